Source: an optimization exercise on an open RTL-to-GDS flow (aim: small area, a short achievable clock period and few clock cycles per item). Production flows keep margins and buffers that such runs may drop. At most, simulation tests tie the RTL to the original design; equivalence was not proved. Order is by start time. A run may have started before the one above it ended, and the first run may already hold edits. Not every run is shown, and edits may drop behaviour that the tests do not exercise. The RTL of runs 2 to 9, 13, 15, 17, 18 and 23 was laid out without a check of its function. Power and IR drop assume default switching activity.

**design/flow/design.v**
```verilog
`timescale 1ns / 1ps
module mmult(
  input  clk,                  
  input  reset_n,              
  input  enable,               
  input  [0:9*8-1] A_mat,      
  input  [0:9*8-1] B_mat,      
  output reg valid,            
  output reg [0:9*17-1] C_mat  
);
reg [7:0] A00,A01,A02,A10,A11,A12,A20,A21,A22,B00,B01,B02,B10,B11,B12,B20,B21,B22;
reg [1:0] counter;
always@(posedge clk)
begin
  if(!reset_n)
  begin
    counter<=2'd0;
    valid<=1'd0;
  end
  else
  begin
    valid<=1'd0;
    if(counter==2'd0)
    begin
      if(enable)
      begin
        A00<=A_mat[0:7];
        A01<=A_mat[8:15];
        A02<=A_mat[16:23];
        A10<=A_mat[24:31];
        A11<=A_mat[32:39];
        A12<=A_mat[40:47];
        A20<=A_mat[48:55];
        A21<=A_mat[56:63];
        A22<=A_mat[64:71];
        B00<=B_mat[0:7];
        B01<=B_mat[8:15];
        B02<=B_mat[16:23];
        B10<=B_mat[24:31];
        B11<=B_mat[32:39];
        B12<=B_mat[40:47];
        B20<=B_mat[48:55];
        B21<=B_mat[56:63];
        B22<=B_mat[64:71];
        counter<=2'd1;
      end
    end
    else if(counter==2'd1)
    begin
      C_mat[0:16]<=A00*B00+A01*B10+A02*B20;
      C_mat[51:67]<=A10*B00+A11*B10+A12*B20;
      C_mat[102:118]<=A20*B00+A21*B10+A22*B20;
      counter<=2'd2;
    end
    else if(counter==2'd2)
    begin
      C_mat[17:33]<=A00*B01+A01*B11+A02*B21;
      C_mat[68:84]<=A10*B01+A11*B11+A12*B21;
      C_mat[119:135]<=A20*B01+A21*B11+A22*B21;
      counter<=2'd3;
    end
    else
    begin
      C_mat[34:50]<=A00*B02+A01*B12+A02*B22;
      C_mat[85:101]<=A10*B02+A11*B12+A12*B22;
      C_mat[136:152]<=A20*B02+A21*B12+A22*B22;
      counter<=2'd0;
      valid<=1'd1;
    end
  end
end
endmodule
```
**design/flow/run.sh**
```bash
#!/bin/bash
# synth_recipe.tcl (not shown) runs the flow's synth.tcl, then flattens the netlist and writes it again
# the make line also repeats each setting of config.mk as NAME=value (left out here)
make -C /OpenROAD-flow-scripts/flow DESIGN_CONFIG=/design/flow/config.mk WORK_HOME=/design/flow/orfs CLKGATE_MAP_FILE= SYNTH_SCRIPT=/design/flow/synth_recipe.tcl finish
```
**design/flow/config.mk**
```make
export PLATFORM = sky130hd
export DESIGN_NAME = mmult
export DESIGN_NICKNAME = mmult
export VERILOG_FILES = /design/flow/design.v
export SDC_FILE = /design/flow/constraint.sdc
export NUM_CORES = 4
export LEC_CHECK = 0
export CAP_MARGIN = 20
export CORE_MARGIN = 2
export CORE_UTILIZATION = 40
export SLEW_MARGIN = 20
```
**design/flow/constraint.sdc**
```tcl
create_clock -name core_clock -period 9.0 [get_ports {clk}]
set_input_delay 1.8000 -clock core_clock [delete_from_list [all_inputs] [get_ports {clk}]]
set_output_delay 1.8000 -clock core_clock [all_outputs]
set_load 0.01 [all_outputs]
```
==> metrics.cfg, run 1 <==
[job]
drv_cap = 0

[min_path]
min_to = counter[0]$_SDFFE_PN0P_
hp-class = reg2reg
worstHoldStart = counter[0]$_SDFFE_PN0P_
worstHoldPathCells = 2

[final_layout]
final_nets = 9878
fin_area_sq_mm = 0.0781
drive_above_1_share_pct = 2.64
fill_cells = 16900
syn2layout_area_growth_pct = 10.7

[clock_network]
cts_buffers = 45
clock_latency_ns = 0.68
cts_resized = 0
cts_root_buffer = clkbuf_16
cts_num_sinks = 300
cts_setup_buffers = 0
tritoncts = built
cts_buffer_depth = 3
postCtsHoldBufs = 0
clk_pin_slew_ns = 0.07
cts_max_level = 2

[detailed_routing]
drc = 0
dr.pass1.iters = 6
ant_nets = 0
drt-total-wl_um = 195000
wl_per_cell_um = 19.9
vias = 47400
drt_iter0_drc = 2246
detail_route.vias_per_cell = 4.83

[global_route]
grt_overflow = 0
grt_pass1_wl_um = 309000
grt_antenna_before_repair = 7
grtUsageTotal_pct = 22.5
grt_max_degree = 113
grt_pass1_vias = 53200

[die]
dieArea_sq_mm = 0.180
dieHeight_um = 424
row_count = 154
initial_core_util_pct = 40.1
io_pins = 301
core_sq_mm = 0.176
fp.dieW_um = 424

[critical_path]
worstSetupEndpointType = register
rr_worst_depth = 18
r2r_setup_slack_ns = 1.88
crit_required_ns = 9.41
critPathMaxFanout = 24
start_kind = register
criticalPathCategory = reg2reg
arrival_ns = 7.53
r2r-end = C_mat[103]$_DFFE_PP_
r2r-start = B00[3]$_DFFE_PP_

[synthesis]
synthCells = 7242
netlist.area_leader.share_pct = 40.9
yosysTopAreaCell = fa_1
ys_ff_latch = 300
synth_area_leaders = fa_1 (41%), ha_1 (16%), edfxtp_1 (13%), inv_1 (11%), and2_1 (9.9%)
yosysWarnings = 1
netlist_area_sq_mm = 0.0705
synth_ff_type = edfxtp_1
yosysUniqueCellTypes = 47
ys_async_sr_fraction_pct = 0
synth_area_per_cell_sq_um = 9.74
seq_area_frac_synth_pct = 12.7
synth-edff-count = 297

[placement]
place_hpwl_um = 158000
dp_slack_ns = 1.91
gp_congestion = 0.882
post_dp_cell_area_sq_mm = 0.0763
portBuffers = 300

[sta]
max-slew-margin-rel_pct = 19.7
final.setup_skew_ns = 0.0329
setup_violations = 0
fin_crit_sh_pct = 79.1
worst_pin_slew_ns = 1.20
finalHoldViolations = 0
max_clock_freq_mhz = 140
fin_crit_ns = 7.12
rsz0062_at_grt = false
worst_slack_ns = 1.88
maxSlewViolCount = 0
fin_setup_tns_ns = 0

[run_status]
outcome = complete, no violations

-- worst max-delay path, cell delays in order (launching register included) --
cell      delay (ns)
edfxtp_1        1.08
nand2_1         0.19
fa_1            0.61
fa_1            0.46
fa_1            0.55
inv_1           0.06
fa_1            0.48
fa_1            0.51
fa_1            0.51
inv_1           0.05
fa_1            0.48
inv_1           0.04
ha_1            0.31
nor2b_1         0.15
o21a_1          0.17
o21ai_0         0.40
a21oi_1         0.27
a311oi_1        0.38
xnor2_1         0.11
-- logic make-up after synthesis --
family	after synthesis	share of synthesized area (%)
AO/OA/AOI/OAI	240	2.19
XOR/XNOR	132	1.64
adder cells (fa/ha/maj)	2317	56.4
buffers and inverters	2350	12.5
flip-flops	300	12.7
multiplexers	3	0.0426
AND/OR/NAND/NOR	1900	14.5
-- synth_stat cells (2+ instances only) --
| cell type | n |
|---|---|
| a2111oi_0 | 2 |
| a211o_1 | 8 |
| and4_1 | 2 |
| nor2b_1 | 19 |
| a311oi_1 | 7 |
| o311ai_0 | 3 |
| nand4b_1 | 2 |
| xor2_1 | 33 |
| o22ai_1 | 5 |
| a21oi_1 | 66 |
| xnor2_1 | 99 |
| nand4_1 | 14 |
| a211oi_1 | 19 |
| ha_1 | 877 |
| nand3_1 | 4 |
| o211ai_1 | 2 |
| o31a_1 | 2 |
| o21a_1 | 23 |
| edfxtp_1 | 297 |
| fa_1 | 1440 |
| o31ai_1 | 10 |
| a22oi_1 | 2 |
| dfxtp_1 | 3 |
| inv_1 | 2059 |
| clkbuf_1 | 290 |
| o21ai_0 | 46 |
| nor3b_1 | 4 |
| a21o_1 | 24 |
| and3_1 | 8 |
| nand2_1 | 631 |
| and2_1 | 1117 |
| nor4_1 | 11 |
| or4_1 | 4 |
| nor2_1 | 42 |
| o21bai_1 | 9 |
| nor3_1 | 15 |
| mux2i_1 | 3 |
| nand2b_1 | 26 |
| a31oi_1 | 6 |
-- cell type report --
class	count	area (sq um)	share of cell area (%)
sequential	300	8980	11.5
multi-input combinational	4592	52800	67.6
clock inverter	35	480	0.615
clock buffer	49	1140	1.46
antenna	9	22.5	0.0288
timing repair buffer	416	4040	5.17
inverter	2059	7730	9.90
tap	2340	2930	3.75
-- layout by cell type (no fill, tap or decap), types with 14 or more instances in the layout --
master           instances
a211oi_1                19
a21o_1                  24
a21oi_1                 66
and2_1                1117
buf_4                  103
clkbuf_16               45
clkdlybuf4s50_1        300
edfxtp_1               297
fa_1                  1440
ha_1                   877
inv_1                 2059
nand2_1                631
nand2b_1                26
nand4_1                 14
nor2_1                  40
nor2b_1                 19
nor3_1                  15
o21a_1                  23
o21ai_0                 46
xnor2_1                 99
xor2_1                  33
-- how the worst max path moves through the flow --
stage / depth (start not counted) / endpoint / slack, ns / from
after floorplan: 2 / C_mat[119]$_DFFE_PP_ / 2.82 / reset_n
after global placement: 17 / C_mat[35]$_DFFE_PP_ / 1.85 / B22[1]$_DFFE_PP_
after detailed placement: 18 / C_mat[103]$_DFFE_PP_ / 1.91 / A20[2]$_DFFE_PP_
after CTS: 18 / C_mat[103]$_DFFE_PP_ / 1.89 / A20[2]$_DFFE_PP_
after global routing: 18 / C_mat[35]$_DFFE_PP_ / 1.62 / B02[3]$_DFFE_PP_
final: 18 / C_mat[103]$_DFFE_PP_ / 1.88 / B00[3]$_DFFE_PP_
-- sequential cells by signal (all words and copies together), names as in the netlist --
signal / count
A21: 8
A00: 8
valid: 1
B20: 8
A10: 8
B22: 8
A11: 8
C_mat: 153
counter: 2
A02: 8
B21: 8
B10: 8
A20: 8
A22: 8
B02: 8
B01: 8
A12: 8
B11: 8
B12: 8
B00: 8
A01: 8
-- through the flow --
step	std cells	hold slack (ns)	utilization, %
after floorplan	7242	0.502	-
final	9800	0.543	44.4
after global routing	9791	0.613	44.4
after CTS	9786	0.545	44.4
after global placement	9695	0.520	43.4
after detailed placement	9702	0.535	43.4
-- layer usage --
layer	vias up	global-route usage (%)	part of all wire [%]
met5	-	0	0.0067
li1	21400	-	-
met3	283	2.71	4.2
met2	1059	39.4	50
met1	24600	27.8	41
met4	2	9.65	4.9
Testbench counts, summed over its fixed seeds: cycles 6,400, products 1,600.
Power of run 1 is left out: the tool's default activity adds up to more than one toggle a clock period on the data nets, which glitch-free logic cannot reach.
--- run 2: outline of the changes from run 1 ---
design/flow/design.v: 72 -> 6542 lines; modules unchanged: 0
  fa: new, 4 lines
  mmult: edited, 71 -> 6538 lines, shown in part
  code outside the modules changed too, not shown
==> module fa as of run 2 <==
module fa(input a, input b, input c, output s, output co);
  assign s = a ^ b ^ c;
  assign co = (a & b) | (a & c) | (b & c);
endmodule
==> module mmult, changes in run 2, first 77 of 6593 lines <==
@@ -7,65 +7,6532 @@
   output reg valid,            
   output reg [0:9*17-1] C_mat  
 );
-reg [7:0] A00,A01,A02,A10,A11,A12,A20,A21,A22,B00,B01,B02,B10,B11,B12,B20,B21,B22;
-reg [1:0] counter;
-always@(posedge clk)
-begin
-  if(!reset_n)
-  begin
-    counter<=2'd0;
-    valid<=1'd0;
+  wire [7:0] a00 = A_mat[0:7];
+  wire [7:0] b00 = B_mat[0:7];
+  wire [7:0] a01 = A_mat[8:15];
+  wire [7:0] b01 = B_mat[8:15];
+  wire [7:0] a02 = A_mat[16:23];
+  wire [7:0] b02 = B_mat[16:23];
+  wire [7:0] a10 = A_mat[24:31];
+  wire [7:0] b10 = B_mat[24:31];
+  wire [7:0] a11 = A_mat[32:39];
+  wire [7:0] b11 = B_mat[32:39];
+  wire [7:0] a12 = A_mat[40:47];
+  wire [7:0] b12 = B_mat[40:47];
+  wire [7:0] a20 = A_mat[48:55];
+  wire [7:0] b20 = B_mat[48:55];
+  wire [7:0] a21 = A_mat[56:63];
+  wire [7:0] b21 = B_mat[56:63];
+  wire [7:0] a22 = A_mat[64:71];
+  wire [7:0] b22 = B_mat[64:71];
+  wire pp0_0_0_0;
+  wire pp0_0_0_1;
+  wire pp0_0_0_2;
+  wire pp0_0_0_3;
+  wire pp0_0_0_4;
+  wire pp0_0_0_5;
+  wire pp0_0_0_6;
+  wire pp0_0_0_7;
+  wire pp0_0_1_0;
+  wire pp0_0_1_1;
+  wire pp0_0_1_2;
+  wire pp0_0_1_3;
+  wire pp0_0_1_4;
+  wire pp0_0_1_5;
+  wire pp0_0_1_6;
+  wire pp0_0_1_7;
+  wire pp0_0_2_0;
+  wire pp0_0_2_1;
+  wire pp0_0_2_2;
+  wire pp0_0_2_3;
+  wire pp0_0_2_4;
+  wire pp0_0_2_5;
+  wire pp0_0_2_6;
+  wire pp0_0_2_7;
+  wire pp0_0_3_0;
+  wire pp0_0_3_1;
+  wire pp0_0_3_2;
+  wire pp0_0_3_3;
+  wire pp0_0_3_4;
+  wire pp0_0_3_5;
+  wire pp0_0_3_6;
+  wire pp0_0_3_7;
+  wire pp0_0_4_0;
+  wire pp0_0_4_1;
+  wire pp0_0_4_2;
+  wire pp0_0_4_3;
+  wire pp0_0_4_4;
+  wire pp0_0_4_5;
+  wire pp0_0_4_6;
+  wire pp0_0_4_7;
+  wire pp0_0_5_0;
+  wire pp0_0_5_1;
+  wire pp0_0_5_2;
+  wire pp0_0_5_3;
+  wire pp0_0_5_4;
+  wire pp0_0_5_5;
+  wire pp0_0_5_6;
--- a/design/flow/config.mk
+++ b/design/flow/config.mk
@@ -9,3 +9,4 @@
 export CORE_MARGIN = 2
 export CORE_UTILIZATION = 40
 export SLEW_MARGIN = 20
+export SYNTH_HIERARCHICAL = 1
==> metrics.cfg, run 2 <==
[detailed_routing]
dr.pass1.iters = 6  ; unchanged
vias = 36000  ; -24%
wl_per_cell_um = 26.4  ; +32%
drc = 0  ; unchanged
drt-total-wl_um = 167000  ; -15%
ant_nets = 0  ; unchanged
drt_iter0_drc = 3722  ; +66%
detail_route.vias_per_cell = 5.70  ; +18%

[clock_network]
cts_setup_buffers = 0  ; unchanged
clk_pin_slew_ns = 0.09  ; +0.02 ns
cts_max_level = 4  ; +2
tritoncts = built
cts_num_sinks = 154  ; -49%
cts_buffers = 17  ; -62%
cts_buffer_depth = 2  ; -1
postCtsHoldBufs = 0  ; unchanged
cts_root_buffer = clkbuf_16
cts_resized = 0  ; unchanged

[synthesis]
netlist.area_leader.share_pct = 65.6  ; +25 points
synth_mux_area_share_pct = 0.0434  ; +0.00081 points
ys_async_sr_fraction_pct = 0  ; unchanged
synth_top_family_by_area = adder cells
yosys.area_share.simple_pct = 17.3  ; +2.8 points
yosys.area_share.xor_xnor_pct = 1.56  ; -0.083 points
synth_most_common_cell = nand2_1
synth_area_leaders = fa_1 (66%), nand2_1 (14%), dfxtp_1 (6.7%), clkbuf_1 (2.4%), ha_1 (2.0%)
synthCells = 4480  ; -38%
netlist_area_sq_mm = 0.0461  ; -35%
yosysUniqueCellTypes = 56  ; +19%
synth_commonest_cells = nand2_1 (1766), fa_1 (1512), clkbuf_1 (295), inv_1 (185), dfxtp_1 (154)
yosysTopAreaCell = fa_1
ys_ff_latch = 154  ; -49%
synth_ff_type = dfxtp_1
yosysWarnings = 7  ; +6
synth_area_per_cell_sq_um = 10.3  ; +5.7%
synth-adder-area-share_pct = 67.5  ; +11 points
seq_area_frac_synth_pct = 6.68  ; -6.0 points
synth-compound-area-share_pct = 3.00  ; +0.81 points
synth-edff-count = 0  ; -100%

[sta]
fin_setup_tns_ns = 0  ; unchanged
max-slew-margin-rel_pct = 41.4  ; +22 points
worst_pin_slew_ns = 0.866  ; -0.338 ns
maxSlewViolCount = 0  ; unchanged
rsz0062_at_grt = false
max_clock_freq_mhz = 125  ; -11%
setup_violations = 0  ; unchanged
finalHoldViolations = 0  ; unchanged
fin_crit_sh_pct = 88.9  ; +9.8 points
fin_crit_ns = 8.00  ; +0.882 ns

[global_route]
grt_antenna_before_repair = 22  ; +15
grtUsageTotal_pct = 29.4  ; +6.9 points
grt_overflow = 0  ; unchanged
grt_pass1_wl_um = 254000  ; -18%
grt_pass1_vias = 40800  ; -23%
grt_max_degree = 25  ; -78%

[final_layout]
mostFrequentLayoutCell = nand2_1
drive_above_1_share_pct = 7.17  ; +4.5 points
fill_cells = 10600  ; -38%
final_nets = 6517  ; -34%
final_cell_mix = nand2_1 (1766), fa_1 (1512), clkdlybuf4s50_1 (300)
seq_area_sq_mm = 0.00308  ; -66%
fin_util_pct = 46.4  ; +1.9 points
multi_input_area_sq_mm = 0.0413  ; -22%
top_regs = C_mat x153, valid x1
syn2layout_area_growth_pct = 14.9
regMostFlops = C_mat
largest_reg_flops = 153  ; unchanged

[placement]
place_hpwl_um = 134000  ; -16%
gp_congestion = 0.958  ; +8.6%
portBuffers = 300  ; unchanged

[min_path]
hp-class = in2reg

[die]
initial_core_util_pct = 40.4  ; +0.21 points
dieArea_sq_mm = 0.118  ; -34%
io_pins = 301  ; unchanged
core_sq_mm = 0.114  ; -35%
fp.dieW_um = 344  ; -19%
dieHeight_um = 344  ; -19%
row_count = 124  ; -19%

[critical_path]
critPathMaxFanout = 7  ; -71%
worstSetupEndpointType = register
criticalPathCategory = in2reg
arrival_ns = 8.46  ; +0.93 ns
crit_required_ns = 9.46  ; +0.05 ns
start_kind = primary input

[run_status]
outcome = complete, no violations

[job]
drv_cap = 0  ; unchanged

[run 2: changes by cell type after synthesis, sizes merged, moves of 151 or more]
cell    previous run  this run
and2            1117         1
dfxtp              3       154
edfxtp           297         0
ha               877        72
inv             2059       185
nand2            631      1766
[run 2: layout make-up]
cell class	instances	area share (%)
sequential	154	5.82
antenna	11	0.0519
inverter	185	1.31
multi-input combinational	3846	77.8
timing repair buffer	582	10.3
tap	1512	3.57
clock inverter	14	0.304
clock buffer	18	0.828
[run 2: critical path, cell delays in order]
cell,delay (ns)
clkdlybuf4s50_1,0.91
nand2_1,0.16
fa_1,0.45
fa_1,0.53
fa_1,0.43
fa_1,0.41
fa_1,0.43
fa_1,0.43
fa_1,0.39
fa_1,0.42
fa_1,0.38
inv_1,0.07
ha_1,0.15
or3b_2,0.49
or4_4,0.53
o211a_1,0.25
o311ai_1,0.23
[run 2: layer usage]
layer  vias up  track usage [%]  wire length [um]
met5         -                0               156
met4        22             14.0              9250
met3       569             7.98             18600
met2      2417             46.5             77500
met1     18800             37.5             61300
li1      14200                -                 -
[run 2: per-stage QoR]
stage	std cells	hold slack, ns	setup WS, ns	cell area [sq um]
floorplan	4480	1.92	1.38	46100
global placement	6279	2.38	0.528	52400
detailed placement	6279	2.38	0.408	52400
CTS	6311	1.80	1.05	53000
global route	6318	1.83	0.814	53000
finish	6322	1.83	0.998	53000
[run 2: worst paths after layout]
| check | depth (start not counted) | slack, ns | end | from |
|---|---|---|---|---|
| worst max-delay path | 17 | 1.0 | C_mat[137]$_DFF_P_ | B_mat[46] |
| worst min-delay path | 2 | 1.83 | valid$_DFF_P_ | enable |
[run 2: logic make-up (layout without fill, tap and decap cells)]
kind of cell / count (synthesis) / in the layout
buffers and inverters: 480 / 799
adder cells (fa/ha/maj): 1584 / 1584
multiplexers: 2 / 2
AO/OA/AOI/OAI: 198 / 198
other: 0 / 11
XOR/XNOR: 82 / 82
flip-flops: 154 / 154
AND/OR/NAND/NOR: 1980 / 1980
[run 2: per-module statistics from Yosys (local to each module, per instance)]
module  cell area, sq um  times used
fa                  20.0        1512
mmult              15900           1
Power of run 2 is not shown: the default activity estimate is doubtful for this run.
==> run 3, diff against run 2 <==
--- a/design/flow/design.v
+++ b/design/flow/design.v
@@ -6528,15 +6528,44 @@
   wire [16:0] x8_0 = {~e8_c1511, ~e8_c1510, ~e8_c1506, ~e8_c1499, ~e8_c1489, ~e8_c1476, ~e8_s1476, ~e8_c1442, ~e8_s1442, ~e8_s1422, ~e8_s1402, ~e8_s1385, ~e8_s1371, ~e8_s1360, ~e8_s1351, ~e8_s1347, ~e8_s1344};
   wire [16:0] x8_1 = {1'b0, ~e8_s1511, ~e8_s1510, ~e8_s1506, ~e8_s1499, ~e8_s1489, 1'b0, ~e8_s1460, 1'b0, 1'b0, 1'b0, 1'b0, 1'b0, 1'b0, ~e8_s1352, 1'b0, 1'b0};
   always @(posedge clk) valid <= reset_n & enable;
+  reg [16:0] r0_0, r0_1;
+  reg [16:0] r1_0, r1_1;
+  reg [16:0] r2_0, r2_1;
+  reg [16:0] r3_0, r3_1;
+  reg [16:0] r4_0, r4_1;
+  reg [16:0] r5_0, r5_1;
+  reg [16:0] r6_0, r6_1;
+  reg [16:0] r7_0, r7_1;
+  reg [16:0] r8_0, r8_1;
   always @(posedge clk) begin
-    C_mat[0:16] <= x0_0 + x0_1;
-    C_mat[17:33] <= x1_0 + x1_1;
-    C_mat[34:50] <= x2_0 + x2_1;
-    C_mat[51:67] <= x3_0 + x3_1;
-    C_mat[68:84] <= x4_0 + x4_1;
-    C_mat[85:101] <= x5_0 + x5_1;
-    C_mat[102:118] <= x6_0 + x6_1;
-    C_mat[119:135] <= x7_0 + x7_1;
-    C_mat[136:152] <= x8_0 + x8_1;
+    r0_0 <= x0_0;
+    r0_1 <= x0_1;
+    r1_0 <= x1_0;
+    r1_1 <= x1_1;
+    r2_0 <= x2_0;
+    r2_1 <= x2_1;
+    r3_0 <= x3_0;
+    r3_1 <= x3_1;
+    r4_0 <= x4_0;
+    r4_1 <= x4_1;
+    r5_0 <= x5_0;
+    r5_1 <= x5_1;
+    r6_0 <= x6_0;
+    r6_1 <= x6_1;
+    r7_0 <= x7_0;
+    r7_1 <= x7_1;
+    r8_0 <= x8_0;
+    r8_1 <= x8_1;
+  end
+  always @* begin
+    C_mat[0:16] = r0_0 + r0_1;
+    C_mat[17:33] = r1_0 + r1_1;
+    C_mat[34:50] = r2_0 + r2_1;
+    C_mat[51:67] = r3_0 + r3_1;
+    C_mat[68:84] = r4_0 + r4_1;
+    C_mat[85:101] = r5_0 + r5_1;
+    C_mat[102:118] = r6_0 + r6_1;
+    C_mat[119:135] = r7_0 + r7_1;
+    C_mat[136:152] = r8_0 + r8_1;
   end
 endmodule
==> metrics.cfg, run 3 <==
[global_route]
grtUsageTotal_pct = 28.8  ; -0.58 points
grt_max_degree = 25  ; unchanged
grt_pass1_wl_um = 255000  ; +0.20%
grt_overflow = 0  ; unchanged
grt_pass1_vias = 40600  ; -0.44%
grt_antenna_before_repair = 26  ; +18%

[detailed_routing]
drt_iter0_drc = 3158  ; -15%
detail_route.vias_per_cell = 5.60  ; -1.7%
drc = 0  ; unchanged
ant_nets = 0  ; unchanged
vias = 34800  ; -3.5%
wl_per_cell_um = 26.8  ; +1.6%
dr.pass1.iters = 5  ; -1
drt-total-wl_um = 166000  ; -0.26%

[clock_network]
cts_setup_buffers = 0  ; unchanged
cts_buffer_depth = 3  ; +1
cts_resized = 0  ; unchanged
cts_root_buffer = clkbuf_16
tritoncts = built
cts_max_level = 2  ; -2
clk_pin_slew_ns = 0.06  ; -0.03 ns
cts_num_sinks = 217  ; +41%
postCtsHoldBufs = 0  ; unchanged
cts_buffers = 34  ; +17

[synthesis]
synth_ff_type = dfxtp_1
ys_ff_latch = 217  ; +41%
netlist.area_leader.share_pct = 64.9  ; -0.69 points
synth-edff-count = 0  ; unchanged
yosysTopAreaCell = fa_1
netlist_area_sq_mm = 0.0466  ; +1.1%
synth_area_leaders = fa_1 (65%), nand2_1 (14%), dfxtp_1 (9.3%), clkbuf_1 (2.3%), ha_1 (1.9%)
yosysWarnings = 7  ; unchanged
synth_area_per_cell_sq_um = 10.5  ; +2.0%
synthCells = 4441  ; -0.87%
ys_async_sr_fraction_pct = 0  ; unchanged
synth_commonest_cells = nand2_1 (1756), fa_1 (1512), clkbuf_1 (288), inv_1 (228), dfxtp_1 (217)
seq_area_frac_synth_pct = 9.32  ; +2.6 points
synth_most_common_cell = nand2_1
yosysUniqueCellTypes = 52  ; -7.1%

[sta]
worst_pin_slew_ns = 1.27  ; +0.407 ns
max_clock_freq_mhz = 144  ; +15%
fin_setup_tns_ns = 0  ; unchanged
finalHoldViolations = 0  ; unchanged
fin_crit_ns = 6.94  ; -1.06 ns
setup_violations = 0  ; unchanged
fin_crit_sh_pct = 77.1  ; -12 points
rsz0062_at_grt = false
max-slew-margin-rel_pct = 14.8  ; -27 points
maxSlewViolCount = 0  ; unchanged

[min_path]
worstHoldStart = enable
hp-class = in2reg

[critical_path]
path_buf_inv = 2  ; unchanged
path_cells = clkdlybuf4s50_1 > nand2_1 > fa_1 > fa_1 > fa_1 > fa_1 > fa_1 > fa_1 > fa_1 > fa_1 > fa_1 > inv_1
critPathMaxFanout = 18  ; +11
critPathMostFrequentCell = fa_1
cp_top_family = adder cells
arrival_ns = 7.43  ; -1.03 ns
criticalPathCategory = in2reg
crit_required_ns = 9.49  ; +0.03 ns
start_kind = primary input
crit_start = A_mat[63]
worst_path_largest_cell_delay_ns = 1.31  ; +0.40 ns
critical_path.slowest_cell = clkdlybuf4s50_1
worstSetupEndpointType = register

[power_and_ir_drop]
leakage_uw = 0.0193
power.density_mw_per_mm2 = 329
peakVddDrop_uv = 226

[final_layout]
seq_area_sq_mm = 0.00434  ; +41%
drive_above_1_share_pct = 6.24  ; -0.93 points
final_cell_mix = nand2_1 (1756), fa_1 (1512), clkdlybuf4s50_1 (257)
fill_cells = 10800  ; +2.5%
final_nets = 6371  ; -2.2%
fin_area_sq_mm = 0.0526  ; -0.79%
mostFrequentLayoutCell = nand2_1
fin_util_pct = 45.4  ; -0.98 points
syn2layout_area_growth_pct = 12.8
multi_input_area_sq_mm = 0.0402  ; -2.5%

[placement]
post_dp_cell_area_sq_mm = 0.0514  ; -1.9%
gp_congestion = 0.921  ; -3.8%
place_hpwl_um = 128000  ; -4.0%
portBuffers = 300  ; unchanged

[die]
fp.dieW_um = 345  ; +0.52%
io_pins = 301  ; unchanged
initial_core_util_pct = 40.2  ; -0.12 points
core_sq_mm = 0.116  ; +1.4%
dieHeight_um = 345  ; +0.52%
row_count = 125  ; +0.81%
dieArea_sq_mm = 0.119  ; +1.1%

[run_status]
outcome = complete, no violations

[job]
drv_cap = 0  ; unchanged

==> run 3: cell types whose count changed after synthesis, sizes merged, moves of 14 or more <==
cell     previous run  this run
dfxtp             154       217
nor3               34        11
nand3               5        41
o21ai              38        20
o2111ai            18         0
and3                1        15
nor3b              32         0
inv               185       228
or4b               15         1
nor2               53        30
xnor2              48        73
nor2b              14         0
buf                 0        18
==> run 3: layer usage <==
metal	vias up	wire length, um	global-route usage [%]
li1	13600	-	-
met1	18200	62400	37.2
met2	2417	74300	43.7
met3	534	20900	9.56
met4	16	8760	14.0
met5	-	94	0.0800
==> run 3: path summary, 6_finish.rpt <==
check              end  depth (start not counted)  slack [ns]
max    r6_0[8]$_DFF_P_                         12        2.06
min      valid$_DFF_P_                          2        1.77
==> run 3: logic make-up after synthesis <==
group,synth area share [%]
buffers and inverters,4.44
DFF,9.32
muxes,0.0215
and+or+nand+nor,15.6
AOI/OAI and AO/OA,1.60
xor gates and xnor gates,2.16
adders and majority gates,66.8
==> run 3: power by group <==
part	leakage (uW)	switching (uW)	internal, uW
logic	0.0169	7480	6420
registers	0.00183	299	1720
clock network	0.000563	570	832
==> run 3: through the flow <==
step / worst slack [ns] / power [uW] / instances / hold WS (ns)
after floorplan: 2.81 / 11000 / 4441 / 1.92
after global placement: 1.51 / 16000 / 6128 / 2.37
after detailed placement: 1.48 / 16000 / 6128 / 2.39
after CTS: 2.11 / 17600 / 6188 / 1.75
after global routing: 1.98 / 19600 / 6202 / 1.80
final: 2.06 / 17300 / 6207 / 1.77
==> run 3: per-module statistics from Yosys, one instance, submodules excluded <==
module / cells inside / flip-flops and latches / copies in the design
fa: 1 / 0 / 1512
mmult: 2929 / 217 / 1
==> run 3: layout make-up <==
| class | count | share of cell area (%) |
|---|---|---|
| clock buffers | 43 | 1.86 |
| diodes | 19 | 0.0904 |
| repair buffers | 469 | 7.74 |
| clock inverters | 17 | 0.335 |
| well taps | 1524 | 3.63 |
| flip-flops and latches | 217 | 8.26 |
| inverters | 228 | 1.63 |
| multi-input cells | 3690 | 76.5 |
==> run 4, diff against run 3 <==
--- a/design/flow/config.mk
+++ b/design/flow/config.mk
@@ -8,5 +8,6 @@
 export CAP_MARGIN = 20
 export CORE_MARGIN = 2
 export CORE_UTILIZATION = 40
+export SETUP_SLACK_MARGIN = 2.5
 export SLEW_MARGIN = 20
 export SYNTH_HIERARCHICAL = 1
==> metrics.cfg, run 4 <==
[synthesis]
synth_commonest_cells = nand2_1 (1756), fa_1 (1512), clkbuf_1 (288), inv_1 (228), dfxtp_1 (217)
yosys.area_share.simple_pct = 15.6  ; unchanged
synth-compound-area-share_pct = 1.60  ; unchanged
synth_mux_area_share_pct = 0.0215  ; unchanged
synth-adder-area-share_pct = 66.8  ; unchanged
yosysTopAreaCell = fa_1
synth_top_family_by_area = adder cells
netlist_area_sq_mm = 0.0466  ; unchanged
synthCells = 4441  ; unchanged
synth_ff_type = dfxtp_1
synth_area_leaders = fa_1 (65%), nand2_1 (14%), dfxtp_1 (9.3%), clkbuf_1 (2.3%), ha_1 (1.9%)
yosysUniqueCellTypes = 52  ; unchanged
yosysWarnings = 7  ; unchanged
ys_async_sr_fraction_pct = 0  ; unchanged
seq_area_frac_synth_pct = 9.32  ; unchanged
netlist.area_leader.share_pct = 64.9  ; unchanged
yosys.area_share.xor_xnor_pct = 2.16  ; unchanged
ys_ff_latch = 217  ; unchanged
synth_most_common_cell = nand2_1
synth-edff-count = 0  ; unchanged
synth_area_per_cell_sq_um = 10.5  ; unchanged

[final_layout]
fill_cells = 10900  ; +0.17%
final_cell_mix = nand2_1 (1756), fa_1 (1512), inv_1 (228)
mostFrequentLayoutCell = nand2_1
syn2layout_area_growth_pct = 12.7  ; about the same
final_nets = 6372  ; +0.016%
drive_above_1_share_pct = 6.69  ; +0.45 points

[placement]
gp_congestion = 0.921  ; unchanged
place_hpwl_um = 128000  ; unchanged
portBuffers = 300  ; unchanged
dp_slack_ns = 1.48  ; unchanged

[min_path]
hp-class = in2reg
worstHoldPathCells = 2  ; unchanged
worstHoldStart = enable

[critical_path]
crit_required_ns = 9.49  ; about the same
crit_start = B_mat[30]
path_cells = clkdlybuf4s15_1 > nand2_1 > fa_1 > fa_1 > fa_1 > fa_1 > fa_1 > fa_1 > fa_1 > fa_1 > fa_1 > inv_1
endpoint = r3_0[8]$_DFF_P_
cp_top_family = adder cells
worst_path_largest_cell_delay_ns = 0.87  ; -0.44 ns
criticalPathCategory = in2reg
start_kind = primary input
critical_path_depth = 12  ; unchanged
critPathMaxFanout = 14  ; -4
arrival_ns = 6.96  ; -0.47 ns
critical_path.slowest_cell = clkdlybuf4s15_1
worstSetupEndpointType = register
path_buf_inv = 2  ; unchanged
critPathMostFrequentCell = fa_1

[clock_network]
cts_buffer_depth = 3  ; unchanged
cts_buffers = 34  ; unchanged
cts_setup_buffers = 0  ; unchanged
postCtsHoldBufs = 0  ; unchanged
cts_max_level = 2  ; unchanged
cts_num_sinks = 217  ; unchanged
cts_root_buffer = clkbuf_16
clk_pin_slew_ns = 0.06  ; about the same
tritoncts = built

[global_route]
grtUsageTotal_pct = 28.8  ; about the same
grt_max_degree = 25  ; unchanged
grt_pass1_vias = 40600  ; -0.037%
grt_antenna_before_repair = 28  ; +7.7%
grt_pass1_wl_um = 255000  ; unchanged
grt_overflow = 0  ; unchanged

[detailed_routing]
drt_iter0_drc = 3206  ; +1.5%
detail_route.vias_per_cell = 5.62  ; +0.38%
drc = 0  ; unchanged
ant_nets = 0  ; unchanged
dr.pass1.iters = 7  ; +2
drt-total-wl_um = 167000  ; about the same
vias = 34900  ; +0.39%
wl_per_cell_um = 26.8  ; about the same

[die]
io_pins = 301  ; unchanged
core_sq_mm = 0.116  ; unchanged
row_count = 125  ; unchanged
dieHeight_um = 345  ; unchanged
initial_core_util_pct = 40.2  ; unchanged
dieArea_sq_mm = 0.119  ; unchanged
fp.dieW_um = 345  ; unchanged

[sta]
fin_crit_ns = 6.47  ; -0.468 ns
worst_pin_slew_ns = 1.22  ; -0.0548 ns
max_clock_freq_mhz = 154  ; +7.2%
fin_setup_tns_ns = 0  ; unchanged
finalHoldViolations = 0  ; unchanged
worst_slack_ns = 2.53  ; +0.468 ns
setup_violations = 0  ; unchanged
maxSlewViolCount = 0  ; unchanged
rsz0062_at_grt = true
fin_crit_sh_pct = 71.9  ; -5.2 points
max-slew-margin-rel_pct = 18.6  ; +3.8 points

[job]
drv_cap = 0  ; unchanged

[power_and_ir_drop]
peakVddDrop_uv = 226  ; about the same
power.density_mw_per_mm2 = 329  ; about the same
leakage_uw = 0.0195  ; +1.0%

[run_status]
outcome = complete, no violations

## run 4: cell types whose count changed in the layout (fill, tap and decap cells not counted)
cell	previous run	this run
clkbuf_2	0	22
buf_6	0	2
clkdlybuf4s15_1	0	5
buf_2	43	40
dlygate4sd2_1	0	13
buf_4	168	167
clkdlybuf4s15_2	0	1
dlymetal6s2s_1	0	18
clkdlybuf4s50_1	257	201
## run 4: timing repair
item,CTS,global route
resized for setup,45,66
hold endpoints to repair,0,0
setup endpoints to repair,30,33
## run 4: kinds of logic after synthesis
kind of cell    Yosys count
buf+inv                 534
flops                   217
simple gates           1882
fa+ha+maj              1584
mux                       1
compound gates          108
xor+xnor                115
## run 4: metal layers
layer  GRT usage [%]  routed length (um)
met1            37.2               62100
met2            43.6               74000
met3            9.57               21200
met4            14.1                9150
met5          0.0800                 102
## run 4: area by class of cell
class | count | area (sq um) | share of cell area, %
flip-flops and latches | 217 | 4340 | 8.27
repair buffers | 470 | 4020 | 7.65
well taps | 1524 | 1910 | 3.63
inverters | 228 | 856 | 1.63
multi-input cells | 3690 | 40200 | 76.5
diodes | 19 | 47.5 | 0.0905
clock inverters | 17 | 176 | 0.336
clock buffers | 43 | 976 | 1.86
## run 4: worst min path at each step
stage                     slack [ns]       endpoint
after floorplan                 1.92  valid$_DFF_P_
after global placement          2.37  valid$_DFF_P_
after detailed placement        2.39  valid$_DFF_P_
after CTS                       1.75  valid$_DFF_P_
after global routing            1.80  valid$_DFF_P_
final                           1.77  valid$_DFF_P_
## run 4: Yosys stat by module, one instance, submodules excluded
module,cells,flip-flops and latches,times used
mmult,2929,217,1
fa,1,0,1512
## run 4: report_power, final
| part | leakage [uW] | switching (uW) | internal, uW |
|---|---|---|---|
| registers | 0.00183 | 300 | 1720 |
| logic | 0.0171 | 7470 | 6410 |
| clock network | 0.000563 | 570 | 832 |
| total | 0.0195 | 8340 | 8960 |
## run 4: per-stage QoR
step                instance area [sq um]  utilization, %  std cells  hold WS (ns)  power [uW]
floorplan                           46600               -       4441          1.92       11000
global placement                    51400            44.4       6128          2.37       16000
detailed placement                  51400            44.4       6128          2.39       16000
CTS                                 52500            45.3       6188          1.75       17600
global route                        52500            45.3       6203          1.80       19600
finish                              52500            45.3       6208          1.77       17300
==> run 5, diff against run 4 <==
--- a/design/flow/config.mk
+++ b/design/flow/config.mk
@@ -8,6 +8,6 @@
 export CAP_MARGIN = 20
 export CORE_MARGIN = 2
 export CORE_UTILIZATION = 40
-export SETUP_SLACK_MARGIN = 2.5
+export SETUP_SLACK_MARGIN = 4
 export SLEW_MARGIN = 20
 export SYNTH_HIERARCHICAL = 1
==> metrics.cfg, run 5 <==
[sta]
fin_crit_ns = 5.50  ; -0.975 ns
max_clock_freq_mhz = 182  ; +18%
setup_violations = 0  ; unchanged
maxSlewViolCount = 0  ; unchanged
max-slew-margin-rel_pct = 67.3  ; +49 points
fin_crit_sh_pct = 61.1  ; -11 points
rsz0062_at_grt = true
hold_slack_ns = 1.71  ; -0.0627 ns
worst_pin_slew_ns = 0.487  ; -0.732 ns
fin_setup_tns_ns = 0  ; unchanged
finalHoldViolations = 0  ; unchanged

[synthesis]
ys_async_sr_fraction_pct = 0  ; unchanged
synth_most_common_cell = nand2_1
netlist.area_leader.share_pct = 64.9  ; unchanged
synthCells = 4441  ; unchanged
ys_ff_latch = 217  ; unchanged
synth_ff_type = dfxtp_1
netlist_area_sq_mm = 0.0466  ; unchanged
yosysUniqueCellTypes = 52  ; unchanged
synth_commonest_cells = nand2_1 (1756), fa_1 (1512), clkbuf_1 (288), inv_1 (228), dfxtp_1 (217)
seq_area_frac_synth_pct = 9.32  ; unchanged
synth-edff-count = 0  ; unchanged
synth_area_per_cell_sq_um = 10.5  ; unchanged
yosysWarnings = 7  ; unchanged
synth_area_leaders = fa_1 (65%), nand2_1 (14%), dfxtp_1 (9.3%), clkbuf_1 (2.3%), ha_1 (1.9%)
yosysTopAreaCell = fa_1

[power_and_ir_drop]
peakVddDrop_uv = 290  ; +28%
power.density_mw_per_mm2 = 319  ; -3.3%
leakage_uw = 0.0221  ; +13%

[final_layout]
final_cell_mix = nand2_1 (1578), fa_1 (867), fa_2 (645)
fill_cells = 9906  ; -8.8%
drive_above_1_share_pct = 29.7  ; +23 points
fin_area_sq_mm = 0.0604  ; +15%
syn2layout_area_growth_pct = 29.5
mostFrequentLayoutCell = nand2_1
final_nets = 6574  ; +3.2%

[detailed_routing]
ant_nets = 0  ; unchanged
drc = 0  ; unchanged
detail_route.vias_per_cell = 5.91  ; +5.1%
drt_iter0_drc = 4240  ; +32%
dr.pass1.iters = 8  ; +1
wl_per_cell_um = 30.1  ; +12%
vias = 37800  ; +8.4%
drt-total-wl_um = 193000  ; +16%

[critical_path]
worstSetupEndpointType = register
endpoint = r8_0[8]$_DFF_P_
criticalPathCategory = in2reg
start_kind = primary input
crit_start = B_mat[44]
arrival_ns = 5.99  ; -0.97 ns
critPathMaxFanout = 6  ; -8
crit_required_ns = 9.49  ; about the same

[global_route]
grt_pass1_vias = 42000  ; +3.5%
grt_antenna_before_repair = 7  ; -75%
grtUsageTotal_pct = 32.9  ; +4.0 points
grt_overflow = 0  ; unchanged
grt_pass1_wl_um = 283000  ; +11%
grt_max_degree = 25  ; unchanged

[die]
dieArea_sq_mm = 0.119  ; unchanged
dieHeight_um = 345  ; unchanged
core_sq_mm = 0.116  ; unchanged
fp.dieW_um = 345  ; unchanged
initial_core_util_pct = 40.2  ; unchanged
row_count = 125  ; unchanged
io_pins = 301  ; unchanged

[run_status]
outcome = complete, no violations

[placement]
post_dp_cell_area_sq_mm = 0.0525  ; +2.0%
gp_congestion = 0.920  ; -0.15%
portBuffers = 300  ; unchanged
place_hpwl_um = 123000  ; -3.9%

[clock_network]
cts_buffer_depth = 3  ; unchanged
tritoncts = built
cts_num_sinks = 217  ; unchanged
clk_pin_slew_ns = 0.06  ; about the same
cts_buffers = 36  ; +5.9%
cts_max_level = 2  ; unchanged
cts_root_buffer = clkbuf_16

[job]
drv_cap = 0  ; unchanged

[min_path]
hp-class = in2reg
worstHoldStart = A_mat[39]

[run 5: cell counts after synthesis]
No cell type changed its count.
[run 5: how the worst min path moves through the flow]
stage	slack, ns	endpoint	cells after the start
finish	1.71	r5_0[0]$_DFF_P_	4
global route	1.72	r5_0[0]$_DFF_P_	4
CTS	1.71	r6_0[0]$_DFF_P_	4
detailed placement	2.39	valid$_DFF_P_	2
global placement	2.38	valid$_DFF_P_	2
floorplan	1.92	valid$_DFF_P_	1
[run 5: power by group]
part           leakage, uW  total [uW]  internal [uW]  switching [uW]
clock network     0.000598        1480            892             584
registers          0.00183        2010           1720             287
logic               0.0197       15800           7570            8180
total               0.0221       19200          10200            9050
[run 5: final cells by class]
type / instances / area [sq um] / share of cell area, %
clock inverter: 20 / 234 / 0.387
timing repair buffer: 670 / 9500 / 15.7
multi-input combinational: 3690 / 42500 / 70.4
sequential: 217 / 4340 / 7.19
antenna: 9 / 22.5 / 0.0373
tap: 1524 / 1910 / 3.16
clock buffer: 44 / 1000 / 1.66
inverter: 228 / 856 / 1.42
[run 5: repair_timing]
action                      CTS  global route
gates resized for setup    1249           144
buffers inserted            175            28
setup endpoints to repair   166            72
hold buffers                  0             0
pin swaps                   258           102
cloned                       54             1
[run 5: stage by stage]
stage	setup slack (ns)	instances	power (uW)	utilization (%)
2_1_floorplan	3.24	4441	11700	-
3_3_place_gp	1.70	6071	16900	45.3
3_5_place_dp	1.74	6071	17000	45.3
4_1_cts	3.55	6364	19100	51.5
5_1_grt	3.48	6397	21200	52.1
6_report	3.50	6402	19200	52.1
[run 5: per-module statistics from Yosys (local to each module, per instance)]
module	cell area, sq um	times used	flip-flops and latches	cells
fa	20.0	1512	0	1
mmult	16400	1	217	2929
[run 5: layer usage]
metal / vias to the layer above / track usage [%] / part of all wire, %
met5: - / 1.36 / 0.12
li1: 14100 / - / -
met2: 3251 / 48.8 / 43
met4: 6 / 21.2 / 8.1
met1: 19600 / 39.7 / 34
met3: 911 / 13.0 / 14
[run 5: critical path: stages]
cell,delay (ns)
buf_12,0.14
buf_12,0.18
nand2_1,0.11
fa_1,0.44
fa_2,0.59
fa_2,0.46
fa_1,0.55
fa_1,0.45
fa_2,0.38
fa_2,0.34
fa_1,0.51
inv_1,0.05
[run 5: kinds of logic (layout without fill, tap and decap cells)]
kind of cell,after synthesis,count (layout),share of synthesized area [%]
AO/OA/AOI/OAI,108,108,1.60
other,0,9,0
AND/OR/NAND/NOR,1882,1882,15.6
flip-flops,217,217,9.32
buffers and inverters,534,962,4.44
XOR/XNOR,115,115,2.16
multiplexers,1,1,0.0215
adder cells (fa/ha/maj),1584,1584,66.8
==> run 6, diff against run 5 <==
--- a/design/flow/config.mk
+++ b/design/flow/config.mk
@@ -8,6 +8,6 @@
 export CAP_MARGIN = 20
 export CORE_MARGIN = 2
 export CORE_UTILIZATION = 40
-export SETUP_SLACK_MARGIN = 4
-export SLEW_MARGIN = 20
+export SETUP_SLACK_MARGIN = 2.5
+export SLEW_MARGIN = 70
 export SYNTH_HIERARCHICAL = 1
==> metrics.cfg, run 6 <==
[synthesis]
netlist.area_leader.share_pct = 64.9  ; unchanged
synth_mux_area_share_pct = 0.0215  ; unchanged
synth_area_per_cell_sq_um = 10.5  ; unchanged
yosysUniqueCellTypes = 52  ; unchanged
synth_top_family_by_area = adder cells
synth-edff-count = 0  ; unchanged
netlist_area_sq_mm = 0.0466  ; unchanged
seq_area_frac_synth_pct = 9.32  ; unchanged
synthCells = 4441  ; unchanged
ys_ff_latch = 217  ; unchanged
synth_ff_type = dfxtp_1
synth_area_leaders = fa_1 (65%), nand2_1 (14%), dfxtp_1 (9.3%), clkbuf_1 (2.3%), ha_1 (1.9%)
synth-adder-area-share_pct = 66.8  ; unchanged
synth-compound-area-share_pct = 1.60  ; unchanged
ys_async_sr_fraction_pct = 0  ; unchanged
synth_most_common_cell = nand2_1
yosysTopAreaCell = fa_1
yosys.area_share.simple_pct = 15.6  ; unchanged
yosys.area_share.xor_xnor_pct = 2.16  ; unchanged
synth_commonest_cells = nand2_1 (1756), fa_1 (1512), clkbuf_1 (288), inv_1 (228), dfxtp_1 (217)
yosysWarnings = 7  ; unchanged

[job]
drv_cap = 0  ; unchanged

[critical_path]
worst_path_largest_cell_delay_ns = 0.54  ; -0.05 ns
path_buf_inv = 3  ; unchanged
start_kind = primary input
critical_path.slowest_cell = fa_1
critPathMostFrequentCell = fa_1
path_cells = clkdlybuf4s50_1 > buf_4 > nand2_1 > fa_1 > fa_1 > fa_1 > fa_1 > fa_1 > fa_1 > fa_1 > fa_1 > fa_1 > inv_1
criticalPathCategory = in2reg
crit_required_ns = 9.48  ; about the same
critPathMaxFanout = 24  ; +18
arrival_ns = 6.83  ; +0.84 ns
worstSetupEndpointType = register
cp_top_family = adder cells

[min_path]
worstHoldStart = enable
min_to = valid$_DFF_P_
worstHoldPathCells = 2  ; -2
hp-class = in2reg

[sta]
finalHoldViolations = 0  ; unchanged
max-slew-margin-rel_pct = 68.5  ; +1.2 points
fin_crit_ns = 6.35  ; +0.850 ns
worst_pin_slew_ns = 0.472  ; -0.0147 ns
fin_crit_sh_pct = 70.6  ; +9.4 points
fin_setup_tns_ns = 0  ; unchanged
setup_violations = 0  ; unchanged
rsz0062_at_grt = false
maxSlewViolCount = 0  ; unchanged
max_clock_freq_mhz = 157  ; -13%

[detailed_routing]
detail_route.vias_per_cell = 5.62  ; -4.9%
drt_iter0_drc = 3169  ; -25%
drc = 0  ; unchanged
ant_nets = 0  ; unchanged
wl_per_cell_um = 26.9  ; -11%
vias = 34900  ; -7.7%
drt-total-wl_um = 167000  ; -14%
dr.pass1.iters = 6  ; -2

[final_layout]
final_cell_mix = nand2_1 (1756), fa_1 (1512), buf_4 (236)
drive_above_1_share_pct = 8.37  ; -21 points
final_nets = 6376  ; -3.0%
fin_util_pct = 45.7  ; -6.4 points
mostFrequentLayoutCell = nand2_1
syn2layout_area_growth_pct = 13.5

[clock_network]
cts_buffers = 34  ; -5.6%
cts_root_buffer = clkbuf_16
cts_resized = 1  ; -99.9%
cts_setup_buffers = 0  ; -100%
cts_max_level = 2  ; unchanged
postCtsHoldBufs = 0  ; unchanged
clk_pin_slew_ns = 0.05  ; about the same
tritoncts = built
cts_buffer_depth = 3  ; unchanged
cts_num_sinks = 217  ; unchanged

[die]
core_sq_mm = 0.116  ; unchanged
row_count = 125  ; unchanged
fp.dieW_um = 345  ; unchanged
dieArea_sq_mm = 0.119  ; unchanged
io_pins = 301  ; unchanged
initial_core_util_pct = 40.2  ; unchanged
dieHeight_um = 345  ; unchanged

[power_and_ir_drop]
power.density_mw_per_mm2 = 332  ; +4.1%
peakVddDrop_uv = 200  ; -31%
leakage_uw = 0.0196  ; -11%

[global_route]
grt_pass1_wl_um = 255000  ; -9.6%
grt_pass1_vias = 40700  ; -3.3%
grt_antenna_before_repair = 20  ; +13
grt_overflow = 0  ; unchanged
grtUsageTotal_pct = 28.8  ; -4.1 points
grt_max_degree = 25  ; unchanged

[placement]
place_hpwl_um = 129000  ; +4.5%
gp_congestion = 0.921  ; +0.15%
portBuffers = 300  ; unchanged

[run_status]
outcome = complete, no violations

==> run 6: cell count changes in the layout (fill, tap and decap cells not counted), sizes merged, moves of 2 or more <==
| cell | delta |
|---|---|
| buf | -210 |
| clkdlybuf4s50 | +29 |
| bufbuf | -13 |
| clkbuf | -7 |
| diode | +5 |
| bufinv | +3 |
| inv | -2 |
==> run 6: cell type report <==
class / instances / area (sq um)
Clock inverter: 22 / 312
Sequential cell: 217 / 4340
Clock buffer: 39 / 890
Timing Repair Buffer: 474 / 4170
Antenna cell: 14 / 35.0
Fill cell: 10800 / 62900
Inverter: 228 / 856
Tap cell: 1524 / 1910
Multi-Input combinational cell: 3690 / 40400
==> run 6: kinds of logic (layout without fill, tap and decap cells) <==
family                   after synthesis  in the layout
flip-flops                           217            217
adder cells (fa/ha/maj)             1584           1584
XOR/XNOR                             115            115
AND/OR/NAND/NOR                     1882           1882
AO/OA/AOI/OAI                        108            108
buffers and inverters                534            763
other                                  0             14
multiplexers                           1              1
==> run 6: power by group <==
group	switching, uW	internal (uW)	leakage [uW]
registers	305	1720	0.00183
clock network	567	893	0.000576
logic	7570	6510	0.0172
==> run 6: worst max path at each step <==
stage / start / endpoint / depth (start not counted)
final: B_mat[31] / r6_0[8]$_DFF_P_ / 13
after global routing: A_mat[7] / r0_0[8]$_DFF_P_ / 13
after CTS: A_mat[53] / r6_0[8]$_DFF_P_ / 13
after detailed placement: B_mat[7] / r6_0[8]$_DFF_P_ / 13
after global placement: A_mat[47] / r3_0[8]$_DFF_P_ / 12
after floorplan: A_mat[31] / r3_0[8]$_DFF_P_ / 12
==> run 6: Yosys stat by module, one instance, submodules excluded <==
module / area (sq um) / times used / cells
fa: 20.0 / 1512 / 1
mmult: 16400 / 1 / 2929
==> run 6: metrics by stage <==
stage / cell area (sq um) / hold WS, ns / cells / power (uW) / worst slack [ns]
after floorplan: 46600 / 1.92 / 4441 / 11000 / 2.81
after global placement: 51400 / 2.37 / 6128 / 16000 / 1.51
after detailed placement: 51600 / 2.38 / 6132 / 16200 / 1.87
after CTS: 52800 / 1.75 / 6193 / 17800 / 2.58
after global routing: 52900 / 1.80 / 6204 / 19700 / 2.51
final: 53000 / 1.77 / 6208 / 17600 / 2.65
==> run 6: routing by layer <==
| layer | up-vias | wire [um] | global-route usage (%) |
|---|---|---|---|
| li1 | 13600 | - | - |
| met1 | 18300 | 62100 | 37.4 |
| met2 | 2471 | 75200 | 44.1 |
| met3 | 516 | 21000 | 9.07 |
| met4 | 12 | 8350 | 13.4 |
| met5 | - | 65 | 0 |
--- run 7: outline of the changes from run 6 ---
design/flow/design.v: 6571 -> 5392 lines; modules unchanged: 1
  mmult: edited, 6567 -> 5388 lines, shown in part
==> module mmult as of run 7, first 94 of 5388 lines <==
module mmult(
  input  clk,                  
  input  reset_n,              
  input  enable,               
  input  [0:9*8-1] A_mat,      
  input  [0:9*8-1] B_mat,      
  output reg valid,            
  output reg [0:9*17-1] C_mat  
);
  wire [7:0] a00 = A_mat[0:7];
  wire [7:0] b00 = B_mat[0:7];
  wire [7:0] a01 = A_mat[8:15];
  wire [7:0] b01 = B_mat[8:15];
  wire [7:0] a02 = A_mat[16:23];
  wire [7:0] b02 = B_mat[16:23];
  wire [7:0] a10 = A_mat[24:31];
  wire [7:0] b10 = B_mat[24:31];
  wire [7:0] a11 = A_mat[32:39];
  wire [7:0] b11 = B_mat[32:39];
  wire [7:0] a12 = A_mat[40:47];
  wire [7:0] b12 = B_mat[40:47];
  wire [7:0] a20 = A_mat[48:55];
  wire [7:0] b20 = B_mat[48:55];
  wire [7:0] a21 = A_mat[56:63];
  wire [7:0] b21 = B_mat[56:63];
  wire [7:0] a22 = A_mat[64:71];
  wire [7:0] b22 = B_mat[64:71];
  reg q0_0_0;
  reg q0_1_0;
  reg q0_2_0;
  reg q0_2_1;
  reg q0_3_0;
  reg q0_4_0;
  reg q0_5_0;
  reg q0_6_0;
  reg q0_6_1;
  reg q0_6_2;
  reg q0_7_0;
  reg q0_7_1;
  reg q0_8_0;
  reg q0_8_1;
  reg q0_8_2;
  reg q0_8_3;
  reg q0_9_0;
  reg q0_9_1;
  reg q0_10_0;
  reg q0_10_1;
  reg q0_10_2;
  reg q0_10_3;
  reg q0_11_0;
  reg q0_11_1;
  reg q0_12_0;
  reg q0_12_1;
  reg q0_12_2;
  reg q0_13_0;
  reg q0_14_0;
  reg q0_14_1;
  reg q0_15_0;
  reg q0_15_1;
  reg q0_16_0;
  reg q1_0_0;
  reg q1_1_0;
  reg q1_2_0;
  reg q1_2_1;
  reg q1_3_0;
  reg q1_4_0;
  reg q1_5_0;
  reg q1_6_0;
  reg q1_6_1;
  reg q1_6_2;
  reg q1_7_0;
  reg q1_7_1;
  reg q1_8_0;
  reg q1_8_1;
  reg q1_8_2;
  reg q1_8_3;
  reg q1_9_0;
  reg q1_9_1;
  reg q1_10_0;
  reg q1_10_1;
  reg q1_10_2;
  reg q1_10_3;
  reg q1_11_0;
  reg q1_11_1;
  reg q1_12_0;
  reg q1_12_1;
  reg q1_12_2;
  reg q1_13_0;
  reg q1_14_0;
  reg q1_14_1;
  reg q1_15_0;
  reg q1_15_1;
  reg q1_16_0;
  reg q2_0_0;
--- a/design/flow/config.mk
+++ b/design/flow/config.mk
@@ -8,6 +8,6 @@
 export CAP_MARGIN = 20
 export CORE_MARGIN = 2
 export CORE_UTILIZATION = 40
-export SETUP_SLACK_MARGIN = 2.5
+export SETUP_SLACK_MARGIN = 3.5
 export SLEW_MARGIN = 70
 export SYNTH_HIERARCHICAL = 1
==> metrics.cfg, run 7 <==
[synthesis]
netlist_area_sq_mm = 0.0480  ; +2.8%
netlist.area_leader.share_pct = 63.1  ; -1.8 points
synth_commonest_cells = nand2_1 (1760), fa_1 (1512), dfxtp_1 (298), clkbuf_1 (288), inv_1 (165)
synth_most_common_cell = nand2_1
yosysUniqueCellTypes = 41  ; -21%
ys_async_sr_fraction_pct = 0  ; unchanged
synth_area_per_cell_sq_um = 10.8  ; +2.6%
synth-edff-count = 0  ; unchanged
synth_ff_type = dfxtp_1
yosysWarnings = 7  ; unchanged
yosysTopAreaCell = fa_1
seq_area_frac_synth_pct = 12.4  ; +3.1 points
synth_area_leaders = fa_1 (63%), nand2_1 (14%), dfxtp_1 (12%), clkbuf_1 (2.3%), ha_1 (1.9%)
ys_ff_latch = 298  ; +37%
synthCells = 4450  ; +0.20%

[clock_network]
tritoncts = built
cts_buffer_depth = 3  ; unchanged
cts_num_sinks = 298  ; +37%
cts_root_buffer = clkbuf_16
cts_max_level = 2  ; unchanged
cts_buffers = 41  ; +21%
clk_pin_slew_ns = 0.06  ; about the same

[die]
dieHeight_um = 350  ; +1.4%
io_pins = 301  ; unchanged
row_count = 127  ; +1.6%
core_sq_mm = 0.119  ; +3.1%
initial_core_util_pct = 40.1  ; -0.11 points
fp.dieW_um = 350  ; +1.4%
dieArea_sq_mm = 0.123  ; +2.8%

[global_route]
grt_pass1_wl_um = 254000  ; -0.38%
grt_antenna_before_repair = 18  ; -10%
grt_overflow = 0  ; unchanged
grtUsageTotal_pct = 28.2  ; -0.61 points
grt_max_degree = 25  ; unchanged
grt_pass1_vias = 40900  ; +0.62%

[min_path]
hp-class = in2reg
worstHoldStart = enable

[sta]
fin_setup_tns_ns = 0  ; unchanged
hold_slack_ns = 1.73  ; -0.0405 ns
rsz0062_at_grt = true
worst_slack_ns = 3.46  ; +0.812 ns
max_clock_freq_mhz = 181  ; +15%
worst_pin_slew_ns = 0.550  ; +0.0780 ns
fin_crit_sh_pct = 61.5  ; -9.0 points
max-slew-margin-rel_pct = 62.8  ; -5.7 points
fin_crit_ns = 5.54  ; -0.812 ns
finalHoldViolations = 0  ; unchanged
maxSlewViolCount = 0  ; unchanged
setup_violations = 0  ; unchanged

[final_layout]
final_nets = 6356  ; -0.31%
fin_util_pct = 46.2  ; +0.54 points
mostFrequentLayoutCell = nand2_1
final_cell_mix = nand2_1 (1760), fa_1 (1490), dfxtp_1 (296)
drive_above_1_share_pct = 8.14  ; -0.23 points
syn2layout_area_growth_pct = 15.2

[critical_path]
worst_path_largest_cell_delay_ns = 0.52  ; -0.02 ns
critical_path.slowest_cell = fa_1
criticalPathCategory = reg2out
crit_start = q5_8_0$_DFF_P_
arrival_ns = 3.74  ; -3.09 ns
crit_required_ns = 7.20  ; -2.28 ns
endpoint = C_mat[86]
start_kind = register
cp_top_family = adder cells
critical_path_depth = 11  ; -2
path_cells = fa_1 > fa_1 > inv_1 > ha_4 > or4b_4 > o211ai_1 > buf_2 > a31o_1 > a21oi_2 > xnor2_2 > buf_2
path_buf_inv = 3  ; unchanged
worstSetupEndpointType = primary output
critPathMaxFanout = 2  ; -92%

[run_status]
outcome = complete, no violations

[detailed_routing]
detail_route.vias_per_cell = 5.63  ; +0.13%
drt-total-wl_um = 167000  ; +0.17%
dr.pass1.iters = 5  ; -1
wl_per_cell_um = 26.6  ; -0.96%
ant_nets = 0  ; unchanged
vias = 35300  ; +1.3%
drt_iter0_drc = 3091  ; -2.5%
drc = 0  ; unchanged

[placement]
portBuffers = 300  ; unchanged
place_hpwl_um = 119000  ; -8.0%
dp_slack_ns = 3.15  ; +1.28 ns
gp_congestion = 0.880  ; -4.4%

[power_and_ir_drop]
leakage_uw = 0.0198  ; +1.0%
power.density_mw_per_mm2 = 363  ; +9.5%
peakVddDrop_uv = 523  ; +160%

[job]
drv_cap = 0  ; unchanged

run 7: cell types whose count changed after synthesis, moves of 7 or more:
cell     previous run  this run
dfxtp_1           217       298
inv_1             228       165
nand3_1            38         2
a21oi_1            28        53
buf_4              18         0
and3_1             15         0
xor2_1             42        53
nand4_1            10         0
xnor2_1            73        63
nor3b_1             0         9
o21ai_1             1         9
a31oi_1             9        16
nor4b_1             1         8
run 7: area by class of cell:
type                    instances  area, sq um
multi-input cells            3699        41000
diodes                         12         30.0
inverters                     165          619
clock inverters                19          254
clock buffers                  54         1140
repair buffers                420         4210
fillers                     11000        64300
well taps                    1612         2020
flip-flops and latches        298         5970
run 7: worst min path at each step:
stage / to / cells past startpoint / slack, ns
3_3_place_gp: valid$_DFF_P_ / 2 / 2.37
2_1_floorplan: valid$_DFF_P_ / 1 / 1.92
3_5_place_dp: q2_0_0$_DFF_P_ / 3 / 2.35
5_1_grt: q2_0_0$_DFF_P_ / 3 / 1.73
4_1_cts: q2_0_0$_DFF_P_ / 3 / 1.68
6_report: valid$_DFF_P_ / 2 / 1.73
run 7: modules after synthesis, one instance, submodules excluded:
module	cells	area [sq um]	copies in the design
fa	1	20.0	1512
mmult	2938	17700	1
run 7: layer usage:
layer  share of wire (%)  global-route usage [%]  wire length, um
met3                  11                    7.40            17800
met4                 4.9                    13.1             8160
met2                  47                    45.2            78800
met1                  37                    35.8            62200
met5               0.053                       0               88
run 7: power by group:
group,switching [uW],leakage (uW),internal [uW]
Clock,690,0.000680,1040
Sequential,394,0.00251,2110
Combinational,8440,0.0166,7390
run 7: per-stage QoR:
| stage | total power (uW) | cell area (sq um) | cells |
|---|---|---|---|
| 4_1_cts | 19900 | 54700 | 6256 |
| 5_1_grt | 22000 | 55200 | 6275 |
| 2_1_floorplan | 11000 | 48000 | 4450 |
| 3_5_place_dp | 17600 | 52900 | 6175 |
| 3_3_place_gp | 17400 | 52300 | 6167 |
| 6_report | 20100 | 55200 | 6279 |
run 7: what timing repair did:
action | in CTS | in global routing
hold buffers | 0 | 0
pin swaps | 36 | 35
buffers inserted | 8 | 1
resized for setup | 139 | 57
setup endpoints to repair | 53 | 33
run 7: cell families (layout without fill, tap and decap cells):
group	count (synthesis)	after routing	share of synthesized area, %
XOR/XNOR	116	116	2.12
AND/OR/NAND/NOR	1863	1863	15.2
buffers and inverters	453	658	3.55
other	0	12	0
adder cells (fa/ha/maj)	1584	1584	65.0
flip-flops	298	298	12.4
AO/OA/AOI/OAI	136	136	1.71
==> run 8, diff against run 7 <==
==> design/flow/flow/run.sh (new file) <==
#!/bin/bash
# Layout flow: the standard ORFS flow (standard.sh, unchanged synthesis),
# except that the port buffers are plain buffers (buf_4) instead of the
# delay-cell buffers buffer_ports picks by default. Every input and output
# port still gets its own buffer. Each step's full output goes to a log here.
set -euo pipefail
export BUFFER_PORTS_ARGS="-buffer_cell sky130_fd_sc_hd__buf_4"
bash standard.sh finish > standard_finish.log 2>&1
==> design/flow/standard.sh (new file) <==
#!/bin/bash
# synth_recipe.tcl (not shown) runs the flow's synth.tcl, then flattens the netlist and writes it again
# the make line also repeats each setting of config.mk as NAME=value (left out here)
make -C /OpenROAD-flow-scripts/flow DESIGN_CONFIG=/design/flow/config.mk WORK_HOME=/design/flow/orfs CLKGATE_MAP_FILE= SYNTH_SCRIPT=/design/flow/synth_recipe.tcl "${@:-finish}"
removed: design/flow/run.sh
==> metrics.cfg, run 8 <==
[run_status]
outcome = complete, no violations

[detailed_routing]
detail_route.vias_per_cell = 5.65  ; +0.37%
dr.pass1.iters = 8  ; +3
drc = 0  ; unchanged
drt_iter0_drc = 3243  ; +4.9%
ant_nets = 0  ; unchanged
wl_per_cell_um = 27.2  ; +2.4%
drt-total-wl_um = 169000  ; +0.99%
vias = 35000  ; -1.1%

[final_layout]
mostFrequentLayoutCell = nand2_1
final_cell_mix = nand2_1 (1760), fa_1 (1484), dfxtp_1 (296)
drive_above_1_share_pct = 11.1  ; +2.9 points
layoutNonFillerInstCount = 6190  ; -1.4%
final_nets = 6265  ; -1.4%
syn2layout_area_growth_pct = 12.8

[global_route]
grt_max_degree = 25  ; unchanged
grt_use_met3_pct = 8.38  ; +0.99 points
grt_pass1_wl_um = 254000  ; -0.14%
use_met2_pct = 44.2  ; -1.1 points
grtUsageTotal_pct = 28.3  ; +0.16 points
grt.busiest_layer = met2
grt_overflow = 0  ; unchanged
grtUsageMet1_pct = 36.9  ; +1.0 points
grt_antenna_before_repair = 12  ; -6
grt_pass1_vias = 39800  ; -2.8%

[power_and_ir_drop]
power.density_mw_per_mm2 = 369  ; +1.6%
sw_frac_of_total_pct = 48.4  ; +0.93 points
power_uw = 20000  ; -0.48%
seqPwrFrac_pct = 12.5  ; about the same
peakVddDrop_uv = 397  ; -24%
clkPwrFrac_pct = 10.1  ; +1.5 points
p_int_uw = 10300  ; -2.3%
leakage_uw = 0.0196  ; -1.2%
power_frac_comb_pct = 77.4  ; -1.5 points
power_switching_uw = 9660  ; +1.5%

[synthesis]
synth_area_leaders = fa_1 (63%), nand2_1 (14%), dfxtp_1 (12%), clkbuf_1 (2.3%), ha_1 (1.9%)
ys_async_sr_fraction_pct = 0  ; unchanged
netlist_area_sq_mm = 0.0480  ; unchanged
synth-edff-count = 0  ; unchanged
yosysWarnings = 7  ; unchanged
synth_most_common_cell = nand2_1
netlist.area_leader.share_pct = 63.1  ; unchanged
synthCells = 4450  ; unchanged
synth_ff_type = dfxtp_1
synth_commonest_cells = nand2_1 (1760), fa_1 (1512), dfxtp_1 (298), clkbuf_1 (288), inv_1 (165)
yosysTopAreaCell = fa_1
synth_area_per_cell_sq_um = 10.8  ; unchanged
seq_area_frac_synth_pct = 12.4  ; unchanged
ys_ff_latch = 298  ; unchanged
yosysUniqueCellTypes = 41  ; unchanged

[critical_path]
path_buf_inv = 2  ; -1
crit_required_ns = 7.20  ; about the same
criticalPathCategory = reg2out
critPathMostFrequentCell = fa_2
start_kind = register
arrival_ns = 3.80  ; +0.06 ns
critical_path.slowest_cell = or4b_4
worst_path_largest_cell_delay_ns = 0.48  ; -0.04 ns
cp_top_family = adder cells
path_cells = fa_2 > fa_2 > fa_2 > inv_2 > ha_4 > or4b_4 > o311ai_4 > a31o_1 > a21oi_2 > xnor2_2 > buf_4
worstSetupEndpointType = primary output
critPathMaxFanout = 4  ; +2
critical_path_depth = 11  ; unchanged

[clock_network]
tritoncts = built
cts_buffers = 44  ; +7.3%
cts_num_sinks = 298  ; unchanged
clk_pin_slew_ns = 0.06  ; about the same
cts_root_buffer = clkbuf_16
postCtsHoldBufs = 0  ; unchanged
cts_max_level = 2  ; unchanged
cts_buffer_depth = 3  ; unchanged

[min_path]
hp-class = in2reg
worstHoldPathCells = 2  ; unchanged

[placement]
place_inst = 6087  ; -1.4%
gp_congestion = 0.890  ; +1.2%
portBuffers = 300  ; unchanged
dp_slack_ns = 3.61  ; +0.465 ns
place_hpwl_um = 119000  ; +0.31%

[sta]
hold_slack_ns = 1.34  ; -0.392 ns
fin_setup_tns_ns = 0  ; unchanged
finalHoldViolations = 0  ; unchanged
maxSlewViolCount = 0  ; unchanged
worst_slack_ns = 3.40  ; -0.0671 ns
max-slew-margin-rel_pct = 67.6  ; +4.8 points
setup_violations = 0  ; unchanged
worst_pin_slew_ns = 0.486  ; -0.0643 ns
fin_crit_sh_pct = 62.3  ; +0.75 points
max_clock_freq_mhz = 178  ; -1.2%
fin_crit_ns = 5.60  ; +0.0671 ns
rsz0062_at_grt = true

[die]
initial_core_util_pct = 40.1  ; unchanged
row_count = 127  ; unchanged
dieHeight_um = 350  ; unchanged
core_sq_mm = 0.119  ; unchanged
fp.dieW_um = 350  ; unchanged
io_pins = 301  ; unchanged
dieArea_sq_mm = 0.123  ; unchanged

[job]
drv_cap = 0  ; unchanged

## run 8: cell families after synthesis
group                      synth area share [%]
AOI/OAI and AO/OA                          1.71
xor gates and xnor gates                   2.12
adders and majority gates                  65.0
buffers and inverters                      3.55
DFF                                        12.4
and+or+nand+nor                            15.2
## run 8: area by class of cell
cell class | count | area [sq um]
fillers | 11100 | 65400
well taps | 1612 | 2020
inverters | 165 | 619
multi-input cells | 3699 | 40800
clock inverters | 27 | 463
diodes | 9 | 22.5
repair buffers | 326 | 3010
clock buffers | 54 | 1190
flip-flops and latches | 298 | 5970
## run 8: power groups by stage
| stage | clock (uW) | sequential [uW] | combinational (uW) |
|---|---|---|---|
| finish | 2010 | 2500 | 15500 |
| global route | 2100 | 2570 | 17200 |
| CTS | 2050 | 2500 | 15300 |
| detailed placement | 0 | 2510 | 14800 |
| global placement | 0 | 2490 | 14500 |
| floorplan | 0 | 2400 | 8630 |
## run 8: metrics by stage
step                util, %  cell area [sq um]
global route           45.3              54100
finish                 45.3              54100
CTS                    44.9              53600
global placement       42.8              51100
floorplan                 -              48000
detailed placement     43.3              51700
## run 8: routing by layer
metal	vias up	part of all wire, %
met5	-	0.022
met4	6	4.7
met3	449	12
met2	2435	46
met1	18600	37
li1	13500	-
## run 8: per-module statistics from Yosys, one instance, submodules excluded
module | copies in the design | flops+latches | cells inside
mmult | 1 | 298 | 2938
fa | 1512 | 0 | 1
## run 8: final timing paths
path      startpoint            end  slack [ns]
min           enable  valid$_DFF_P_        1.34
max   q4_6_0$_DFF_P_      C_mat[69]        3.40
## run 8: repair_timing
action	in CTS	in global routing
setup buffers	3	0
pin swaps	24	35
endpoints found under the setup margin	12	14
gates resized for setup	47	33
==> run 9, diff against run 8 <==
==> design/flow/run.sh (new file) <==
#!/bin/bash
# synth_recipe.tcl (not shown) runs the flow's synth.tcl, then flattens the netlist and writes it again
# the make line also repeats each setting of config.mk as NAME=value (left out here)
make -C /OpenROAD-flow-scripts/flow DESIGN_CONFIG=/design/flow/config.mk WORK_HOME=/design/flow/orfs CLKGATE_MAP_FILE= SYNTH_SCRIPT=/design/flow/synth_recipe.tcl finish
--- a/design/flow/config.mk
+++ b/design/flow/config.mk
@@ -5,6 +5,7 @@
 export SDC_FILE = /design/flow/constraint.sdc
 export NUM_CORES = 4
 export LEC_CHECK = 0
+export ABC_CLOCK_PERIOD_IN_PS = 2000
 export CAP_MARGIN = 20
 export CORE_MARGIN = 2
 export CORE_UTILIZATION = 40
removed: design/flow/flow/run.sh
removed: design/flow/standard.sh
==> metrics.cfg, run 9 <==
[run_status]
outcome = complete, no violations

[sta]
rsz0062_at_grt = true
fin_setup_tns_ns = 0  ; unchanged
max-slew-margin-rel_pct = 62.8  ; -4.8 points
finalHoldViolations = 0  ; unchanged
fin_crit_sh_pct = 61.5  ; -0.75 points
worst_pin_slew_ns = 0.550  ; +0.0643 ns
worst_slack_ns = 3.46  ; +0.0671 ns
maxSlewViolCount = 0  ; unchanged
max_clock_freq_mhz = 181  ; +1.2%
setup_violations = 0  ; unchanged
hold_slack_ns = 1.73  ; +0.392 ns
fin_crit_ns = 5.54  ; -0.0671 ns

[job]
drv_cap = 0  ; unchanged

[synthesis]
seq_area_frac_synth_pct = 12.4  ; unchanged
synth_area_leaders = fa_1 (63%), nand2_1 (14%), dfxtp_1 (12%), clkbuf_1 (2.3%), ha_1 (1.9%)
ys_ff_latch = 298  ; unchanged
yosysWarnings = 7  ; unchanged
synth_ff_type = dfxtp_1
synthCells = 4450  ; unchanged
synth_area_per_cell_sq_um = 10.8  ; unchanged
yosysTopAreaCell = fa_1
ys_async_sr_fraction_pct = 0  ; unchanged
synth_commonest_cells = nand2_1 (1760), fa_1 (1512), dfxtp_1 (298), clkbuf_1 (288), inv_1 (165)
netlist_area_sq_mm = 0.0480  ; unchanged
synth_most_common_cell = nand2_1
netlist.area_leader.share_pct = 63.1  ; unchanged
yosysUniqueCellTypes = 41  ; unchanged
synth-edff-count = 0  ; unchanged

[clock_network]
tritoncts = built
cts_root_buffer = clkbuf_16
postCtsHoldBufs = 0  ; unchanged
cts_max_level = 2  ; unchanged
cts_buffers = 41  ; -6.8%
cts_num_sinks = 298  ; unchanged
clk_pin_slew_ns = 0.06  ; about the same
cts_buffer_depth = 3  ; unchanged

[global_route]
grt_pass1_vias = 40900  ; +2.8%
grt_pass1_wl_um = 254000  ; +0.14%
grt_overflow = 0  ; unchanged
grt_antenna_before_repair = 18  ; +6
grt_max_degree = 25  ; unchanged
grtUsageTotal_pct = 28.2  ; -0.16 points

[min_path]
min_to = valid$_DFF_P_
worstHoldStart = enable
hp-class = in2reg
worstHoldPathCells = 2  ; unchanged

[die]
row_count = 127  ; unchanged
dieHeight_um = 350  ; unchanged
core_sq_mm = 0.119  ; unchanged
io_pins = 301  ; unchanged
dieArea_sq_mm = 0.123  ; unchanged
initial_core_util_pct = 40.1  ; unchanged
fp.dieW_um = 350  ; unchanged

[critical_path]
worstSetupEndpointType = primary output
crit_required_ns = 7.20  ; about the same
arrival_ns = 3.74  ; -0.06 ns
critical_path.slowest_cell = fa_1
path_cells = fa_1 > fa_1 > inv_1 > ha_4 > or4b_4 > o211ai_1 > buf_2 > a31o_1 > a21oi_2 > xnor2_2 > buf_2
start_kind = register
critPathMaxFanout = 2  ; -2
criticalPathCategory = reg2out
worst_path_largest_cell_delay_ns = 0.52  ; +0.04 ns

[final_layout]
syn2layout_area_growth_pct = 15.2
final_nets = 6356  ; +1.5%
drive_above_1_share_pct = 8.14  ; -2.9 points
mostFrequentLayoutCell = nand2_1
layoutNonFillerInstCount = 6279  ; +1.4%
final_cell_mix = nand2_1 (1760), fa_1 (1490), dfxtp_1 (296)

[detailed_routing]
drt-total-wl_um = 167000  ; -0.98%
drc = 0  ; unchanged
drt_iter0_drc = 3091  ; -4.7%
wl_per_cell_um = 26.6  ; -2.4%
wl_met3_um = 17800  ; -12%
top_layer = met5
detail_route.vias_per_cell = 5.63  ; -0.37%
vias = 35300  ; +1.1%
wl_met2_um = 78800  ; +0.88%
dr.pass1.iters = 5  ; -3
ant_nets = 0  ; unchanged
wl_met1_um = 62200  ; -0.29%

[power_and_ir_drop]
power_uw = 20100  ; +0.48%
peakVddDrop_uv = 523  ; +32%
power.density_mw_per_mm2 = 363  ; -1.6%
leakage_uw = 0.0198  ; +1.2%

[placement]
place_inst = 6175  ; +1.4%
dp_slack_ns = 3.15  ; -0.465 ns
place_hpwl_um = 119000  ; -0.31%
portBuffers = 300  ; unchanged
gp_congestion = 0.880  ; -1.1%

## run 9: layout make-up
| class | instances | area (sq um) |
|---|---|---|
| well taps | 1612 | 2020 |
| clock buffers | 54 | 1140 |
| flip-flops and latches | 298 | 5970 |
| clock inverters | 19 | 254 |
| repair buffers | 420 | 4210 |
| fillers | 11000 | 64300 |
| inverters | 165 | 619 |
| multi-input cells | 3699 | 41000 |
| diodes | 12 | 30.0 |
## run 9: what timing repair did
action                                  4_1_cts  5_1_grt
cloned                                        0        0
buffers inserted                              8        1
pin swaps                                    36       35
resized for setup                           139       57
endpoints found under the setup margin       53       33
## run 9: routing by layer
metal / up-vias / global-route usage (%)
met5: - / 0
met4: 14 / 13.1
met1: 18800 / 35.8
li1: 13700 / -
met3: 533 / 7.40
met2: 2350 / 45.2
## run 9: modules after synthesis, one instance, submodules excluded
module / times used / cell area, sq um / cells
mmult: 1 / 17700 / 2938
fa: 1512 / 20.0 / 1
## run 9: report_power, final
| part | switching [uW] | total [uW] | internal (uW) |
|---|---|---|---|
| Clock | 690 | 1730 | 1040 |
| Sequential | 394 | 2500 | 2110 |
| Combinational | 8440 | 15800 | 7390 |
| Total | 9520 | 20100 | 10500 |
## run 9: kinds of logic (layout without fill, tap and decap cells)
kind of cell	Yosys count	in the layout	synth area share, %
AND/OR/NAND/NOR	1863	1863	15.2
adder cells (fa/ha/maj)	1584	1584	65.0
buffers and inverters	453	658	3.55
flip-flops	298	298	12.4
AO/OA/AOI/OAI	136	136	1.71
XOR/XNOR	116	116	2.12
other	0	12	0
## run 9: per-stage QoR
| step | util [%] | area [sq um] |
|---|---|---|
| final | 46.2 | 55200 |
| after global placement | 43.8 | 52300 |
| after global routing | 46.2 | 55200 |
| after CTS | 45.7 | 54700 |
| after detailed placement | 44.3 | 52900 |
| after floorplan | - | 48000 |
## run 9: worst max path at each step
stage | to | startpoint
2_1_floorplan | q6_13_0$_DFF_P_ | A_mat[51]
3_5_place_dp | q6_11_1$_DFF_P_ | A_mat[54]
5_1_grt | C_mat[86] | q5_8_0$_DFF_P_
6_report | C_mat[86] | q5_8_0$_DFF_P_
3_3_place_gp | q6_11_1$_DFF_P_ | A_mat[54]
4_1_cts | C_mat[35] | q2_8_0$_DFF_P_
## run 9: worst max-delay path, delay by kind of cell (launching register included)
| kind | cells | cell delay [ns] |
|---|---|---|
| buffers and inverters | 3 | 0.45 |
| flip-flops | 1 | 0.32 |
| adder cells (fa/ha/maj) | 3 | 1.22 |
| AND/OR/NAND/NOR | 1 | 0.45 |
| AO/OA/AOI/OAI | 3 | 0.48 |
| XOR/XNOR | 1 | 0.21 |
--- run 10: outline of the changes from run 9 ---
design/flow/design.v: 5392 -> 5413 lines; modules unchanged: 1
  aoi222: new, 3 lines
  mmult: edited, 5388 -> 5406 lines, shown in part
==> module aoi222 as of run 10 <==
module aoi222(input s1, input x1, input s2, input x2, input s3, input x3, output y);
  assign y = ~((s1 & x1) | (s2 & x2) | (s3 & x3));
endmodule
==> module mmult, changes in run 10, first 113 of 4064 lines <==
@@ -39,16 +39,14 @@
   reg q0_7_1;
   reg q0_8_0;
   reg q0_8_1;
-  reg q0_8_2;
-  reg q0_8_3;
   reg q0_9_0;
   reg q0_9_1;
+  reg q0_9_2;
   reg q0_10_0;
   reg q0_10_1;
-  reg q0_10_2;
-  reg q0_10_3;
   reg q0_11_0;
   reg q0_11_1;
+  reg q0_11_2;
   reg q0_12_0;
   reg q0_12_1;
   reg q0_12_2;
@@ -72,16 +70,14 @@
   reg q1_7_1;
   reg q1_8_0;
   reg q1_8_1;
-  reg q1_8_2;
-  reg q1_8_3;
   reg q1_9_0;
   reg q1_9_1;
+  reg q1_9_2;
   reg q1_10_0;
   reg q1_10_1;
-  reg q1_10_2;
-  reg q1_10_3;
   reg q1_11_0;
   reg q1_11_1;
+  reg q1_11_2;
   reg q1_12_0;
   reg q1_12_1;
   reg q1_12_2;
@@ -105,16 +101,14 @@
   reg q2_7_1;
   reg q2_8_0;
   reg q2_8_1;
-  reg q2_8_2;
-  reg q2_8_3;
   reg q2_9_0;
   reg q2_9_1;
+  reg q2_9_2;
   reg q2_10_0;
   reg q2_10_1;
-  reg q2_10_2;
-  reg q2_10_3;
   reg q2_11_0;
   reg q2_11_1;
+  reg q2_11_2;
   reg q2_12_0;
   reg q2_12_1;
   reg q2_12_2;
@@ -138,16 +132,14 @@
   reg q3_7_1;
   reg q3_8_0;
   reg q3_8_1;
-  reg q3_8_2;
-  reg q3_8_3;
   reg q3_9_0;
   reg q3_9_1;
+  reg q3_9_2;
   reg q3_10_0;
   reg q3_10_1;
-  reg q3_10_2;
-  reg q3_10_3;
   reg q3_11_0;
   reg q3_11_1;
+  reg q3_11_2;
   reg q3_12_0;
   reg q3_12_1;
   reg q3_12_2;
@@ -171,16 +163,14 @@
   reg q4_7_1;
   reg q4_8_0;
   reg q4_8_1;
-  reg q4_8_2;
-  reg q4_8_3;
   reg q4_9_0;
   reg q4_9_1;
+  reg q4_9_2;
   reg q4_10_0;
   reg q4_10_1;
-  reg q4_10_2;
-  reg q4_10_3;
   reg q4_11_0;
   reg q4_11_1;
+  reg q4_11_2;
   reg q4_12_0;
   reg q4_12_1;
   reg q4_12_2;
@@ -204,16 +194,14 @@
   reg q5_7_1;
   reg q5_8_0;
   reg q5_8_1;
-  reg q5_8_2;
-  reg q5_8_3;
   reg q5_9_0;
   reg q5_9_1;
+  reg q5_9_2;
   reg q5_10_0;
   reg q5_10_1;
-  reg q5_10_2;
-  reg q5_10_3;
   reg q5_11_0;
   reg q5_11_1;
+  reg q5_11_2;
   reg q5_12_0;
   reg q5_12_1;
removed: design/flow/run.sh
==> design/flow/flow/run.sh (new file) <==
#!/bin/bash
# Layout flow: the standard ORFS flow (standard.sh, unchanged synthesis),
# except that the port buffers are plain buffers (buf_4) instead of the
# delay-cell buffers buffer_ports picks by default. Every input and output
# port still gets its own buffer. Each step's full output goes to a log here.
set -euo pipefail
export BUFFER_PORTS_ARGS="-buffer_cell sky130_fd_sc_hd__buf_4"
bash standard.sh finish > standard_finish.log 2>&1
==> design/flow/standard.sh (new file) <==
#!/bin/bash
# synth_recipe.tcl (not shown) runs the flow's synth.tcl, then flattens the netlist and writes it again
# the make line also repeats each setting of config.mk as NAME=value (left out here)
make -C /OpenROAD-flow-scripts/flow DESIGN_CONFIG=/design/flow/config.mk WORK_HOME=/design/flow/orfs CLKGATE_MAP_FILE= SYNTH_SCRIPT=/design/flow/synth_recipe.tcl "${@:-finish}"
==> design/flow/config.mk (replaced) <==
export PLATFORM = sky130hd
export DESIGN_NAME = mmult
export DESIGN_NICKNAME = mmult
export VERILOG_FILES = /design/flow/design.v
export SDC_FILE = /design/flow/constraint.sdc
export NUM_CORES = 4
export LEC_CHECK = 0
export CAP_MARGIN = 20
export CORE_MARGIN = 2
export CORE_UTILIZATION = 40
export SETUP_SLACK_MARGIN = 4.2
export SLEW_MARGIN = 70
export SYNTH_HIERARCHICAL = 1
==> metrics.cfg, run 10 <==
[synthesis]
netlist.area_leader.share_pct = 60.9  ; -2.3 points
netlist_area_sq_mm = 0.0489  ; +1.9%
synth_ff_type = dfxtp_1
synth_area_leaders = fa_1 (61%), nand2_1 (14%), dfxtp_1 (11%), ha_1 (3.7%), clkbuf_1 (2.3%)
ys_async_sr_fraction_pct = 0  ; unchanged
yosysUniqueCellTypes = 62  ; +51%
synth_commonest_cells = nand2_1 (1773), fa_1 (1485), clkbuf_1 (293), dfxtp_1 (280), inv_1 (227)
yosysTopAreaCell = fa_1
synthCells = 4659  ; +4.7%
synth-edff-count = 0  ; unchanged
ys_ff_latch = 280  ; -6.0%
yosysWarnings = 7  ; unchanged
synth_most_common_cell = nand2_1
seq_area_frac_synth_pct = 11.5  ; -0.97 points
synth_area_per_cell_sq_um = 10.5  ; -2.7%

[die]
initial_core_util_pct = 40.2  ; +0.058 points
io_pins = 301  ; unchanged
dieArea_sq_mm = 0.125  ; +1.9%
row_count = 128  ; +0.79%
dieHeight_um = 353  ; +0.92%
fp.dieW_um = 353  ; +0.92%
core_sq_mm = 0.122  ; +1.7%

[power_and_ir_drop]
leakage_uw = 0.0206  ; +4.2%
power.density_mw_per_mm2 = 357  ; -1.8%
power_uw = 20000  ; -0.35%
peakVddDrop_uv = 521  ; -0.52%

[final_layout]
syn2layout_area_growth_pct = 14.7
drive_above_1_share_pct = 18.2  ; +10 points
mostFrequentLayoutCell = nand2_1
fin_area_sq_mm = 0.0560  ; +1.4%
final_nets = 6511  ; +2.4%
final_cell_mix = nand2_1 (1741), fa_1 (1205), fa_2 (280)

[sta]
rsz0062_at_grt = true
max_clock_freq_mhz = 197  ; +9.3%
fin_setup_tns_ns = 0  ; unchanged
fin_crit_ns = 5.06  ; -0.473 ns
maxSlewViolCount = 0  ; unchanged
fin_crit_sh_pct = 56.3  ; -5.3 points
hold_slack_ns = 1.36  ; -0.376 ns
finalHoldViolations = 0  ; unchanged
max-slew-margin-rel_pct = 67.9  ; +5.1 points
setup_violations = 0  ; unchanged
worst_pin_slew_ns = 0.481  ; -0.0692 ns

[clock_network]
cts_max_level = 2  ; unchanged
cts_buffers = 40  ; -2.4%
cts_buffer_depth = 3  ; unchanged
cts_root_buffer = clkbuf_16
clk_pin_slew_ns = 0.06  ; about the same
cts_num_sinks = 280  ; -6.0%
tritoncts = built

[global_route]
grt_overflow = 0  ; unchanged
grt_pass1_wl_um = 260000  ; +2.2%
grtUsageTotal_pct = 28.0  ; -0.20 points
grt_antenna_before_repair = 8  ; -10
grt_max_degree = 25  ; unchanged
grt_pass1_vias = 41500  ; +1.4%

[critical_path]
crit_required_ns = 7.20  ; about the same
criticalPathCategory = reg2out
critPathMaxFanout = 3  ; +1
critical_path.slowest_cell = or4_4
path_cells = fa_1 > inv_2 > ha_4 > and2_4 > a221o_1 > o21ai_2 > a31oi_1 > or4_4 > buf_6
worstSetupEndpointType = primary output
start_kind = register
worst_path_largest_cell_delay_ns = 0.58  ; +0.06 ns
arrival_ns = 3.26  ; -0.48 ns

[detailed_routing]
detail_route.vias_per_cell = 5.75  ; +2.2%
drt_iter0_drc = 3542  ; +15%
ant_nets = 0  ; unchanged
drt-total-wl_um = 173000  ; +3.4%
vias = 36800  ; +4.1%
wl_per_cell_um = 27.0  ; +1.5%
dr.pass1.iters = 7  ; +2
drc = 0  ; unchanged

[placement]
post_dp_cell_area_sq_mm = 0.0533  ; +0.75%
place_hpwl_um = 125000  ; +5.3%
portBuffers = 300  ; unchanged
gp_congestion = 0.917  ; +4.2%

[min_path]
hp-class = in2reg

[job]
drv_cap = 0  ; unchanged

[run_status]
outcome = complete, no violations

-- run 10: cell count changes in the layout (fill, tap and decap cells not counted), sizes merged, moves of 18 or more --
| cell | before | now |
|---|---|---|
| xor2 | 53 | 21 |
| inv | 169 | 232 |
| dfxtp | 298 | 280 |
| ha | 72 | 145 |
| nor2 | 34 | 59 |
| buf | 177 | 335 |
| fa | 1512 | 1485 |
| clkdlybuf4s50 | 204 | 0 |
| dlygate4sd2 | 28 | 0 |
-- run 10: logic make-up after synthesis --
logic type | after synthesis | share of synthesized area [%]
buffers and inverters | 529 | 4.13
AND/OR/NAND/NOR | 1952 | 15.7
AO/OA/AOI/OAI | 161 | 2.18
flip-flops | 280 | 11.5
XOR/XNOR | 100 | 1.79
multiplexers | 7 | 0.151
adder cells (fa/ha/maj) | 1630 | 64.6
-- run 10: final timing paths --
kind                            from            end  slack [ns]  cells after the start
worst max-delay path  q5_9_2$_DFF_P_      C_mat[86]        3.94                      9
worst min-delay path          enable  valid$_DFF_P_        1.36                      2
-- run 10: what timing repair did --
item,4_1_cts,5_1_grt
pin swaps,51,50
setup endpoints to repair,42,39
resized for setup,100,73
buffers inserted,9,9
hold buffers,0,0
-- run 10: metrics by stage --
step | utilization [%] | worst slack (ns) | instances
floorplan | - | 4.20 | 4659
global placement | 43.4 | 3.69 | 6282
detailed placement | 43.8 | 3.69 | 6293
CTS | 45.5 | 3.93 | 6376
global route | 46.1 | 3.85 | 6391
finish | 46.1 | 3.94 | 6395
-- run 10: worst max-delay path, delay by kind of cell, from the launching register on --
kind	cells	cell delay [ns]
fa+ha+maj	2	0.77
simple gates	2	0.72
compound gates	3	0.63
flops	1	0.32
buf+inv	2	0.20
-- run 10: cell type report --
cell class | count | area (sq um)
Timing Repair Buffer | 335 | 3110
Clock inverter | 17 | 239
Clock buffer | 57 | 1200
Multi-Input combinational cell | 3850 | 43000
Fill cell | 11200 | 65500
Antenna cell | 4 | 10.0
Tap cell | 1625 | 2030
Sequential cell | 280 | 5620
Inverter | 227 | 852
-- run 10: routing by layer --
metal  global-route usage [%]  share of wire (%)
met2                     45.0                 47
met4                     14.5                5.7
met1                     35.4                 36
met3                     6.57                 11
met5                        0              0.023
-- run 10: per-module statistics from Yosys (local to each module, per instance) --
module / flip-flops and latches / cells
mmult: 280 / 3174
fa: 0 / 1
-- run 10: where the power goes --
group | switching (uW) | total, uW | internal [uW]
clock network | 681 | 1750 | 1070
registers | 268 | 2280 | 2010
logic | 8550 | 16000 | 7410
total | 9500 | 20000 | 10500
Testbench counts for the RTL of run 10, summed over its fixed seeds: cycles 1,600, products 1,600.
==> run 11, diff against run 10 <==
--- a/design/flow/config.mk
+++ b/design/flow/config.mk
@@ -8,6 +8,6 @@
 export CAP_MARGIN = 20
 export CORE_MARGIN = 2
 export CORE_UTILIZATION = 40
-export SETUP_SLACK_MARGIN = 4.2
+export SETUP_SLACK_MARGIN = 3.5
 export SLEW_MARGIN = 70
 export SYNTH_HIERARCHICAL = 1
==> metrics.cfg, run 11 <==
[run_status]
outcome = complete, no violations

[synthesis]
synthCells = 4659  ; unchanged
synth_area_per_cell_sq_um = 10.5  ; unchanged
synth_ff_type = dfxtp_1
synth_most_common_cell = nand2_1
ys_ff_latch = 280  ; unchanged
yosysTopAreaCell = fa_1
netlist_area_sq_mm = 0.0489  ; unchanged
seq_area_frac_synth_pct = 11.5  ; unchanged
netlist.area_leader.share_pct = 60.9  ; unchanged
yosysWarnings = 7  ; unchanged
synth_area_leaders = fa_1 (61%), nand2_1 (14%), dfxtp_1 (11%), ha_1 (3.7%), clkbuf_1 (2.3%)
ys_async_sr_fraction_pct = 0  ; unchanged
yosysUniqueCellTypes = 62  ; unchanged
synth-edff-count = 0  ; unchanged
synth_commonest_cells = nand2_1 (1773), fa_1 (1485), clkbuf_1 (293), dfxtp_1 (280), inv_1 (227)

[placement]
post_dp_cell_area_sq_mm = 0.0522  ; -2.1%
dp_slack_ns = 3.64  ; -0.0493 ns
gp_congestion = 0.887  ; -3.3%
portBuffers = 300  ; unchanged
place_hpwl_um = 116000  ; -7.5%

[sta]
max_clock_freq_mhz = 191  ; -3.4%
fin_crit_sh_pct = 58.2  ; +2.0 points
fin_crit_ns = 5.24  ; +0.177 ns
finalHoldViolations = 0  ; unchanged
rsz0062_at_grt = false
fin_setup_tns_ns = 0  ; unchanged
setup_violations = 0  ; unchanged
max-slew-margin-rel_pct = 67.8  ; -0.099 points
worst_pin_slew_ns = 0.482  ; +0.00148 ns
worst_slack_ns = 3.76  ; -0.177 ns
hold_slack_ns = 1.37  ; +0.0120 ns
maxSlewViolCount = 0  ; unchanged

[critical_path]
critical_path.slowest_cell = fa_1
worst_path_largest_cell_delay_ns = 0.42  ; -0.16 ns
criticalPathCategory = reg2out
path_cells = fa_1 > inv_1 > ha_1 > nor4bb_1 > a221oi_1 > buf_1 > o21ai_0 > nand4b_1 > o211ai_1 > clkdlybuf4s15_2 > buf_4
arrival_ns = 3.44  ; +0.18 ns
worstSetupEndpointType = primary output
start_kind = register
crit_required_ns = 7.20  ; about the same
critPathMaxFanout = 4  ; +1

[clock_network]
cts_buffers = 41  ; +2.5%
cts_resized = 0  ; -100%
postCtsHoldBufs = 0  ; unchanged
tritoncts = built
clk_pin_slew_ns = 0.06  ; about the same
cts_num_sinks = 280  ; unchanged
cts_root_buffer = clkbuf_16
cts_setup_buffers = 0  ; -9
cts_max_level = 2  ; unchanged
cts_buffer_depth = 3  ; unchanged

[final_layout]
fill_cells = 11400  ; +1.8%
final_cell_mix = nand2_1 (1773), fa_1 (1485), dfxtp_1 (280)
syn2layout_area_growth_pct = 10.2
multi_input_area_sq_mm = 0.0414  ; -3.8%
mostFrequentLayoutCell = nand2_1
fin_area_sq_mm = 0.0538  ; -3.9%
final_nets = 6488  ; -0.35%
drive_above_1_share_pct = 8.77  ; -9.4 points
antenna_cells = 0  ; -4
seq_area_sq_mm = 0.00561  ; -0.22%

[global_route]
grtUsageTotal_pct = 26.6  ; -1.4 points
grt_overflow = 0  ; unchanged
grt_pass1_wl_um = 250000  ; -3.8%
grt_pass1_vias = 40900  ; -1.4%
grt_antenna_before_repair = 3  ; -5
grt_max_degree = 25  ; unchanged

[power_and_ir_drop]
power_frac_comb_pct = 78.1  ; -1.7 points
power_switching_uw = 8780  ; -7.5%
power.density_mw_per_mm2 = 340  ; -4.7%
seqPwrFrac_pct = 12.4  ; +1.0 points
peakVddDrop_uv = 289  ; -45%
power_uw = 18300  ; -8.5%
leakage_uw = 0.0203  ; -1.8%
sw_frac_of_total_pct = 48.0  ; +0.47 points
p_int_uw = 9520  ; -9.3%
clkPwrFrac_pct = 9.6  ; +0.8 points

[die]
core_sq_mm = 0.122  ; unchanged
dieArea_sq_mm = 0.125  ; unchanged
fp.dieW_um = 353  ; unchanged
io_pins = 301  ; unchanged
row_count = 128  ; unchanged
initial_core_util_pct = 40.2  ; unchanged
dieHeight_um = 353  ; unchanged

[job]
drv_cap = 0  ; unchanged

[min_path]
worstHoldPathCells = 2  ; unchanged
worstHoldStart = enable
hp-class = in2reg
min_to = valid$_DFF_P_

[detailed_routing]
detail_route.vias_per_cell = 5.58  ; -3.1%
drc = 0  ; unchanged
drt-total-wl_um = 161000  ; -7.0%
dr.pass1.iters = 6  ; -1
wl_per_cell_um = 25.2  ; -6.6%
ant_nets = 0  ; unchanged
drt_iter0_drc = 3096  ; -13%
vias = 35500  ; -3.5%

## run 11: area by class of cell
type	count	share of cell area [%]
Inverter	227	1.58
Multi-Input combinational cell	3850	76.8
Clock inverter	21	0.544
Sequential cell	280	10.4
Clock buffer	53	2.12
Timing Repair Buffer	311	4.76
Tap cell	1625	3.78
## run 11: stage by stage
step           instances  utilization (%)
2_1_floorplan       4659                -
3_3_place_gp        6283             42.8
3_5_place_dp        6288             42.9
4_1_cts             6362             44.1
5_1_grt             6367             44.3
6_report            6367             44.3
## run 11: layer usage
metal / up-vias / share of wire [%] / GRT usage, %
met4: 6 / 4.5 / 11.5
li1: 14100 / - / -
met2: 2120 / 48 / 43.8
met5: - / 0.046 / 0
met3: 478 / 9.7 / 6.47
met1: 18800 / 37 / 33.5
## run 11: cell families (layout without fill, tap and decap cells)
logic type	after synthesis	after routing	synth area share, %
AND/OR/NAND/NOR	1952	1952	15.7
adder cells (fa/ha/maj)	1630	1630	64.6
buffers and inverters	529	612	4.13
flip-flops	280	280	11.5
AO/OA/AOI/OAI	161	161	2.18
XOR/XNOR	100	100	1.79
multiplexers	7	7	0.151
## run 11: worst max-delay path, delay by kind of cell (launching register included)
family / cells / cell delay, ns
buffers and inverters: 4 / 0.66
AND/OR/NAND/NOR: 2 / 0.54
AO/OA/AOI/OAI: 3 / 0.67
adder cells (fa/ha/maj): 2 / 0.64
flip-flops: 1 / 0.32
## run 11: Yosys stat by module (local to each module, per instance)
module | cell area [sq um] | flops+latches
mmult | 19100 | 280
fa | 20.0 | 0
## run 11: worst max-delay path by stage
stage,start,to,cells after the start,slack (ns)
after CTS,q4_9_0$_DFF_P_,C_mat[69],10,3.75
after global placement,A_mat[30],q3_10_1$_DFF_P_,8,3.67
after global routing,q4_2_0$_DFF_P_,C_mat[69],12,3.52
final,q4_6_0$_DFF_P_,C_mat[69],11,3.76
after detailed placement,B_mat[21],q5_8_1$_DFF_P_,8,3.64
after floorplan,B_mat[8],q1_10_1$_DFF_P_,8,3.93
## run 11: power by group through the flow
stage	Sequential [uW]	Clock [uW]	Combinational [uW]
2_1_floorplan	2220	0	8740
3_3_place_gp	2290	0	14100
3_5_place_dp	2300	0	14400
4_1_cts	2280	1800	14500
5_1_grt	2330	1850	16100
6_report	2270	1750	14300
==> run 12, diff against run 11 <==
--- a/design/flow/config.mk
+++ b/design/flow/config.mk
@@ -7,7 +7,7 @@
 export LEC_CHECK = 0
 export CAP_MARGIN = 20
 export CORE_MARGIN = 2
-export CORE_UTILIZATION = 40
-export SETUP_SLACK_MARGIN = 3.5
+export CORE_UTILIZATION = 55
+export SETUP_SLACK_MARGIN = 3.8
 export SLEW_MARGIN = 70
 export SYNTH_HIERARCHICAL = 1
==> metrics.cfg, run 12 <==
[run_status]
outcome = complete, no violations

[final_layout]
drive_above_1_share_pct = 8.93  ; +0.16 points
syn2layout_area_growth_pct = 9.39
final_cell_mix = nand2_1 (1773), fa_1 (1485), dfxtp_1 (280)
fill_cells = 7487  ; -34%
final_nets = 6495  ; +0.11%
mostFrequentLayoutCell = nand2_1

[synthesis]
synth_commonest_cells = nand2_1 (1773), fa_1 (1485), clkbuf_1 (293), dfxtp_1 (280), inv_1 (227)
synth_most_common_cell = nand2_1
synth_ff_type = dfxtp_1
synth-edff-count = 0  ; unchanged
synth_top_family_by_area = adder cells
yosysUniqueCellTypes = 62  ; unchanged
synth-adder-area-share_pct = 64.6  ; unchanged
seq_area_frac_synth_pct = 11.5  ; unchanged
synth-compound-area-share_pct = 2.18  ; unchanged
netlist_area_sq_mm = 0.0489  ; unchanged
synth_mux_area_share_pct = 0.151  ; unchanged
synth_area_leaders = fa_1 (61%), nand2_1 (14%), dfxtp_1 (11%), ha_1 (3.7%), clkbuf_1 (2.3%)
synthCells = 4659  ; unchanged
netlist.area_leader.share_pct = 60.9  ; unchanged
ys_async_sr_fraction_pct = 0  ; unchanged
yosysTopAreaCell = fa_1
yosys.area_share.xor_xnor_pct = 1.79  ; unchanged
yosysWarnings = 7  ; unchanged
yosys.area_share.simple_pct = 15.7  ; unchanged
ys_ff_latch = 280  ; unchanged
synth_area_per_cell_sq_um = 10.5  ; unchanged

[critical_path]
critPathMaxFanout = 5  ; +1
worstSetupEndpointType = primary output
start_kind = register
crit_required_ns = 7.20  ; about the same
arrival_ns = 3.33  ; -0.11 ns
criticalPathCategory = reg2out

[placement]
portBuffers = 300  ; unchanged
gp_congestion = 0.919  ; +3.6%
place_hpwl_um = 113000  ; -2.1%

[die]
dieArea_sq_mm = 0.0912  ; -27%
core_sq_mm = 0.0882  ; -27%
row_count = 109  ; -15%
fp.dieW_um = 302  ; -15%
dieHeight_um = 302  ; -15%
io_pins = 301  ; unchanged
initial_core_util_pct = 55.4  ; +15 points

[clock_network]
cts_num_sinks = 280  ; unchanged
cts_root_buffer = clkbuf_16
cts_buffer_depth = 3  ; unchanged
cts_max_level = 2  ; unchanged
clk_pin_slew_ns = 0.06  ; about the same
tritoncts = built
cts_buffers = 38  ; -7.3%

[sta]
worst_pin_slew_ns = 0.482  ; -0.000124 ns
finalHoldViolations = 0  ; unchanged
hold_slack_ns = 1.40  ; +0.0324 ns
maxSlewViolCount = 0  ; unchanged
max-slew-margin-rel_pct = 67.9  ; about the same
fin_setup_tns_ns = 0  ; unchanged
fin_crit_sh_pct = 57.0  ; -1.2 points
fin_crit_ns = 5.13  ; -0.111 ns
rsz0062_at_grt = true
setup_violations = 0  ; unchanged
max_clock_freq_mhz = 195  ; +2.2%

[detailed_routing]
ant_nets = 0  ; unchanged
detail_route.vias_per_cell = 6.10  ; +9.3%
drt_iter0_drc = 3362  ; +8.6%
drc = 0  ; unchanged
drt-total-wl_um = 160000  ; -0.42%
dr.pass1.iters = 6  ; unchanged
vias = 36000  ; +1.6%
wl_per_cell_um = 27.0  ; +7.2%

[min_path]
hp-class = in2reg

[power_and_ir_drop]
power_uw = 17900  ; -2.0%
power.density_mw_per_mm2 = 336  ; -1.3%
peakVddDrop_uv = 521  ; +80%
leakage_uw = 0.0203  ; +0.31%

[global_route]
grt_antenna_before_repair = 3  ; unchanged
grt_pass1_vias = 40300  ; -1.4%
grt_max_degree = 25  ; unchanged
grt_pass1_wl_um = 245000  ; -1.9%
grtUsageTotal_pct = 36.7  ; +10 points
grt_overflow = 0  ; unchanged

[job]
drv_cap = 0  ; unchanged

run 12: final timing paths:
kind	startpoint	end	slack [ns]	cells past startpoint
min	enable	valid$_DFF_P_	1.40	2
max	q6_9_0$_DFF_P_	C_mat[102]	3.87	9
run 12: layer usage:
layer / up-vias / part of all wire, % / global-route usage [%] / routed length (um)
li1: 14100 / - / - / -
met1: 19100 / 37 / 49.3 / 59800
met2: 2405 / 47 / 58.4 / 75600
met3: 438 / 11 / 8.23 / 17500
met4: 0 / 4.4 / 15.1 / 7080
met5: - / 0 / 0 / 0
run 12: cell type report:
type	instances	area [sq um]	share of cell area, %
antenna	3	7.51	0.0140
timing repair buffer	321	2810	5.26
inverter	227	852	1.59
sequential	280	5610	10.5
tap	1165	1460	2.73
multi-input combinational	3850	41400	77.5
clock inverter	15	155	0.290
clock buffer	53	1140	2.14
run 12: Yosys stat by module (local to each module, per instance):
module / flip-flops and latches / times used / cell area (sq um)
mmult: 280 / 1 / 19100
fa: 0 / 1485 / 20.0
run 12: logic make-up (layout without fill, tap and decap cells):
kind of cell,Yosys count,in the layout
AND/OR/NAND/NOR,1952,1952
XOR/XNOR,100,100
adder cells (fa/ha/maj),1630,1630
buffers and inverters,529,616
AO/OA/AOI/OAI,161,161
multiplexers,7,7
other,0,3
flip-flops,280,280
run 12: timing repair:
| item | in CTS | in global routing |
|---|---|---|
| setup endpoints to repair | 3 | 8 |
| resized for setup | 0 | 6 |
| pin swaps | 2 | 2 |
| hold buffers | 0 | 0 |
| setup buffers | 2 | 2 |
| cloned | 0 | 0 |
run 12: per-stage QoR:
step / area, sq um / utilization, % / setup WS, ns / cells
after floorplan: 48900 / - / 3.93 / 4659
after CTS: 53000 / 60.1 / 3.80 / 5899
after global placement: 51400 / 58.2 / 3.61 / 5822
after global routing: 53400 / 60.6 / 3.72 / 5914
after detailed placement: 51700 / 58.6 / 3.60 / 5829
final: 53400 / 60.6 / 3.87 / 5914
run 12: critical path, stage by stage, from the launching register on:
cell      delay, ns
dfxtp_1        0.31
fa_1           0.52
inv_1          0.04
ha_1           0.35
and2_1         0.22
a221oi_4       0.34
a21oi_1        0.15
or4_1          0.48
o311ai_0       0.14
buf_4          0.20
run 12: power breakdown:
group          leakage (uW)  switching (uW)  internal, uW  total (uW)
Combinational        0.0173            7570          6490       14100
Clock              0.000631             650           946        1600
Sequential          0.00236             269          2000        2270
Total                0.0203            8490          9440       17900
==> run 13: too many edits to list; what changed since run 12 <==
design/flow/design.v: 5413 -> 5395 lines; modules unchanged: 2
  mmult: edited, 5406 -> 5388 lines, shown in part
==> module mmult, changes in run 13, first 113 of 4008 lines <==
@@ -33,10 +33,9 @@
   reg q0_4_0;
   reg q0_5_0;
   reg q0_6_0;
-  reg q0_6_1;
-  reg q0_6_2;
   reg q0_7_0;
   reg q0_7_1;
+  reg q0_7_2;
   reg q0_8_0;
   reg q0_8_1;
   reg q0_9_0;
@@ -48,9 +47,8 @@
   reg q0_11_1;
   reg q0_11_2;
   reg q0_12_0;
-  reg q0_12_1;
-  reg q0_12_2;
   reg q0_13_0;
+  reg q0_13_1;
   reg q0_14_0;
   reg q0_14_1;
   reg q0_15_0;
@@ -64,10 +62,9 @@
   reg q1_4_0;
   reg q1_5_0;
   reg q1_6_0;
-  reg q1_6_1;
-  reg q1_6_2;
   reg q1_7_0;
   reg q1_7_1;
+  reg q1_7_2;
   reg q1_8_0;
   reg q1_8_1;
   reg q1_9_0;
@@ -79,9 +76,8 @@
   reg q1_11_1;
   reg q1_11_2;
   reg q1_12_0;
-  reg q1_12_1;
-  reg q1_12_2;
   reg q1_13_0;
+  reg q1_13_1;
   reg q1_14_0;
   reg q1_14_1;
   reg q1_15_0;
@@ -95,10 +91,9 @@
   reg q2_4_0;
   reg q2_5_0;
   reg q2_6_0;
-  reg q2_6_1;
-  reg q2_6_2;
   reg q2_7_0;
   reg q2_7_1;
+  reg q2_7_2;
   reg q2_8_0;
   reg q2_8_1;
   reg q2_9_0;
@@ -110,9 +105,8 @@
   reg q2_11_1;
   reg q2_11_2;
   reg q2_12_0;
-  reg q2_12_1;
-  reg q2_12_2;
   reg q2_13_0;
+  reg q2_13_1;
   reg q2_14_0;
   reg q2_14_1;
   reg q2_15_0;
@@ -126,10 +120,9 @@
   reg q3_4_0;
   reg q3_5_0;
   reg q3_6_0;
-  reg q3_6_1;
-  reg q3_6_2;
   reg q3_7_0;
   reg q3_7_1;
+  reg q3_7_2;
   reg q3_8_0;
   reg q3_8_1;
   reg q3_9_0;
@@ -141,9 +134,8 @@
   reg q3_11_1;
   reg q3_11_2;
   reg q3_12_0;
-  reg q3_12_1;
-  reg q3_12_2;
   reg q3_13_0;
+  reg q3_13_1;
   reg q3_14_0;
   reg q3_14_1;
   reg q3_15_0;
@@ -157,10 +149,9 @@
   reg q4_4_0;
   reg q4_5_0;
   reg q4_6_0;
-  reg q4_6_1;
-  reg q4_6_2;
   reg q4_7_0;
   reg q4_7_1;
+  reg q4_7_2;
   reg q4_8_0;
   reg q4_8_1;
   reg q4_9_0;
@@ -172,9 +163,8 @@
   reg q4_11_1;
   reg q4_11_2;
   reg q4_12_0;
-  reg q4_12_1;
-  reg q4_12_2;
   reg q4_13_0;
+  reg q4_13_1;
   reg q4_14_0;
==> metrics.cfg, run 13 <==
[run_status]
outcome = complete, no violations

[sta]
worst_pin_slew_ns = 0.465  ; -0.0173 ns
fin_setup_tns_ns = 0  ; unchanged
max-slew-margin-rel_pct = 69.0  ; +1.2 points
finalHoldViolations = 0  ; unchanged
fin_crit_sh_pct = 57.3  ; +0.25 points
rsz0062_at_grt = true
max_clock_freq_mhz = 194  ; -0.44%
fin_crit_ns = 5.15  ; +0.0224 ns
maxSlewViolCount = 0  ; unchanged
setup_violations = 0  ; unchanged

[clock_network]
cts_num_sinks = 262  ; -6.4%
tritoncts = built
cts_buffer_depth = 3  ; unchanged
cts_max_level = 2  ; unchanged
clk_pin_slew_ns = 0.05  ; about the same
cts_buffers = 37  ; -2.6%
postCtsHoldBufs = 0  ; unchanged
cts_root_buffer = clkbuf_16

[final_layout]
final_nets = 6376  ; -1.8%
mostFrequentLayoutCell = nand2_1
final_cell_mix = nand2_1 (1759), fa_1 (1494), buf_4 (268)
layoutNonFillerInstCount = 5788  ; -2.1%
fin_util_pct = 60.8  ; +0.23 points
drive_above_1_share_pct = 9.41  ; +0.47 points
fill_cells = 7292  ; -2.6%
syn2layout_area_growth_pct = 9.57

[detailed_routing]
drt_iter0_drc = 3134  ; -6.8%
wl_per_cell_um = 27.4  ; +1.3%
drc = 0  ; unchanged
detail_route.vias_per_cell = 6.07  ; -0.36%
drt-total-wl_um = 159000  ; -0.86%
vias = 35200  ; -2.5%
ant_nets = 0  ; unchanged
dr.pass1.iters = 8  ; +2

[placement]
gp_congestion = 0.875  ; -4.8%
portBuffers = 300  ; unchanged
place_inst = 5712  ; -2.0%
place_hpwl_um = 114000  ; +0.33%

[synthesis]
seq_area_frac_synth_pct = 10.9  ; -0.58 points
yosysWarnings = 7  ; unchanged
ys_async_sr_fraction_pct = 0  ; unchanged
synthCells = 4543  ; -2.5%
synth_ff_type = dfxtp_1
ys_ff_latch = 262  ; -6.4%
synth-edff-count = 0  ; unchanged
netlist_area_sq_mm = 0.0481  ; -1.5%
synth-compound-area-share_pct = 2.00  ; -0.18 points
yosysUniqueCellTypes = 68  ; +9.7%
yosys.area_share.xor_xnor_pct = 1.89  ; +0.10 points
synth_mux_area_share_pct = 0.0208  ; -0.13 points
synth_commonest_cells = nand2_1 (1759), fa_1 (1494), clkbuf_1 (288), dfxtp_1 (262), inv_1 (206)
synth-adder-area-share_pct = 65.7  ; +1.1 points
synth_area_leaders = fa_1 (62%), nand2_1 (14%), dfxtp_1 (11%), ha_1 (3.5%), clkbuf_1 (2.2%)
synth_most_common_cell = nand2_1
yosys.area_share.simple_pct = 15.5  ; -0.16 points
netlist.area_leader.share_pct = 62.1  ; +1.3 points
yosysTopAreaCell = fa_1
synth_area_per_cell_sq_um = 10.6  ; +1.0%
synth_top_family_by_area = adder cells

[die]
row_count = 108  ; -0.92%
io_pins = 301  ; unchanged
dieHeight_um = 300  ; -0.73%
core_sq_mm = 0.0868  ; -1.7%
initial_core_util_pct = 55.5  ; +0.12 points
fp.dieW_um = 300  ; -0.73%
dieArea_sq_mm = 0.0899  ; -1.5%

[power_and_ir_drop]
leakage_uw = 0.0199  ; -2.1%
power_uw = 17600  ; -2.0%
peakVddDrop_uv = 531  ; +1.9%
power.density_mw_per_mm2 = 333  ; -0.73%

[critical_path]
endpoint = C_mat[17]
critical_path_depth = 9  ; unchanged
criticalPathCategory = reg2out
critical_path.slowest_cell = fa_1
crit_start = q1_9_0$_DFF_P_
path_buf_inv = 2  ; unchanged
worst_path_largest_cell_delay_ns = 0.55  ; +0.03 ns
worstSetupEndpointType = primary output
arrival_ns = 3.35  ; +0.02 ns
crit_required_ns = 7.20  ; about the same
cp_top_family = adder cells
start_kind = register
path_cells = fa_1 > inv_1 > ha_1 > and2_2 > a22o_1 > a31o_2 > a311o_1 > xnor2_2 > buf_4
critPathMaxFanout = 4  ; -1

[job]
drv_cap = 0  ; unchanged

[global_route]
grtUsageTotal_pct = 37.1  ; +0.37 points
grt_pass1_vias = 40000  ; -0.87%
grt_antenna_before_repair = 14  ; +11
grt_overflow = 0  ; unchanged
grt_max_degree = 25  ; unchanged
grt_pass1_wl_um = 246000  ; +0.10%

[min_path]
hp-class = in2reg

-- run 13: cell types whose count changed in the layout (fill, tap and decap cells not counted), sizes merged, moves of 7 or more --
cell,previous run,this run
ha,145,135
nand2,1773,1759
xor2,21,28
fa,1485,1494
a21oi,41,25
buf,321,311
inv,229,207
dfxtp,280,262
nor2,59,39
o21ai,30,19
-- run 13: repair_timing --
| item | in CTS | in global routing |
|---|---|---|
| resized for setup | 5 | 16 |
| setup endpoints to repair | 5 | 9 |
| pin swaps | 3 | 4 |
| setup buffers | 0 | 1 |
| hold endpoints to repair | 0 | 0 |
-- run 13: layer usage --
layer	global-route usage, %	vias to the layer above	share of wire (%)
met1	48.6	18600	37
met3	9.26	471	11
met5	0	-	0.035
met2	58.7	2248	47
met4	17.3	10	4.8
li1	-	13800	-
-- run 13: power breakdown --
group / total, uW / switching, uW / leakage (uW) / internal, uW
Combinational: 13800 / 7540 / 0.0171 / 6260
Sequential: 2180 / 263 / 0.00221 / 1910
Clock: 1590 / 611 / 0.000625 / 980
-- run 13: modules after synthesis, one instance, submodules excluded --
module  area (sq um)  flops+latches  cells inside  times used
mmult          18200            262          3049           1
fa              20.0              0             1        1494
-- run 13: final cells by class --
| class | instances | area [sq um] | area share [%] |
|---|---|---|---|
| multi-input cells | 3777 | 41300 | 78.4 |
| clock inverters | 14 | 214 | 0.406 |
| clock buffers | 50 | 1080 | 2.04 |
| inverters | 206 | 773 | 1.47 |
| repair buffers | 316 | 2640 | 5.00 |
| flip-flops and latches | 262 | 5250 | 9.95 |
| diodes | 8 | 20.0 | 0.0380 |
| well taps | 1155 | 1450 | 2.74 |
-- run 13: how the worst min path moves through the flow --
| stage | startpoint | endpoint | slack (ns) | cells after the start |
|---|---|---|---|---|
| after floorplan | enable | valid$_DFF_P_ | 1.92 | 1 |
| after global placement | enable | valid$_DFF_P_ | 2.00 | 2 |
| after detailed placement | enable | valid$_DFF_P_ | 2.01 | 2 |
| after CTS | enable | valid$_DFF_P_ | 1.39 | 2 |
| after global routing | enable | valid$_DFF_P_ | 1.42 | 2 |
| final | enable | valid$_DFF_P_ | 1.41 | 2 |
-- run 13: logic make-up after synthesis --
logic type / count (synthesis)
AOI/OAI and AO/OA: 133
xor gates and xnor gates: 104
adders and majority gates: 1629
buffers and inverters: 504
DFF: 262
muxes: 1
and+or+nand+nor: 1910
-- run 13: per-stage QoR --
step / area (sq um) / worst slack (ns) / hold WS, ns
2_1_floorplan: 48400 / 3.78 / 1.92
3_3_place_gp: 50700 / 3.42 / 2.00
3_5_place_dp: 51100 / 3.39 / 2.01
4_1_cts: 52500 / 3.80 / 1.39
5_1_grt: 52700 / 3.74 / 1.42
6_report: 52700 / 3.85 / 1.41
--- run 14: outline of the changes from run 13 ---
design/flow/design.v: 5395 -> 6068 lines; modules unchanged: 2
  pgcell: new, 4 lines
  gcell: new, 3 lines
  mmult: edited, 5388 -> 6054 lines, shown in part
==> module pgcell as of run 14 <==
module pgcell(input g1, input p1, input g0, input p0, output g, output p);
  assign g = g1 | (p1 & g0);
  assign p = p1 & p0;
endmodule
==> module gcell as of run 14 <==
module gcell(input g1, input p1, input g0, output g);
  assign g = g1 | (p1 & g0);
endmodule
==> module mmult, changes in run 14, first 113 of 4692 lines <==
@@ -33,9 +33,10 @@
   reg q0_4_0;
   reg q0_5_0;
   reg q0_6_0;
+  reg q0_6_1;
+  reg q0_6_2;
   reg q0_7_0;
   reg q0_7_1;
-  reg q0_7_2;
   reg q0_8_0;
   reg q0_8_1;
   reg q0_9_0;
@@ -47,8 +48,9 @@
   reg q0_11_1;
   reg q0_11_2;
   reg q0_12_0;
+  reg q0_12_1;
+  reg q0_12_2;
   reg q0_13_0;
-  reg q0_13_1;
   reg q0_14_0;
   reg q0_14_1;
   reg q0_15_0;
@@ -62,9 +64,10 @@
   reg q1_4_0;
   reg q1_5_0;
   reg q1_6_0;
+  reg q1_6_1;
+  reg q1_6_2;
   reg q1_7_0;
   reg q1_7_1;
-  reg q1_7_2;
   reg q1_8_0;
   reg q1_8_1;
   reg q1_9_0;
@@ -76,8 +79,9 @@
   reg q1_11_1;
   reg q1_11_2;
   reg q1_12_0;
+  reg q1_12_1;
+  reg q1_12_2;
   reg q1_13_0;
-  reg q1_13_1;
   reg q1_14_0;
   reg q1_14_1;
   reg q1_15_0;
@@ -91,9 +95,10 @@
   reg q2_4_0;
   reg q2_5_0;
   reg q2_6_0;
+  reg q2_6_1;
+  reg q2_6_2;
   reg q2_7_0;
   reg q2_7_1;
-  reg q2_7_2;
   reg q2_8_0;
   reg q2_8_1;
   reg q2_9_0;
@@ -105,8 +110,9 @@
   reg q2_11_1;
   reg q2_11_2;
   reg q2_12_0;
+  reg q2_12_1;
+  reg q2_12_2;
   reg q2_13_0;
-  reg q2_13_1;
   reg q2_14_0;
   reg q2_14_1;
   reg q2_15_0;
@@ -120,9 +126,10 @@
   reg q3_4_0;
   reg q3_5_0;
   reg q3_6_0;
+  reg q3_6_1;
+  reg q3_6_2;
   reg q3_7_0;
   reg q3_7_1;
-  reg q3_7_2;
   reg q3_8_0;
   reg q3_8_1;
   reg q3_9_0;
@@ -134,8 +141,9 @@
   reg q3_11_1;
   reg q3_11_2;
   reg q3_12_0;
+  reg q3_12_1;
+  reg q3_12_2;
   reg q3_13_0;
-  reg q3_13_1;
   reg q3_14_0;
   reg q3_14_1;
   reg q3_15_0;
@@ -149,9 +157,10 @@
   reg q4_4_0;
   reg q4_5_0;
   reg q4_6_0;
+  reg q4_6_1;
+  reg q4_6_2;
   reg q4_7_0;
   reg q4_7_1;
-  reg q4_7_2;
   reg q4_8_0;
   reg q4_8_1;
   reg q4_9_0;
@@ -163,8 +172,9 @@
   reg q4_11_1;
   reg q4_11_2;
   reg q4_12_0;
+  reg q4_12_1;
+  reg q4_12_2;
   reg q4_13_0;
-  reg q4_13_1;
   reg q4_14_0;
--- a/design/flow/config.mk
+++ b/design/flow/config.mk
@@ -7,7 +7,7 @@
 export LEC_CHECK = 0
 export CAP_MARGIN = 20
 export CORE_MARGIN = 2
-export CORE_UTILIZATION = 55
-export SETUP_SLACK_MARGIN = 3.8
+export CORE_UTILIZATION = 65
+export SETUP_SLACK_MARGIN = 4.5
 export SLEW_MARGIN = 70
 export SYNTH_HIERARCHICAL = 1
==> metrics.cfg, run 14 <==
[clock_network]
tritoncts = built
cts_buffers = 37  ; unchanged
cts_root_buffer = clkbuf_16
cts_buffer_depth = 3  ; unchanged
cts_max_level = 2  ; unchanged
cts_num_sinks = 280  ; +6.9%
postCtsHoldBufs = 0  ; unchanged
clk_pin_slew_ns = 0.06  ; about the same

[final_layout]
final_cell_mix = nand2_1 (1619), fa_1 (936), fa_2 (549)
mostFrequentLayoutCell = nand2_1
final_nets = 6512  ; +2.1%
drive_above_1_share_pct = 26.6  ; +17 points
syn2layout_area_growth_pct = 14.9
fill_cells = 5143  ; -29%
fin_area_sq_mm = 0.0585  ; +11%

[sta]
finalHoldViolations = 0  ; unchanged
max_clock_freq_mhz = 212  ; +9.5%
hold_slack_ns = 1.43  ; +0.0139 ns
setup_violations = 0  ; unchanged
rsz0062_at_grt = true
fin_crit_sh_pct = 52.3  ; -5.0 points
fin_crit_ns = 4.71  ; -0.446 ns
maxSlewViolCount = 0  ; unchanged
fin_setup_tns_ns = 0  ; unchanged

[critical_path]
worstSetupEndpointType = primary output
critPathMaxFanout = 3  ; -1
criticalPathCategory = reg2out
crit_required_ns = 7.20  ; about the same
arrival_ns = 2.91  ; -0.44 ns
start_kind = register

[run_status]
outcome = complete, no violations

[die]
row_count = 102  ; -5.6%
fp.dieW_um = 284  ; -5.4%
core_sq_mm = 0.0775  ; -11%
initial_core_util_pct = 65.7  ; +10 points
io_pins = 301  ; unchanged
dieHeight_um = 284  ; -5.4%
dieArea_sq_mm = 0.0805  ; -10%

[synthesis]
synth-edff-count = 0  ; unchanged
yosysUniqueCellTypes = 13  ; -81%
synth_area_leaders = fa_1 (58%), nand2_1 (13%), dfxtp_1 (11%), buf_6 (5.8%), ha_1 (3.3%)
synth_most_common_cell = nand2_1
ys_ff_latch = 280  ; +6.9%
synth_commonest_cells = nand2_1 (1728), fa_1 (1485), dfxtp_1 (280), buf_6 (262), inv_1 (234)
seq_area_frac_synth_pct = 11.0  ; +0.12 points
yosysTopAreaCell = fa_1
yosysWarnings = 7  ; unchanged
netlist_area_sq_mm = 0.0509  ; +5.7%
synth_area_per_cell_sq_um = 11.1  ; +5.0%
synth_ff_type = dfxtp_1
synthCells = 4575  ; +0.70%
ys_async_sr_fraction_pct = 0  ; unchanged
netlist.area_leader.share_pct = 58.4  ; -3.7 points

[power_and_ir_drop]
power.density_mw_per_mm2 = 347  ; +4.1%
peakVddDrop_uv = 602  ; +13%
leakage_uw = 0.0229  ; +15%

[job]
drv_cap = 0  ; unchanged

[min_path]
min_to = valid$_DFF_P_
worstHoldStart = enable
hp-class = in2reg
worstHoldPathCells = 2  ; unchanged

[global_route]
grt_antenna_before_repair = 4  ; -10
grtUsageTotal_pct = 40.3  ; +3.2 points
grt_pass1_vias = 41400  ; +3.5%
grt_use_met3_pct = 10.8  ; +1.6 points
grt_overflow = 0  ; unchanged
use_met2_pct = 64.6  ; +5.9 points
grt.busiest_layer = met2
grt_max_degree = 25  ; unchanged
grtUsageMet1_pct = 51.1  ; +2.6 points
grt_pass1_wl_um = 241000  ; -1.9%

[detailed_routing]
ant_nets = 0  ; unchanged
drt-total-wl_um = 164000  ; +3.5%
wl_per_cell_um = 28.2  ; +3.1%
dr.pass1.iters = 8  ; unchanged
detail_route.vias_per_cell = 6.30  ; +3.8%
drt_iter0_drc = 3922  ; +25%
drc = 0  ; unchanged
vias = 36600  ; +4.2%

[placement]
portBuffers = 300  ; unchanged
gp_congestion = 0.882  ; +0.89%
post_dp_cell_area_sq_mm = 0.0533  ; +4.3%
place_hpwl_um = 108000  ; -5.3%

==> run 14: critical path, stage by stage, from the launching register on <==
cell	delay [ns]
dfxtp_2	0.32
fa_2	0.60
inv_2	0.05
ha_4	0.22
a21o_1	0.17
a21o_1	0.20
a21o_1	0.18
a21o_1	0.15
xnor3_2	0.28
buf_6	0.15
==> run 14: area by class of cell <==
class	instances	area (sq um)	share of cell area, %
multi-input cells	3799	43900	75.1
flip-flops and latches	280	5650	9.67
repair buffers	393	5470	9.36
well taps	1040	1300	2.23
clock buffers	52	1070	1.83
inverters	234	878	1.50
clock inverters	12	178	0.304
diodes	1	2.50	0.00428
==> run 14: report_power, final <==
| group | leakage, uW | internal [uW] | switching [uW] |
|---|---|---|---|
| registers | 0.00235 | 2020 | 259 |
| clock network | 0.000613 | 944 | 625 |
| logic | 0.0199 | 8080 | 8350 |
==> run 14: per-stage QoR <==
| stage | cells | setup WS (ns) | power (uW) | util (%) |
|---|---|---|---|---|
| 2_1_floorplan | 4619 | 4.23 | 11300 | - |
| 3_3_place_gp | 5653 | 3.75 | 16300 | 68.4 |
| 3_5_place_dp | 5660 | 3.70 | 16600 | 68.8 |
| 4_1_cts | 5766 | 4.27 | 19500 | 72.8 |
| 5_1_grt | 5810 | 4.24 | 21900 | 75.5 |
| 6_report | 5811 | 4.29 | 20300 | 75.5 |
==> run 14: per-layer routing <==
metal / vias to the layer above / wire length, um
met3: 768 / 22000
met5: - / 31
li1: 13900 / -
met2: 2990 / 77300
met1: 19000 / 54700
met4: 4 / 10100
==> run 14: per-module statistics from Yosys (local to each module, per instance) <==
| module | cells | flip-flops and latches | copies in the design | area [sq um] |
|---|---|---|---|---|
| mmult | 2802 | 280 | 1 | 19100 |
| gcell | 1 | 0 | 108 | 7.51 |
| pgcell | 2 | 0 | 90 | 13.8 |
| fa | 1 | 0 | 1485 | 20.0 |
==> run 14: timing repair <==
action	in CTS	in global routing
endpoints found under the setup margin	127	107
gates resized for setup	327	322
hold endpoints to repair	0	0
pin swaps	86	112
setup buffers	39	29
gates cloned	3	15
==> run 14: kinds of logic (layout without fill, tap and decap cells) <==
family | count (synthesis) | after routing | synth area share (%)
xor+xnor | 117 | 117 | 2.26
compound gates | 198 | 198 | 2.92
other cells | 1 | 46 | 0.00737
fa+ha+maj | 1620 | 1620 | 61.8
flops | 280 | 280 | 11.0
buf+inv | 540 | 691 | 8.17
simple gates | 1819 | 1819 | 13.9
==> run 14: worst max-delay path by stage <==
| stage | start | to | slack [ns] |
|---|---|---|---|
| final | q4_12_0$_DFF_P_ | C_mat[68] | 4.29 |
| after global routing | q4_11_0$_DFF_P_ | C_mat[68] | 4.24 |
| after global placement | B_mat[1] | q6_8_1$_DFF_P_ | 3.75 |
| after detailed placement | B_mat[1] | q6_8_1$_DFF_P_ | 3.70 |
| after floorplan | A_mat[10] | q0_10_1$_DFF_P_ | 4.23 |
| after CTS | q4_12_2$_DFF_P_ | C_mat[68] | 4.27 |
Testbench counts for the RTL of run 14, summed over its fixed seeds: cycles 1,600, products 1,600.
==> run 15, diff against run 14 <==
--- a/design/flow/design.v
+++ b/design/flow/design.v
@@ -12,6 +12,15 @@
 module gcell(input g1, input p1, input g0, output g);
   assign g = g1 | (p1 & g0);
 endmodule
+module nor2m(input a, input b, output y);
+  assign y = ~(a | b);
+endmodule
+module and2m(input a, input b, output y);
+  assign y = a & b;
+endmodule
+module andn2m(input a, input bn, output y);
+  assign y = a & ~bn;
+endmodule
 module mmult(
   input  clk,                  
   input  reset_n,              
@@ -672,56 +681,58 @@
   wire s159, c159;
   wire s160, c160;
   wire h0s = q0_2_0 ^ q0_2_1;
-  wire h0c = ~(q0_2_0 | q0_2_1);
+  wire h0c;
   wire s161, c161;
   wire h1s = q0_7_0 ^ q0_7_1;
-  wire h1c = ~(q0_7_0 | q0_7_1);
+  wire h1c;
   wire h2s = q0_8_0 ^ q0_8_1;
-  wire h2c = ~(q0_8_0 | q0_8_1);
+  wire h2c;
   wire s162, c162;
   wire h3s = q0_10_0 ^ q0_10_1;
-  wire h3c = ~(q0_10_0 | q0_10_1);
+  wire h3c;
   wire s163, c163;
   wire s164, c164;
   wire h4s = q0_14_0 ^ q0_14_1;
-  wire h4c = ~(q0_14_0 | q0_14_1);
+  wire h4c;
   wire h5s = q0_15_0 ^ q0_15_1;
-  wire h5c = ~(q0_15_0 | q0_15_1);
-  wire gy0_3 = h0c & ~q0_3_0;
-  wire py0_3 = h0c ^ ~q0_3_0;
+  wire h5c;
+  wire gy0_3;
+  wire py0_3 = ~(h0c ^ q0_3_0);
   wire gy0_4 = 1'b0;
   wire py0_4 = ~q0_4_0;
   wire gy0_5 = 1'b0;
   wire py0_5 = ~q0_5_0;
   wire gy0_6 = 1'b0;
   wire py0_6 = ~s161;
-  wire gy0_7 = ~c161 & h1s;
-  wire py0_7 = ~c161 ^ h1s;
-  wire gy0_8 = h1c & h2s;
+  wire gy0_7;
+  wire py0_7 = ~(h1s ^ c161);
+  wire gy0_8;
   wire py0_8 = h1c ^ h2s;
-  wire gy0_9 = h2c & ~s162;
-  wire py0_9 = h2c ^ ~s162;
-  wire gy0_10 = ~c162 & h3s;
-  wire py0_10 = ~c162 ^ h3s;
-  wire gy0_11 = h3c & ~s163;
-  wire py0_11 = h3c ^ ~s163;
-  wire gy0_12 = ~c163 & ~s164;
-  wire py0_12 = ~c163 ^ ~s164;
-  wire gy0_13 = ~c164 & ~q0_13_0;
-  wire py0_13 = ~c164 ^ ~q0_13_0;
+  wire gy0_9;
+  wire py0_9 = ~(h2c ^ s162);
+  wire gy0_10;
+  wire py0_10 = ~(h3s ^ c162);
+  wire gy0_11;
+  wire py0_11 = ~(h3c ^ s163);
+  wire gy0_12;
+  wire py0_12 = c163 ^ s164;
+  wire gy0_13;
+  wire py0_13 = c164 ^ q0_13_0;
   wire gy0_14 = 1'b0;
   wire py0_14 = h4s;
-  wire gy0_15 = h4c & h5s;
+  wire gy0_15;
   wire py0_15 = h4c ^ h5s;
-  wire gy0_16 = h5c & ~q0_16_0;
-  wire py0_16 = h5c ^ ~q0_16_0;
-  wire Gz0_0_4;
-  wire Gz0_0_6, Pz0_0_6;
+  wire gy0_16;
+  wire py0_16 = ~(h5c ^ q0_16_0);
+  wire Gz0_0_4 = py0_4 & gy0_3;
+  wire Gz0_0_6 = py0_6 & gy0_5;
+  wire Pz0_0_6 = py0_6 & py0_5;
   wire Gz0_0_8, Pz0_0_8;
   wire Gz0_0_10, Pz0_0_10;
   wire Gz0_0_12, Pz0_0_12;
-  wire Gz0_0_14, Pz0_0_14;
-  wire Gz0_1_5;
+  wire Gz0_0_14 = py0_14 & gy0_13;
+  wire Pz0_0_14 = py0_14 & py0_13;
+  wire Gz0_1_5 = py0_5 & Gz0_0_4;
   wire Gz0_1_6;
   wire Gz0_1_9, Pz0_1_9;
   wire Gz0_1_10, Pz0_1_10;
@@ -1091,56 +1102,58 @@
   wire s324, c324;
   wire s325, c325;
   wire h6s = q1_2_0 ^ q1_2_1;
-  wire h6c = ~(q1_2_0 | q1_2_1);
+  wire h6c;
   wire s326, c326;
   wire h7s = q1_7_0 ^ q1_7_1;
-  wire h7c = ~(q1_7_0 | q1_7_1);
+  wire h7c;
   wire h8s = q1_8_0 ^ q1_8_1;
-  wire h8c = ~(q1_8_0 | q1_8_1);
+  wire h8c;
   wire s327, c327;
   wire h9s = q1_10_0 ^ q1_10_1;
-  wire h9c = ~(q1_10_0 | q1_10_1);
+  wire h9c;
   wire s328, c328;
   wire s329, c329;
   wire h10s = q1_14_0 ^ q1_14_1;
-  wire h10c = ~(q1_14_0 | q1_14_1);
+  wire h10c;
   wire h11s = q1_15_0 ^ q1_15_1;
-  wire h11c = ~(q1_15_0 | q1_15_1);
-  wire gy1_3 = h6c & ~q1_3_0;
-  wire py1_3 = h6c ^ ~q1_3_0;
+  wire h11c;
+  wire gy1_3;
+  wire py1_3 = ~(h6c ^ q1_3_0);
   wire gy1_4 = 1'b0;
   wire py1_4 = ~q1_4_0;
   wire gy1_5 = 1'b0;
   wire py1_5 = ~q1_5_0;
   wire gy1_6 = 1'b0;
   wire py1_6 = ~s326;
-  wire gy1_7 = ~c326 & h7s;
-  wire py1_7 = ~c326 ^ h7s;
-  wire gy1_8 = h7c & h8s;
+  wire gy1_7;
+  wire py1_7 = ~(h7s ^ c326);
+  wire gy1_8;
   wire py1_8 = h7c ^ h8s;
-  wire gy1_9 = h8c & ~s327;
-  wire py1_9 = h8c ^ ~s327;
-  wire gy1_10 = ~c327 & h9s;
-  wire py1_10 = ~c327 ^ h9s;
-  wire gy1_11 = h9c & ~s328;
-  wire py1_11 = h9c ^ ~s328;
-  wire gy1_12 = ~c328 & ~s329;
-  wire py1_12 = ~c328 ^ ~s329;
-  wire gy1_13 = ~c329 & ~q1_13_0;
-  wire py1_13 = ~c329 ^ ~q1_13_0;
+  wire gy1_9;
+  wire py1_9 = ~(h8c ^ s327);
+  wire gy1_10;
+  wire py1_10 = ~(h9s ^ c327);
+  wire gy1_11;
+  wire py1_11 = ~(h9c ^ s328);
+  wire gy1_12;
+  wire py1_12 = c328 ^ s329;
+  wire gy1_13;
+  wire py1_13 = c329 ^ q1_13_0;
   wire gy1_14 = 1'b0;
   wire py1_14 = h10s;
-  wire gy1_15 = h10c & h11s;
+  wire gy1_15;
   wire py1_15 = h10c ^ h11s;
-  wire gy1_16 = h11c & ~q1_16_0;
-  wire py1_16 = h11c ^ ~q1_16_0;
-  wire Gz1_0_4;
-  wire Gz1_0_6, Pz1_0_6;
+  wire gy1_16;
+  wire py1_16 = ~(h11c ^ q1_16_0);
+  wire Gz1_0_4 = py1_4 & gy1_3;
+  wire Gz1_0_6 = py1_6 & gy1_5;
+  wire Pz1_0_6 = py1_6 & py1_5;
   wire Gz1_0_8, Pz1_0_8;
   wire Gz1_0_10, Pz1_0_10;
   wire Gz1_0_12, Pz1_0_12;
-  wire Gz1_0_14, Pz1_0_14;
-  wire Gz1_1_5;
+  wire Gz1_0_14 = py1_14 & gy1_13;
+  wire Pz1_0_14 = py1_14 & py1_13;
+  wire Gz1_1_5 = py1_5 & Gz1_0_4;
   wire Gz1_1_6;
   wire Gz1_1_9, Pz1_1_9;
   wire Gz1_1_10, Pz1_1_10;
@@ -1510,56 +1523,58 @@
   wire s489, c489;
   wire s490, c490;
   wire h12s = q2_2_0 ^ q2_2_1;
-  wire h12c = ~(q2_2_0 | q2_2_1);
+  wire h12c;
   wire s491, c491;
   wire h13s = q2_7_0 ^ q2_7_1;
-  wire h13c = ~(q2_7_0 | q2_7_1);
+  wire h13c;
   wire h14s = q2_8_0 ^ q2_8_1;
-  wire h14c = ~(q2_8_0 | q2_8_1);
+  wire h14c;
   wire s492, c492;
   wire h15s = q2_10_0 ^ q2_10_1;
-  wire h15c = ~(q2_10_0 | q2_10_1);
+  wire h15c;
   wire s493, c493;
   wire s494, c494;
   wire h16s = q2_14_0 ^ q2_14_1;
-  wire h16c = ~(q2_14_0 | q2_14_1);
+  wire h16c;
   wire h17s = q2_15_0 ^ q2_15_1;
-  wire h17c = ~(q2_15_0 | q2_15_1);
-  wire gy2_3 = h12c & ~q2_3_0;
-  wire py2_3 = h12c ^ ~q2_3_0;
+  wire h17c;
+  wire gy2_3;
+  wire py2_3 = ~(h12c ^ q2_3_0);
   wire gy2_4 = 1'b0;
   wire py2_4 = ~q2_4_0;
   wire gy2_5 = 1'b0;
   wire py2_5 = ~q2_5_0;
   wire gy2_6 = 1'b0;
   wire py2_6 = ~s491;
-  wire gy2_7 = ~c491 & h13s;
-  wire py2_7 = ~c491 ^ h13s;
-  wire gy2_8 = h13c & h14s;
+  wire gy2_7;
+  wire py2_7 = ~(h13s ^ c491);
+  wire gy2_8;
   wire py2_8 = h13c ^ h14s;
-  wire gy2_9 = h14c & ~s492;
-  wire py2_9 = h14c ^ ~s492;
-  wire gy2_10 = ~c492 & h15s;
-  wire py2_10 = ~c492 ^ h15s;
-  wire gy2_11 = h15c & ~s493;
-  wire py2_11 = h15c ^ ~s493;
-  wire gy2_12 = ~c493 & ~s494;
-  wire py2_12 = ~c493 ^ ~s494;
-  wire gy2_13 = ~c494 & ~q2_13_0;
-  wire py2_13 = ~c494 ^ ~q2_13_0;
+  wire gy2_9;
+  wire py2_9 = ~(h14c ^ s492);
+  wire gy2_10;
+  wire py2_10 = ~(h15s ^ c492);
+  wire gy2_11;
+  wire py2_11 = ~(h15c ^ s493);
+  wire gy2_12;
+  wire py2_12 = c493 ^ s494;
+  wire gy2_13;
+  wire py2_13 = c494 ^ q2_13_0;
   wire gy2_14 = 1'b0;
   wire py2_14 = h16s;
-  wire gy2_15 = h16c & h17s;
+  wire gy2_15;
   wire py2_15 = h16c ^ h17s;
-  wire gy2_16 = h17c & ~q2_16_0;
-  wire py2_16 = h17c ^ ~q2_16_0;
-  wire Gz2_0_4;
-  wire Gz2_0_6, Pz2_0_6;
+  wire gy2_16;
+  wire py2_16 = ~(h17c ^ q2_16_0);
+  wire Gz2_0_4 = py2_4 & gy2_3;
+  wire Gz2_0_6 = py2_6 & gy2_5;
+  wire Pz2_0_6 = py2_6 & py2_5;
   wire Gz2_0_8, Pz2_0_8;
   wire Gz2_0_10, Pz2_0_10;
   wire Gz2_0_12, Pz2_0_12;
-  wire Gz2_0_14, Pz2_0_14;
-  wire Gz2_1_5;
+  wire Gz2_0_14 = py2_14 & gy2_13;
+  wire Pz2_0_14 = py2_14 & py2_13;
+  wire Gz2_1_5 = py2_5 & Gz2_0_4;
   wire Gz2_1_6;
   wire Gz2_1_9, Pz2_1_9;
   wire Gz2_1_10, Pz2_1_10;
@@ -1929,56 +1944,58 @@
   wire s654, c654;
   wire s655, c655;
   wire h18s = q3_2_0 ^ q3_2_1;
-  wire h18c = ~(q3_2_0 | q3_2_1);
+  wire h18c;
   wire s656, c656;
   wire h19s = q3_7_0 ^ q3_7_1;
-  wire h19c = ~(q3_7_0 | q3_7_1);
+  wire h19c;
   wire h20s = q3_8_0 ^ q3_8_1;
-  wire h20c = ~(q3_8_0 | q3_8_1);
+  wire h20c;
   wire s657, c657;
   wire h21s = q3_10_0 ^ q3_10_1;
-  wire h21c = ~(q3_10_0 | q3_10_1);
+  wire h21c;
   wire s658, c658;
   wire s659, c659;
   wire h22s = q3_14_0 ^ q3_14_1;
-  wire h22c = ~(q3_14_0 | q3_14_1);
+  wire h22c;
   wire h23s = q3_15_0 ^ q3_15_1;
-  wire h23c = ~(q3_15_0 | q3_15_1);
-  wire gy3_3 = h18c & ~q3_3_0;
-  wire py3_3 = h18c ^ ~q3_3_0;
+  wire h23c;
+  wire gy3_3;
+  wire py3_3 = ~(h18c ^ q3_3_0);
   wire gy3_4 = 1'b0;
   wire py3_4 = ~q3_4_0;
   wire gy3_5 = 1'b0;
   wire py3_5 = ~q3_5_0;
   wire gy3_6 = 1'b0;
   wire py3_6 = ~s656;
-  wire gy3_7 = ~c656 & h19s;
-  wire py3_7 = ~c656 ^ h19s;
-  wire gy3_8 = h19c & h20s;
+  wire gy3_7;
+  wire py3_7 = ~(h19s ^ c656);
+  wire gy3_8;
   wire py3_8 = h19c ^ h20s;
-  wire gy3_9 = h20c & ~s657;
-  wire py3_9 = h20c ^ ~s657;
-  wire gy3_10 = ~c657 & h21s;
-  wire py3_10 = ~c657 ^ h21s;
-  wire gy3_11 = h21c & ~s658;
-  wire py3_11 = h21c ^ ~s658;
-  wire gy3_12 = ~c658 & ~s659;
-  wire py3_12 = ~c658 ^ ~s659;
-  wire gy3_13 = ~c659 & ~q3_13_0;
-  wire py3_13 = ~c659 ^ ~q3_13_0;
+  wire gy3_9;
+  wire py3_9 = ~(h20c ^ s657);
+  wire gy3_10;
+  wire py3_10 = ~(h21s ^ c657);
+  wire gy3_11;
+  wire py3_11 = ~(h21c ^ s658);
+  wire gy3_12;
+  wire py3_12 = c658 ^ s659;
+  wire gy3_13;
+  wire py3_13 = c659 ^ q3_13_0;
   wire gy3_14 = 1'b0;
   wire py3_14 = h22s;
-  wire gy3_15 = h22c & h23s;
+  wire gy3_15;
   wire py3_15 = h22c ^ h23s;
-  wire gy3_16 = h23c & ~q3_16_0;
-  wire py3_16 = h23c ^ ~q3_16_0;
-  wire Gz3_0_4;
-  wire Gz3_0_6, Pz3_0_6;
+  wire gy3_16;
+  wire py3_16 = ~(h23c ^ q3_16_0);
+  wire Gz3_0_4 = py3_4 & gy3_3;
+  wire Gz3_0_6 = py3_6 & gy3_5;
+  wire Pz3_0_6 = py3_6 & py3_5;
   wire Gz3_0_8, Pz3_0_8;
   wire Gz3_0_10, Pz3_0_10;
   wire Gz3_0_12, Pz3_0_12;
-  wire Gz3_0_14, Pz3_0_14;
-  wire Gz3_1_5;
+  wire Gz3_0_14 = py3_14 & gy3_13;
+  wire Pz3_0_14 = py3_14 & py3_13;
+  wire Gz3_1_5 = py3_5 & Gz3_0_4;
   wire Gz3_1_6;
   wire Gz3_1_9, Pz3_1_9;
   wire Gz3_1_10, Pz3_1_10;
@@ -2348,56 +2365,58 @@
   wire s819, c819;
   wire s820, c820;
   wire h24s = q4_2_0 ^ q4_2_1;
-  wire h24c = ~(q4_2_0 | q4_2_1);
+  wire h24c;
   wire s821, c821;
   wire h25s = q4_7_0 ^ q4_7_1;
-  wire h25c = ~(q4_7_0 | q4_7_1);
+  wire h25c;
   wire h26s = q4_8_0 ^ q4_8_1;
-  wire h26c = ~(q4_8_0 | q4_8_1);
+  wire h26c;
   wire s822, c822;
   wire h27s = q4_10_0 ^ q4_10_1;
-  wire h27c = ~(q4_10_0 | q4_10_1);
+  wire h27c;
   wire s823, c823;
   wire s824, c824;
   wire h28s = q4_14_0 ^ q4_14_1;
-  wire h28c = ~(q4_14_0 | q4_14_1);
+  wire h28c;
   wire h29s = q4_15_0 ^ q4_15_1;
-  wire h29c = ~(q4_15_0 | q4_15_1);
-  wire gy4_3 = h24c & ~q4_3_0;
-  wire py4_3 = h24c ^ ~q4_3_0;
+  wire h29c;
+  wire gy4_3;
+  wire py4_3 = ~(h24c ^ q4_3_0);
   wire gy4_4 = 1'b0;
   wire py4_4 = ~q4_4_0;
   wire gy4_5 = 1'b0;
   wire py4_5 = ~q4_5_0;
   wire gy4_6 = 1'b0;
   wire py4_6 = ~s821;
-  wire gy4_7 = ~c821 & h25s;
-  wire py4_7 = ~c821 ^ h25s;
-  wire gy4_8 = h25c & h26s;
+  wire gy4_7;
+  wire py4_7 = ~(h25s ^ c821);
+  wire gy4_8;
   wire py4_8 = h25c ^ h26s;
-  wire gy4_9 = h26c & ~s822;
-  wire py4_9 = h26c ^ ~s822;
-  wire gy4_10 = ~c822 & h27s;
-  wire py4_10 = ~c822 ^ h27s;
-  wire gy4_11 = h27c & ~s823;
-  wire py4_11 = h27c ^ ~s823;
-  wire gy4_12 = ~c823 & ~s824;
-  wire py4_12 = ~c823 ^ ~s824;
-  wire gy4_13 = ~c824 & ~q4_13_0;
-  wire py4_13 = ~c824 ^ ~q4_13_0;
+  wire gy4_9;
+  wire py4_9 = ~(h26c ^ s822);
+  wire gy4_10;
+  wire py4_10 = ~(h27s ^ c822);
+  wire gy4_11;
+  wire py4_11 = ~(h27c ^ s823);
+  wire gy4_12;
+  wire py4_12 = c823 ^ s824;
+  wire gy4_13;
+  wire py4_13 = c824 ^ q4_13_0;
   wire gy4_14 = 1'b0;
   wire py4_14 = h28s;
-  wire gy4_15 = h28c & h29s;
+  wire gy4_15;
   wire py4_15 = h28c ^ h29s;
-  wire gy4_16 = h29c & ~q4_16_0;
-  wire py4_16 = h29c ^ ~q4_16_0;
-  wire Gz4_0_4;
-  wire Gz4_0_6, Pz4_0_6;
+  wire gy4_16;
+  wire py4_16 = ~(h29c ^ q4_16_0);
+  wire Gz4_0_4 = py4_4 & gy4_3;
+  wire Gz4_0_6 = py4_6 & gy4_5;
+  wire Pz4_0_6 = py4_6 & py4_5;
   wire Gz4_0_8, Pz4_0_8;
   wire Gz4_0_10, Pz4_0_10;
   wire Gz4_0_12, Pz4_0_12;
-  wire Gz4_0_14, Pz4_0_14;
-  wire Gz4_1_5;
+  wire Gz4_0_14 = py4_14 & gy4_13;
+  wire Pz4_0_14 = py4_14 & py4_13;
+  wire Gz4_1_5 = py4_5 & Gz4_0_4;
   wire Gz4_1_6;
   wire Gz4_1_9, Pz4_1_9;
   wire Gz4_1_10, Pz4_1_10;
@@ -2767,56 +2786,58 @@
   wire s984, c984;
   wire s985, c985;
   wire h30s = q5_2_0 ^ q5_2_1;
-  wire h30c = ~(q5_2_0 | q5_2_1);
+  wire h30c;
   wire s986, c986;
   wire h31s = q5_7_0 ^ q5_7_1;
-  wire h31c = ~(q5_7_0 | q5_7_1);
+  wire h31c;
   wire h32s = q5_8_0 ^ q5_8_1;
-  wire h32c = ~(q5_8_0 | q5_8_1);
+  wire h32c;
   wire s987, c987;
   wire h33s = q5_10_0 ^ q5_10_1;
-  wire h33c = ~(q5_10_0 | q5_10_1);
+  wire h33c;
   wire s988, c988;
   wire s989, c989;
   wire h34s = q5_14_0 ^ q5_14_1;
-  wire h34c = ~(q5_14_0 | q5_14_1);
+  wire h34c;
   wire h35s = q5_15_0 ^ q5_15_1;
-  wire h35c = ~(q5_15_0 | q5_15_1);
-  wire gy5_3 = h30c & ~q5_3_0;
-  wire py5_3 = h30c ^ ~q5_3_0;
+  wire h35c;
+  wire gy5_3;
+  wire py5_3 = ~(h30c ^ q5_3_0);
   wire gy5_4 = 1'b0;
   wire py5_4 = ~q5_4_0;
   wire gy5_5 = 1'b0;
   wire py5_5 = ~q5_5_0;
   wire gy5_6 = 1'b0;
   wire py5_6 = ~s986;
-  wire gy5_7 = ~c986 & h31s;
-  wire py5_7 = ~c986 ^ h31s;
-  wire gy5_8 = h31c & h32s;
+  wire gy5_7;
+  wire py5_7 = ~(h31s ^ c986);
+  wire gy5_8;
   wire py5_8 = h31c ^ h32s;
-  wire gy5_9 = h32c & ~s987;
-  wire py5_9 = h32c ^ ~s987;
-  wire gy5_10 = ~c987 & h33s;
-  wire py5_10 = ~c987 ^ h33s;
-  wire gy5_11 = h33c & ~s988;
-  wire py5_11 = h33c ^ ~s988;
-  wire gy5_12 = ~c988 & ~s989;
-  wire py5_12 = ~c988 ^ ~s989;
-  wire gy5_13 = ~c989 & ~q5_13_0;
-  wire py5_13 = ~c989 ^ ~q5_13_0;
+  wire gy5_9;
+  wire py5_9 = ~(h32c ^ s987);
+  wire gy5_10;
+  wire py5_10 = ~(h33s ^ c987);
+  wire gy5_11;
+  wire py5_11 = ~(h33c ^ s988);
+  wire gy5_12;
+  wire py5_12 = c988 ^ s989;
+  wire gy5_13;
+  wire py5_13 = c989 ^ q5_13_0;
   wire gy5_14 = 1'b0;
   wire py5_14 = h34s;
-  wire gy5_15 = h34c & h35s;
+  wire gy5_15;
   wire py5_15 = h34c ^ h35s;
-  wire gy5_16 = h35c & ~q5_16_0;
-  wire py5_16 = h35c ^ ~q5_16_0;
-  wire Gz5_0_4;
-  wire Gz5_0_6, Pz5_0_6;
+  wire gy5_16;
+  wire py5_16 = ~(h35c ^ q5_16_0);
+  wire Gz5_0_4 = py5_4 & gy5_3;
+  wire Gz5_0_6 = py5_6 & gy5_5;
+  wire Pz5_0_6 = py5_6 & py5_5;
   wire Gz5_0_8, Pz5_0_8;
   wire Gz5_0_10, Pz5_0_10;
   wire Gz5_0_12, Pz5_0_12;
-  wire Gz5_0_14, Pz5_0_14;
-  wire Gz5_1_5;
+  wire Gz5_0_14 = py5_14 & gy5_13;
+  wire Pz5_0_14 = py5_14 & py5_13;
+  wire Gz5_1_5 = py5_5 & Gz5_0_4;
   wire Gz5_1_6;
   wire Gz5_1_9, Pz5_1_9;
   wire Gz5_1_10, Pz5_1_10;
@@ -3186,56 +3207,58 @@
   wire s1149, c1149;
   wire s1150, c1150;
   wire h36s = q6_2_0 ^ q6_2_1;
-  wire h36c = ~(q6_2_0 | q6_2_1);
+  wire h36c;
   wire s1151, c1151;
   wire h37s = q6_7_0 ^ q6_7_1;
-  wire h37c = ~(q6_7_0 | q6_7_1);
+  wire h37c;
   wire h38s = q6_8_0 ^ q6_8_1;
-  wire h38c = ~(q6_8_0 | q6_8_1);
+  wire h38c;
   wire s1152, c1152;
   wire h39s = q6_10_0 ^ q6_10_1;
-  wire h39c = ~(q6_10_0 | q6_10_1);
+  wire h39c;
   wire s1153, c1153;
   wire s1154, c1154;
   wire h40s = q6_14_0 ^ q6_14_1;
-  wire h40c = ~(q6_14_0 | q6_14_1);
+  wire h40c;
   wire h41s = q6_15_0 ^ q6_15_1;
-  wire h41c = ~(q6_15_0 | q6_15_1);
-  wire gy6_3 = h36c & ~q6_3_0;
-  wire py6_3 = h36c ^ ~q6_3_0;
+  wire h41c;
+  wire gy6_3;
+  wire py6_3 = ~(h36c ^ q6_3_0);
   wire gy6_4 = 1'b0;
   wire py6_4 = ~q6_4_0;
   wire gy6_5 = 1'b0;
   wire py6_5 = ~q6_5_0;
   wire gy6_6 = 1'b0;
   wire py6_6 = ~s1151;
-  wire gy6_7 = ~c1151 & h37s;
-  wire py6_7 = ~c1151 ^ h37s;
-  wire gy6_8 = h37c & h38s;
+  wire gy6_7;
+  wire py6_7 = ~(h37s ^ c1151);
+  wire gy6_8;
   wire py6_8 = h37c ^ h38s;
-  wire gy6_9 = h38c & ~s1152;
-  wire py6_9 = h38c ^ ~s1152;
-  wire gy6_10 = ~c1152 & h39s;
-  wire py6_10 = ~c1152 ^ h39s;
-  wire gy6_11 = h39c & ~s1153;
-  wire py6_11 = h39c ^ ~s1153;
-  wire gy6_12 = ~c1153 & ~s1154;
-  wire py6_12 = ~c1153 ^ ~s1154;
-  wire gy6_13 = ~c1154 & ~q6_13_0;
-  wire py6_13 = ~c1154 ^ ~q6_13_0;
+  wire gy6_9;
+  wire py6_9 = ~(h38c ^ s1152);
+  wire gy6_10;
+  wire py6_10 = ~(h39s ^ c1152);
+  wire gy6_11;
+  wire py6_11 = ~(h39c ^ s1153);
+  wire gy6_12;
+  wire py6_12 = c1153 ^ s1154;
+  wire gy6_13;
+  wire py6_13 = c1154 ^ q6_13_0;
   wire gy6_14 = 1'b0;
   wire py6_14 = h40s;
-  wire gy6_15 = h40c & h41s;
+  wire gy6_15;
   wire py6_15 = h40c ^ h41s;
-  wire gy6_16 = h41c & ~q6_16_0;
-  wire py6_16 = h41c ^ ~q6_16_0;
-  wire Gz6_0_4;
-  wire Gz6_0_6, Pz6_0_6;
+  wire gy6_16;
+  wire py6_16 = ~(h41c ^ q6_16_0);
+  wire Gz6_0_4 = py6_4 & gy6_3;
+  wire Gz6_0_6 = py6_6 & gy6_5;
+  wire Pz6_0_6 = py6_6 & py6_5;
   wire Gz6_0_8, Pz6_0_8;
   wire Gz6_0_10, Pz6_0_10;
   wire Gz6_0_12, Pz6_0_12;
-  wire Gz6_0_14, Pz6_0_14;
-  wire Gz6_1_5;
+  wire Gz6_0_14 = py6_14 & gy6_13;
+  wire Pz6_0_14 = py6_14 & py6_13;
+  wire Gz6_1_5 = py6_5 & Gz6_0_4;
   wire Gz6_1_6;
   wire Gz6_1_9, Pz6_1_9;
   wire Gz6_1_10, Pz6_1_10;
@@ -3605,56 +3628,58 @@
   wire s1314, c1314;
   wire s1315, c1315;
   wire h42s = q7_2_0 ^ q7_2_1;
-  wire h42c = ~(q7_2_0 | q7_2_1);
+  wire h42c;
   wire s1316, c1316;
   wire h43s = q7_7_0 ^ q7_7_1;
-  wire h43c = ~(q7_7_0 | q7_7_1);
+  wire h43c;
   wire h44s = q7_8_0 ^ q7_8_1;
-  wire h44c = ~(q7_8_0 | q7_8_1);
+  wire h44c;
   wire s1317, c1317;
   wire h45s = q7_10_0 ^ q7_10_1;
-  wire h45c = ~(q7_10_0 | q7_10_1);
+  wire h45c;
   wire s1318, c1318;
   wire s1319, c1319;
   wire h46s = q7_14_0 ^ q7_14_1;
-  wire h46c = ~(q7_14_0 | q7_14_1);
+  wire h46c;
   wire h47s = q7_15_0 ^ q7_15_1;
-  wire h47c = ~(q7_15_0 | q7_15_1);
-  wire gy7_3 = h42c & ~q7_3_0;
-  wire py7_3 = h42c ^ ~q7_3_0;
+  wire h47c;
+  wire gy7_3;
+  wire py7_3 = ~(h42c ^ q7_3_0);
   wire gy7_4 = 1'b0;
   wire py7_4 = ~q7_4_0;
   wire gy7_5 = 1'b0;
   wire py7_5 = ~q7_5_0;
   wire gy7_6 = 1'b0;
   wire py7_6 = ~s1316;
-  wire gy7_7 = ~c1316 & h43s;
-  wire py7_7 = ~c1316 ^ h43s;
-  wire gy7_8 = h43c & h44s;
+  wire gy7_7;
+  wire py7_7 = ~(h43s ^ c1316);
+  wire gy7_8;
   wire py7_8 = h43c ^ h44s;
-  wire gy7_9 = h44c & ~s1317;
-  wire py7_9 = h44c ^ ~s1317;
-  wire gy7_10 = ~c1317 & h45s;
-  wire py7_10 = ~c1317 ^ h45s;
-  wire gy7_11 = h45c & ~s1318;
-  wire py7_11 = h45c ^ ~s1318;
-  wire gy7_12 = ~c1318 & ~s1319;
-  wire py7_12 = ~c1318 ^ ~s1319;
-  wire gy7_13 = ~c1319 & ~q7_13_0;
-  wire py7_13 = ~c1319 ^ ~q7_13_0;
+  wire gy7_9;
+  wire py7_9 = ~(h44c ^ s1317);
+  wire gy7_10;
+  wire py7_10 = ~(h45s ^ c1317);
+  wire gy7_11;
+  wire py7_11 = ~(h45c ^ s1318);
+  wire gy7_12;
+  wire py7_12 = c1318 ^ s1319;
+  wire gy7_13;
+  wire py7_13 = c1319 ^ q7_13_0;
   wire gy7_14 = 1'b0;
   wire py7_14 = h46s;
-  wire gy7_15 = h46c & h47s;
+  wire gy7_15;
   wire py7_15 = h46c ^ h47s;
-  wire gy7_16 = h47c & ~q7_16_0;
-  wire py7_16 = h47c ^ ~q7_16_0;
-  wire Gz7_0_4;
-  wire Gz7_0_6, Pz7_0_6;
+  wire gy7_16;
+  wire py7_16 = ~(h47c ^ q7_16_0);
+  wire Gz7_0_4 = py7_4 & gy7_3;
+  wire Gz7_0_6 = py7_6 & gy7_5;
+  wire Pz7_0_6 = py7_6 & py7_5;
   wire Gz7_0_8, Pz7_0_8;
   wire Gz7_0_10, Pz7_0_10;
   wire Gz7_0_12, Pz7_0_12;
-  wire Gz7_0_14, Pz7_0_14;
-  wire Gz7_1_5;
+  wire Gz7_0_14 = py7_14 & gy7_13;
+  wire Pz7_0_14 = py7_14 & py7_13;
+  wire Gz7_1_5 = py7_5 & Gz7_0_4;
   wire Gz7_1_6;
   wire Gz7_1_9, Pz7_1_9;
   wire Gz7_1_10, Pz7_1_10;
@@ -4024,56 +4049,58 @@
   wire s1479, c1479;
   wire s1480, c1480;
   wire h48s = q8_2_0 ^ q8_2_1;
-  wire h48c = ~(q8_2_0 | q8_2_1);
+  wire h48c;
   wire s1481, c1481;
   wire h49s = q8_7_0 ^ q8_7_1;
-  wire h49c = ~(q8_7_0 | q8_7_1);
+  wire h49c;
   wire h50s = q8_8_0 ^ q8_8_1;
-  wire h50c = ~(q8_8_0 | q8_8_1);
+  wire h50c;
   wire s1482, c1482;
   wire h51s = q8_10_0 ^ q8_10_1;
-  wire h51c = ~(q8_10_0 | q8_10_1);
+  wire h51c;
   wire s1483, c1483;
   wire s1484, c1484;
   wire h52s = q8_14_0 ^ q8_14_1;
-  wire h52c = ~(q8_14_0 | q8_14_1);
+  wire h52c;
   wire h53s = q8_15_0 ^ q8_15_1;
-  wire h53c = ~(q8_15_0 | q8_15_1);
-  wire gy8_3 = h48c & ~q8_3_0;
-  wire py8_3 = h48c ^ ~q8_3_0;
+  wire h53c;
+  wire gy8_3;
+  wire py8_3 = ~(h48c ^ q8_3_0);
   wire gy8_4 = 1'b0;
   wire py8_4 = ~q8_4_0;
   wire gy8_5 = 1'b0;
   wire py8_5 = ~q8_5_0;
   wire gy8_6 = 1'b0;
   wire py8_6 = ~s1481;
-  wire gy8_7 = ~c1481 & h49s;
-  wire py8_7 = ~c1481 ^ h49s;
-  wire gy8_8 = h49c & h50s;
+  wire gy8_7;
+  wire py8_7 = ~(h49s ^ c1481);
+  wire gy8_8;
   wire py8_8 = h49c ^ h50s;
-  wire gy8_9 = h50c & ~s1482;
-  wire py8_9 = h50c ^ ~s1482;
-  wire gy8_10 = ~c1482 & h51s;
-  wire py8_10 = ~c1482 ^ h51s;
-  wire gy8_11 = h51c & ~s1483;
-  wire py8_11 = h51c ^ ~s1483;
-  wire gy8_12 = ~c1483 & ~s1484;
-  wire py8_12 = ~c1483 ^ ~s1484;
-  wire gy8_13 = ~c1484 & ~q8_13_0;
-  wire py8_13 = ~c1484 ^ ~q8_13_0;
+  wire gy8_9;
+  wire py8_9 = ~(h50c ^ s1482);
+  wire gy8_10;
+  wire py8_10 = ~(h51s ^ c1482);
+  wire gy8_11;
+  wire py8_11 = ~(h51c ^ s1483);
+  wire gy8_12;
+  wire py8_12 = c1483 ^ s1484;
+  wire gy8_13;
+  wire py8_13 = c1484 ^ q8_13_0;
   wire gy8_14 = 1'b0;
   wire py8_14 = h52s;
-  wire gy8_15 = h52c & h53s;
+  wire gy8_15;
   wire py8_15 = h52c ^ h53s;
-  wire gy8_16 = h53c & ~q8_16_0;
-  wire py8_16 = h53c ^ ~q8_16_0;
-  wire Gz8_0_4;
-  wire Gz8_0_6, Pz8_0_6;
+  wire gy8_16;
+  wire py8_16 = ~(h53c ^ q8_16_0);
+  wire Gz8_0_4 = py8_4 & gy8_3;
+  wire Gz8_0_6 = py8_6 & gy8_5;
+  wire Pz8_0_6 = py8_6 & py8_5;
   wire Gz8_0_8, Pz8_0_8;
   wire Gz8_0_10, Pz8_0_10;
   wire Gz8_0_12, Pz8_0_12;
-  wire Gz8_0_14, Pz8_0_14;
-  wire Gz8_1_5;
+  wire Gz8_0_14 = py8_14 & gy8_13;
+  wire Pz8_0_14 = py8_14 & py8_13;
+  wire Gz8_1_5 = py8_5 & Gz8_0_4;
   wire Gz8_1_6;
   wire Gz8_1_9, Pz8_1_9;
   wire Gz8_1_10, Pz8_1_10;
@@ -4250,17 +4277,29 @@
   fa u158(.a(c151), .b(s157), .c(c152), .s(s158), .co(c158));
   fa u159(.a(s158), .b(c153), .c(c154), .s(s159), .co(c159));
   fa u160(.a(c156), .b(c157), .c(c158), .s(s160), .co(c160));
+  nor2m w0(.a(q0_2_0), .b(q0_2_1), .y(h0c));
   fa u161(.a(q0_6_0), .b(q0_6_1), .c(q0_6_2), .s(s161), .co(c161));
+  nor2m w1(.a(q0_7_0), .b(q0_7_1), .y(h1c));
+  nor2m w2(.a(q0_8_0), .b(q0_8_1), .y(h2c));
   fa u162(.a(q0_9_0), .b(q0_9_1), .c(q0_9_2), .s(s162), .co(c162));
+  nor2m w3(.a(q0_10_0), .b(q0_10_1), .y(h3c));
   fa u163(.a(q0_11_0), .b(q0_11_1), .c(q0_11_2), .s(s163), .co(c163));
   fa u164(.a(q0_12_0), .b(q0_12_1), .c(q0_12_2), .s(s164), .co(c164));
-  gcell kz0_0_4(.g1(gy0_4), .p1(py0_4), .g0(gy0_3), .g(Gz0_0_4));
-  pgcell kz0_0_6(.g1(gy0_6), .p1(py0_6), .g0(gy0_5), .p0(py0_5), .g(Gz0_0_6), .p(Pz0_0_6));
+  nor2m w4(.a(q0_14_0), .b(q0_14_1), .y(h4c));
+  nor2m w5(.a(q0_15_0), .b(q0_15_1), .y(h5c));
+  andn2m vy0_3(.a(h0c), .bn(q0_3_0), .y(gy0_3));
+  andn2m vy0_7(.a(h1s), .bn(c161), .y(gy0_7));
+  and2m vy0_8(.a(h1c), .b(h2s), .y(gy0_8));
+  andn2m vy0_9(.a(h2c), .bn(s162), .y(gy0_9));
+  andn2m vy0_10(.a(h3s), .bn(c162), .y(gy0_10));
+  andn2m vy0_11(.a(h3c), .bn(s163), .y(gy0_11));
+  nor2m vy0_12(.a(c163), .b(s164), .y(gy0_12));
+  nor2m vy0_13(.a(c164), .b(q0_13_0), .y(gy0_13));
+  and2m vy0_15(.a(h4c), .b(h5s), .y(gy0_15));
+  andn2m vy0_16(.a(h5c), .bn(q0_16_0), .y(gy0_16));
   pgcell kz0_0_8(.g1(gy0_8), .p1(py0_8), .g0(gy0_7), .p0(py0_7), .g(Gz0_0_8), .p(Pz0_0_8));
   pgcell kz0_0_10(.g1(gy0_10), .p1(py0_10), .g0(gy0_9), .p0(py0_9), .g(Gz0_0_10), .p(Pz0_0_10));
   pgcell kz0_0_12(.g1(gy0_12), .p1(py0_12), .g0(gy0_11), .p0(py0_11), .g(Gz0_0_12), .p(Pz0_0_12));
-  pgcell kz0_0_14(.g1(gy0_14), .p1(py0_14), .g0(gy0_13), .p0(py0_13), .g(Gz0_0_14), .p(Pz0_0_14));
-  gcell kz0_1_5(.g1(gy0_5), .p1(py0_5), .g0(Gz0_0_4), .g(Gz0_1_5));
   gcell kz0_1_6(.g1(Gz0_0_6), .p1(Pz0_0_6), .g0(Gz0_0_4), .g(Gz0_1_6));
   pgcell kz0_1_9(.g1(gy0_9), .p1(py0_9), .g0(Gz0_0_8), .p0(Pz0_0_8), .g(Gz0_1_9), .p(Pz0_1_9));
   pgcell kz0_1_10(.g1(Gz0_0_10), .p1(Pz0_0_10), .g0(Gz0_0_8), .p0(Pz0_0_8), .g(Gz0_1_10), .p(Pz0_1_10));
@@ -4437,17 +4476,29 @@
   fa u323(.a(c316), .b(s322), .c(c317), .s(s323), .co(c323));
   fa u324(.a(s323), .b(c318), .c(c319), .s(s324), .co(c324));
   fa u325(.a(c321), .b(c322), .c(c323), .s(s325), .co(c325));
+  nor2m w6(.a(q1_2_0), .b(q1_2_1), .y(h6c));
   fa u326(.a(q1_6_0), .b(q1_6_1), .c(q1_6_2), .s(s326), .co(c326));
+  nor2m w7(.a(q1_7_0), .b(q1_7_1), .y(h7c));
+  nor2m w8(.a(q1_8_0), .b(q1_8_1), .y(h8c));
   fa u327(.a(q1_9_0), .b(q1_9_1), .c(q1_9_2), .s(s327), .co(c327));
+  nor2m w9(.a(q1_10_0), .b(q1_10_1), .y(h9c));
   fa u328(.a(q1_11_0), .b(q1_11_1), .c(q1_11_2), .s(s328), .co(c328));
   fa u329(.a(q1_12_0), .b(q1_12_1), .c(q1_12_2), .s(s329), .co(c329));
-  gcell kz1_0_4(.g1(gy1_4), .p1(py1_4), .g0(gy1_3), .g(Gz1_0_4));
-  pgcell kz1_0_6(.g1(gy1_6), .p1(py1_6), .g0(gy1_5), .p0(py1_5), .g(Gz1_0_6), .p(Pz1_0_6));
+  nor2m w10(.a(q1_14_0), .b(q1_14_1), .y(h10c));
+  nor2m w11(.a(q1_15_0), .b(q1_15_1), .y(h11c));
+  andn2m vy1_3(.a(h6c), .bn(q1_3_0), .y(gy1_3));
+  andn2m vy1_7(.a(h7s), .bn(c326), .y(gy1_7));
+  and2m vy1_8(.a(h7c), .b(h8s), .y(gy1_8));
+  andn2m vy1_9(.a(h8c), .bn(s327), .y(gy1_9));
+  andn2m vy1_10(.a(h9s), .bn(c327), .y(gy1_10));
+  andn2m vy1_11(.a(h9c), .bn(s328), .y(gy1_11));
+  nor2m vy1_12(.a(c328), .b(s329), .y(gy1_12));
+  nor2m vy1_13(.a(c329), .b(q1_13_0), .y(gy1_13));
+  and2m vy1_15(.a(h10c), .b(h11s), .y(gy1_15));
+  andn2m vy1_16(.a(h11c), .bn(q1_16_0), .y(gy1_16));
   pgcell kz1_0_8(.g1(gy1_8), .p1(py1_8), .g0(gy1_7), .p0(py1_7), .g(Gz1_0_8), .p(Pz1_0_8));
   pgcell kz1_0_10(.g1(gy1_10), .p1(py1_10), .g0(gy1_9), .p0(py1_9), .g(Gz1_0_10), .p(Pz1_0_10));
   pgcell kz1_0_12(.g1(gy1_12), .p1(py1_12), .g0(gy1_11), .p0(py1_11), .g(Gz1_0_12), .p(Pz1_0_12));
-  pgcell kz1_0_14(.g1(gy1_14), .p1(py1_14), .g0(gy1_13), .p0(py1_13), .g(Gz1_0_14), .p(Pz1_0_14));
-  gcell kz1_1_5(.g1(gy1_5), .p1(py1_5), .g0(Gz1_0_4), .g(Gz1_1_5));
   gcell kz1_1_6(.g1(Gz1_0_6), .p1(Pz1_0_6), .g0(Gz1_0_4), .g(Gz1_1_6));
   pgcell kz1_1_9(.g1(gy1_9), .p1(py1_9), .g0(Gz1_0_8), .p0(Pz1_0_8), .g(Gz1_1_9), .p(Pz1_1_9));
   pgcell kz1_1_10(.g1(Gz1_0_10), .p1(Pz1_0_10), .g0(Gz1_0_8), .p0(Pz1_0_8), .g(Gz1_1_10), .p(Pz1_1_10));
@@ -4624,17 +4675,29 @@
   fa u488(.a(c481), .b(s487), .c(c482), .s(s488), .co(c488));
   fa u489(.a(s488), .b(c483), .c(c484), .s(s489), .co(c489));
   fa u490(.a(c486), .b(c487), .c(c488), .s(s490), .co(c490));
+  nor2m w12(.a(q2_2_0), .b(q2_2_1), .y(h12c));
   fa u491(.a(q2_6_0), .b(q2_6_1), .c(q2_6_2), .s(s491), .co(c491));
+  nor2m w13(.a(q2_7_0), .b(q2_7_1), .y(h13c));
+  nor2m w14(.a(q2_8_0), .b(q2_8_1), .y(h14c));
   fa u492(.a(q2_9_0), .b(q2_9_1), .c(q2_9_2), .s(s492), .co(c492));
+  nor2m w15(.a(q2_10_0), .b(q2_10_1), .y(h15c));
   fa u493(.a(q2_11_0), .b(q2_11_1), .c(q2_11_2), .s(s493), .co(c493));
   fa u494(.a(q2_12_0), .b(q2_12_1), .c(q2_12_2), .s(s494), .co(c494));
-  gcell kz2_0_4(.g1(gy2_4), .p1(py2_4), .g0(gy2_3), .g(Gz2_0_4));
-  pgcell kz2_0_6(.g1(gy2_6), .p1(py2_6), .g0(gy2_5), .p0(py2_5), .g(Gz2_0_6), .p(Pz2_0_6));
+  nor2m w16(.a(q2_14_0), .b(q2_14_1), .y(h16c));
+  nor2m w17(.a(q2_15_0), .b(q2_15_1), .y(h17c));
+  andn2m vy2_3(.a(h12c), .bn(q2_3_0), .y(gy2_3));
+  andn2m vy2_7(.a(h13s), .bn(c491), .y(gy2_7));
+  and2m vy2_8(.a(h13c), .b(h14s), .y(gy2_8));
+  andn2m vy2_9(.a(h14c), .bn(s492), .y(gy2_9));
+  andn2m vy2_10(.a(h15s), .bn(c492), .y(gy2_10));
+  andn2m vy2_11(.a(h15c), .bn(s493), .y(gy2_11));
+  nor2m vy2_12(.a(c493), .b(s494), .y(gy2_12));
+  nor2m vy2_13(.a(c494), .b(q2_13_0), .y(gy2_13));
+  and2m vy2_15(.a(h16c), .b(h17s), .y(gy2_15));
+  andn2m vy2_16(.a(h17c), .bn(q2_16_0), .y(gy2_16));
   pgcell kz2_0_8(.g1(gy2_8), .p1(py2_8), .g0(gy2_7), .p0(py2_7), .g(Gz2_0_8), .p(Pz2_0_8));
   pgcell kz2_0_10(.g1(gy2_10), .p1(py2_10), .g0(gy2_9), .p0(py2_9), .g(Gz2_0_10), .p(Pz2_0_10));
   pgcell kz2_0_12(.g1(gy2_12), .p1(py2_12), .g0(gy2_11), .p0(py2_11), .g(Gz2_0_12), .p(Pz2_0_12));
-  pgcell kz2_0_14(.g1(gy2_14), .p1(py2_14), .g0(gy2_13), .p0(py2_13), .g(Gz2_0_14), .p(Pz2_0_14));
-  gcell kz2_1_5(.g1(gy2_5), .p1(py2_5), .g0(Gz2_0_4), .g(Gz2_1_5));
   gcell kz2_1_6(.g1(Gz2_0_6), .p1(Pz2_0_6), .g0(Gz2_0_4), .g(Gz2_1_6));
   pgcell kz2_1_9(.g1(gy2_9), .p1(py2_9), .g0(Gz2_0_8), .p0(Pz2_0_8), .g(Gz2_1_9), .p(Pz2_1_9));
   pgcell kz2_1_10(.g1(Gz2_0_10), .p1(Pz2_0_10), .g0(Gz2_0_8), .p0(Pz2_0_8), .g(Gz2_1_10), .p(Pz2_1_10));
@@ -4811,17 +4874,29 @@
   fa u653(.a(c646), .b(s652), .c(c647), .s(s653), .co(c653));
   fa u654(.a(s653), .b(c648), .c(c649), .s(s654), .co(c654));
   fa u655(.a(c651), .b(c652), .c(c653), .s(s655), .co(c655));
+  nor2m w18(.a(q3_2_0), .b(q3_2_1), .y(h18c));
   fa u656(.a(q3_6_0), .b(q3_6_1), .c(q3_6_2), .s(s656), .co(c656));
+  nor2m w19(.a(q3_7_0), .b(q3_7_1), .y(h19c));
+  nor2m w20(.a(q3_8_0), .b(q3_8_1), .y(h20c));
   fa u657(.a(q3_9_0), .b(q3_9_1), .c(q3_9_2), .s(s657), .co(c657));
+  nor2m w21(.a(q3_10_0), .b(q3_10_1), .y(h21c));
   fa u658(.a(q3_11_0), .b(q3_11_1), .c(q3_11_2), .s(s658), .co(c658));
   fa u659(.a(q3_12_0), .b(q3_12_1), .c(q3_12_2), .s(s659), .co(c659));
-  gcell kz3_0_4(.g1(gy3_4), .p1(py3_4), .g0(gy3_3), .g(Gz3_0_4));
-  pgcell kz3_0_6(.g1(gy3_6), .p1(py3_6), .g0(gy3_5), .p0(py3_5), .g(Gz3_0_6), .p(Pz3_0_6));
+  nor2m w22(.a(q3_14_0), .b(q3_14_1), .y(h22c));
+  nor2m w23(.a(q3_15_0), .b(q3_15_1), .y(h23c));
+  andn2m vy3_3(.a(h18c), .bn(q3_3_0), .y(gy3_3));
+  andn2m vy3_7(.a(h19s), .bn(c656), .y(gy3_7));
+  and2m vy3_8(.a(h19c), .b(h20s), .y(gy3_8));
+  andn2m vy3_9(.a(h20c), .bn(s657), .y(gy3_9));
+  andn2m vy3_10(.a(h21s), .bn(c657), .y(gy3_10));
+  andn2m vy3_11(.a(h21c), .bn(s658), .y(gy3_11));
+  nor2m vy3_12(.a(c658), .b(s659), .y(gy3_12));
+  nor2m vy3_13(.a(c659), .b(q3_13_0), .y(gy3_13));
+  and2m vy3_15(.a(h22c), .b(h23s), .y(gy3_15));
+  andn2m vy3_16(.a(h23c), .bn(q3_16_0), .y(gy3_16));
   pgcell kz3_0_8(.g1(gy3_8), .p1(py3_8), .g0(gy3_7), .p0(py3_7), .g(Gz3_0_8), .p(Pz3_0_8));
   pgcell kz3_0_10(.g1(gy3_10), .p1(py3_10), .g0(gy3_9), .p0(py3_9), .g(Gz3_0_10), .p(Pz3_0_10));
   pgcell kz3_0_12(.g1(gy3_12), .p1(py3_12), .g0(gy3_11), .p0(py3_11), .g(Gz3_0_12), .p(Pz3_0_12));
-  pgcell kz3_0_14(.g1(gy3_14), .p1(py3_14), .g0(gy3_13), .p0(py3_13), .g(Gz3_0_14), .p(Pz3_0_14));
-  gcell kz3_1_5(.g1(gy3_5), .p1(py3_5), .g0(Gz3_0_4), .g(Gz3_1_5));
   gcell kz3_1_6(.g1(Gz3_0_6), .p1(Pz3_0_6), .g0(Gz3_0_4), .g(Gz3_1_6));
   pgcell kz3_1_9(.g1(gy3_9), .p1(py3_9), .g0(Gz3_0_8), .p0(Pz3_0_8), .g(Gz3_1_9), .p(Pz3_1_9));
   pgcell kz3_1_10(.g1(Gz3_0_10), .p1(Pz3_0_10), .g0(Gz3_0_8), .p0(Pz3_0_8), .g(Gz3_1_10), .p(Pz3_1_10));
@@ -4998,17 +5073,29 @@
   fa u818(.a(c811), .b(s817), .c(c812), .s(s818), .co(c818));
   fa u819(.a(s818), .b(c813), .c(c814), .s(s819), .co(c819));
   fa u820(.a(c816), .b(c817), .c(c818), .s(s820), .co(c820));
+  nor2m w24(.a(q4_2_0), .b(q4_2_1), .y(h24c));
   fa u821(.a(q4_6_0), .b(q4_6_1), .c(q4_6_2), .s(s821), .co(c821));
+  nor2m w25(.a(q4_7_0), .b(q4_7_1), .y(h25c));
+  nor2m w26(.a(q4_8_0), .b(q4_8_1), .y(h26c));
   fa u822(.a(q4_9_0), .b(q4_9_1), .c(q4_9_2), .s(s822), .co(c822));
+  nor2m w27(.a(q4_10_0), .b(q4_10_1), .y(h27c));
   fa u823(.a(q4_11_0), .b(q4_11_1), .c(q4_11_2), .s(s823), .co(c823));
   fa u824(.a(q4_12_0), .b(q4_12_1), .c(q4_12_2), .s(s824), .co(c824));
-  gcell kz4_0_4(.g1(gy4_4), .p1(py4_4), .g0(gy4_3), .g(Gz4_0_4));
-  pgcell kz4_0_6(.g1(gy4_6), .p1(py4_6), .g0(gy4_5), .p0(py4_5), .g(Gz4_0_6), .p(Pz4_0_6));
+  nor2m w28(.a(q4_14_0), .b(q4_14_1), .y(h28c));
+  nor2m w29(.a(q4_15_0), .b(q4_15_1), .y(h29c));
+  andn2m vy4_3(.a(h24c), .bn(q4_3_0), .y(gy4_3));
+  andn2m vy4_7(.a(h25s), .bn(c821), .y(gy4_7));
+  and2m vy4_8(.a(h25c), .b(h26s), .y(gy4_8));
+  andn2m vy4_9(.a(h26c), .bn(s822), .y(gy4_9));
+  andn2m vy4_10(.a(h27s), .bn(c822), .y(gy4_10));
+  andn2m vy4_11(.a(h27c), .bn(s823), .y(gy4_11));
+  nor2m vy4_12(.a(c823), .b(s824), .y(gy4_12));
+  nor2m vy4_13(.a(c824), .b(q4_13_0), .y(gy4_13));
+  and2m vy4_15(.a(h28c), .b(h29s), .y(gy4_15));
+  andn2m vy4_16(.a(h29c), .bn(q4_16_0), .y(gy4_16));
   pgcell kz4_0_8(.g1(gy4_8), .p1(py4_8), .g0(gy4_7), .p0(py4_7), .g(Gz4_0_8), .p(Pz4_0_8));
   pgcell kz4_0_10(.g1(gy4_10), .p1(py4_10), .g0(gy4_9), .p0(py4_9), .g(Gz4_0_10), .p(Pz4_0_10));
   pgcell kz4_0_12(.g1(gy4_12), .p1(py4_12), .g0(gy4_11), .p0(py4_11), .g(Gz4_0_12), .p(Pz4_0_12));
-  pgcell kz4_0_14(.g1(gy4_14), .p1(py4_14), .g0(gy4_13), .p0(py4_13), .g(Gz4_0_14), .p(Pz4_0_14));
-  gcell kz4_1_5(.g1(gy4_5), .p1(py4_5), .g0(Gz4_0_4), .g(Gz4_1_5));
   gcell kz4_1_6(.g1(Gz4_0_6), .p1(Pz4_0_6), .g0(Gz4_0_4), .g(Gz4_1_6));
   pgcell kz4_1_9(.g1(gy4_9), .p1(py4_9), .g0(Gz4_0_8), .p0(Pz4_0_8), .g(Gz4_1_9), .p(Pz4_1_9));
   pgcell kz4_1_10(.g1(Gz4_0_10), .p1(Pz4_0_10), .g0(Gz4_0_8), .p0(Pz4_0_8), .g(Gz4_1_10), .p(Pz4_1_10));
@@ -5185,17 +5272,29 @@
   fa u983(.a(c976), .b(s982), .c(c977), .s(s983), .co(c983));
   fa u984(.a(s983), .b(c978), .c(c979), .s(s984), .co(c984));
   fa u985(.a(c981), .b(c982), .c(c983), .s(s985), .co(c985));
+  nor2m w30(.a(q5_2_0), .b(q5_2_1), .y(h30c));
   fa u986(.a(q5_6_0), .b(q5_6_1), .c(q5_6_2), .s(s986), .co(c986));
+  nor2m w31(.a(q5_7_0), .b(q5_7_1), .y(h31c));
+  nor2m w32(.a(q5_8_0), .b(q5_8_1), .y(h32c));
   fa u987(.a(q5_9_0), .b(q5_9_1), .c(q5_9_2), .s(s987), .co(c987));
+  nor2m w33(.a(q5_10_0), .b(q5_10_1), .y(h33c));
   fa u988(.a(q5_11_0), .b(q5_11_1), .c(q5_11_2), .s(s988), .co(c988));
   fa u989(.a(q5_12_0), .b(q5_12_1), .c(q5_12_2), .s(s989), .co(c989));
-  gcell kz5_0_4(.g1(gy5_4), .p1(py5_4), .g0(gy5_3), .g(Gz5_0_4));
-  pgcell kz5_0_6(.g1(gy5_6), .p1(py5_6), .g0(gy5_5), .p0(py5_5), .g(Gz5_0_6), .p(Pz5_0_6));
+  nor2m w34(.a(q5_14_0), .b(q5_14_1), .y(h34c));
+  nor2m w35(.a(q5_15_0), .b(q5_15_1), .y(h35c));
+  andn2m vy5_3(.a(h30c), .bn(q5_3_0), .y(gy5_3));
+  andn2m vy5_7(.a(h31s), .bn(c986), .y(gy5_7));
+  and2m vy5_8(.a(h31c), .b(h32s), .y(gy5_8));
+  andn2m vy5_9(.a(h32c), .bn(s987), .y(gy5_9));
+  andn2m vy5_10(.a(h33s), .bn(c987), .y(gy5_10));
+  andn2m vy5_11(.a(h33c), .bn(s988), .y(gy5_11));
+  nor2m vy5_12(.a(c988), .b(s989), .y(gy5_12));
+  nor2m vy5_13(.a(c989), .b(q5_13_0), .y(gy5_13));
+  and2m vy5_15(.a(h34c), .b(h35s), .y(gy5_15));
+  andn2m vy5_16(.a(h35c), .bn(q5_16_0), .y(gy5_16));
   pgcell kz5_0_8(.g1(gy5_8), .p1(py5_8), .g0(gy5_7), .p0(py5_7), .g(Gz5_0_8), .p(Pz5_0_8));
   pgcell kz5_0_10(.g1(gy5_10), .p1(py5_10), .g0(gy5_9), .p0(py5_9), .g(Gz5_0_10), .p(Pz5_0_10));
   pgcell kz5_0_12(.g1(gy5_12), .p1(py5_12), .g0(gy5_11), .p0(py5_11), .g(Gz5_0_12), .p(Pz5_0_12));
-  pgcell kz5_0_14(.g1(gy5_14), .p1(py5_14), .g0(gy5_13), .p0(py5_13), .g(Gz5_0_14), .p(Pz5_0_14));
-  gcell kz5_1_5(.g1(gy5_5), .p1(py5_5), .g0(Gz5_0_4), .g(Gz5_1_5));
   gcell kz5_1_6(.g1(Gz5_0_6), .p1(Pz5_0_6), .g0(Gz5_0_4), .g(Gz5_1_6));
   pgcell kz5_1_9(.g1(gy5_9), .p1(py5_9), .g0(Gz5_0_8), .p0(Pz5_0_8), .g(Gz5_1_9), .p(Pz5_1_9));
   pgcell kz5_1_10(.g1(Gz5_0_10), .p1(Pz5_0_10), .g0(Gz5_0_8), .p0(Pz5_0_8), .g(Gz5_1_10), .p(Pz5_1_10));
@@ -5372,17 +5471,29 @@
   fa u1148(.a(c1141), .b(s1147), .c(c1142), .s(s1148), .co(c1148));
   fa u1149(.a(s1148), .b(c1143), .c(c1144), .s(s1149), .co(c1149));
   fa u1150(.a(c1146), .b(c1147), .c(c1148), .s(s1150), .co(c1150));
+  nor2m w36(.a(q6_2_0), .b(q6_2_1), .y(h36c));
   fa u1151(.a(q6_6_0), .b(q6_6_1), .c(q6_6_2), .s(s1151), .co(c1151));
+  nor2m w37(.a(q6_7_0), .b(q6_7_1), .y(h37c));
+  nor2m w38(.a(q6_8_0), .b(q6_8_1), .y(h38c));
   fa u1152(.a(q6_9_0), .b(q6_9_1), .c(q6_9_2), .s(s1152), .co(c1152));
+  nor2m w39(.a(q6_10_0), .b(q6_10_1), .y(h39c));
   fa u1153(.a(q6_11_0), .b(q6_11_1), .c(q6_11_2), .s(s1153), .co(c1153));
   fa u1154(.a(q6_12_0), .b(q6_12_1), .c(q6_12_2), .s(s1154), .co(c1154));
-  gcell kz6_0_4(.g1(gy6_4), .p1(py6_4), .g0(gy6_3), .g(Gz6_0_4));
-  pgcell kz6_0_6(.g1(gy6_6), .p1(py6_6), .g0(gy6_5), .p0(py6_5), .g(Gz6_0_6), .p(Pz6_0_6));
+  nor2m w40(.a(q6_14_0), .b(q6_14_1), .y(h40c));
+  nor2m w41(.a(q6_15_0), .b(q6_15_1), .y(h41c));
+  andn2m vy6_3(.a(h36c), .bn(q6_3_0), .y(gy6_3));
+  andn2m vy6_7(.a(h37s), .bn(c1151), .y(gy6_7));
+  and2m vy6_8(.a(h37c), .b(h38s), .y(gy6_8));
+  andn2m vy6_9(.a(h38c), .bn(s1152), .y(gy6_9));
+  andn2m vy6_10(.a(h39s), .bn(c1152), .y(gy6_10));
+  andn2m vy6_11(.a(h39c), .bn(s1153), .y(gy6_11));
+  nor2m vy6_12(.a(c1153), .b(s1154), .y(gy6_12));
+  nor2m vy6_13(.a(c1154), .b(q6_13_0), .y(gy6_13));
+  and2m vy6_15(.a(h40c), .b(h41s), .y(gy6_15));
+  andn2m vy6_16(.a(h41c), .bn(q6_16_0), .y(gy6_16));
   pgcell kz6_0_8(.g1(gy6_8), .p1(py6_8), .g0(gy6_7), .p0(py6_7), .g(Gz6_0_8), .p(Pz6_0_8));
   pgcell kz6_0_10(.g1(gy6_10), .p1(py6_10), .g0(gy6_9), .p0(py6_9), .g(Gz6_0_10), .p(Pz6_0_10));
   pgcell kz6_0_12(.g1(gy6_12), .p1(py6_12), .g0(gy6_11), .p0(py6_11), .g(Gz6_0_12), .p(Pz6_0_12));
-  pgcell kz6_0_14(.g1(gy6_14), .p1(py6_14), .g0(gy6_13), .p0(py6_13), .g(Gz6_0_14), .p(Pz6_0_14));
-  gcell kz6_1_5(.g1(gy6_5), .p1(py6_5), .g0(Gz6_0_4), .g(Gz6_1_5));
   gcell kz6_1_6(.g1(Gz6_0_6), .p1(Pz6_0_6), .g0(Gz6_0_4), .g(Gz6_1_6));
   pgcell kz6_1_9(.g1(gy6_9), .p1(py6_9), .g0(Gz6_0_8), .p0(Pz6_0_8), .g(Gz6_1_9), .p(Pz6_1_9));
   pgcell kz6_1_10(.g1(Gz6_0_10), .p1(Pz6_0_10), .g0(Gz6_0_8), .p0(Pz6_0_8), .g(Gz6_1_10), .p(Pz6_1_10));
@@ -5559,17 +5670,29 @@
   fa u1313(.a(c1306), .b(s1312), .c(c1307), .s(s1313), .co(c1313));
   fa u1314(.a(s1313), .b(c1308), .c(c1309), .s(s1314), .co(c1314));
   fa u1315(.a(c1311), .b(c1312), .c(c1313), .s(s1315), .co(c1315));
+  nor2m w42(.a(q7_2_0), .b(q7_2_1), .y(h42c));
   fa u1316(.a(q7_6_0), .b(q7_6_1), .c(q7_6_2), .s(s1316), .co(c1316));
+  nor2m w43(.a(q7_7_0), .b(q7_7_1), .y(h43c));
+  nor2m w44(.a(q7_8_0), .b(q7_8_1), .y(h44c));
   fa u1317(.a(q7_9_0), .b(q7_9_1), .c(q7_9_2), .s(s1317), .co(c1317));
+  nor2m w45(.a(q7_10_0), .b(q7_10_1), .y(h45c));
   fa u1318(.a(q7_11_0), .b(q7_11_1), .c(q7_11_2), .s(s1318), .co(c1318));
   fa u1319(.a(q7_12_0), .b(q7_12_1), .c(q7_12_2), .s(s1319), .co(c1319));
-  gcell kz7_0_4(.g1(gy7_4), .p1(py7_4), .g0(gy7_3), .g(Gz7_0_4));
-  pgcell kz7_0_6(.g1(gy7_6), .p1(py7_6), .g0(gy7_5), .p0(py7_5), .g(Gz7_0_6), .p(Pz7_0_6));
+  nor2m w46(.a(q7_14_0), .b(q7_14_1), .y(h46c));
+  nor2m w47(.a(q7_15_0), .b(q7_15_1), .y(h47c));
+  andn2m vy7_3(.a(h42c), .bn(q7_3_0), .y(gy7_3));
+  andn2m vy7_7(.a(h43s), .bn(c1316), .y(gy7_7));
+  and2m vy7_8(.a(h43c), .b(h44s), .y(gy7_8));
+  andn2m vy7_9(.a(h44c), .bn(s1317), .y(gy7_9));
+  andn2m vy7_10(.a(h45s), .bn(c1317), .y(gy7_10));
+  andn2m vy7_11(.a(h45c), .bn(s1318), .y(gy7_11));
+  nor2m vy7_12(.a(c1318), .b(s1319), .y(gy7_12));
+  nor2m vy7_13(.a(c1319), .b(q7_13_0), .y(gy7_13));
+  and2m vy7_15(.a(h46c), .b(h47s), .y(gy7_15));
+  andn2m vy7_16(.a(h47c), .bn(q7_16_0), .y(gy7_16));
   pgcell kz7_0_8(.g1(gy7_8), .p1(py7_8), .g0(gy7_7), .p0(py7_7), .g(Gz7_0_8), .p(Pz7_0_8));
   pgcell kz7_0_10(.g1(gy7_10), .p1(py7_10), .g0(gy7_9), .p0(py7_9), .g(Gz7_0_10), .p(Pz7_0_10));
   pgcell kz7_0_12(.g1(gy7_12), .p1(py7_12), .g0(gy7_11), .p0(py7_11), .g(Gz7_0_12), .p(Pz7_0_12));
-  pgcell kz7_0_14(.g1(gy7_14), .p1(py7_14), .g0(gy7_13), .p0(py7_13), .g(Gz7_0_14), .p(Pz7_0_14));
-  gcell kz7_1_5(.g1(gy7_5), .p1(py7_5), .g0(Gz7_0_4), .g(Gz7_1_5));
   gcell kz7_1_6(.g1(Gz7_0_6), .p1(Pz7_0_6), .g0(Gz7_0_4), .g(Gz7_1_6));
   pgcell kz7_1_9(.g1(gy7_9), .p1(py7_9), .g0(Gz7_0_8), .p0(Pz7_0_8), .g(Gz7_1_9), .p(Pz7_1_9));
   pgcell kz7_1_10(.g1(Gz7_0_10), .p1(Pz7_0_10), .g0(Gz7_0_8), .p0(Pz7_0_8), .g(Gz7_1_10), .p(Pz7_1_10));
@@ -5746,17 +5869,29 @@
   fa u1478(.a(c1471), .b(s1477), .c(c1472), .s(s1478), .co(c1478));
   fa u1479(.a(s1478), .b(c1473), .c(c1474), .s(s1479), .co(c1479));
   fa u1480(.a(c1476), .b(c1477), .c(c1478), .s(s1480), .co(c1480));
+  nor2m w48(.a(q8_2_0), .b(q8_2_1), .y(h48c));
   fa u1481(.a(q8_6_0), .b(q8_6_1), .c(q8_6_2), .s(s1481), .co(c1481));
+  nor2m w49(.a(q8_7_0), .b(q8_7_1), .y(h49c));
+  nor2m w50(.a(q8_8_0), .b(q8_8_1), .y(h50c));
   fa u1482(.a(q8_9_0), .b(q8_9_1), .c(q8_9_2), .s(s1482), .co(c1482));
+  nor2m w51(.a(q8_10_0), .b(q8_10_1), .y(h51c));
   fa u1483(.a(q8_11_0), .b(q8_11_1), .c(q8_11_2), .s(s1483), .co(c1483));
   fa u1484(.a(q8_12_0), .b(q8_12_1), .c(q8_12_2), .s(s1484), .co(c1484));
-  gcell kz8_0_4(.g1(gy8_4), .p1(py8_4), .g0(gy8_3), .g(Gz8_0_4));
-  pgcell kz8_0_6(.g1(gy8_6), .p1(py8_6), .g0(gy8_5), .p0(py8_5), .g(Gz8_0_6), .p(Pz8_0_6));
+  nor2m w52(.a(q8_14_0), .b(q8_14_1), .y(h52c));
+  nor2m w53(.a(q8_15_0), .b(q8_15_1), .y(h53c));
+  andn2m vy8_3(.a(h48c), .bn(q8_3_0), .y(gy8_3));
+  andn2m vy8_7(.a(h49s), .bn(c1481), .y(gy8_7));
+  and2m vy8_8(.a(h49c), .b(h50s), .y(gy8_8));
+  andn2m vy8_9(.a(h50c), .bn(s1482), .y(gy8_9));
+  andn2m vy8_10(.a(h51s), .bn(c1482), .y(gy8_10));
+  andn2m vy8_11(.a(h51c), .bn(s1483), .y(gy8_11));
+  nor2m vy8_12(.a(c1483), .b(s1484), .y(gy8_12));
+  nor2m vy8_13(.a(c1484), .b(q8_13_0), .y(gy8_13));
+  and2m vy8_15(.a(h52c), .b(h53s), .y(gy8_15));
+  andn2m vy8_16(.a(h53c), .bn(q8_16_0), .y(gy8_16));
   pgcell kz8_0_8(.g1(gy8_8), .p1(py8_8), .g0(gy8_7), .p0(py8_7), .g(Gz8_0_8), .p(Pz8_0_8));
   pgcell kz8_0_10(.g1(gy8_10), .p1(py8_10), .g0(gy8_9), .p0(py8_9), .g(Gz8_0_10), .p(Pz8_0_10));
   pgcell kz8_0_12(.g1(gy8_12), .p1(py8_12), .g0(gy8_11), .p0(py8_11), .g(Gz8_0_12), .p(Pz8_0_12));
-  pgcell kz8_0_14(.g1(gy8_14), .p1(py8_14), .g0(gy8_13), .p0(py8_13), .g(Gz8_0_14), .p(Pz8_0_14));
-  gcell kz8_1_5(.g1(gy8_5), .p1(py8_5), .g0(Gz8_0_4), .g(Gz8_1_5));
   gcell kz8_1_6(.g1(Gz8_0_6), .p1(Pz8_0_6), .g0(Gz8_0_4), .g(Gz8_1_6));
   pgcell kz8_1_9(.g1(gy8_9), .p1(py8_9), .g0(Gz8_0_8), .p0(Pz8_0_8), .g(Gz8_1_9), .p(Pz8_1_9));
   pgcell kz8_1_10(.g1(Gz8_0_10), .p1(Pz8_0_10), .g0(Gz8_0_8), .p0(Pz8_0_8), .g(Gz8_1_10), .p(Pz8_1_10));
--- a/design/flow/config.mk
+++ b/design/flow/config.mk
@@ -8,6 +8,6 @@
 export CAP_MARGIN = 20
 export CORE_MARGIN = 2
 export CORE_UTILIZATION = 65
-export SETUP_SLACK_MARGIN = 4.5
+export SETUP_SLACK_MARGIN = 4.3
 export SLEW_MARGIN = 70
 export SYNTH_HIERARCHICAL = 1
==> metrics.cfg, run 15 <==
[run_status]
outcome = complete, no violations

[die]
dieArea_sq_mm = 0.0781  ; -3.0%
io_pins = 301  ; unchanged
dieHeight_um = 279  ; -1.5%
initial_core_util_pct = 65.9  ; +0.22 points
row_count = 100  ; -2.0%
core_sq_mm = 0.0748  ; -3.4%
fp.dieW_um = 279  ; -1.5%

[final_layout]
fill_cells = 5166  ; +0.45%
mostFrequentLayoutCell = nand2_1
drive_above_1_share_pct = 22.9  ; -3.6 points
final_nets = 6277  ; -3.6%
final_cell_mix = nand2_1 (1633), fa_1 (1101), fa_2 (384)
syn2layout_area_growth_pct = 12.2

[min_path]
min_to = valid$_DFF_P_
worstHoldPathCells = 2  ; unchanged
hp-class = in2reg
worstHoldStart = enable

[sta]
worst_slack_ns = 4.15  ; -0.139 ns
max_clock_freq_mhz = 206  ; -2.9%
fin_setup_tns_ns = 0  ; unchanged
fin_crit_ns = 4.85  ; +0.139 ns
fin_crit_sh_pct = 53.8  ; +1.5 points
setup_violations = 0  ; unchanged
hold_slack_ns = 1.43  ; -0.00314 ns
rsz0062_at_grt = true
finalHoldViolations = 0  ; unchanged
maxSlewViolCount = 0  ; unchanged

[detailed_routing]
detail_route.vias_per_cell = 6.41  ; +1.7%
dr.pass1.iters = 12  ; +4
drt_iter0_drc = 4048  ; +3.2%
wl_per_cell_um = 28.5  ; +0.90%
vias = 36000  ; -1.6%
drc = 0  ; unchanged
drt-total-wl_um = 160000  ; -2.3%
ant_nets = 0  ; unchanged

[global_route]
grt_pass1_wl_um = 242000  ; +0.30%
grt_antenna_before_repair = 5  ; +1
grt_max_degree = 25  ; unchanged
grtUsageTotal_pct = 42.6  ; +2.2 points
grt_overflow = 0  ; unchanged
grt_pass1_vias = 40300  ; -2.5%

[power_and_ir_drop]
power.density_mw_per_mm2 = 369  ; +6.2%
peakVddDrop_uv = 763  ; +27%
leakage_uw = 0.0206  ; -10%

[clock_network]
cts_num_sinks = 280  ; unchanged
cts_buffer_depth = 3  ; unchanged
clk_pin_slew_ns = 0.06  ; about the same
cts_buffers = 38  ; +2.7%
tritoncts = built
cts_root_buffer = clkbuf_16
cts_max_level = 2  ; unchanged

[critical_path]
worstSetupEndpointType = primary output
criticalPathCategory = reg2out
arrival_ns = 3.05  ; +0.14 ns
critPathMaxFanout = 6  ; +3
start_kind = register
crit_required_ns = 7.20  ; about the same

[synthesis]
synth_ff_type = dfxtp_1
synth_most_common_cell = nand2_1
yosysTopAreaCell = fa_1
synth_area_leaders = fa_1 (60%), nand2_1 (13%), dfxtp_1 (11%), buf_2 (2.9%), xnor2_1 (2.7%)
synthCells = 4539  ; -0.79%
netlist.area_leader.share_pct = 60.3  ; +1.9 points
seq_area_frac_synth_pct = 11.4  ; +0.35 points
synth_commonest_cells = nand2_1 (1728), fa_1 (1485), buf_2 (288), dfxtp_1 (280), a21o_1 (162)
yosysUniqueCellTypes = 16  ; +3
netlist_area_sq_mm = 0.0493  ; -3.1%
ys_async_sr_fraction_pct = 0  ; unchanged
yosysWarnings = 7  ; unchanged
ys_ff_latch = 280  ; unchanged
synth-edff-count = 0  ; unchanged
synth_area_per_cell_sq_um = 10.9  ; -2.3%

[placement]
portBuffers = 300  ; unchanged
gp_congestion = 0.947  ; +7.3%
place_hpwl_um = 113000  ; +5.1%
dp_slack_ns = 3.69  ; -0.0133 ns

[job]
drv_cap = 0  ; unchanged

run 15: cell types whose count changed after synthesis, moves of 26 or more:
cell     previous run  this run
buf_2               0       288
a21o_1            198       162
buf_6             262         0
xnor2_1            27       153
xor2_2              0        36
nor2_1              0        90
nor2b_4             0        45
buf_4              44        18
inv_1             234        45
ha_1              135        18
run 15: cell type report:
cell class                      count  area, sq um  share of cell area, %
Multi-Input combinational cell   3916        44000                   79.5
Clock buffer                       55         1130                   2.04
Sequential cell                   280         5620                   10.2
Inverter                           45          169                  0.305
Tap cell                          969         1210                   2.19
Timing Repair Buffer              346         3100                   5.60
Antenna cell                        1         2.50                0.00452
Clock inverter                     12         98.8                  0.179
run 15: Yosys stat by module (local to each module, per instance):
module | times used | cell area [sq um] | flops+latches | cells inside
and2m | 18 | 6.26 | 0 | 1
fa | 1485 | 20.0 | 0 | 1
mmult | 1 | 16900 | 280 | 2685
nor2m | 72 | 3.75 | 0 | 1
gcell | 90 | 7.51 | 0 | 1
pgcell | 72 | 13.8 | 0 | 2
andn2m | 45 | 13.8 | 0 | 1
run 15: what timing repair did:
action                     CTS  global route
setup buffers               17            16
hold buffers                 0             0
resized for setup           62            80
pin swaps                   42            62
setup endpoints to repair   32            47
run 15: critical path, cell delays in order, from the launching register on:
cell     delay, ns
dfxtp_2       0.32
fa_2          0.66
xnor2_4       0.09
and2_4        0.15
and2_4        0.15
a21o_4        0.22
a21o_1        0.18
xnor2_2       0.15
xnor2_2       0.34
buf_4         0.20
run 15: layer usage:
| metal | global-route usage (%) | vias to the layer above | routed length (um) |
|---|---|---|---|
| met2 | 65.8 | 3017 | 74100 |
| met3 | 14.4 | 811 | 21600 |
| met1 | 52.8 | 18600 | 53200 |
| met4 | 25.0 | 8 | 11400 |
| met5 | 0 | - | 51 |
| li1 | - | 13600 | - |
run 15: worst max path at each step:
stage | end | start
2_1_floorplan | q7_8_1$_DFF_P_ | A_mat[68]
3_3_place_gp | q8_13_0$_DFF_P_ | A_mat[57]
3_5_place_dp | q5_8_1$_DFF_P_ | A_mat[44]
4_1_cts | C_mat[120] | q7_9_2$_DFF_P_
5_1_grt | C_mat[119] | q7_12_0$_DFF_P_
6_report | C_mat[120] | q7_9_0$_DFF_P_
run 15: logic make-up after synthesis:
logic type      share of synthesized area, %
buf+inv                                 3.54
compound gates                          2.47
simple gates                            16.4
flops                                   11.4
xor+xnor                                5.50
other cells                          0.00761
fa+ha+maj                               60.7
run 15: through the flow:
stage / util (%) / total power (uW) / std cells / cell area [sq um]
3_3_place_gp: 70.1 / 17000 / 5510 / 52400
4_1_cts: 72.8 / 19800 / 5599 / 54500
6_report: 73.9 / 20400 / 5624 / 55300
5_1_grt: 73.9 / 22000 / 5623 / 55300
3_5_place_dp: 70.6 / 17500 / 5515 / 52800
2_1_floorplan: - / 12000 / 4547 / 51800
run 15: power by group:
group	leakage (uW)	switching [uW]	internal (uW)	total (uW)
logic	0.0176	8500	7910	16400
clock network	0.000596	631	895	1530
registers	0.00236	438	2020	2450
total	0.0206	9570	10800	20400
==> run 16, diff against run 15 <==
==> design/flow/design.v: back to that of run 14 <==
--- a/design/flow/config.mk
+++ b/design/flow/config.mk
@@ -7,7 +7,7 @@
 export LEC_CHECK = 0
 export CAP_MARGIN = 20
 export CORE_MARGIN = 2
-export CORE_UTILIZATION = 65
-export SETUP_SLACK_MARGIN = 4.3
+export CORE_UTILIZATION = 55
+export SETUP_SLACK_MARGIN = 4.2
 export SLEW_MARGIN = 70
 export SYNTH_HIERARCHICAL = 1
==> metrics.cfg, run 16 <==
[final_layout]
drive_above_1_share_pct = 11.9  ; -11 points
mostFrequentLayoutCell = nand2_1
antenna_cells = 0  ; -1
fin_util_pct = 59.0  ; -15 points
fill_cells = 7794  ; +51%
syn2layout_area_growth_pct = 6.23
final_nets = 6437  ; +2.5%
fin_area_sq_mm = 0.0540  ; -2.3%
final_cell_mix = nand2_1 (1728), fa_1 (1351), dfxtp_1 (278)

[synthesis]
synth_area_leaders = fa_1 (58%), nand2_1 (13%), dfxtp_1 (11%), buf_6 (5.8%), ha_1 (3.3%)
yosysTopAreaCell = fa_1
ys_ff_latch = 280  ; unchanged
netlist.area_leader.share_pct = 58.4  ; -1.9 points
yosysUniqueCellTypes = 13  ; -3
synth_most_common_cell = nand2_1
netlist_area_sq_mm = 0.0509  ; +3.2%
synth_area_per_cell_sq_um = 11.1  ; +2.4%
synth_ff_type = dfxtp_1
synth_commonest_cells = nand2_1 (1728), fa_1 (1485), dfxtp_1 (280), buf_6 (262), inv_1 (234)
seq_area_frac_synth_pct = 11.0  ; -0.35 points
synthCells = 4575  ; +0.79%
ys_async_sr_fraction_pct = 0  ; unchanged
synth-edff-count = 0  ; unchanged
yosysWarnings = 7  ; unchanged

[die]
dieHeight_um = 308  ; +10%
row_count = 111  ; +11%
io_pins = 301  ; unchanged
fp.dieW_um = 308  ; +10%
dieArea_sq_mm = 0.0950  ; +22%
core_sq_mm = 0.0917  ; +23%
initial_core_util_pct = 55.5  ; -10 points

[sta]
worst_slack_ns = 4.25  ; +0.0933 ns
max_clock_freq_mhz = 210  ; +2.0%
fin_crit_ns = 4.75  ; -0.0933 ns
setup_violations = 0  ; unchanged
fin_crit_sh_pct = 52.8  ; -1.0 points
finalHoldViolations = 0  ; unchanged
rsz0062_at_grt = true
maxSlewViolCount = 0  ; unchanged
fin_setup_tns_ns = 0  ; unchanged

[clock_network]
cts_num_sinks = 280  ; unchanged
cts_buffers = 36  ; -5.3%
cts_buffer_depth = 3  ; unchanged
tritoncts = built
cts_max_level = 2  ; unchanged
cts_root_buffer = clkbuf_16
clk_pin_slew_ns = 0.06  ; about the same

[detailed_routing]
drc = 0  ; unchanged
vias = 34900  ; -3.3%
ant_nets = 0  ; unchanged
dr.pass1.iters = 6  ; -6
wl_per_cell_um = 26.5  ; -7.1%
drt_iter0_drc = 2935  ; -27%
detail_route.vias_per_cell = 5.92  ; -7.6%
drt-total-wl_um = 156000  ; -2.8%

[power_and_ir_drop]
power.density_mw_per_mm2 = 341  ; -7.5%
peakVddDrop_uv = 701  ; -8.2%
leakage_uw = 0.0216  ; +5.3%
power_uw = 18400  ; -9.6%

[global_route]
grt_antenna_before_repair = 3  ; -2
grt_pass1_wl_um = 240000  ; -0.76%
grtUsageTotal_pct = 34.3  ; -8.3 points
grt_overflow = 0  ; unchanged
grt_pass1_vias = 39500  ; -2.0%
grt_max_degree = 25  ; unchanged

[critical_path]
start_kind = primary input
critPathMaxFanout = 24  ; +18
crit_required_ns = 9.47  ; +2.27 ns
worstSetupEndpointType = register
criticalPathCategory = in2reg
arrival_ns = 5.22  ; +2.17 ns

[min_path]
hp-class = in2reg

[placement]
post_dp_cell_area_sq_mm = 0.0521  ; -1.3%
dp_slack_ns = 3.68  ; -0.0115 ns
gp_congestion = 0.883  ; -6.8%
place_hpwl_um = 110000  ; -2.5%
portBuffers = 300  ; unchanged

[job]
drv_cap = 0  ; unchanged

[run_status]
outcome = complete, no violations

[run 16: power by group]
group          total, uW  switching [uW]  internal (uW)
combinational      14600            7620           6930
clock               1620             638            983
sequential          2260             252           2010
[run 16: area by class of cell]
type | instances | area (sq um) | area share (%)
Multi-Input combinational cell | 3799 | 41900 | 77.6
Sequential cell | 280 | 5610 | 10.4
Timing Repair Buffer | 319 | 2830 | 5.24
Tap cell | 1186 | 1480 | 2.75
Clock buffer | 46 | 1030 | 1.91
Inverter | 234 | 878 | 1.63
Clock inverter | 19 | 267 | 0.493
[run 16: Yosys stat by module, one instance, submodules excluded]
module | cells | cell area, sq um | flip-flops and latches | times used
gcell | 1 | 7.51 | 0 | 108
pgcell | 2 | 13.8 | 0 | 90
fa | 1 | 20.0 | 0 | 1485
mmult | 2802 | 19100 | 280 | 1
[run 16: through the flow]
stage	instances	hold WS, ns
6_report	5883	1.41
5_1_grt	5883	1.41
4_1_cts	5871	1.39
3_5_place_dp	5806	2.01
3_3_place_gp	5799	2.00
2_1_floorplan	4619	1.92
[run 16: worst max-delay path, cell delays in order]
cell     delay [ns]
buf_4          0.35
nand2_1        0.16
fa_1           0.48
fa_1           0.57
fa_1           0.45
fa_1           0.46
fa_1           0.51
fa_1           0.40
[run 16: logic make-up (layout without fill, tap and decap cells)]
group                      count (synthesis)  count (layout)  synth area share, %
adders and majority gates               1620            1620                 61.8
buffers and inverters                    540             618                 8.17
xor gates and xnor gates                 117             117                 2.26
DFF                                      280             280                 11.0
AOI/OAI and AO/OA                        198             198                 2.92
other                                      1              45              0.00737
and+or+nand+nor                         1819            1819                 13.9
[run 16: worst paths after layout]
check                start              to  cells after the start
setup / recovery  A_mat[7]  q0_8_1$_DFF_P_                      8
hold / removal      enable   valid$_DFF_P_                      2
[run 16: what timing repair did]
item                       CTS  global route
cloned                       0             0
setup endpoints to repair   14            29
hold buffers                 0             0
gates resized for setup     20            23
setup buffers                0             4
pin swaps                    5             7
[run 16: per-layer routing]
| layer | routed length (um) | track usage [%] |
|---|---|---|
| met1 | 58400 | 45.2 |
| met2 | 74100 | 55.1 |
| met3 | 16900 | 8.79 |
| met4 | 6390 | 13.0 |
| met5 | 38 | 0 |
Testbench counts for the RTL of run 16, summed over its fixed seeds: cycles 1,600, products 1,600.
==> run 17, diff against run 16 <==
==> design/flow/design.v: back to that of run 15 <==
--- a/design/flow/config.mk
+++ b/design/flow/config.mk
@@ -8,6 +8,6 @@
 export CAP_MARGIN = 20
 export CORE_MARGIN = 2
 export CORE_UTILIZATION = 55
-export SETUP_SLACK_MARGIN = 4.2
+export SETUP_SLACK_MARGIN = 4.15
 export SLEW_MARGIN = 70
 export SYNTH_HIERARCHICAL = 1
==> metrics.cfg, run 17 <==
[run_status]
outcome = complete, no violations

[synthesis]
synthCells = 4539  ; -0.79%
ys_ff_latch = 280  ; unchanged
netlist_area_sq_mm = 0.0493  ; -3.1%
synth_area_per_cell_sq_um = 10.9  ; -2.3%
synth_ff_type = dfxtp_1
seq_area_frac_synth_pct = 11.4  ; +0.35 points
synth_commonest_cells = nand2_1 (1728), fa_1 (1485), buf_2 (288), dfxtp_1 (280), a21o_1 (162)
netlist.area_leader.share_pct = 60.3  ; +1.9 points
synth_most_common_cell = nand2_1
yosysWarnings = 7  ; unchanged
yosysUniqueCellTypes = 16  ; +3
synth_area_leaders = fa_1 (60%), nand2_1 (13%), dfxtp_1 (11%), buf_2 (2.9%), xnor2_1 (2.7%)
ys_async_sr_fraction_pct = 0  ; unchanged
yosysTopAreaCell = fa_1
synth-edff-count = 0  ; unchanged

[die]
dieArea_sq_mm = 0.0921  ; -3.0%
dieHeight_um = 303  ; -1.5%
fp.dieW_um = 303  ; -1.5%
initial_core_util_pct = 55.6  ; +0.12 points
row_count = 109  ; -1.8%
io_pins = 301  ; unchanged
core_sq_mm = 0.0886  ; -3.3%

[critical_path]
critPathMaxFanout = 3  ; -88%
crit_required_ns = 7.20  ; -2.27 ns
critical_path.slowest_cell = fa_1
critPathMostFrequentCell = a21o_1
start_kind = register
cp_top_family = compound AO/OA/AOI/OAI gates
criticalPathCategory = reg2out
worst_path_largest_cell_delay_ns = 0.54  ; -0.03 ns
worstSetupEndpointType = primary output
path_buf_inv = 1  ; unchanged
path_cells = fa_1 > xor2_2 > a21o_1 > a21o_1 > a21o_1 > a21o_1 > xor2_2 > xnor2_2 > buf_4
arrival_ns = 2.98  ; -2.24 ns

[job]
drv_cap = 0  ; unchanged

[sta]
maxSlewViolCount = 0  ; unchanged
fin_setup_tns_ns = 0  ; unchanged
rsz0062_at_grt = true
setup_violations = 0  ; unchanged
worst_slack_ns = 4.22  ; -0.0317 ns
fin_crit_sh_pct = 53.2  ; +0.35 points
fin_crit_ns = 4.78  ; +0.0317 ns
finalHoldViolations = 0  ; unchanged
hold_slack_ns = 1.44  ; +0.0302 ns
max_clock_freq_mhz = 209  ; -0.66%

[detailed_routing]
drc = 0  ; unchanged
ant_nets = 0  ; unchanged
wl_per_cell_um = 27.1  ; +2.2%
dr.pass1.iters = 6  ; unchanged
drt-total-wl_um = 157000  ; +0.66%
vias = 34700  ; -0.53%
detail_route.vias_per_cell = 5.98  ; +0.99%
drt_iter0_drc = 2789  ; -5.0%

[placement]
gp_congestion = 0.849  ; -3.8%
portBuffers = 300  ; unchanged
dp_slack_ns = 3.62  ; -0.0597 ns
post_dp_cell_area_sq_mm = 0.0521  ; about the same
place_hpwl_um = 113000  ; +2.4%

[power_and_ir_drop]
power_uw = 19200  ; +4.3%
power_frac_comb_pct = 79.1  ; +0.2 points
p_int_uw = 10300  ; +3.5%
peakVddDrop_uv = 583  ; -17%
sw_frac_of_total_pct = 46.6  ; +0.44 points
leakage_uw = 0.0202  ; -6.5%
clkPwrFrac_pct = 8.2  ; -0.6 points
power.density_mw_per_mm2 = 356  ; +4.4%
power_switching_uw = 8960  ; +5.3%
seqPwrFrac_pct = 12.6  ; +0.3 points

[global_route]
grt_antenna_before_repair = 3  ; unchanged
grt_pass1_wl_um = 240000  ; +0.15%
grt_overflow = 0  ; unchanged
grtUsageTotal_pct = 35.6  ; +1.3 points
grt_max_degree = 25  ; unchanged
grt_pass1_vias = 39300  ; -0.47%

[final_layout]
final_nets = 6252  ; -2.9%
drive_above_1_share_pct = 14.0  ; +2.1 points
mostFrequentLayoutCell = nand2_1
final_cell_mix = nand2_1 (1728), fa_1 (1357), dfxtp_1 (278)
fin_area_sq_mm = 0.0540  ; about the same
fill_cells = 7335  ; -5.9%
syn2layout_area_growth_pct = 9.55

[clock_network]
cts_max_level = 2  ; unchanged
cts_root_buffer = clkbuf_16
tritoncts = built
cts_buffers = 37  ; +2.8%
clk_pin_slew_ns = 0.06  ; about the same
cts_buffer_depth = 3  ; unchanged
cts_num_sinks = 280  ; unchanged

[min_path]
hp-class = in2reg

[run 17: cell types whose count changed in the layout (fill, tap and decap cells not counted), moves of 12 or more]
| cell | change |
|---|---|
| xnor2_1 | +96 |
| xor2_1 | +12 |
| a21o_1 | -35 |
| xor2_2 | +34 |
| inv_1 | -187 |
| xnor2_2 | +27 |
| nor2_1 | +88 |
| ha_1 | -106 |
| nor2b_4 | +45 |
| conb_1 | -36 |
[run 17: final cells by class]
cell class | count | area (sq um) | area share (%)
Inverter | 45 | 169 | 0.313
Tap cell | 1165 | 1460 | 2.70
Clock inverter | 14 | 166 | 0.308
Antenna cell | 1 | 2.50 | 0.00463
Sequential cell | 280 | 5610 | 10.4
Timing Repair Buffer | 322 | 2800 | 5.18
Multi-Input combinational cell | 3916 | 42700 | 79.1
Clock buffer | 52 | 1090 | 2.03
[run 17: logic make-up after synthesis]
logic type | count (synthesis) | synth area share [%]
compound gates | 162 | 2.47
xor+xnor | 279 | 5.50
fa+ha+maj | 1503 | 60.7
buf+inv | 351 | 3.54
flops | 280 | 11.4
other cells | 1 | 0.00761
simple gates | 1963 | 16.4
[run 17: worst paths after layout]
check,from,endpoint,slack [ns],cells past startpoint
max,q3_12_0$_DFF_P_,C_mat[51],4.22,9
min,enable,valid$_DFF_P_,1.44,2
[run 17: through the flow]
| step | util (%) | std cells |
|---|---|---|
| detailed placement | 58.8 | 5714 |
| CTS | 60.4 | 5784 |
| global placement | 58.4 | 5706 |
| global route | 60.9 | 5795 |
| finish | 60.9 | 5795 |
| floorplan | - | 4547 |
[run 17: modules after synthesis, one instance, submodules excluded]
module	cells	times used
mmult	2685	1
nor2m	1	72
fa	1	1485
andn2m	1	45
and2m	1	18
pgcell	2	72
gcell	1	90
[run 17: power by group through the flow]
| stage | Clock [uW] | Sequential, uW | Combinational, uW |
|---|---|---|---|
| 2_1_floorplan | 0 | 2370 | 9460 |
| 3_3_place_gp | 0 | 2440 | 14500 |
| 3_5_place_dp | 0 | 2450 | 14800 |
| 4_1_cts | 1620 | 2430 | 15000 |
| 5_1_grt | 1660 | 2500 | 16900 |
| 6_report | 1580 | 2430 | 15200 |
[run 17: what timing repair did]
action,in CTS,in global routing
resized for setup,20,38
endpoints found under the setup margin,13,20
buffers inserted,4,5
pin swaps,8,17
endpoints found under the hold margin,0,0
hold buffers,0,0
[run 17: metal layers]
layer | wire length, um | GRT usage (%) | share of wire (%)
met1 | 59200 | 47.4 | 38
met2 | 75800 | 58.1 | 48
met3 | 15100 | 7.55 | 9.6
met4 | 6730 | 13.6 | 4.3
met5 | 26 | 0 | 0.017
==> run 18, diff against run 17 <==
--- a/design/flow/config.mk
+++ b/design/flow/config.mk
@@ -8,6 +8,6 @@
 export CAP_MARGIN = 20
 export CORE_MARGIN = 2
 export CORE_UTILIZATION = 55
-export SETUP_SLACK_MARGIN = 4.15
+export SETUP_SLACK_MARGIN = 4.0
 export SLEW_MARGIN = 70
 export SYNTH_HIERARCHICAL = 1
==> metrics.cfg, run 18 <==
[placement]
gp_congestion = 0.894  ; +5.3%
post_dp_cell_area_sq_mm = 0.0517  ; -0.87%
portBuffers = 300  ; unchanged
place_hpwl_um = 113000  ; about the same

[synthesis]
yosysTopAreaCell = fa_1
yosys.area_share.simple_pct = 16.4  ; unchanged
synth-adder-area-share_pct = 60.7  ; unchanged
ys_async_sr_fraction_pct = 0  ; unchanged
synth-compound-area-share_pct = 2.47  ; unchanged
synth_ff_type = dfxtp_1
synth_commonest_cells = nand2_1 (1728), fa_1 (1485), buf_2 (288), dfxtp_1 (280), a21o_1 (162)
synth_top_family_by_area = adder cells
netlist.area_leader.share_pct = 60.3  ; unchanged
synth_area_per_cell_sq_um = 10.9  ; unchanged
synth_area_leaders = fa_1 (60%), nand2_1 (13%), dfxtp_1 (11%), buf_2 (2.9%), xnor2_1 (2.7%)
synth-edff-count = 0  ; unchanged
synth_most_common_cell = nand2_1
netlist_area_sq_mm = 0.0493  ; unchanged
synth_mux_area_share_pct = 0  ; unchanged
synthCells = 4539  ; unchanged
seq_area_frac_synth_pct = 11.4  ; unchanged
yosys.area_share.xor_xnor_pct = 5.50  ; unchanged
yosysUniqueCellTypes = 16  ; unchanged
yosysWarnings = 7  ; unchanged
ys_ff_latch = 280  ; unchanged

[detailed_routing]
wl_per_cell_um = 26.9  ; -0.58%
detail_route.vias_per_cell = 5.96  ; -0.39%
drt_iter0_drc = 2769  ; -0.72%
drt-total-wl_um = 156000  ; -0.53%
drc = 0  ; unchanged
ant_nets = 0  ; unchanged
dr.pass1.iters = 6  ; unchanged
vias = 34600  ; -0.34%

[sta]
maxSlewViolCount = 0  ; unchanged
fin_setup_tns_ns = 0  ; unchanged
setup_violations = 0  ; unchanged
rsz0062_at_grt = true
fin_crit_ns = 4.91  ; +0.124 ns
max_clock_freq_mhz = 204  ; -2.5%
fin_crit_sh_pct = 54.5  ; +1.4 points
finalHoldViolations = 0  ; unchanged

[final_layout]
final_nets = 6245  ; -0.11%
syn2layout_area_growth_pct = 8.59
drive_above_1_share_pct = 10.6  ; -3.4 points
fin_area_sq_mm = 0.0535  ; -0.87%
fill_cells = 7430  ; +1.3%
final_cell_mix = nand2_1 (1728), fa_1 (1483), dfxtp_1 (280)
seq_area_sq_mm = 0.00561  ; about the same
mostFrequentLayoutCell = nand2_1
multi_input_area_sq_mm = 0.0422  ; -1.2%

[critical_path]
criticalPathCategory = reg2out
start_kind = register
critPathMaxFanout = 3  ; unchanged
arrival_ns = 3.11  ; +0.13 ns
crit_required_ns = 7.20  ; about the same
crit_start = q4_11_0$_DFF_P_
worstSetupEndpointType = primary output

[min_path]
worstHoldStart = enable
min_to = valid$_DFF_P_
worstHoldPathCells = 2  ; unchanged
hp-class = in2reg

[die]
initial_core_util_pct = 55.6  ; unchanged
row_count = 109  ; unchanged
core_sq_mm = 0.0886  ; unchanged
dieHeight_um = 303  ; unchanged
io_pins = 301  ; unchanged
dieArea_sq_mm = 0.0921  ; unchanged
fp.dieW_um = 303  ; unchanged

[clock_network]
tritoncts = built
clk_pin_slew_ns = 0.06  ; about the same
cts_max_level = 2  ; unchanged
cts_buffer_depth = 3  ; unchanged
cts_num_sinks = 280  ; unchanged
cts_root_buffer = clkbuf_16
cts_buffers = 39  ; +5.4%

[global_route]
grt_pass1_vias = 39100  ; -0.71%
grt_antenna_before_repair = 13  ; +10
grt_overflow = 0  ; unchanged
grt_pass1_wl_um = 238000  ; -0.83%
grt_max_degree = 25  ; unchanged
grtUsageTotal_pct = 35.5  ; -0.094 points

[power_and_ir_drop]
leakage_uw = 0.0202  ; -0.12%
peakVddDrop_uv = 457  ; -22%
power.density_mw_per_mm2 = 351  ; -1.4%

[run_status]
outcome = complete, no violations

[job]
drv_cap = 0  ; unchanged

## run 18: cell counts after synthesis
Identical to the previous run, type by type.
## run 18: Yosys stat by module (local to each module, per instance)
module | cells inside | area [sq um] | flip-flops and latches | times used
fa | 1 | 20.0 | 0 | 1485
gcell | 1 | 7.51 | 0 | 90
mmult | 2685 | 16900 | 280 | 1
pgcell | 2 | 13.8 | 0 | 72
andn2m | 1 | 13.8 | 0 | 45
and2m | 1 | 6.26 | 0 | 18
nor2m | 1 | 3.75 | 0 | 72
## run 18: worst max path at each step
stage	to	slack (ns)	cells past startpoint
3_5_place_dp	q3_8_1$_DFF_P_	3.63	8
4_1_cts	C_mat[102]	4.00	9
2_1_floorplan	q1_10_1$_DFF_P_	4.06	8
3_3_place_gp	q5_10_1$_DFF_P_	3.61	8
5_1_grt	C_mat[68]	3.93	9
6_report	C_mat[68]	4.09	9
## run 18: cells by family (layout without fill, tap and decap cells)
family                   Yosys count  in the layout
adder cells (fa/ha/maj)         1503           1503
AO/OA/AOI/OAI                    162            162
buffers and inverters            351            427
AND/OR/NAND/NOR                 1963           1963
flip-flops                       280            280
XOR/XNOR                         279            279
other                              1             19
## run 18: routing by layer
metal	GRT usage [%]	share of wire, %	up-vias
li1	-	-	13600
met1	47.0	37	18300
met2	57.0	48	2212
met3	8.08	10	460
met4	15.3	4.6	6
met5	0	0.022	-
## run 18: area by class of cell
class | count | area share (%)
Sequential cell | 280 | 10.5
Antenna cell | 10 | 0.0467
Multi-Input combinational cell | 3916 | 78.8
Clock inverter | 20 | 0.661
Clock buffer | 49 | 1.97
Tap cell | 1165 | 2.72
Inverter | 45 | 0.315
Timing Repair Buffer | 313 | 5.03
## run 18: critical path, stage by stage (launching register included)
cell and delay [ns]:
dfxtp_1 0.31, fa_1 0.58, xnor2_1 0.32, and2_1 0.23
and2_1 0.16, and2_1 0.12, a21o_1 0.13, xor2_1 0.23
xnor2_2 0.22, buf_4 0.20
## run 18: metrics by stage
step	power (uW)	util, %	worst slack (ns)	instances	hold WS, ns
6_report	18800	60.4	4.09	5798	1.42
5_1_grt	20600	60.4	3.93	5798	1.42
4_1_cts	18900	59.9	4.00	5779	1.38
3_5_place_dp	17000	58.3	3.63	5710	2.01
3_3_place_gp	16800	58.1	3.61	5706	2.00
2_1_floorplan	11800	-	4.06	4547	1.92
## run 18: where the power goes
part	internal, uW	switching [uW]	leakage [uW]	total [uW]
registers	2010	433	0.00236	2440
logic	6970	7640	0.0172	14600
clock network	1090	636	0.000686	1730
## run 18: timing repair
item,CTS,global route
gates resized for setup,2,13
pin swaps,0,3
buffers inserted,0,1
cloned,0,0
setup endpoints to repair,4,13
hold buffers,0,0
endpoints found under the hold margin,0,0
==> run 19, diff against run 18 <==
==> design/flow/design.v: back to that of run 14 <==
--- a/design/flow/config.mk
+++ b/design/flow/config.mk
@@ -7,7 +7,7 @@
 export LEC_CHECK = 0
 export CAP_MARGIN = 20
 export CORE_MARGIN = 2
-export CORE_UTILIZATION = 55
-export SETUP_SLACK_MARGIN = 4.0
+export CORE_UTILIZATION = 45
+export SETUP_SLACK_MARGIN = 4.2
 export SLEW_MARGIN = 70
 export SYNTH_HIERARCHICAL = 1
==> metrics.cfg, run 19 <==
[sta]
fin_crit_ns = 4.81  ; -0.0999 ns
fin_setup_tns_ns = 0  ; unchanged
setup_violations = 0  ; unchanged
maxSlewViolCount = 0  ; unchanged
max_clock_freq_mhz = 208  ; +2.1%
finalHoldViolations = 0  ; unchanged
rsz0062_at_grt = true
fin_crit_sh_pct = 53.4  ; -1.1 points
worst_slack_ns = 4.19  ; +0.0999 ns

[global_route]
grt_use_met3_pct = 6.97  ; -1.1 points
grtUsageMet1_pct = 37.3  ; -9.7 points
grt_pass1_vias = 39900  ; +2.0%
use_met2_pct = 45.7  ; -11 points
grt.busiest_layer = met2
grtUsageTotal_pct = 28.5  ; -7.1 points
grt_antenna_before_repair = 7  ; -6
grt_pass1_wl_um = 246000  ; +3.1%
grt_overflow = 0  ; unchanged
grt_max_degree = 25  ; unchanged

[die]
initial_core_util_pct = 45.3  ; -10 points
fp.dieW_um = 340  ; +12%
dieArea_sq_mm = 0.116  ; +26%
dieHeight_um = 340  ; +12%
io_pins = 301  ; unchanged
core_sq_mm = 0.112  ; +27%
row_count = 123  ; +13%

[placement]
place_hpwl_um = 114000  ; +0.78%
dp_slack_ns = 3.66  ; +0.0326 ns
gp_congestion = 0.861  ; -3.6%
place_inst = 6119  ; +7.2%
portBuffers = 300  ; unchanged

[power_and_ir_drop]
power_frac_comb_pct = 79.0  ; +1.2 points
leakage_uw = 0.0218  ; +7.7%
power.density_mw_per_mm2 = 342  ; -2.6%
p_int_uw = 10000  ; -0.46%
power_switching_uw = 8710  ; about the same
clkPwrFrac_pct = 9.0  ; -0.2 points
seqPwrFrac_pct = 12.0  ; -1.0 points
peakVddDrop_uv = 467  ; +2.1%
sw_frac_of_total_pct = 46.5  ; +0.12 points

[min_path]
worstHoldStart = enable
hp-class = in2reg
min_to = valid$_DFF_P_
worstHoldPathCells = 2  ; unchanged

[clock_network]
cts_buffers = 40  ; +2.6%
cts_buffer_depth = 3  ; unchanged
postCtsHoldBufs = 0  ; unchanged
cts_max_level = 2  ; unchanged
clk_pin_slew_ns = 0.06  ; about the same
cts_root_buffer = clkbuf_16
tritoncts = built
cts_num_sinks = 280  ; unchanged

[critical_path]
crit_required_ns = 7.20  ; about the same
worstSetupEndpointType = primary output
start_kind = register
critPathMaxFanout = 3  ; unchanged
criticalPathCategory = reg2out
arrival_ns = 3.01  ; -0.10 ns

[final_layout]
final_nets = 6446  ; +3.2%
syn2layout_area_growth_pct = 7.76
final_cell_mix = nand2_1 (1728), fa_1 (1352), dfxtp_1 (276)
drive_above_1_share_pct = 12.4  ; +1.9 points
layoutNonFillerInstCount = 6211  ; +7.1%
mostFrequentLayoutCell = nand2_1

[detailed_routing]
drt-total-wl_um = 161000  ; +3.4%
dr.pass1.iters = 6  ; unchanged
wl_per_cell_um = 26.0  ; -3.5%
ant_nets = 0  ; unchanged
vias = 35200  ; +2.0%
detail_route.vias_per_cell = 5.67  ; -4.8%
drc = 0  ; unchanged
drt_iter0_drc = 3011  ; +8.7%

[synthesis]
synth-adder-area-share_pct = 61.8  ; +1.0 points
synth_ff_type = dfxtp_1
yosysWarnings = 7  ; unchanged
yosysUniqueCellTypes = 13  ; -3
synth_area_leaders = fa_1 (58%), nand2_1 (13%), dfxtp_1 (11%), buf_6 (5.8%), ha_1 (3.3%)
synth-edff-count = 0  ; unchanged
synth_most_common_cell = nand2_1
synth-compound-area-share_pct = 2.92  ; +0.46 points
synth_top_family_by_area = adder cells
ys_async_sr_fraction_pct = 0  ; unchanged
synth_commonest_cells = nand2_1 (1728), fa_1 (1485), dfxtp_1 (280), buf_6 (262), inv_1 (234)
netlist.area_leader.share_pct = 58.4  ; -1.9 points
ys_ff_latch = 280  ; unchanged
yosys.area_share.simple_pct = 13.9  ; -2.5 points
seq_area_frac_synth_pct = 11.0  ; -0.35 points
netlist_area_sq_mm = 0.0509  ; +3.2%
synthCells = 4575  ; +0.79%
synth_area_per_cell_sq_um = 11.1  ; +2.4%
yosysTopAreaCell = fa_1
yosys.area_share.xor_xnor_pct = 2.26  ; -3.2 points
synth_mux_area_share_pct = 0  ; unchanged

[run_status]
outcome = complete, no violations

[job]
drv_cap = 0  ; unchanged

==> run 19: per-module statistics from Yosys, one instance, submodules excluded <==
module  flip-flops and latches  cells inside  times used  cell area, sq um
pgcell                       0             2          90              13.8
gcell                        0             1         108              7.51
fa                           0             1        1485              20.0
mmult                      280          2802           1             19100
==> run 19: power groups by stage <==
stage	combinational, uW	sequential [uW]	clock (uW)
4_1_cts	14800	2260	1730
5_1_grt	16500	2320	1780
3_3_place_gp	14100	2270	0
6_report	14800	2250	1680
2_1_floorplan	8860	2210	0
3_5_place_dp	14400	2290	0
==> run 19: worst max path at each step <==
stage | startpoint | end | slack (ns) | cells past startpoint
finish | q3_12_0$_DFF_P_ | C_mat[51] | 4.19 | 9
global route | q3_12_0$_DFF_P_ | C_mat[51] | 4.12 | 9
CTS | q3_9_2$_DFF_P_ | C_mat[51] | 4.15 | 9
detailed placement | B_mat[8] | q4_10_1$_DFF_P_ | 3.66 | 8
global placement | B_mat[4] | q6_8_1$_DFF_P_ | 3.70 | 8
floorplan | A_mat[9] | q1_10_1$_DFF_P_ | 4.19 | 8
==> run 19: repair_timing <==
action,in CTS,in global routing
resized for setup,38,24
setup endpoints to repair,36,37
endpoints found under the hold margin,0,0
pin swaps,10,14
buffers inserted,2,3
==> run 19: metrics by stage <==
stage | power [uW] | util [%] | instance area (sq um) | hold WS [ns]
3_3_place_gp | 16400 | 46.5 | 52200 | 2.00
4_1_cts | 18800 | 48.2 | 54200 | 1.36
2_1_floorplan | 11100 | - | 51400 | 1.92
5_1_grt | 20600 | 48.8 | 54800 | 1.37
6_report | 18700 | 48.8 | 54800 | 1.39
3_5_place_dp | 16700 | 46.8 | 52600 | 2.01
==> run 19: logic make-up after synthesis <==
kind of cell    Yosys count
fa+ha+maj              1620
buf+inv                 540
compound gates          198
simple gates           1819
flops                   280
other cells               1
xor+xnor                117
==> run 19: metal layers <==
metal	share of wire, %	vias up
met3	11	533
met2	47	2358
met1	38	18600
met5	0.019	-
li1	-	13700
met4	4.8	4
==> run 19: area by class of cell <==
class                           count  area [sq um]
Fill cell                       10200         57500
Clock inverter                     17           229
Timing Repair Buffer              324          3010
Inverter                          234           878
Tap cell                         1500          1880
Antenna cell                        4          10.0
Sequential cell                   280          5610
Multi-Input combinational cell   3799         42100
Clock buffer                       53          1130
==> run 19: critical path: stages, from the launching register on <==
cell	delay, ns
dfxtp_1	0.32
fa_1	0.55
inv_1	0.07
ha_4	0.22
a21o_1	0.19
a21o_1	0.19
a21o_1	0.17
a21o_1	0.19
xnor3_2	0.33
buf_6	0.16
Testbench counts for the RTL of run 19, summed over its fixed seeds: cycles 1,600, products 1,600.
==> run 20, diff against run 19 <==
--- a/design/flow/config.mk
+++ b/design/flow/config.mk
@@ -7,7 +7,8 @@
 export LEC_CHECK = 0
 export CAP_MARGIN = 20
 export CORE_MARGIN = 2
-export CORE_UTILIZATION = 45
+export CORE_UTILIZATION = 55
+export GPL_ROUTABILITY_DRIVEN = 0
 export SETUP_SLACK_MARGIN = 4.2
 export SLEW_MARGIN = 70
 export SYNTH_HIERARCHICAL = 1
==> metrics.cfg, run 20 <==
[run_status]
outcome = complete, no violations

[detailed_routing]
vias = 34900  ; -1.1%
drc = 0  ; unchanged
detail_route.vias_per_cell = 5.92  ; +4.4%
drt_iter0_drc = 2935  ; -2.5%
wl_per_cell_um = 26.5  ; +2.0%
dr.pass1.iters = 6  ; unchanged
drt-total-wl_um = 156000  ; -3.4%
ant_nets = 0  ; unchanged

[clock_network]
cts_root_buffer = clkbuf_16
cts_buffers = 36  ; -10%
postCtsHoldBufs = 0  ; unchanged
cts_max_level = 2  ; unchanged
clk_pin_slew_ns = 0.06  ; about the same
cts_buffer_depth = 3  ; unchanged
cts_num_sinks = 280  ; unchanged
tritoncts = built

[sta]
setup_violations = 0  ; unchanged
fin_setup_tns_ns = 0  ; unchanged
fin_crit_sh_pct = 52.8  ; -0.62 points
worst_slack_ns = 4.25  ; +0.0559 ns
rsz0062_at_grt = true
fin_crit_ns = 4.75  ; -0.0559 ns
finalHoldViolations = 0  ; unchanged
max_clock_freq_mhz = 210  ; +1.2%
maxSlewViolCount = 0  ; unchanged

[critical_path]
worstSetupEndpointType = register
cp_top_family = adder cells
path_buf_inv = 1  ; -1
critPathMaxFanout = 24  ; +21
worst_path_largest_cell_delay_ns = 0.57  ; +0.02 ns
arrival_ns = 5.22  ; +2.21 ns
critical_path.slowest_cell = fa_1
start_kind = primary input
criticalPathCategory = in2reg
critical_path_depth = 8  ; -1
critPathMostFrequentCell = fa_1
crit_required_ns = 9.47  ; +2.27 ns
path_cells = buf_4 > nand2_1 > fa_1 > fa_1 > fa_1 > fa_1 > fa_1 > fa_1

[synthesis]
netlist.area_leader.share_pct = 58.4  ; unchanged
ys_ff_latch = 280  ; unchanged
synth_ff_type = dfxtp_1
yosysTopAreaCell = fa_1
synth_commonest_cells = nand2_1 (1728), fa_1 (1485), dfxtp_1 (280), buf_6 (262), inv_1 (234)
yosysWarnings = 7  ; unchanged
yosys.area_share.xor_xnor_pct = 2.26  ; unchanged
synth-edff-count = 0  ; unchanged
yosysUniqueCellTypes = 13  ; unchanged
synth_area_per_cell_sq_um = 11.1  ; unchanged
seq_area_frac_synth_pct = 11.0  ; unchanged
synth_mux_area_share_pct = 0  ; unchanged
netlist_area_sq_mm = 0.0509  ; unchanged
yosys.area_share.simple_pct = 13.9  ; unchanged
synth_area_leaders = fa_1 (58%), nand2_1 (13%), dfxtp_1 (11%), buf_6 (5.8%), ha_1 (3.3%)
synth_top_family_by_area = adder cells
synth-compound-area-share_pct = 2.92  ; unchanged
synth-adder-area-share_pct = 61.8  ; unchanged
ys_async_sr_fraction_pct = 0  ; unchanged
synthCells = 4575  ; unchanged
synth_most_common_cell = nand2_1

[power_and_ir_drop]
peakVddDrop_uv = 701  ; +50%
power_uw = 18400  ; -1.6%
leakage_uw = 0.0216  ; -0.53%
power.density_mw_per_mm2 = 341  ; -0.22%

[die]
dieArea_sq_mm = 0.0950  ; -18%
dieHeight_um = 308  ; -9.4%
core_sq_mm = 0.0917  ; -18%
row_count = 111  ; -9.8%
io_pins = 301  ; unchanged
initial_core_util_pct = 55.5  ; +10 points
fp.dieW_um = 308  ; -9.4%

[placement]
portBuffers = 300  ; unchanged
dp_slack_ns = 3.68  ; +0.0174 ns
place_hpwl_um = 110000  ; -3.1%

[min_path]
worstHoldPathCells = 2  ; unchanged
hp-class = in2reg

[global_route]
grt_overflow = 0  ; unchanged
grt_pass1_vias = 39500  ; -0.84%
grtUsageTotal_pct = 34.3  ; +5.8 points
grt_pass1_wl_um = 240000  ; -2.3%
grt_max_degree = 25  ; unchanged
grt_antenna_before_repair = 3  ; -4

[final_layout]
syn2layout_area_growth_pct = 6.23
antenna_cells = 0  ; -4
mostFrequentLayoutCell = nand2_1
final_nets = 6437  ; -0.14%
final_cell_mix = nand2_1 (1728), fa_1 (1351), dfxtp_1 (278)
drive_above_1_share_pct = 11.9  ; -0.59 points

[job]
drv_cap = 0  ; unchanged

## run 20: cell counts after synthesis
No cell type changed its count.
## run 20: worst paths after layout
path / from / end / slack (ns)
max: A_mat[7] / q0_8_1$_DFF_P_ / 4.25
min: enable / valid$_DFF_P_ / 1.41
## run 20: timing repair
item	CTS	global route
pin swaps	5	7
setup endpoints to repair	14	29
buffers inserted	0	4
gates resized for setup	20	23
## run 20: cell type report
type,instances,area (sq um)
clock buffers,46,1030
clock inverters,19,267
fillers,7794,37600
inverters,234,878
multi-input cells,3799,41900
flip-flops and latches,280,5610
well taps,1186,1480
repair buffers,319,2830
## run 20: layer usage
| metal | global-route usage, % | vias to the layer above | wire length, um |
|---|---|---|---|
| li1 | - | 13700 | - |
| met1 | 45.2 | 18400 | 58400 |
| met2 | 55.1 | 2211 | 74100 |
| met3 | 8.79 | 483 | 16900 |
| met4 | 13.0 | 6 | 6390 |
| met5 | 0 | - | 38 |
## run 20: where the power goes
group	leakage (uW)	switching [uW]	total, uW	internal, uW
sequential	0.00236	252	2260	2010
clock	0.000643	638	1620	983
combinational	0.0186	7620	14600	6930
total	0.0216	8510	18400	9920
## run 20: logic make-up after synthesis
| family | after synthesis |
|---|---|
| xor gates and xnor gates | 117 |
| AOI/OAI and AO/OA | 198 |
| DFF | 280 |
| and+or+nand+nor | 1819 |
| buffers and inverters | 540 |
| adders and majority gates | 1620 |
| other | 1 |
## run 20: per-module statistics from Yosys (local to each module, per instance)
module | times used | area (sq um) | flops+latches | cells inside
mmult | 1 | 19100 | 280 | 2802
fa | 1485 | 20.0 | 0 | 1
pgcell | 90 | 13.8 | 0 | 2
gcell | 108 | 7.51 | 0 | 1
## run 20: stage by stage
step / hold WS [ns] / instances / utilization [%] / area [sq um]
global placement: 2.00 / 5799 / 56.5 / 51800
floorplan: 1.92 / 4619 / - / 51400
detailed placement: 2.01 / 5806 / 56.9 / 52100
global route: 1.41 / 5883 / 59.0 / 54000
finish: 1.41 / 5883 / 59.0 / 54000
CTS: 1.39 / 5871 / 58.4 / 53600
==> run 21, diff against run 20 <==
--- a/design/flow/config.mk
+++ b/design/flow/config.mk
@@ -8,7 +8,7 @@
 export CAP_MARGIN = 20
 export CORE_MARGIN = 2
 export CORE_UTILIZATION = 55
-export GPL_ROUTABILITY_DRIVEN = 0
+export CTS_BUF_LIST = sky130_fd_sc_hd__clkbuf_4 sky130_fd_sc_hd__clkbuf_8
 export SETUP_SLACK_MARGIN = 4.2
 export SLEW_MARGIN = 70
 export SYNTH_HIERARCHICAL = 1
==> metrics.cfg, run 21 <==
[synthesis]
ys_async_sr_fraction_pct = 0  ; unchanged
netlist.area_leader.share_pct = 58.4  ; unchanged
yosysWarnings = 7  ; unchanged
yosysUniqueCellTypes = 13  ; unchanged
synth_area_per_cell_sq_um = 11.1  ; unchanged
yosysTopAreaCell = fa_1
synth_area_leaders = fa_1 (58%), nand2_1 (13%), dfxtp_1 (11%), buf_6 (5.8%), ha_1 (3.3%)
ys_ff_latch = 280  ; unchanged
synth-edff-count = 0  ; unchanged
synthCells = 4575  ; unchanged
synth_commonest_cells = nand2_1 (1728), fa_1 (1485), dfxtp_1 (280), buf_6 (262), inv_1 (234)
seq_area_frac_synth_pct = 11.0  ; unchanged
synth_ff_type = dfxtp_1
netlist_area_sq_mm = 0.0509  ; unchanged
synth_most_common_cell = nand2_1

[detailed_routing]
dr.pass1.iters = 6  ; unchanged
vias = 35000  ; +0.37%
ant_nets = 0  ; unchanged
drt_iter0_drc = 3078  ; +4.9%
drt-total-wl_um = 156000  ; +0.39%
drc = 0  ; unchanged
detail_route.vias_per_cell = 5.88  ; -0.77%
wl_per_cell_um = 26.3  ; -0.76%

[critical_path]
critPathMaxFanout = 3  ; -88%
path_buf_inv = 3  ; +2
cp_top_family = adder cells
critPathMostFrequentCell = a21o_1
start_kind = register
arrival_ns = 3.08  ; -2.14 ns
worstSetupEndpointType = primary output
path_cells = fa_1 > inv_2 > ha_4 > a21o_1 > buf_4 > a21o_1 > a21o_1 > xor2_2 > buf_4
crit_required_ns = 7.20  ; -2.27 ns
critical_path.slowest_cell = fa_1
worst_path_largest_cell_delay_ns = 0.59  ; +0.02 ns
criticalPathCategory = reg2out

[final_layout]
fin_area_sq_mm = 0.0548  ; +1.3%
final_nets = 6485  ; +0.75%
final_cell_mix = nand2_1 (1728), fa_1 (1352), buf_4 (288)
syn2layout_area_growth_pct = 7.63
fill_cells = 7757  ; -0.47%
mostFrequentLayoutCell = nand2_1
drive_above_1_share_pct = 15.1  ; +3.2 points

[power_and_ir_drop]
leakage_uw = 0.0219  ; +1.1%
power_uw = 19300  ; +4.6%
peakVddDrop_uv = 712  ; +1.7%
power.density_mw_per_mm2 = 352  ; +3.3%

[global_route]
grt_antenna_before_repair = 4  ; +1
grtUsageTotal_pct = 34.5  ; +0.22 points
grt_pass1_wl_um = 241000  ; +0.62%
grt_pass1_vias = 40000  ; +1.1%
grt_max_degree = 25  ; unchanged
grt_overflow = 0  ; unchanged

[sta]
setup_violations = 0  ; unchanged
rsz0062_at_grt = true
maxSlewViolCount = 0  ; unchanged
fin_crit_ns = 4.88  ; +0.129 ns
max_clock_freq_mhz = 205  ; -2.6%
fin_setup_tns_ns = 0  ; unchanged
fin_crit_sh_pct = 54.2  ; +1.4 points
finalHoldViolations = 0  ; unchanged

[die]
io_pins = 301  ; unchanged
fp.dieW_um = 308  ; unchanged
dieHeight_um = 308  ; unchanged
row_count = 111  ; unchanged
initial_core_util_pct = 55.5  ; unchanged
dieArea_sq_mm = 0.0950  ; unchanged
core_sq_mm = 0.0917  ; unchanged

[clock_network]
clk_pin_slew_ns = 0.06  ; about the same
tritoncts = built
cts_max_level = 2  ; unchanged
cts_root_buffer = clkbuf_8
cts_num_sinks = 280  ; unchanged
cts_buffer_depth = 3  ; unchanged
cts_buffers = 55  ; +53%

[placement]
portBuffers = 300  ; unchanged
post_dp_cell_area_sq_mm = 0.0521  ; unchanged
place_hpwl_um = 110000  ; unchanged
gp_congestion = 0.883

[job]
drv_cap = 0  ; unchanged

[run_status]
outcome = complete, no violations

[min_path]
hp-class = in2reg

## run 21: cell count changes in the layout (fill, tap and decap cells not counted), moves of 17 or more
cell	before	now
clkbuf_16	37	0
clkbuf_8	7	67
ha_4	11	32
and2_4	1	28
and2_1	90	63
inv_2	2	19
buf_4	268	288
dfxtp_1	278	251
ha_1	124	103
inv_1	232	215
dfxtp_2	2	29
## run 21: layout make-up
class	instances	area, sq um	share of cell area (%)
Inverter	234	878	1.60
Multi-Input combinational cell	3799	42300	77.3
Tap cell	1186	1480	2.71
Antenna cell	3	7.51	0.0137
Timing Repair Buffer	348	3080	5.63
Sequential cell	280	5640	10.3
Clock inverter	24	349	0.637
Clock buffer	77	997	1.82
## run 21: kinds of logic (layout without fill, tap and decap cells)
kind of cell | Yosys count | count (layout) | synth area share, %
AOI/OAI and AO/OA | 198 | 198 | 2.92
xor gates and xnor gates | 117 | 117 | 2.26
adders and majority gates | 1620 | 1620 | 61.8
buffers and inverters | 540 | 683 | 8.17
DFF | 280 | 280 | 11.0
other | 1 | 48 | 0.00737
and+or+nand+nor | 1819 | 1819 | 13.9
## run 21: per-layer routing
metal | vias up | global-route usage, % | wire length (um)
met5 | - | 0 | 24
met4 | 4 | 13.3 | 6110
met3 | 453 | 8.99 | 17200
met2 | 2245 | 55.5 | 74900
met1 | 18500 | 45.3 | 58200
li1 | 13800 | - | -
## run 21: through the flow
step / hold WS, ns / std cells / utilization [%] / worst slack (ns)
final: 1.27 / 5951 / 59.7 / 4.12
after global routing: 1.24 / 5950 / 59.7 / 4.05
after CTS: 1.21 / 5930 / 59.1 / 4.05
after detailed placement: 2.01 / 5806 / 56.9 / 3.68
after global placement: 2.00 / 5799 / 56.5 / 3.72
after floorplan: 1.92 / 4619 / - / 4.19
## run 21: power by group
part / internal, uW / switching, uW / total (uW)
Combinational: 7540 / 7870 / 15400
Sequential: 2020 / 252 / 2270
Clock: 950 / 656 / 1610
## run 21: worst paths after layout
check	start	endpoint	slack [ns]	cells after the start
setup / recovery	q4_12_0$_DFF_P_	C_mat[70]	4.12	9
hold / removal	enable	valid$_DFF_P_	1.27	2
## run 21: what timing repair did
action,in CTS,in global routing
gates resized for setup,102,44
hold buffers,0,0
buffers inserted,23,10
pin swaps,54,50
setup endpoints to repair,47,36
hold endpoints to repair,0,0
## run 21: per-module statistics from Yosys (local to each module, per instance)
module / flops+latches / cells inside
fa: 0 / 1
mmult: 280 / 2802
gcell: 0 / 1
pgcell: 0 / 2
==> run 22, diff against run 21 <==
--- a/design/flow/config.mk
+++ b/design/flow/config.mk
@@ -8,7 +8,6 @@
 export CAP_MARGIN = 20
 export CORE_MARGIN = 2
 export CORE_UTILIZATION = 55
-export CTS_BUF_LIST = sky130_fd_sc_hd__clkbuf_4 sky130_fd_sc_hd__clkbuf_8
-export SETUP_SLACK_MARGIN = 4.2
-export SLEW_MARGIN = 70
+export SETUP_SLACK_MARGIN = 4.35
+export SLEW_MARGIN = 20
 export SYNTH_HIERARCHICAL = 1
==> metrics.cfg, run 22 <==
[clock_network]
cts_max_level = 2  ; unchanged
clk_pin_slew_ns = 0.05  ; about the same
cts_num_sinks = 280  ; unchanged
cts_buffer_depth = 3  ; unchanged
cts_root_buffer = clkbuf_16
postCtsHoldBufs = 0  ; unchanged
tritoncts = built
cts_buffers = 37  ; -33%

[min_path]
worstHoldPathCells = 2  ; unchanged
hp-class = in2reg
min_to = valid$_DFF_P_
worstHoldStart = enable

[critical_path]
critPathMaxFanout = 6  ; +3
worstSetupEndpointType = primary output
crit_required_ns = 7.20  ; about the same
arrival_ns = 2.96  ; -0.12 ns
start_kind = register
criticalPathCategory = reg2out

[sta]
fin_crit_ns = 4.76  ; -0.120 ns
hold_slack_ns = 1.43  ; +0.160 ns
setup_violations = 0  ; unchanged
rsz0062_at_grt = true
maxSlewViolCount = 0  ; unchanged
finalHoldViolations = 0  ; unchanged
worst_pin_slew_ns = 0.792
fin_crit_sh_pct = 52.9  ; -1.3 points
max-slew-margin-rel_pct = 46.8
max_clock_freq_mhz = 210  ; +2.5%
fin_setup_tns_ns = 0  ; unchanged

[synthesis]
synth_commonest_cells = nand2_1 (1728), fa_1 (1485), dfxtp_1 (280), buf_6 (262), inv_1 (234)
yosys.area_share.simple_pct = 13.9  ; unchanged
synth-adder-area-share_pct = 61.8  ; unchanged
synth_most_common_cell = nand2_1
yosys.area_share.xor_xnor_pct = 2.26  ; unchanged
seq_area_frac_synth_pct = 11.0  ; unchanged
synth_mux_area_share_pct = 0  ; unchanged
synth-compound-area-share_pct = 2.92  ; unchanged
yosysTopAreaCell = fa_1
synth_ff_type = dfxtp_1
synth_top_family_by_area = adder cells
synth-edff-count = 0  ; unchanged
ys_async_sr_fraction_pct = 0  ; unchanged
yosysWarnings = 7  ; unchanged
synthCells = 4575  ; unchanged
ys_ff_latch = 280  ; unchanged
synth_area_per_cell_sq_um = 11.1  ; unchanged
netlist.area_leader.share_pct = 58.4  ; unchanged
synth_area_leaders = fa_1 (58%), nand2_1 (13%), dfxtp_1 (11%), buf_6 (5.8%), ha_1 (3.3%)
netlist_area_sq_mm = 0.0509  ; unchanged
yosysUniqueCellTypes = 13  ; unchanged

[global_route]
grt_pass1_wl_um = 240000  ; -0.69%
grt_antenna_before_repair = 3  ; -1
grt_max_degree = 25  ; unchanged
grtUsageTotal_pct = 34.2  ; -0.31 points
grt_pass1_vias = 39800  ; -0.51%
grt_overflow = 0  ; unchanged

[job]
drv_cap = 0  ; unchanged

[detailed_routing]
ant_nets = 0  ; unchanged
wl_met3_um = 15000  ; -13%
dr.pass1.iters = 6  ; unchanged
drt-total-wl_um = 156000  ; -0.29%
wl_met1_um = 59900  ; +3.0%
detail_route.vias_per_cell = 5.89  ; +0.14%
wl_met2_um = 74500  ; -0.64%
wl_per_cell_um = 26.4  ; +0.62%
drc = 0  ; unchanged
vias = 34700  ; -0.77%
top_layer = met5
drt_iter0_drc = 2790  ; -9.4%

[final_layout]
drive_above_1_share_pct = 20.2  ; +5.1 points
final_cell_mix = nand2_1 (1659), fa_1 (1102), fa_2 (383)
mostFrequentLayoutCell = nand2_1
final_nets = 6453  ; -0.49%
syn2layout_area_growth_pct = 8.57

[die]
io_pins = 301  ; unchanged
row_count = 111  ; unchanged
dieArea_sq_mm = 0.0950  ; unchanged
core_sq_mm = 0.0917  ; unchanged
dieHeight_um = 308  ; unchanged
fp.dieW_um = 308  ; unchanged
initial_core_util_pct = 55.5  ; unchanged

[power_and_ir_drop]
leakage_uw = 0.0217  ; -0.70%
power.density_mw_per_mm2 = 347  ; -1.5%
peakVddDrop_uv = 814  ; +14%
power_uw = 19200  ; -0.64%

[placement]
portBuffers = 300  ; unchanged
gp_congestion = 0.872  ; -1.1%
place_hpwl_um = 111000  ; +0.94%

[run_status]
outcome = complete, no violations

-- run 22: Yosys stat by module, one instance, submodules excluded --
module | copies in the design | flip-flops and latches
gcell | 108 | 0
mmult | 1 | 280
fa | 1485 | 0
pgcell | 90 | 0
-- run 22: area by class of cell --
type                            instances  area [sq um]
Clock buffer                           57          1100
Timing Repair Buffer                  334          3010
Antenna cell                            1          2.50
Multi-Input combinational cell       3799         43000
Fill cell                            7669         36400
Clock inverter                          6          90.1
Sequential cell                       280          5640
Tap cell                             1186          1480
Inverter                              234           878
-- run 22: cell families (layout without fill, tap and decap cells) --
| family | Yosys count | count (layout) |
|---|---|---|
| AO/OA/AOI/OAI | 198 | 198 |
| other | 1 | 46 |
| XOR/XNOR | 117 | 117 |
| buffers and inverters | 540 | 631 |
| adder cells (fa/ha/maj) | 1620 | 1620 |
| flip-flops | 280 | 280 |
| AND/OR/NAND/NOR | 1819 | 1819 |
-- run 22: worst max path at each step --
stage,startpoint,to,slack [ns]
after floorplan,A_mat[10],q1_10_1$_DFF_P_,4.23
after global placement,A_mat[8],q1_10_1$_DFF_P_,3.76
after detailed placement,A_mat[19],q1_10_1$_DFF_P_,3.71
after CTS,q4_9_2$_DFF_P_,C_mat[68],4.22
after global routing,q4_12_0$_DFF_P_,C_mat[68],4.22
final,q4_9_0$_DFF_P_,C_mat[68],4.24
-- run 22: worst max-delay path, stage by stage (launching register included) --
cell     delay [ns]
dfxtp_2        0.32
fa_2           0.59
inv_2          0.05
ha_4           0.21
and2_4         0.14
a21o_1         0.16
a21o_4         0.22
a21o_1         0.19
xnor3_2        0.31
buf_6          0.16
-- run 22: per-stage QoR --
| stage | cells | area, sq um | worst slack [ns] | utilization [%] |
|---|---|---|---|---|
| floorplan | 4619 | 52400 | 4.23 | - |
| global placement | 5799 | 52700 | 3.76 | 57.5 |
| detailed placement | 5799 | 52700 | 3.71 | 57.5 |
| CTS | 5878 | 54400 | 4.22 | 59.4 |
| global route | 5897 | 55200 | 4.22 | 60.3 |
| finish | 5897 | 55200 | 4.24 | 60.3 |
-- run 22: what timing repair did --
action                     in CTS  in global routing
gates resized for setup        75                180
setup buffers                  16                 18
pin swaps                      44                 60
setup endpoints to repair      49                 81
-- run 22: layer usage --
metal | vias up | track usage (%)
li1 | 13700 | -
met1 | 18400 | 45.6
met2 | 2090 | 55.4
met3 | 429 | 7.22
met4 | 2 | 13.3
met5 | - | 0
-- run 22: report_power, final --
part	switching, uW	internal (uW)
sequential	249	2020
combinational	7850	7530
clock	615	897
==> run 23, diff against run 22 <==
==> design/flow/design.v: back to that of run 15 <==
--- a/design/flow/config.mk
+++ b/design/flow/config.mk
@@ -8,6 +8,6 @@
 export CAP_MARGIN = 20
 export CORE_MARGIN = 2
 export CORE_UTILIZATION = 55
-export SETUP_SLACK_MARGIN = 4.35
+export SETUP_SLACK_MARGIN = 4.2
 export SLEW_MARGIN = 20
 export SYNTH_HIERARCHICAL = 1
==> metrics.cfg, run 23 <==
[clock_network]
cts_num_sinks = 280  ; unchanged
tritoncts = built
cts_buffers = 38  ; +2.7%
postCtsHoldBufs = 0  ; unchanged
cts_max_level = 2  ; unchanged
clk_pin_slew_ns = 0.05  ; about the same
cts_buffer_depth = 3  ; unchanged
cts_root_buffer = clkbuf_16

[final_layout]
layoutNonFillerInstCount = 5799  ; -1.7%
syn2layout_area_growth_pct = 9.75
final_cell_mix = nand2_1 (1712), fa_1 (1242), buf_4 (323)
final_nets = 6254  ; -3.1%
mostFrequentLayoutCell = nand2_1
drive_above_1_share_pct = 17.1  ; -3.1 points

[global_route]
grt_pass1_wl_um = 238000  ; -0.59%
grt_overflow = 0  ; unchanged
grt_pass1_vias = 39400  ; -1.0%
grt_antenna_before_repair = 2  ; -1
grt_max_degree = 25  ; unchanged
grtUsageTotal_pct = 35.3  ; +1.1 points

[critical_path]
endpoint = C_mat[69]
criticalPathCategory = reg2out
worst_path_largest_cell_delay_ns = 0.62  ; +0.03 ns
crit_required_ns = 7.20  ; about the same
path_buf_inv = 1  ; -1
start_kind = register
crit_start = q4_9_2$_DFF_P_
path_cells = fa_2 > xnor2_2 > and2_4 > and2_1 > a21o_4 > a21o_1 > xnor2_2 > xnor2_2 > buf_4
cp_top_family = adder cells
arrival_ns = 3.03  ; +0.07 ns
critPathMostFrequentCell = xnor2_2
critPathMaxFanout = 5  ; -1
critical_path.slowest_cell = fa_2
worstSetupEndpointType = primary output
critical_path_depth = 9  ; unchanged

[sta]
max_clock_freq_mhz = 207  ; -1.5%
finalHoldViolations = 0  ; unchanged
setup_violations = 0  ; unchanged
max-slew-margin-rel_pct = 50.3  ; +3.5 points
worst_pin_slew_ns = 0.740  ; -0.0523 ns
fin_crit_ns = 4.83  ; +0.0733 ns
rsz0062_at_grt = true
fin_crit_sh_pct = 53.7  ; +0.81 points
fin_setup_tns_ns = 0  ; unchanged
maxSlewViolCount = 0  ; unchanged

[die]
fp.dieW_um = 303  ; -1.5%
row_count = 109  ; -1.8%
initial_core_util_pct = 55.6  ; +0.12 points
dieHeight_um = 303  ; -1.5%
core_sq_mm = 0.0886  ; -3.3%
dieArea_sq_mm = 0.0921  ; -3.0%
io_pins = 301  ; unchanged

[placement]
gp_congestion = 0.846  ; -3.0%
place_inst = 5706  ; -1.6%
place_hpwl_um = 110000  ; -1.3%
portBuffers = 300  ; unchanged

[synthesis]
synth_area_leaders = fa_1 (60%), nand2_1 (13%), dfxtp_1 (11%), buf_2 (2.9%), xnor2_1 (2.7%)
synth_commonest_cells = nand2_1 (1728), fa_1 (1485), buf_2 (288), dfxtp_1 (280), a21o_1 (162)
synth_area_per_cell_sq_um = 10.9  ; -2.3%
seq_area_frac_synth_pct = 11.4  ; +0.35 points
yosysUniqueCellTypes = 16  ; +3
netlist_area_sq_mm = 0.0493  ; -3.1%
ys_async_sr_fraction_pct = 0  ; unchanged
ys_ff_latch = 280  ; unchanged
yosysTopAreaCell = fa_1
synth-edff-count = 0  ; unchanged
synth_most_common_cell = nand2_1
synthCells = 4539  ; -0.79%
yosysWarnings = 7  ; unchanged
netlist.area_leader.share_pct = 60.3  ; +1.9 points
synth_ff_type = dfxtp_1

[min_path]
worstHoldStart = enable
hp-class = in2reg

[job]
drv_cap = 0  ; unchanged

[power_and_ir_drop]
leakage_uw = 0.0201  ; -7.3%
power.density_mw_per_mm2 = 361  ; +4.2%
peakVddDrop_uv = 533  ; -35%

[detailed_routing]
wl_per_cell_um = 26.6  ; +0.55%
dr.pass1.iters = 5  ; -1
ant_nets = 0  ; unchanged
drt-total-wl_um = 154000  ; -1.1%
drt_iter0_drc = 2951  ; +5.8%
vias = 34400  ; -0.87%
drc = 0  ; unchanged
detail_route.vias_per_cell = 5.93  ; +0.81%

[run_status]
outcome = complete, no violations

## run 23: final cells by class
class                           count  area (sq um)
Clock buffer                       52          1130
Timing Repair Buffer              323          2420
Multi-Input combinational cell   3916         43100
Tap cell                         1165          1460
Inverter                           45           169
Clock inverter                     17           269
Fill cell                        7396         34500
Antenna cell                        1          2.50
Sequential cell                   280          5610
## run 23: how the worst min path moves through the flow
stage,cells after the start,slack [ns],end
2_1_floorplan,1,1.92,valid$_DFF_P_
5_1_grt,2,1.40,valid$_DFF_P_
6_report,2,1.39,valid$_DFF_P_
3_5_place_dp,2,2.01,valid$_DFF_P_
4_1_cts,2,1.37,valid$_DFF_P_
3_3_place_gp,2,2.00,valid$_DFF_P_
## run 23: cell families after synthesis
| logic type | after synthesis | share of synthesized area [%] |
|---|---|---|
| flops | 280 | 11.4 |
| simple gates | 1963 | 16.4 |
| other cells | 1 | 0.00761 |
| fa+ha+maj | 1503 | 60.7 |
| buf+inv | 351 | 3.54 |
| xor+xnor | 279 | 5.50 |
| compound gates | 162 | 2.47 |
## run 23: Yosys stat by module, one instance, submodules excluded
module | cell area, sq um | copies in the design | cells
and2m | 6.26 | 18 | 1
fa | 20.0 | 1485 | 1
andn2m | 13.8 | 45 | 1
mmult | 16900 | 1 | 2685
gcell | 7.51 | 90 | 1
nor2m | 3.75 | 72 | 1
pgcell | 13.8 | 72 | 2
## run 23: power breakdown
part / leakage [uW] / switching (uW) / total [uW] / internal (uW)
Sequential: 0.00236 / 416 / 2430 / 2010
Clock: 0.000685 / 644 / 1720 / 1070
Combinational: 0.0171 / 7880 / 15400 / 7530
Total: 0.0201 / 8940 / 19600 / 10600
## run 23: stage by stage
stage          area, sq um  setup WS, ns  utilization, %  total power, uW  hold slack, ns
2_1_floorplan        50500          4.19               -            11900            1.92
3_3_place_gp         52100          3.72            58.7            16900            2.00
3_5_place_dp         52100          3.69            58.7            17100            2.01
4_1_cts              53800          4.09            60.7            19400            1.37
5_1_grt              54100          4.09            61.0            21400            1.40
6_report             54100          4.17            61.0            19600            1.39
## run 23: per-layer routing
layer	part of all wire (%)	global-route usage, %	vias to the layer above	wire length, um
li1	-	-	13600	-
met2	48	56.9	1918	74400
met3	9.4	7.57	390	14400
met1	38	47.8	18500	59100
met5	0.0084	0	-	13
met4	4.1	12.9	2	6280
## run 23: repair_timing
item,4_1_cts,5_1_grt
endpoints found under the setup margin,27,26
gates resized for setup,48,45
buffers inserted,12,11
pin swaps,31,44
==> run 24, diff against run 23 <==
==> design/flow/design.v: back to that of run 14 <==
==> metrics.cfg, run 24 <==
[global_route]
grt_overflow = 0  ; unchanged
grt_antenna_before_repair = 2  ; unchanged
grtUsageTotal_pct = 34.3  ; -0.99 points
grt_pass1_vias = 39400  ; +0.17%
grt_pass1_wl_um = 240000  ; +0.67%
grt_max_degree = 25  ; unchanged

[synthesis]
synth_area_leaders = fa_1 (58%), nand2_1 (13%), dfxtp_1 (11%), buf_6 (5.8%), ha_1 (3.3%)
synth_most_common_cell = nand2_1
yosysTopAreaCell = fa_1
synth_ff_type = dfxtp_1
synth_area_per_cell_sq_um = 11.1  ; +2.4%
synth-edff-count = 0  ; unchanged
netlist.area_leader.share_pct = 58.4  ; -1.9 points
yosysUniqueCellTypes = 13  ; -3
ys_async_sr_fraction_pct = 0  ; unchanged
synthCells = 4575  ; +0.79%
netlist_area_sq_mm = 0.0509  ; +3.2%
yosysWarnings = 7  ; unchanged
seq_area_frac_synth_pct = 11.0  ; -0.35 points
ys_ff_latch = 280  ; unchanged
synth_commonest_cells = nand2_1 (1728), fa_1 (1485), dfxtp_1 (280), buf_6 (262), inv_1 (234)

[die]
dieHeight_um = 308  ; +1.6%
dieArea_sq_mm = 0.0950  ; +3.1%
initial_core_util_pct = 55.5  ; -0.12 points
row_count = 111  ; +1.8%
core_sq_mm = 0.0917  ; +3.4%
io_pins = 301  ; unchanged
fp.dieW_um = 308  ; +1.6%

[detailed_routing]
drc = 0  ; unchanged
drt_iter0_drc = 2776  ; -5.9%
detail_route.vias_per_cell = 5.91  ; -0.42%
vias = 34700  ; +0.83%
drt-total-wl_um = 155000  ; +0.74%
wl_per_cell_um = 26.5  ; -0.51%
ant_nets = 0  ; unchanged
dr.pass1.iters = 6  ; +1

[clock_network]
cts_root_buffer = clkbuf_16
cts_buffers = 37  ; -2.6%
clk_pin_slew_ns = 0.07  ; +0.02 ns
cts_buffer_depth = 3  ; unchanged
cts_num_sinks = 280  ; unchanged
tritoncts = built
postCtsHoldBufs = 0  ; unchanged
cts_max_level = 2  ; unchanged

[power_and_ir_drop]
peakVddDrop_uv = 507  ; -4.8%
clkPwrFrac_pct = 8.7  ; about the same
power.density_mw_per_mm2 = 343  ; -5.1%
leakage_uw = 0.0214  ; +6.1%
power_uw = 18300  ; -6.2%
power_switching_uw = 8490  ; -5.0%
seqPwrFrac_pct = 12.3  ; about the same
p_int_uw = 9850  ; -7.2%
power_frac_comb_pct = 79.0  ; +0.2 points
sw_frac_of_total_pct = 46.3  ; +0.57 points

[sta]
finalHoldViolations = 0  ; unchanged
fin_setup_tns_ns = 0  ; unchanged
fin_crit_ns = 4.77  ; -0.0659 ns
worst_pin_slew_ns = 0.748  ; +0.00850 ns
max_clock_freq_mhz = 210  ; +1.4%
fin_crit_sh_pct = 53.0  ; -0.73 points
max-slew-margin-rel_pct = 49.8  ; -0.57 points
setup_violations = 0  ; unchanged
rsz0062_at_grt = true
maxSlewViolCount = 0  ; unchanged

[final_layout]
fin_util_pct = 58.3  ; -2.7 points
syn2layout_area_growth_pct = 5.10
final_nets = 6423  ; +2.7%
drive_above_1_share_pct = 11.5  ; -5.5 points
mostFrequentLayoutCell = nand2_1
final_cell_mix = nand2_1 (1728), fa_1 (1352), buf_4 (302)

[critical_path]
path_cells = fa_1 > inv_2 > ha_4 > a21o_1 > a21o_1 > a21o_1 > a21o_1 > xnor3_2 > buf_6
start_kind = register
critical_path.slowest_cell = fa_1
path_buf_inv = 2  ; +1
critPathMostFrequentCell = a21o_1
crit_required_ns = 7.20  ; about the same
worst_path_largest_cell_delay_ns = 0.60  ; -0.02 ns
worstSetupEndpointType = primary output
arrival_ns = 2.97  ; -0.06 ns
cp_top_family = adder cells
criticalPathCategory = reg2out
critPathMaxFanout = 3  ; -2

[placement]
gp_congestion = 0.883  ; +4.3%
place_hpwl_um = 110000  ; +0.12%
portBuffers = 300  ; unchanged

[run_status]
outcome = complete, no violations

[min_path]
hp-class = in2reg

[job]
drv_cap = 0  ; unchanged

[run 24: cell types whose count changed after synthesis, moves of 26 or more]
cell	before	now
xnor2_1	153	27
a21o_1	162	198
nor2_1	90	0
xor2_2	36	0
buf_4	18	44
nor2b_4	45	0
buf_2	288	0
buf_6	0	262
ha_1	18	135
inv_1	45	234
[run 24: cell type report]
class | instances | area, sq um
clock buffers | 47 | 1020
multi-input cells | 3799 | 41900
inverters | 234 | 878
diodes | 2 | 5.00
clock inverters | 20 | 259
fillers | 7831 | 38200
repair buffers | 304 | 2290
well taps | 1186 | 1480
flip-flops and latches | 280 | 5610
[run 24: repair_timing]
item,CTS,global route
pin swaps,6,8
setup buffers,1,3
gates resized for setup,24,23
setup endpoints to repair,14,29
[run 24: power groups by stage]
stage | Sequential [uW] | Combinational, uW | Clock (uW)
after global routing | 2320 | 16200 | 1680
after CTS | 2260 | 14400 | 1640
after detailed placement | 2280 | 14100 | 0
after floorplan | 2210 | 8860 | 0
after global placement | 2280 | 14000 | 0
final | 2250 | 14500 | 1600
[run 24: cell families (layout without fill, tap and decap cells)]
family                   count (synthesis)  count (layout)  share of synthesized area, %
AO/OA/AOI/OAI                          198             198                          2.92
XOR/XNOR                               117             117                          2.26
adder cells (fa/ha/maj)               1620            1620                          61.8
buffers and inverters                  540             605                          8.17
flip-flops                             280             280                          11.0
other                                    1              47                       0.00737
AND/OR/NAND/NOR                       1819            1819                          13.9
[run 24: per-module statistics from Yosys (local to each module, per instance)]
module  cells inside  times used
pgcell             2          90
mmult           2802           1
fa                 1        1485
gcell              1         108
[run 24: per-layer routing]
metal | up-vias | wire length, um | track usage [%]
met3 | 445 | 16400 | 8.01
met4 | 2 | 6710 | 13.6
li1 | 13700 | - | -
met2 | 2189 | 73500 | 54.5
met5 | - | 11 | 0
met1 | 18400 | 58700 | 46.0
[run 24: worst paths after layout]
path / depth (start not counted) / endpoint / slack (ns) / startpoint
max: 9 / C_mat[68] / 4.23 / q4_12_0$_DFF_P_
min: 2 / valid$_DFF_P_ / 1.41 / enable
[run 24: through the flow]
stage          setup WS, ns  instance area (sq um)  instances  hold slack (ns)
4_1_cts                4.21                  53300       5867             1.38
5_1_grt                4.18                  53500       5871             1.41
6_report               4.23                  53500       5872             1.41
2_1_floorplan          4.19                  51400       4619             1.92
3_5_place_dp           3.68                  51800       5799             2.01
3_3_place_gp           3.72                  51800       5799             2.00
Testbench counts for the RTL of run 24, summed over its fixed seeds: cycles 1,600, products 1,600.

[separate check: timing with driven ports]
Ports are ideal in the flow. The routed layouts listed here were re-timed in OpenROAD.
Step 1 assumes that a clkbuf_16 drives the clock port and a buf_2 every other input.
Step 2 also shifts input and output timing later by t, the mid clock arrival at the registers, as if the neighbouring blocks saw the same clock.
Three values: no drivers, after step 1, after step 2; two values: the first two.
run | shift t [ns] | slack for setup (ns) | worst slew at a driven data input, ns
run 1 | 0.744 | 1.880 / 1.880 / 1.880 | 0.14
run 2 | 0.613 | 0.998 / 0.974 / 0.361 | 0.16
run 3 | 0.667 | 2.057 / 2.048 / 1.381 | 0.16
run 4 | 0.667 | 2.525 / 2.541 / 1.874 | 0.15
run 5 | 0.679 | 3.500 / 3.434 / 2.754 | 0.24
run 6 | 0.660 | 2.650 / 2.604 / 1.944 | 0.15
run 7 | 0.686 | 3.463 / 3.390 / 3.082 | 0.16
run 8 | 0.720 | 3.396 / 3.319 / 3.573 | 0.15
run 9 | 0.686 | 3.463 / 3.390 / 3.082 | 0.16
run 10 | 0.691 | 3.936 / 3.865 / 3.615 | 0.13
run 11 | 0.684 | 3.759 / 3.682 / 3.592 | 0.09
run 12 | 0.661 | 3.870 / 3.796 / 3.559 | 0.09
run 13 | 0.665 | 3.847 / 3.770 / 3.291 | 0.14
run 14 | 0.649 | 4.293 / 4.221 / 3.671 | 0.29
run 15 | 0.634 | 4.154 / 4.086 / 3.673 | 0.11
run 16 | 0.677 | 4.248 / 4.177 / 3.585 | 0.11
run 17 | 0.644 | 4.216 / 4.142 / 3.577 | 0.12
run 18 | 0.661 | 4.092 / 4.018 / 3.524 | 0.12
run 19 | 0.690 | 4.192 / 4.118 / 3.567 | 0.15
run 20 | 0.677 | 4.248 / 4.177 / 3.585 | 0.11
run 21 | 0.822 | 4.118 / 4.052 / 3.551 | 0.11
run 22 | 0.666 | 4.238 / 4.168 / 3.713 | 0.13
run 23 | 0.685 | 4.165 / 4.092 / 3.634 | 0.11
run 24 | 0.684 | 4.231 / 4.159 / 3.574 | 0.10
After both steps every run listed still meets setup and hold. The setup slack of run 5, which loses most, moves by -0.066 ns with the drivers and by -0.746 ns with both steps.
